This is an optimization exercise on Yosys and OpenROAD, whose aim is small area, not a production implementation. In this exercise RTL edits were held to simulation tests only and were not proved equivalent to the original. The runs stand in the order in which they began. Some may have run side by side, so a run need not build on the results above it, and the first need not be the original design. Some runs may be left out. An edit can pass the tests and still lose a function that they never use. In runs 11 to 16 the design's own scripts or RTL, not TritonCTS, make the clock network. The flow treats the clock pin as an ideal source. Dropping or thinning the clock tree relies on that and would not hold on a real chip. Power and IR drop assume default switching activity.

$ cat flow/run.sh
#!/bin/bash
# synth_recipe.tcl (not shown) runs the flow's synth.tcl, then flattens the netlist and writes it again
# the make line also repeats each setting of config.mk as NAME=value (left out here)
make -C /OpenROAD-flow-scripts/flow DESIGN_CONFIG=/design/flow/config.mk WORK_HOME=/design/flow/orfs CLKGATE_MAP_FILE= SYNTH_SCRIPT=/design/flow/synth_recipe.tcl finish
$ cat flow/constraint.sdc
create_clock -name core_clock -period 10.0 [get_ports {clk}]
set_input_delay 2.0000 -clock core_clock [delete_from_list [all_inputs] [get_ports {clk}]]
set_output_delay 2.0000 -clock core_clock [all_outputs]
set_load 0.01 [all_outputs]
$ cat flow/design.v
`timescale 1ns / 1ps
module clk_1khz(
    input clk,
    input rst,
    output reg clock_1khz_output,
    output tick
    );
    parameter HALF_PERIOD = 4; 
    reg [19:0] clock_counter;
    always @(posedge clk)
    begin
        if (rst) begin
            clock_counter <= 0;
            clock_1khz_output <= 0;
        end
        else begin
            clock_counter <= clock_counter +1;
            if (clock_counter == HALF_PERIOD) begin 
                clock_counter <= 0;
                clock_1khz_output <= ~clock_1khz_output;
            end
        end
    end
    assign tick = !rst && (clock_counter == HALF_PERIOD) && !clock_1khz_output;
endmodule
`timescale 1ns / 1ps
module clock_display_refresh(
    input clk,
    input rst,
    output clk_div,
    output tick
    );
    parameter DIV_BIT = 4; 
    reg [25:0] count;
    always @(posedge clk)
    begin
        if (rst) begin
            count <= 0;
        end
        else begin
            count <= count +1;
        end
    end
    assign clk_div = count[DIV_BIT];
    assign tick = !rst && !count[DIV_BIT] && (&count[DIV_BIT-1:0]);
endmodule
`timescale 1ns / 1ps
module pulse_interpreter(
    input morse_in,
    input spaceKey,
    input clk,
    input tick, 
    input includeSpaces,
    input rst,
    output reg [2:0] pulse_event
    );
    parameter dash_time                 = 200; 
    parameter inter_letter_space_time   = 500; 
    parameter inter_word_space_time     = 1600; 
    parameter debounce_width = 30;
    parameter timer_width = 12;
    parameter MAX_TIMER_COUNT = (1 << timer_width) - 1; 
    parameter nothing                   = 0;
    parameter dit                       = 1;
    parameter dash                      = 2;
    parameter inter_letter_space        = 3;
    parameter inter_word_space          = 4;
    reg includeSpaces_registered;
    reg [debounce_width-1:0] morse_shift;
    wire debounced_morse;
    reg debounced_morse_d1;  
    reg [debounce_width-1:0] spaceKey_shift;
    wire debounced_spaceKey;
    reg debounced_spaceKey_d1;
    reg [2:0] next_pulse_event;
    reg [timer_width-1:0] high_pulse_counter;  
    reg [timer_width-1:0] low_pulse_counter;  
    reg high_pulse_counter_enable;
    reg low_pulse_counter_enable;
    always @(posedge clk) begin
        if (rst) begin
            morse_shift <= 0;
            spaceKey_shift <= 0;
        end else if (tick) begin
            morse_shift <= {morse_shift[debounce_width-2:0], morse_in};
            spaceKey_shift <= {spaceKey_shift[debounce_width-2:0], spaceKey};
        end
    end
    assign debounced_morse = &morse_shift;
    assign debounced_spaceKey = &spaceKey_shift;
    always @(posedge clk) begin
        if (rst) begin
            high_pulse_counter_enable <= 0;
            low_pulse_counter_enable <= 0;
            high_pulse_counter <= 0;
            low_pulse_counter <= 0;
            debounced_morse_d1 <= 0;
            debounced_spaceKey_d1 <= 0;
            next_pulse_event <= nothing;
            pulse_event <= nothing;
        end else if (tick) begin
            includeSpaces_registered <= includeSpaces;
            debounced_morse_d1 <= debounced_morse;  
            debounced_spaceKey_d1 <= debounced_spaceKey;
            next_pulse_event <= nothing;  
            if (debounced_spaceKey && !debounced_spaceKey_d1) begin 
                next_pulse_event <= inter_word_space;
            end
            else begin
                if (high_pulse_counter_enable) begin
                    high_pulse_counter <= high_pulse_counter + 1;
                    if (high_pulse_counter == MAX_TIMER_COUNT) begin
                        high_pulse_counter_enable <= 0;
                    end
                end else begin
                    high_pulse_counter <= 0;
                end
                if (low_pulse_counter_enable) begin
                    low_pulse_counter <= low_pulse_counter + 1;
                    if (low_pulse_counter == MAX_TIMER_COUNT) begin
                        low_pulse_counter_enable <= 0;
                    end
                end else begin
                    low_pulse_counter <= 0;
                end
                if (debounced_morse && !debounced_morse_d1) begin
                    high_pulse_counter_enable <= 1;
                    low_pulse_counter_enable <= 0;
                end
                else if (!debounced_morse && debounced_morse_d1) begin
                    high_pulse_counter_enable <= 0;
                    low_pulse_counter_enable <= 1;
                    if (high_pulse_counter < dash_time) begin
                        next_pulse_event <= dit;  
                    end else begin
                        next_pulse_event <= dash;  
                    end
                end
                else if (low_pulse_counter_enable) begin
                    if (low_pulse_counter == inter_word_space_time && includeSpaces_registered) begin
                        next_pulse_event <= inter_word_space;
                    end else if (low_pulse_counter == inter_letter_space_time) begin
                        next_pulse_event <= inter_letter_space;
                    end
                end
                if (next_pulse_event != nothing) begin
                    pulse_event <= next_pulse_event;  
                end else begin
                    pulse_event <= nothing;  
                end
            end
        end
    end
endmodule
`timescale 1ns / 1ps
module translate_morse(
    input clk,
    input tick, 
    input rst,
    input [2:0] pulse_event,
    output reg [4:0] letter,
    output reg shift,
    output shift_done 
    );
    parameter Init = 31;
    parameter ShiftOut = 30;
    parameter Space = 0;
    parameter A = 1;
    parameter B = 2;
    parameter C = 3;
    parameter D = 4;
    parameter E = 5;
    parameter F = 6;
    parameter G = 7;
    parameter H = 8;
    parameter I = 9;
    parameter J = 10;
    parameter K = 11;
    parameter L = 12;
    parameter M = 13;
    parameter N = 14;
    parameter O = 15;
    parameter P = 16;
    parameter Q = 17;
    parameter R = 18;
    parameter S = 19;
    parameter T = 20;
    parameter U = 21;
    parameter V = 22;
    parameter W = 23;
    parameter X = 24;
    parameter Y = 25;
    parameter Z = 26;
    parameter nothing                   = 0;
    parameter dit                       = 1;
    parameter dash                      = 2;
    parameter inter_letter_space        = 3;
    parameter inter_word_space          = 4;
    reg [4:0] current_state;
    reg [4:0] next_state;
    reg [4:0] next_letter;
    reg next_shift;
    always @(posedge clk) begin
        if (rst) begin
            current_state <= Init;
            letter <= 0;
        end
        else if (tick) begin
            current_state   <= next_state; 
            letter          <= next_letter; 
            shift <= next_shift;
        end
    end
    assign shift_done = tick && !rst && shift && !next_shift;
    always @(*) begin
        next_state = current_state;  
        next_letter = letter;        
        next_shift = 0;           
        case (current_state)
            Init: begin
                case (pulse_event)
                    nothing:                next_state = Init;
                    dit:                    next_state = E;
                    dash:                   next_state = T;
                    inter_letter_space: begin
                                            next_state = Init;
                                        end
                    inter_word_space:   begin
                                            next_state = Init;
                                            next_letter = Space;
                                            next_shift = 1;
                                        end
                endcase
                end
            A: begin
                case (pulse_event)
                    nothing:                next_state = current_state;
                    dit:                    next_state = R;
                    dash:                   next_state = W;
                    inter_letter_space: begin
                                            next_state = Init;
                                            next_letter = current_state;
                                            next_shift = 1;
                                        end
                    inter_word_space:   begin
                                            next_state = Init;
                                            next_letter = Space;
                                            next_shift = 1;
                                        end
                endcase
                end
            B: begin
                case (pulse_event)
                    nothing:                next_state = current_state;
                    dit:                    next_state = Init; 
                    dash:                   next_state = Init; 
                    inter_letter_space: begin
                                            next_state = Init;
                                            next_letter = current_state;
                                            next_shift = 1;
                                        end
                    inter_word_space:   begin
                                            next_state = Init;
                                            next_letter = Space;
                                            next_shift = 1;
                                        end
                endcase
                end
            C: begin
                case (pulse_event)
                    nothing:                next_state = current_state;
                    dit:                    next_state = Init; 
                    dash:                   next_state = Init; 
                    inter_letter_space: begin
                                            next_state = Init;
                                            next_letter = current_state;
                                            next_shift = 1;
                                        end
                    inter_word_space:   begin
                                            next_state = Init;
                                            next_letter = Space;
                                            next_shift = 1;
                                        end
                endcase
                end
            D: begin
                case (pulse_event)
                    nothing:                next_state = current_state;
                    dit:                    next_state = B;
                    dash:                   next_state = X;
                    inter_letter_space: begin
                                            next_state = Init;
                                            next_letter = current_state;
                                            next_shift = 1;
                                        end
                    inter_word_space:   begin
                                            next_state = Init;
                                            next_letter = Space;
                                            next_shift = 1;
                                        end
                endcase
                end
            E: begin
                case (pulse_event)
                    nothing:                next_state = current_state;
                    dit:                    next_state = I;
                    dash:                   next_state = A;
                    inter_letter_space: begin
                                            next_state = Init;
                                            next_letter = current_state;
                                            next_shift = 1;
                                        end
                    inter_word_space:   begin
                                            next_state = Init;
                                            next_letter = Space;
                                            next_shift = 1;
                                        end
                endcase
                end
            F: begin
                case (pulse_event)
                    nothing:                next_state = current_state;
                    dit:                    next_state = Init; 
                    dash:                   next_state = Init; 
                    inter_letter_space: begin
                                            next_state = Init;
                                            next_letter = current_state;
                                            next_shift = 1;
                                        end
                    inter_word_space:   begin
                                            next_state = Init;
                                            next_letter = Space;
                                            next_shift = 1;
                                        end
                endcase
                end
            G: begin
                case (pulse_event)
                    nothing:                next_state = current_state;
                    dit:                    next_state = Z;
                    dash:                   next_state = Q;
                    inter_letter_space: begin
                                            next_state = Init;
                                            next_letter = current_state;
                                            next_shift = 1;
                                        end
                    inter_word_space:   begin
                                            next_state = Init;
                                            next_letter = Space;
                                            next_shift = 1;
                                        end
                endcase
                end
            H: begin
                case (pulse_event)
                    nothing:                next_state = current_state;
                    dit:                    next_state = Init; 
                    dash:                   next_state = Init; 
                    inter_letter_space: begin
                                            next_state = Init;
                                            next_letter = current_state;
                                            next_shift = 1;
                                        end
                    inter_word_space:   begin
                                            next_state = Init;
                                            next_letter = Space;
                                            next_shift = 1;
                                        end
                endcase
                end
            I: begin
                case (pulse_event)
                    nothing:                next_state = current_state;
                    dit:                    next_state = S;
                    dash:                   next_state = U;
                    inter_letter_space: begin
                                            next_state = Init;
                                            next_letter = current_state;
                                            next_shift = 1;
                                        end
                    inter_word_space:   begin
                                            next_state = Init;
                                            next_letter = Space;
                                            next_shift = 1;
                                        end
                endcase
                end
            J: begin
                case (pulse_event)
                    nothing:                next_state = current_state;
                    dit:                    next_state = Init; 
                    dash:                   next_state = Init; 
                    inter_letter_space: begin
                                            next_state = Init;
                                            next_letter = current_state;
                                            next_shift = 1;
                                        end
                    inter_word_space:   begin
                                            next_state = Init;
                                            next_letter = Space;
                                            next_shift = 1;
                                        end
                endcase
                end
            K: begin
                case (pulse_event)
                    nothing:                next_state = current_state;
                    dit:                    next_state = C;
                    dash:                   next_state = Y;
                    inter_letter_space: begin
                                            next_state = Init;
                                            next_letter = current_state;
                                            next_shift = 1;
                                        end
                    inter_word_space:   begin
                                            next_state = Init;
                                            next_letter = Space;
                                            next_shift = 1;
                                        end
                endcase
                end
            L: begin
                case (pulse_event)
                    nothing:                next_state = current_state;
                    dit:                    next_state = Init; 
                    dash:                   next_state = Init; 
                    inter_letter_space: begin
                                            next_state = Init;
                                            next_letter = current_state;
                                            next_shift = 1;
                                        end
                    inter_word_space:   begin
                                            next_state = Init;
                                            next_letter = Space;
                                            next_shift = 1;
                                        end
                endcase
                end
            M: begin
                case (pulse_event)
                    nothing:                next_state = current_state;
                    dit:                    next_state = G;
                    dash:                   next_state = O;
                    inter_letter_space: begin
                                            next_state = Init;
                                            next_letter = current_state;
                                            next_shift = 1;
                                        end
                    inter_word_space:   begin
                                            next_state = Init;
                                            next_letter = Space;
                                            next_shift = 1;
                                        end
                endcase
                end
            N: begin
                case (pulse_event)
                    nothing:                next_state = current_state;
                    dit:                    next_state = D;
                    dash:                   next_state = K;
                    inter_letter_space: begin
                                            next_state = Init;
                                            next_letter = current_state;
                                            next_shift = 1;
                                        end
                    inter_word_space:   begin
                                            next_state = Init;
                                            next_letter = Space;
                                            next_shift = 1;
                                        end
                endcase
                end
            O: begin
                case (pulse_event)
                    nothing:                next_state = current_state;
                    dit:                    next_state = Init; 
                    dash:                   next_state = Init; 
                    inter_letter_space: begin
                                            next_state = Init;
                                            next_letter = current_state;
                                            next_shift = 1;
                                        end
                    inter_word_space:   begin
                                            next_state = Init;
                                            next_letter = Space;
                                            next_shift = 1;
                                        end
                endcase
                end
            P: begin
                case (pulse_event)
                    nothing:                next_state = current_state;
                    dit:                    next_state = Init; 
                    dash:                   next_state = Init; 
                    inter_letter_space: begin
                                            next_state = Init;
                                            next_letter = current_state;
                                            next_shift = 1;
                                        end
                    inter_word_space:   begin
                                            next_state = Init;
                                            next_letter = Space;
                                            next_shift = 1;
                                        end
                endcase
                end
            Q: begin
                case (pulse_event)
                    nothing:                next_state = current_state;
                    dit:                    next_state = Init; 
                    dash:                   next_state = Init; 
                    inter_letter_space: begin
                                            next_state = Init;
                                            next_letter = current_state;
                                            next_shift = 1;
                                        end
                    inter_word_space:   begin
                                            next_state = Init;
                                            next_letter = Space;
                                            next_shift = 1;
                                        end
                endcase
                end
            R: begin
                case (pulse_event)
                    nothing:                next_state = current_state;
                    dit:                    next_state = L;
                    dash:                   next_state = Init; 
                    inter_letter_space: begin
                                            next_state = Init;
                                            next_letter = current_state;
                                            next_shift = 1;
                                        end
                    inter_word_space:   begin
                                            next_state = Init;
                                            next_letter = Space;
                                            next_shift = 1;
                                        end
                endcase
                end
            S: begin
                case (pulse_event)
                    nothing:                next_state = current_state;
                    dit:                    next_state = H;
                    dash:                   next_state = V;
                    inter_letter_space: begin
                                            next_state = Init;
                                            next_letter = current_state;
                                            next_shift = 1;
                                        end
                    inter_word_space:   begin
                                            next_state = Init;
                                            next_letter = Space;
                                            next_shift = 1;
                                        end
                endcase
                end
            T: begin
                case (pulse_event)
                    nothing:                next_state = current_state;
                    dit:                    next_state = N;
                    dash:                   next_state = M;
                    inter_letter_space: begin
                                            next_state = Init;
                                            next_letter = current_state;
                                            next_shift = 1;
                                        end
                    inter_word_space:   begin
                                            next_state = Init;
                                            next_letter = Space;
                                            next_shift = 1;
                                        end
                endcase
                end
            U: begin
                case (pulse_event)
                    nothing:                next_state = current_state;
                    dit:                    next_state = F;
                    dash:                   next_state = Init; 
                    inter_letter_space: begin
                                            next_state = Init;
                                            next_letter = current_state;
                                            next_shift = 1;
                                        end
                    inter_word_space:   begin
                                            next_state = Init;
                                            next_letter = Space;
                                            next_shift = 1;
                                        end
                endcase
                end
            V: begin
                case (pulse_event)
                    nothing:                next_state = current_state;
                    dit:                    next_state = Init; 
                    dash:                   next_state = Init; 
                    inter_letter_space: begin
                                            next_state = Init;
                                            next_letter = current_state;
                                            next_shift = 1;
                                        end
                    inter_word_space:   begin
                                            next_state = Init;
                                            next_letter = Space;
                                            next_shift = 1;
                                        end
                endcase
                end
            W: begin
                case (pulse_event)
                    nothing:                next_state = current_state;
                    dit:                    next_state = P;
                    dash:                   next_state = J;
                    inter_letter_space: begin
                                            next_state = Init;
                                            next_letter = current_state;
                                            next_shift = 1;
                                        end
                    inter_word_space:   begin
                                            next_state = Init;
                                            next_letter = Space;
                                            next_shift = 1;
                                        end
                endcase
                end
            X: begin
                case (pulse_event)
                    nothing:                next_state = current_state;
                    dit:                    next_state = Init; 
                    dash:                   next_state = Init; 
                    inter_letter_space: begin
                                            next_state = Init;
                                            next_letter = current_state;
                                            next_shift = 1;
                                        end
                    inter_word_space:   begin
                                            next_state = Init;
                                            next_letter = Space;
                                            next_shift = 1;
                                        end
                endcase
                end
            Y: begin
                case (pulse_event)
                    nothing:                next_state = current_state;
                    dit:                    next_state = Init; 
                    dash:                   next_state = Init; 
                    inter_letter_space: begin
                                            next_state = Init;
                                            next_letter = current_state;
                                            next_shift = 1;
                                        end
                    inter_word_space:   begin
                                            next_state = Init;
                                            next_letter = Space;
                                            next_shift = 1;
                                        end
                endcase
                end
            Z: begin
                case (pulse_event)
                    nothing:                next_state = current_state;
                    dit:                    next_state = Init; 
                    dash:                   next_state = Init; 
                    inter_letter_space: begin
                                            next_state = Init;
                                            next_letter = current_state;
                                            next_shift = 1;
                                        end
                    inter_word_space:   begin
                                            next_state = Init;
                                            next_letter = Space;
                                            next_shift = 1;
                                        end
                endcase
                end
        endcase
    end
endmodule
`timescale 1ns / 1ps
module digit_selector(
    input clk,
    input tick, 
    input rst,
    output reg [3:0] digit_sel
    );
    always @(posedge clk)
    begin
        if (rst) begin
            digit_sel <= 4'b1110;
        end
        else if (tick) begin
            case (digit_sel)
            4'b1110: digit_sel <= 4'b1101;
            4'b1101: digit_sel <= 4'b1011;
            4'b1011: digit_sel <= 4'b0111;
            4'b0111: digit_sel <= 4'b1110;
            default: digit_sel <= 4'b1110;
            endcase
        end
    end
endmodule
`timescale 1ns / 1ps
module character_selector(
    input clk,
    input [3:0] digit_sel, 
    input [4:0] char_num, 
    input shift, 
    input rst, 
    output reg [4:0] char_num_output 
    );
    reg [19:0] digits;
    always @(posedge clk) begin
        if (rst) begin
            digits <= 0;
        end else if (shift) begin
            digits <= {digits[14:0], char_num};
        end
    end
    always @(*)
    begin
    case (digit_sel)
        4'b1110: char_num_output = digits[4:0];
        4'b1101: char_num_output = digits[9:5];
        4'b1011: char_num_output = digits[14:10];
        4'b0111: char_num_output = digits[19:15];
        default: char_num_output = digits[4:0];
        endcase
    end
endmodule
`timescale 1ns / 1ps
module sseg_display(
    output reg [6:0] seg,
    output dp,
    input [4:0] char_num
    );
    assign dp = 1'b1; 
    always @(*) begin
        case (char_num)
            5'd0: seg = 7'b1111111;  
            5'd1:  seg = 7'b0001000;  
            5'd2:  seg = 7'b0000011;  
            5'd3:  seg = 7'b1000110;  
            5'd4:  seg = 7'b0100001;  
            5'd5:  seg = 7'b0000110;  
            5'd6:  seg = 7'b0001110;  
            5'd7:  seg = 7'b0010000;  
            5'd8:  seg = 7'b0001011;  
            5'd9:  seg = 7'b1001111;  
            5'd10:  seg = 7'b1100001;  
            5'd11: seg = 7'b0001010;  
            5'd12: seg = 7'b1000111;  
            5'd13: seg = 7'b0101010;  
            5'd14: seg = 7'b0101011;  
            5'd15: seg = 7'b0100011;  
            5'd16: seg = 7'b0001100;  
            5'd17: seg = 7'b0011000;  
            5'd18: seg = 7'b0101111;  
            5'd19: seg = 7'b0010010;  
            5'd20: seg = 7'b0000111;  
            5'd21: seg = 7'b1100011;  
            5'd22: seg = 7'b1010101;  
            5'd23: seg = 7'b0010101;  
            5'd24: seg = 7'b1101011;  
            5'd25: seg = 7'b0010001;  
            5'd26: seg = 7'b0100100;  
            default: seg = 7'b1111111;
        endcase
    end
endmodule
`timescale 1ns / 1ps
module morse_code_interpreter_top (
    input clk,
    input btnL,
    input btnC,
    input btnR,
    input btnD,
    input [15:0] sw,
    input [4:0] JB,  
    output [6:0] seg,
    output [3:0] an,
    output dp,
    output [4:0] JA,
    output led
    );
    wire d_out;
    wire d_out_raw;
    wire rst;
    wire clock_1khz;
    wire tick_1khz;
    reg source_talking;
    reg source_talking_d1;
    assign rst = btnC || (source_talking ^ source_talking_d1);
    assign JA[0] = btnR;
    assign JA[4:1] = 4'b0000; 
    assign d_out_raw = btnR || JB[0];
    assign led = ~source_talking;
    reg [4:0] d_out_shift;
    always @(posedge clk) begin
        if (btnC) begin
            source_talking <= 0;
            source_talking_d1 <= 0; 
            d_out_shift <= 0; 
        end
        else if (tick_1khz) begin
            if (JB[0]) begin
                source_talking <= 0;
            end
            else if (btnR) begin
                source_talking <= 1;
            end
            d_out_shift <= {d_out_shift[3:0], d_out_raw};
            source_talking_d1 <= source_talking;
        end
    end
    assign d_out = d_out_shift[4];
    clk_1khz U1 (
        .clk(clk),
        .rst(btnC),
        .clock_1khz_output(clock_1khz),
        .tick(tick_1khz)
    );
    wire clk_display_refresh;
    wire tick_refresh;
    clock_display_refresh U2 (
        .clk(clk),
        .rst(rst),
        .clk_div(clk_display_refresh),
        .tick(tick_refresh)
    );
    wire [2:0] output_pulse_event;
    pulse_interpreter U3 (
        .morse_in(d_out),
        .spaceKey(btnD),
        .includeSpaces(sw[15]),
        .clk(clk),
        .tick(tick_1khz),
        .rst(rst),
        .pulse_event(output_pulse_event)
    );
    wire [4:0] letter;
    wire shift_letters;
    wire shift_done;
    translate_morse U4 (
        .clk(clk),
        .tick(tick_1khz),
        .rst(rst),
        .pulse_event(output_pulse_event),
        .letter(letter),
        .shift(shift_letters),
        .shift_done(shift_done)
    );
    digit_selector U5 ( 
    .clk(clk),
    .tick(tick_refresh),
    .rst(rst),
    .digit_sel(an)
    );
    wire [4:0] selected_letter;
    character_selector U6 ( 
    .clk(clk),
    .digit_sel(an),
    .char_num(letter),
    .shift(shift_done),
    .rst(rst),
    .char_num_output(selected_letter)
    );
    sseg_display U7 (
    .seg(seg),
    .dp(dp),
    .char_num(selected_letter)
    );
endmodule
$ cat flow/config.mk
export PLATFORM = sky130hd
export DESIGN_NAME = morse_code_interpreter_top
export DESIGN_NICKNAME = morse_code_interpreter_top
export VERILOG_FILES = /design/flow/design.v
export SDC_FILE = /design/flow/constraint.sdc
export NUM_CORES = 4
export LEC_CHECK = 0
export CAP_MARGIN = 20
export CORE_MARGIN = 2
export CORE_UTILIZATION = 40
export SLEW_MARGIN = 20
==> results.yml, run 1 <==
status:
  outcome: "complete, no violations"
global_route:
  grt_pass1_vias: 6107
  number_of_antenna_violations_at_the_first_check_in_global_routing: 0
  global_routing_usage_summed_across_all_routing_layers: 0.1583
  globalRouteOverflowTotal: 0
  grt_max_degree: 86
  grt_pass1_wl_um: 28660
placed_design:
  global_placement_routability_congestion: 0.8768
  port_buffers: 18
  hpwl_um: 10980
  place.detailed.instances: 1279
synth:
  synth.top_cell.area_share: 0.3978
  post_synth.cell_area_avg_um2: 7.708
  cell_taking_the_most_area_after_synthesis: "sky130_fd_sc_hd__dfxtp_1"
  yosys_most_used_dff: "sky130_fd_sc_hd__dfxtp_1"
  yosysUniqueCellTypes: 66
  synth_seq_cells: 163
  synth_cells: 1051
  yosysWarnings: 8
  ys_async_sr_fraction: 0
  post_synth_edffs: 2
  post_synth_main_area_contributors: "sky130_fd_sc_hd__dfxtp_1, sky130_fd_sc_hd__nand2_1, sky130_fd_sc_hd__a21oi_1, sky130_fd_sc_hd__nor2_1, sky130_fd_sc_hd__mux2i_1"
  synth.most_common_cell: "sky130_fd_sc_hd__nand2_1"
  synth_top_cells_by_count: "sky130_fd_sc_hd__nand2_1, sky130_fd_sc_hd__dfxtp_1, sky130_fd_sc_hd__a21oi_1"
  synth_area_um2: 8102
  ys_seq_area_frac: 0.4053
die:
  placement_rows: 52
  die-area_um2: 21410
  coreArea_um2: 20040
  die_width_um: 146.3
  initial_utilization: 0.4043
  die-height_um: 146.3
  ioPinCount: 44
cells_and_area:
  finish.cell_count_without_fillers: 1311
  layout.nets: 1068
  layout.filler_cells: 2059
  n_antenna_cell: 0
  synthToLayoutAreaGrowth_pct: 11.01
  final_layout_size_suffix_gt1_frac: 0.04803
timing:
  finClkSkew_ns: 0.01083
  period_share: 0.5741
  setup-violations-final: 0
  achievable-frequency_ghz: 0.1742
  worst-slew-pin-transition_ns: 1.100
  setup_total_negative_slack_ns: 0
  final-hold-violation-count: 0
  fin_crit_ns: 5.741
  grt_setup_unrepaired: "no"
  timing.final.max_slew_violations: 0
  slew-limit-headroom: 0.2669
clock_tree:
  cts-buffers-inserted: 17
  holdBufCountCts: 0
  cts_root_buf: "sky130_fd_sc_hd__clkbuf_16"
  cts_tree: "yes"
  cts-root-to-sink-buffers: 2
  h-tree-depth: 4
  post_cts_resize_count: 0
  cts_setup_buffers: 0
  clkTransAtPathRegs_ns: 0.07
  clkSinkCount: 163
  clk-insertion-delay-late_ns: 0.43
worst_setup_path:
  maximum_single_stage_delay_on_the_critical_path_ns: 0.67
  critical-path-slowest-cell: "sky130_fd_sc_hd__dfxtp_1"
  cp-end-kind: "output pin"
  ff2ff_setup_slack_ns: 6.74
  critical_path.startpoint_type: "register"
  critPathArrivalTime_ns: 3.74
  timing.setup.critical_path_class: "register to output pin"
  ordered_list_of_cells_on_the_worst_path: "and4b_1 > a31oi_1 > a221o_1 > inv_1 > ha_1 > o22a_1 > a2bb2oi_1 > clkdlybuf4s50_1"
  critical_path_peak_fanout: 19
  worstPathRequired_ns: 8.00
routing:
  drt_pre_antenna_iters: 5
  drc: 0
  wl_met3_um: 631
  post_drt_wl_per_cell_um: 13.11
  final_antenna_net_count: 0
  top_layer_used: "met4"
  wl_met2_um: 7779
  wl_met1_um: 8522
  drt-total-wl_um: 17190
  detailedRoute.firstIterationViolations: 518
  routed-via-count: 7005
  routed_via_count_divided_by_cell_count: 5.343
min_path:
  worstHoldPathType: "register to register"
power_and_ir_drop:
  power.ir.vdd_worst_mv: 0.09886
  power_per_cell_area_nw_per_um2: 148.5
  power.static_leakage_nw: 3.139
flow_run:
  cap_viol_max_count: 0
per-layer routing:
layer	vias up	track usage
li1	3646	-
met1	3216	0.2081
met2	125	0.2545
met3	18	0.03813
met4	0	0.05680
met5	-	0
power breakdown:
| part | total, mW | leakage, nW | switching (mW) | internal (mW) |
|---|---|---|---|---|
| Sequential | 0.658 | 1.32 | 0.00364 | 0.654 |
| Clock | 0.636 | 0.281 | 0.262 | 0.374 |
| Combinational | 0.0424 | 1.54 | 0.0310 | 0.0114 |
| Total | 1.34 | 3.14 | 0.296 | 1.04 |
cell families after synthesis:
kind of cell / after synthesis / share of synthesized area
and+or+nand+nor: 489 / 0.2882
AOI/OAI and AO/OA: 234 / 0.1711
DFF: 163 / 0.4053
buffers and inverters: 93 / 0.04679
muxes: 33 / 0.04108
xor gates and xnor gates: 22 / 0.02378
adders and majority gates: 15 / 0.02286
other: 2 / 0.0009270
worst paths after layout:
check	from	cells past startpoint	to
min reg2reg	d_out_shift[1]$_SDFFE_PP0P_	2	d_out_shift[1]$_SDFFE_PP0P_
max reg2reg	U1.clock_counter[5]$_SDFF_PP0_	7	U3.low_pulse_counter[8]$_SDFFE_PP0P_
max	U5.digit_sel[3]$_SDFFE_PP1P_	8	seg[1]
min	d_out_shift[1]$_SDFFE_PP0P_	2	d_out_shift[1]$_SDFFE_PP0P_
layout by cell type, fill, tap and decap left out, types with 10 or more instances in the layout:
cell type and instances:
sky130_fd_sc_hd__nand2_1 206, sky130_fd_sc_hd__dfxtp_1 161, sky130_fd_sc_hd__a21oi_1 129, sky130_fd_sc_hd__nor2_1 91, sky130_fd_sc_hd__o21ai_0 40, sky130_fd_sc_hd__nand3_1 34, sky130_fd_sc_hd__nand4_1 32, sky130_fd_sc_hd__mux2i_1 31
sky130_fd_sc_hd__inv_1 19, sky130_fd_sc_hd__clkdlybuf4s50_1 18, sky130_fd_sc_hd__clkbuf_16 17, sky130_fd_sc_hd__nand3b_1 16, sky130_fd_sc_hd__nor3_1 16, sky130_fd_sc_hd__ha_1 14, sky130_fd_sc_hd__xor2_1 13, sky130_fd_sc_hd__and3_1 13
sky130_fd_sc_hd__and2_1 12, sky130_fd_sc_hd__nor4_1 12, sky130_fd_sc_hd__buf_4 10
state kept, by name (all words and copies together) (netlist names), 3 cells and up:
name,cells
U4.current_state,5
d_out_shift,5
U4.letter,5
U3.low_pulse_counter,12
U3.morse_shift,30
U3.pulse_event,3
U6.digits,20
U3.spaceKey_shift,30
U1.clock_counter,20
U3.high_pulse_counter,12
U3.next_pulse_event,3
U5.digit_sel,4
U2.count,5
through the flow:
step	utilization	power (mW)	area [um2]	hold slack (ns)	setup WS, ns
2_1_floorplan	-	0.7032	8113	0.4176	5.457
3_3_place_gp	0.4200	0.7152	8417	0.4337	4.755
3_5_place_dp	0.4200	0.7151	8417	0.4463	4.707
4_1_cts	0.4488	1.354	8994	0.4535	4.251
5_1_grt	0.4488	1.387	8994	0.4773	3.938
6_report	0.4488	1.336	8994	0.4517	4.259
cell type report:
class / count / area [um2] / area share
Multi-Input combinational cell: 798 / 4466 / 0.4965
Sequential cell: 163 / 3283 / 0.3651
Clock buffer: 20 / 446.7 / 0.04967
Tap cell: 270 / 337.8 / 0.03756
Timing Repair Buffer: 28 / 255.2 / 0.02838
Clock inverter: 12 / 130.1 / 0.01447
Inverter: 20 / 75.07 / 0.008347
critical path, delay by kind of cell (launching register included):
family          cells  cell delay (ns)
simple gates        1             0.27
fa+ha+maj           1             0.35
buf+inv             2             0.84
compound gates      4             1.18
flops               1             0.67
==> run 2: changes to the inputs <==
==> flow/design.v (replaced) <==
`timescale 1ns / 1ps
module morse_code_interpreter_top (
    input clk,
    input btnL,
    input btnC,
    input btnR,
    input btnD,
    input [15:0] sw,
    input [4:0] JB,
    output reg [6:0] seg,
    output [3:0] an,
    output dp,
    output [4:0] JA,
    output led
    );
    localparam EV_NONE = 3'b000, EV_LETTER = 3'b010, EV_WORD = 3'b011,
               EV_DIT = 3'b100, EV_DASH = 3'b101;
    reg [3:0] ph;
    always @(posedge clk) begin
        if (btnC || ph == 4'd9) ph <= 4'd0;
        else ph <= ph + 4'd1;
    end
    wire tick = !btnC && ph == 4'd4;
    reg source_talking, source_talking_d1;
    reg [4:0] d_out_shift;
    always @(posedge clk) begin
        if (btnC) begin
            source_talking <= 1'b0;
            source_talking_d1 <= 1'b0;
            d_out_shift <= 5'd0;
        end else if (tick) begin
            if (JB[0]) source_talking <= 1'b0;
            else if (btnR) source_talking <= 1'b1;
            source_talking_d1 <= source_talking;
            d_out_shift <= {d_out_shift[3:0], btnR | JB[0]};
        end
    end
    wire rst = btnC | (source_talking ^ source_talking_d1);
    assign JA = {4'b0000, btnR};
    assign dp = 1'b1;
    assign led = ~source_talking;
    reg [6:0] refresh;
    always @(posedge clk) begin
        if (rst) refresh <= 7'd16;
        else refresh <= refresh + 7'd1;
    end
    wire [1:0] digit = refresh[6:5];
    assign an = ~(4'b0001 << digit);
    reg [4:0] mcnt, scnt;
    reg md1, incl;
    reg mode_h, mode_l;
    reg [11:0] timer;
    reg [2:0] next_ev, ev;
    wire deb   = &mcnt[4:1];
    wire rise  = deb & ~mcnt[0];
    wire fall  = md1 & ~deb;
    wire sedge = scnt == 5'd30;
    wire tmax  = &timer;
    always @(posedge clk) begin
        if (rst) begin
            mcnt <= 5'd0;
            scnt <= 5'd0;
            md1 <= 1'b0;
            mode_h <= 1'b0;
            mode_l <= 1'b0;
            next_ev <= EV_NONE;
            ev <= EV_NONE;
        end else if (tick) begin
            mcnt <= d_out_shift[4] ? (mcnt | {4'd0, &mcnt} ) + {4'd0, ~&mcnt} : 5'd0;
            scnt <= btnD ? (scnt | {4'd0, &scnt}) + {4'd0, ~&scnt} : 5'd0;
            md1 <= deb;
            incl <= sw[15];
            if (sedge) begin
                next_ev <= EV_WORD;
            end else begin
                next_ev <= EV_NONE;
                if (tmax) begin
                    mode_h <= 1'b0;
                    mode_l <= 1'b0;
                end
                if (rise) begin
                    mode_h <= 1'b1;
                    mode_l <= 1'b0;
                end else if (fall) begin
                    mode_h <= 1'b0;
                    mode_l <= 1'b1;
                    next_ev <= (mode_h && timer >= 12'd200) ? EV_DASH : EV_DIT;
                end else if (mode_l) begin
                    if (timer == 12'd1600 && incl) next_ev <= EV_WORD;
                    else if (timer == 12'd500) next_ev <= EV_LETTER;
                end
                ev <= next_ev;
            end
        end
    end
    always @(posedge clk) begin
        if (tick && !sedge) begin
            if ((rise && !mode_h) || (fall && !mode_l)) timer <= 12'd0;
            else timer <= timer + 12'd1;
        end
    end
    reg [4:0] state;
    reg sh;
    wire [4:0] node = sh ? 5'd1 : state;
    wire is_elem = ev[2];
    wire [4:0] child = {node[3:0], ev[0]};
    wire child_bad = node[4] || (node == 5'd9 && ev[0]) || (node == 5'd10 && ev[0]) || node == 5'd15;
    wire emit_letter = ev == EV_LETTER && node != 5'd1;
    wire emit_word = ev == EV_WORD;
    wire next_sh = emit_letter | emit_word;
    always @(posedge clk) begin
        if (rst) begin
            state <= 5'd1;
            sh <= 1'b0;
        end else if (tick) begin
            sh <= next_sh;
            if (emit_word) state <= 5'd0;
            else if (is_elem) state <= child_bad ? 5'd1 : child;
            else state <= node;
        end
    end
    wire shift_done = tick && sh && !next_sh;
    reg [19:0] digits;
    always @(posedge clk) begin
        if (rst) digits <= 20'd0;
        else if (shift_done) digits <= {digits[14:0], state};
    end
    reg [4:0] ch;
    always @(*) begin
        case (digit)
            2'd0: ch = digits[4:0];
            2'd1: ch = digits[9:5];
            2'd2: ch = digits[14:10];
            default: ch = digits[19:15];
        endcase
    end
    always @(*) begin
        case (ch)
            5'd2:  seg = 7'b0000110;  
            5'd3:  seg = 7'b0000111;  
            5'd4:  seg = 7'b1001111;  
            5'd5:  seg = 7'b0001000;  
            5'd6:  seg = 7'b0101011;  
            5'd7:  seg = 7'b0101010;  
            5'd8:  seg = 7'b0010010;  
            5'd9:  seg = 7'b1100011;  
            5'd10: seg = 7'b0101111;  
            5'd11: seg = 7'b0010101;  
            5'd12: seg = 7'b0100001;  
            5'd13: seg = 7'b0001010;  
            5'd14: seg = 7'b0010000;  
            5'd15: seg = 7'b0100011;  
            5'd16: seg = 7'b0001011;  
            5'd17: seg = 7'b1010101;  
            5'd18: seg = 7'b0001110;  
            5'd20: seg = 7'b1000111;  
            5'd22: seg = 7'b0001100;  
            5'd23: seg = 7'b1100001;  
            5'd24: seg = 7'b0000011;  
            5'd25: seg = 7'b1101011;  
            5'd26: seg = 7'b1000110;  
            5'd27: seg = 7'b0010001;  
            5'd28: seg = 7'b0100100;  
            5'd29: seg = 7'b0011000;  
            default: seg = 7'b1111111;  
        endcase
    end
endmodule
==> run 2 against run 1 <==
Against the previous run: power fell by 55%; clock power fell by 59%; die area fell by 48%; final area fell by 49%; clock skew rose by 0.00058 ns; synthesized cell count fell by 56%; hold slack got worse by 0.014 ns; largest power group unchanged.
==> results.yml, run 2 <==
worst_setup_path:
  ordered_list_of_cells_on_the_worst_path: "mux4_1 > inv_1 > ha_1 > o211ai_1 > o21ai_0 > o21ai_0 > clkdlybuf4s50_1"
  ff2ff_setup_slack_ns: 7.45
  maximum_single_stage_delay_on_the_critical_path_ns: 0.81
  cp-end-kind: "output pin"
  rr_worst_depth: 8
  critical_path.startpoint_type: "register"
  worstPathRequired_ns: 8.00
  worstReg2RegEnd: "mode_h$_SDFFE_PP0P_"
  critical-path-slowest-cell: "sky130_fd_sc_hd__mux4_1"
  critical_path_peak_fanout: 11
  cp_common_cell: "sky130_fd_sc_hd__o21ai_0"
  timing.setup.critical_path_class: "register to output pin"
  critPathArrivalTime_ns: 3.42
  crit-reg2reg-launch: "ph[0]$_SDFF_PP0_"
clock_tree:
  cts_setup_buffers: 0
  post_cts_resize_count: 0
  h-tree-depth: 3
  clk-insertion-delay-late_ns: 0.35
  holdBufCountCts: 0
  cts_root_buf: "sky130_fd_sc_hd__clkbuf_8"
  cts-root-to-sink-buffers: 2
  cts-buffers-inserted: 9
  clkSinkCount: 76
  clkTransAtPathRegs_ns: 0.08
  cts_tree: "yes"
cells_and_area:
  final_cell_area_um2: 4592
  layout.nets: 512
  final_cell_mix: "sky130_fd_sc_hd__nor2_1, sky130_fd_sc_hd__dfxtp_1, sky130_fd_sc_hd__nand2_1, sky130_fd_sc_hd__a21oi_1, sky130_fd_sc_hd__mux2i_1"
  synthToLayoutAreaGrowth_pct: 10.74
  most_common_cell_after_layout_fill_and_taps_aside: "sky130_fd_sc_hd__nor2_1"
  layout.filler_cells: 995
  largestRegisters: "digits (20), timer (12), refresh (7)"
  n_antenna_cell: 0
  finish.cell_count_without_fillers: 608
  regMostFlops: "digits"
  largest_register_ff_count: 20
  final_layout_size_suffix_gt1_frac: 0.06780
timing:
  timing.final.max_slew_violations: 0
  setup-violations-final: 0
  final_critical_path_setup_slack_ns: 4.577
  finClkSkew_ns: 0.01141
  worst-slew-pin-transition_ns: 0.9467
  achievable-frequency_ghz: 0.1844
  setup_total_negative_slack_ns: 0
  fin_crit_ns: 5.423
  slew-limit-headroom: 0.3689
  final-hold-violation-count: 0
  grt_setup_unrepaired: "no"
  period_share: 0.5423
global_route:
  number_of_antenna_violations_at_the_first_check_in_global_routing: 0
  grt_max_degree: 45
  globalRouteOverflowTotal: 0
  global_routing_usage_summed_across_all_routing_layers: 0.1469
  grt_pass1_wl_um: 13530
  grt_pass1_vias: 2993
flow_run:
  cap_viol_max_count: 0
power_and_ir_drop:
  power.ir.vdd_worst_mv: 0.07261
  design_power_total_mw: 0.5946
  power_per_cell_area_nw_per_um2: 129.5
  power.static_leakage_nw: 1.754
placed_design:
  port_buffers: 18
  place.detailed.instances: 592
  post_dp_cell_area_um2: 4363
  detailedPlace.worstSlack_ns: 4.952
  hpwl_um: 5233
  global_placement_routability_congestion: 0.8220
synth:
  synth_top_cells_by_count: "sky130_fd_sc_hd__nor2_1, sky130_fd_sc_hd__dfxtp_1, sky130_fd_sc_hd__nand2_1"
  post_synth_main_area_contributors: "sky130_fd_sc_hd__dfxtp_1, sky130_fd_sc_hd__edfxtp_1, sky130_fd_sc_hd__nor2_1, sky130_fd_sc_hd__mux2i_1, sky130_fd_sc_hd__ha_1"
  synth.most_common_cell: "sky130_fd_sc_hd__nor2_1"
  synth_cells: 463
  ys_async_sr_fraction: 0
  ys_seq_area_frac: 0.3983
  synth.top_cell.area_share: 0.3042
  synth_area_um2: 4146
  synth_seq_cells: 76
  post_synth.cell_area_avg_um2: 8.956
  post_synth_edffs: 13
  yosysWarnings: 1
  cell_taking_the_most_area_after_synthesis: "sky130_fd_sc_hd__dfxtp_1"
  yosys_most_used_dff: "sky130_fd_sc_hd__dfxtp_1"
  yosysUniqueCellTypes: 63
routing:
  final_antenna_net_count: 0
  drc: 0
  routed_via_count_divided_by_cell_count: 5.281
  detailedRoute.firstIterationViolations: 110
  post_drt_wl_per_cell_um: 12.78
  drt_pre_antenna_iters: 6
  drt-total-wl_um: 7773
  routed-via-count: 3211
die:
  die_width_um: 105.8
  die-area_um2: 11200
  ioPinCount: 44
  die-height_um: 105.8
  coreArea_um2: 10180
  placement_rows: 37
  initial_utilization: 0.4071
min_path:
  min_delay_worst_endpoint: "d_out_shift[2]$_SDFFE_PP0P_"
  worstHoldPathType: "register to register"
  holdPathStages: 2
  hp-start: "d_out_shift[1]$_SDFFE_PP0P_"
status:
  outcome: "complete, no violations"
run 2: power by group:
part	total (mW)	internal, mW	leakage, nW	switching [mW]
Clock	0.258	0.145	0.114	0.114
Sequential	0.317	0.313	0.626	0.00325
Combinational	0.0196	0.00813	1.01	0.0115
run 2: metrics by stage:
step,util,hold WS (ns)
2_1_floorplan,-,0.4160
3_3_place_gp,0.4284,0.4295
3_5_place_dp,0.4284,0.4310
4_1_cts,0.4509,0.4424
5_1_grt,0.4509,0.4595
6_report,0.4509,0.4380
run 2: metal layers:
metal | vias to the layer above | GRT usage | routed length (um)
li1 | 1627 | - | -
met1 | 1523 | 0.1864 | 3847
met2 | 50 | 0.2415 | 3552
met3 | 11 | 0.02597 | 212
met4 | 0 | 0.07049 | 161
met5 | - | 0 | 0
run 2: how the worst max path moves through the flow:
stage                                     start      to  slack, ns
after global routing      refresh[6]$_SDFF_PP0_  seg[4]       4.37
final                     refresh[6]$_SDFF_PP0_  seg[4]       4.58
after floorplan           refresh[6]$_SDFF_PP0_  seg[4]       5.86
after detailed placement                   btnR   JA[0]       4.95
after CTS                 refresh[6]$_SDFF_PP0_  seg[5]       4.57
after global placement                     btnR   JA[0]       4.96
run 2: logic make-up (layout without fill, tap and decap cells):
group,after synthesis,count (layout),synth area share
muxes,34,34,0.1011
DFF,76,76,0.3983
AOI/OAI and AO/OA,83,83,0.1258
and+or+nand+nor,183,183,0.2124
xor gates and xnor gates,22,22,0.04647
other,2,5,0.001811
adders and majority gates,19,19,0.05733
buffers and inverters,44,50,0.05673
run 2: cell type report:
| type | count | area, um2 | share of cell area |
|---|---|---|---|
| well taps | 136 | 170.2 | 0.03706 |
| flip-flops and latches | 76 | 1652 | 0.3597 |
| multi-input cells | 346 | 2286 | 0.4978 |
| inverters | 12 | 45.04 | 0.009809 |
| repair buffers | 22 | 210.2 | 0.04578 |
| clock inverters | 4 | 52.55 | 0.01144 |
| clock buffers | 12 | 176.4 | 0.03842 |
run 2: critical path: cells and delay by family (launching register included):
kind	cells	cell delay [ns]
adder cells (fa/ha/maj)	1	0.33
buffers and inverters	2	0.81
multiplexers	1	0.81
AO/OA/AOI/OAI	3	0.48
flip-flops	1	0.65
==> run 3: changes to the inputs <==
--- a/flow/design.v
+++ b/flow/design.v
@@ -15,12 +15,12 @@
     );
     localparam EV_NONE = 3'b000, EV_LETTER = 3'b010, EV_WORD = 3'b011,
                EV_DIT = 3'b100, EV_DASH = 3'b101;
-    reg [3:0] ph;
+    reg [4:0] ph;  
     always @(posedge clk) begin
-        if (btnC || ph == 4'd9) ph <= 4'd0;
-        else ph <= ph + 4'd1;
+        if (btnC) ph <= 5'd0;
+        else ph <= {ph[3:0], ~ph[4]};
     end
-    wire tick = !btnC && ph == 4'd4;
+    wire tick = !btnC && ph[3] && !ph[4];
     reg source_talking, source_talking_d1;
     reg [4:0] d_out_shift;
     always @(posedge clk) begin
@@ -50,12 +50,18 @@
     reg md1, incl;
     reg mode_h, mode_l;
     reg [11:0] timer;
+    reg tflag;
     reg [2:0] next_ev, ev;
-    wire deb   = &mcnt[4:1];
-    wire rise  = deb & ~mcnt[0];
+    wire m30   = mcnt == 5'b10000;
+    wire deb   = m30 | (&mcnt);
+    wire rise  = m30;
     wire fall  = md1 & ~deb;
-    wire sedge = scnt == 5'd30;
-    wire tmax  = &timer;
+    wire sedge = scnt == 5'b10000;
+    wire [4:0] mnext = m30 ? 5'b11111 : {mcnt[3:0], ~(mcnt[4] ^ mcnt[2])};
+    wire [4:0] snext = sedge ? 5'b11111 : {scnt[3:0], ~(scnt[4] ^ scnt[2])};
+    localparam [11:0] T199 = 12'b100000000100, T500 = 12'b001100001000,
+                      T1600 = 12'b110010110011;
+    wire tmax = tflag && timer == 12'd0;
     always @(posedge clk) begin
         if (rst) begin
             mcnt <= 5'd0;
@@ -66,8 +72,8 @@
             next_ev <= EV_NONE;
             ev <= EV_NONE;
         end else if (tick) begin
-            mcnt <= d_out_shift[4] ? (mcnt | {4'd0, &mcnt} ) + {4'd0, ~&mcnt} : 5'd0;
-            scnt <= btnD ? (scnt | {4'd0, &scnt}) + {4'd0, ~&scnt} : 5'd0;
+            mcnt <= d_out_shift[4] ? mnext : 5'd0;
+            scnt <= btnD ? snext : 5'd0;
             md1 <= deb;
             incl <= sw[15];
             if (sedge) begin
@@ -84,10 +90,10 @@
                 end else if (fall) begin
                     mode_h <= 1'b0;
                     mode_l <= 1'b1;
-                    next_ev <= (mode_h && timer >= 12'd200) ? EV_DASH : EV_DIT;
+                    next_ev <= (mode_h && tflag) ? EV_DASH : EV_DIT;
                 end else if (mode_l) begin
-                    if (timer == 12'd1600 && incl) next_ev <= EV_WORD;
-                    else if (timer == 12'd500) next_ev <= EV_LETTER;
+                    if (timer == T1600 && incl) next_ev <= EV_WORD;
+                    else if (timer == T500) next_ev <= EV_LETTER;
                 end
                 ev <= next_ev;
             end
@@ -95,8 +101,13 @@
     end
     always @(posedge clk) begin
         if (tick && !sedge) begin
-            if ((rise && !mode_h) || (fall && !mode_l)) timer <= 12'd0;
-            else timer <= timer + 12'd1;
+            if ((rise && !mode_h) || (fall && !mode_l)) begin
+                timer <= 12'd0;
+                tflag <= 1'b0;
+            end else begin
+                timer <= {timer[10:0], ~(timer[11] ^ timer[7] ^ timer[1] ^ timer[0])};
+                if (timer == T199) tflag <= 1'b1;
+            end
         end
     end
     reg [4:0] state;
==> run 3 against run 2 <==
Against the previous run: hold slack lost 0.00055 ns; largest power group unchanged; combinational power shrank 29%; critical path type unchanged; via count shrank 10%; power grew 0.77%; clock power grew 2%; die area shrank 5.6%; area after synthesis shrank 5.8%.
==> results.yml, run 3 <==
synth:
  synth_seq_cells: 78
  complex_gate_fraction_of_the_synthesized_area: 0.1371
  ys_seq_area_frac: 0.4358
  yosys_most_used_dff: "sky130_fd_sc_hd__dfxtp_1"
  yosysWarnings: 1
  main_combinational_cell_family_by_area_after_synthesis: "simple AND/OR/NAND/NOR gates"
  synth.top_cell.area_share: 0.3281
  synth_area_um2: 3905
  synth_cells: 412
  synth_simple_gate_area_frac: 0.2099
  post_synth.cell_area_avg_um2: 9.478
  synth.most_common_cell: "sky130_fd_sc_hd__dfxtp_1"
  synth_top_cells_by_count: "sky130_fd_sc_hd__dfxtp_1, sky130_fd_sc_hd__nor2_1, sky130_fd_sc_hd__nand2_1"
  synthesized_area_fraction_occupied_by_adder_cells: 0.03845
  ys_async_sr_fraction: 0
  post_synth_edffs: 14
  yosysUniqueCellTypes: 65
  cell_taking_the_most_area_after_synthesis: "sky130_fd_sc_hd__dfxtp_1"
  synth_xor_area_frac: 0.02691
  synth.mux.area_fraction: 0.1009
  post_synth_main_area_contributors: "sky130_fd_sc_hd__dfxtp_1, sky130_fd_sc_hd__edfxtp_1, sky130_fd_sc_hd__mux2i_1, sky130_fd_sc_hd__nor2_1, sky130_fd_sc_hd__ha_1"
placed_design:
  port_buffers: 18
  global_placement_routability_congestion: 0.8222
  hpwl_um: 4873
worst_setup_path:
  critPathArrivalTime_ns: 3.44
  worstReg2RegEnd: "tflag$_SDFFCE_PP0P_"
  worstPathRequired_ns: 8.00
  worst_path_dominant_cell_family: "buffers and inverters"
  critical_path.startpoint_type: "register"
  ordered_list_of_cells_on_the_worst_path: "mux4_2 > inv_1 > ha_1 > or2_0 > a311oi_1 > a31o_1 > clkdlybuf4s50_1"
  critical_path_peak_fanout: 12
  timing.setup.critical_path_class: "register to output pin"
  rr_worst_depth: 4
  crit-reg2reg-launch: "mcnt[1]$_SDFFE_PP0P_"
  maximum_single_stage_delay_on_the_critical_path_ns: 0.72
  path_buf_inv: 2
  cp-end-kind: "output pin"
  ff2ff_setup_slack_ns: 7.81
  critical-path-slowest-cell: "sky130_fd_sc_hd__mux4_2"
cells_and_area:
  regMostFlops: "digits"
  layout.filler_cells: 961
  largestRegisters: "digits (20), timer (12), refresh (7)"
  n_antenna_cell: 0
  layout.nets: 457
  largest_register_ff_count: 20
  finalCoreUtilization: 0.4529
  final_cell_mix: "sky130_fd_sc_hd__dfxtp_1, sky130_fd_sc_hd__nor2_1, sky130_fd_sc_hd__nand2_1, sky130_fd_sc_hd__mux2i_1, sky130_fd_sc_hd__a21oi_1"
  final_layout_size_suffix_gt1_frac: 0.08274
  synthToLayoutAreaGrowth_pct: 11.79
  most_common_cell_after_layout_fill_and_taps_aside: "sky130_fd_sc_hd__dfxtp_1"
routing:
  post_drt_wl_per_cell_um: 12.89
  routed_via_count_divided_by_cell_count: 5.182
  final_antenna_net_count: 0
  drc: 0
  drt-total-wl_um: 7168
  routed-via-count: 2881
  detailedRoute.firstIterationViolations: 167
  drt_pre_antenna_iters: 5
timing:
  final-hold-violation-count: 0
  setup_total_negative_slack_ns: 0
  grt_setup_unrepaired: "no"
  worst-slew-pin-transition_ns: 0.8477
  period_share: 0.5439
  timing.final.max_slew_violations: 0
  slew-limit-headroom: 0.4327
  setup-violations-final: 0
  finClkSkew_ns: 0.01091
  achievable-frequency_ghz: 0.1838
  fin_crit_ns: 5.439
die:
  die-area_um2: 10570
  placement_rows: 36
  die-height_um: 102.8
  initial_utilization: 0.4051
  coreArea_um2: 9639
  die_width_um: 102.8
  ioPinCount: 44
clock_tree:
  clkSinkCount: 78
  clk-insertion-delay-late_ns: 0.34
  clkTransAtPathRegs_ns: 0.08
  cts_root_buf: "sky130_fd_sc_hd__clkbuf_8"
  post_cts_resize_count: 0
  cts-root-to-sink-buffers: 2
  cts_tree: "yes"
  cts_setup_buffers: 0
  cts-buffers-inserted: 9
  holdBufCountCts: 0
  h-tree-depth: 3
flow_run:
  cap_viol_max_count: 0
global_route:
  grt_max_degree: 45
  global_routing_usage_summed_across_all_routing_layers: 0.1455
  grt_pass1_vias: 2662
  grt_pass1_wl_um: 12310
  number_of_antenna_violations_at_the_first_check_in_global_routing: 0
  globalRouteOverflowTotal: 0
power_and_ir_drop:
  power.static_leakage_nw: 1.600
  power.ir.vdd_worst_mv: 0.06061
  power_per_cell_area_nw_per_um2: 137.3
min_path:
  holdPathStages: 2
  worstHoldPathType: "register to register"
  hp-start: "d_out_shift[0]$_SDFFE_PP0P_"
  min_delay_worst_endpoint: "d_out_shift[1]$_SDFFE_PP0P_"
status:
  outcome: "complete, no violations"
==> run 3: cell count changes in the layout (fill, tap and decap cells not counted), moves of 4 or more <==
| cell | change |
|---|---|
| sky130_fd_sc_hd__and2_1 | +10 |
| sky130_fd_sc_hd__nand2_1 | -6 |
| sky130_fd_sc_hd__ha_1 | -7 |
| sky130_fd_sc_hd__o21ai_0 | -10 |
| sky130_fd_sc_hd__nand3_1 | -11 |
| sky130_fd_sc_hd__nor3_1 | -5 |
| sky130_fd_sc_hd__nor2_1 | -26 |
| sky130_fd_sc_hd__xor2_1 | -9 |
| sky130_fd_sc_hd__o211ai_1 | +4 |
| sky130_fd_sc_hd__nor2b_1 | +9 |
| sky130_fd_sc_hd__nor3b_1 | -5 |
==> run 3: worst max path at each step <==
stage | start | end | slack (ns) | cells past startpoint
after global routing | refresh[5]$_SDFF_PP0_ | seg[4] | 4.35 | 7
after CTS | refresh[5]$_SDFF_PP0_ | seg[4] | 4.49 | 7
after detailed placement | refresh[5]$_SDFF_PP0_ | seg[4] | 4.86 | 7
final | refresh[5]$_SDFF_PP0_ | seg[4] | 4.56 | 7
after global placement | refresh[5]$_SDFF_PP0_ | seg[4] | 4.89 | 7
after floorplan | refresh[5]$_SDFF_PP0_ | seg[4] | 5.79 | 7
==> run 3: tightest hold or removal path, stage by stage, from the launching register on <==
cell and delay, ns:
sky130_fd_sc_hd__dfxtp_1 0.32, sky130_fd_sc_hd__nand2_1 0.05, sky130_fd_sc_hd__nand2_1 0.04
==> run 3: layout make-up <==
type                            instances  area (um2)  area share
Multi-Input combinational cell        298        2023      0.4635
Sequential cell                        78        1702      0.3898
Timing Repair Buffer                   21       202.7     0.04643
Tap cell                              133       166.4     0.03812
Clock buffer                           10       148.9     0.03411
Clock inverter                          5       81.33     0.01863
Inverter                               11       41.29    0.009458
==> run 3: cells by family after synthesis <==
group	Yosys count
xor gates and xnor gates	12
buffers and inverters	39
and+or+nand+nor	156
muxes	33
adders and majority gates	12
other	2
DFF	78
AOI/OAI and AO/OA	80
==> run 3: per-layer routing <==
metal  vias up  routed length [um]  track usage
met4         0                 104      0.05466
li1       1467                   -            -
met1      1365                3519       0.1918
met3        10                 195      0.02847
met5         -                   0            0
met2        39                3349       0.2378
==> run 3: report_power, final <==
| part | switching (mW) | internal, mW | leakage (nW) |
|---|---|---|---|
| Clock | 0.109 | 0.154 | 0.113 |
| Sequential | 0.00116 | 0.321 | 0.599 |
| Combinational | 0.00888 | 0.00500 | 0.888 |
==> run 3: per-stage QoR <==
stage               cells  total power [mW]  worst slack, ns  hold slack [ns]  area [um2]
floorplan             415            0.3396            5.794           0.4132        3916
global placement      541            0.3430            4.889           0.4168        4135
detailed placement    541            0.3431            4.864           0.4256        4135
CTS                   556            0.6087            4.487           0.4404        4365
global route          556            0.6232            4.353           0.4621        4365
finish                556            0.5992            4.561           0.4375        4365
==> run 4: changes to the inputs <==
--- a/flow/config.mk
+++ b/flow/config.mk
@@ -5,7 +5,8 @@
 export SDC_FILE = /design/flow/constraint.sdc
 export NUM_CORES = 4
 export LEC_CHECK = 0
-export CAP_MARGIN = 20
+export CAP_MARGIN = 0
 export CORE_MARGIN = 2
-export CORE_UTILIZATION = 40
-export SLEW_MARGIN = 20
+export CORE_UTILIZATION = 60
+export CTS_BUF_LIST = sky130_fd_sc_hd__clkbuf_4 sky130_fd_sc_hd__clkbuf_8
+export SLEW_MARGIN = 0
==> run 4 against run 3 <==
Against the previous run: setup slack got worse by 0.021 ns; non-clock buffer count decreased by 1; fmax decreased by 0.39%; area after synthesis unchanged; synthesized cell count unchanged; core utilization increased by 22 points; register-to-register slack got worse by 0.07 ns.
==> results.yml, run 4 <==
status:
  outcome: "complete, no violations"
synth:
  ys_seq_area_frac: 0.4358
  synth_top_cells_by_count: "sky130_fd_sc_hd__dfxtp_1, sky130_fd_sc_hd__nor2_1, sky130_fd_sc_hd__nand2_1"
  cell_taking_the_most_area_after_synthesis: "sky130_fd_sc_hd__dfxtp_1"
  post_synth_main_area_contributors: "sky130_fd_sc_hd__dfxtp_1, sky130_fd_sc_hd__edfxtp_1, sky130_fd_sc_hd__mux2i_1, sky130_fd_sc_hd__nor2_1, sky130_fd_sc_hd__ha_1"
  post_synth.cell_area_avg_um2: 9.478
  synth.most_common_cell: "sky130_fd_sc_hd__dfxtp_1"
  synth_area_um2: 3905
  yosysUniqueCellTypes: 65
  synth.top_cell.area_share: 0.3281
  post_synth_edffs: 14
  yosys_most_used_dff: "sky130_fd_sc_hd__dfxtp_1"
  synth_seq_cells: 78
  ys_async_sr_fraction: 0
  synth_cells: 412
  yosysWarnings: 1
timing:
  setup_total_negative_slack_ns: 0
  fin_crit_ns: 5.460
  period_share: 0.5460
  grt_setup_unrepaired: "no"
  slew-limit-headroom: 0.3960
  finClkSkew_ns: 0.01436
  final-hold-violation-count: 0
  setup-violations-final: 0
  worst-slew-pin-transition_ns: 0.9050
  achievable-frequency_ghz: 0.1831
  timing.final.max_slew_violations: 0
global_route:
  grt_pass1_vias: 2672
  grt_pass1_wl_um: 11910
  number_of_antenna_violations_at_the_first_check_in_global_routing: 0
  grt_max_degree: 31
  globalRouteOverflowTotal: 0
  global_routing_usage_summed_across_all_routing_layers: 0.2040
power_and_ir_drop:
  clock_power_share: 0.418
  power.static_leakage_nw: 1.586
  p_int_mw: 0.4544
  p_switching_mw: 0.1232
  comb_power_share: 0.025
  power_per_cell_area_nw_per_um2: 135.5
  power.ir.vdd_worst_mv: 0.1240
  power.share.switching: 0.2133
  power_frac_seq: 0.557
placed_design:
  post_dp_cell_area_um2: 4058
  port_buffers: 18
  hpwl_um: 4596
  global_placement_routability_congestion: 0.8080
  place.detailed.instances: 484
worst_setup_path:
  critPathLaunch: "refresh[5]$_SDFF_PP0_"
  worst_path_dominant_cell_family: "buffers and inverters"
  critical_path_peak_fanout: 12
  worstPathRequired_ns: 8.00
  cp-end-kind: "output pin"
  ordered_list_of_cells_on_the_worst_path: "mux4_2 > inv_1 > ha_1 > or2_0 > a311oi_1 > a31o_1 > clkdlybuf4s50_1"
  rr_worst_depth: 4
  path_depth: 7
  critical_path.endpoint: "seg[4]"
  timing.setup.critical_path_class: "register to output pin"
  path_buf_inv: 2
  critPathArrivalTime_ns: 3.46
  crit-reg2reg-launch: "mcnt[1]$_SDFFE_PP0P_"
  maximum_single_stage_delay_on_the_critical_path_ns: 0.73
  critical-path-slowest-cell: "sky130_fd_sc_hd__mux4_2"
  worstReg2RegEnd: "tflag$_SDFFCE_PP0P_"
  ff2ff_setup_slack_ns: 7.74
  critical_path.startpoint_type: "register"
clock_tree:
  cts-root-to-sink-buffers: 2
  clkTransAtPathRegs_ns: 0.08
  cts-buffers-inserted: 9
  clkSinkCount: 78
  h-tree-depth: 3
  cts_root_buf: "sky130_fd_sc_hd__clkbuf_8"
  cts_setup_buffers: 0
  post_cts_resize_count: 0
  cts_tree: "yes"
  holdBufCountCts: 0
  clk-insertion-delay-late_ns: 0.35
die:
  placement_rows: 29
  initial_utilization: 0.6185
  ioPinCount: 44
  die-area_um2: 7170
  coreArea_um2: 6314
  die-height_um: 84.68
  die_width_um: 84.68
cells_and_area:
  most_common_cell_after_layout_fill_and_taps_aside: "sky130_fd_sc_hd__dfxtp_1"
  synthToLayoutAreaGrowth_pct: 9.164
  layout.nets: 456
  final_layout_size_suffix_gt1_frac: 0.08274
  largestRegisters: "digits (20), timer (12), refresh (7)"
  layout.filler_cells: 519
  n_antenna_cell: 0
  final_cell_area_um2: 4263
  largest_register_ff_count: 20
  finish.cell_count_without_fillers: 500
  final_cell_mix: "sky130_fd_sc_hd__dfxtp_1, sky130_fd_sc_hd__nor2_1, sky130_fd_sc_hd__nand2_1, sky130_fd_sc_hd__mux2i_1, sky130_fd_sc_hd__a21oi_1"
  regMostFlops: "digits"
routing:
  post_drt_wl_per_cell_um: 13.88
  routed-via-count: 2888
  detailedRoute.firstIterationViolations: 69
  final_antenna_net_count: 0
  routed_via_count_divided_by_cell_count: 5.776
  drc: 0
  drt_pre_antenna_iters: 4
  drt-total-wl_um: 6938
min_path:
  worstHoldPathType: "register to register"
  hp-start: "ph[2]$_SDFF_PP0_"
flow_run:
  cap_viol_max_count: 0
## run 4: final cells by class
class | count | area (um2) | share of cell area
clock inverters | 4 | 52.55 | 0.01233
well taps | 77 | 96.34 | 0.02260
multi-input cells | 298 | 2023 | 0.4746
repair buffers | 20 | 195.2 | 0.04579
inverters | 11 | 41.29 | 0.009686
flip-flops and latches | 78 | 1702 | 0.3992
clock buffers | 12 | 152.6 | 0.03581
## run 4: logic make-up after synthesis
group,share of synthesized area
AND/OR/NAND/NOR,0.2099
AO/OA/AOI/OAI,0.1371
flip-flops,0.4358
buffers and inverters,0.04902
multiplexers,0.1009
adder cells (fa/ha/maj),0.03845
XOR/XNOR,0.02691
other,0.001923
## run 4: routing by layer
metal,vias up,track usage,share of wire
li1,1469,-,-
met1,1368,0.2647,0.48
met2,38,0.3278,0.47
met3,13,0.05211,0.031
met4,0,0.07937,0.017
met5,-,0,0
## run 4: worst min-delay path by stage
stage,slack (ns),to,depth (start not counted)
floorplan,0.41,refresh[0]$_SDFF_PP0_,1
global placement,0.42,ph[3]$_SDFF_PP0_,1
detailed placement,0.42,ph[3]$_SDFF_PP0_,1
CTS,0.44,ph[3]$_SDFF_PP0_,1
global route,0.46,ph[3]$_SDFF_PP0_,1
finish,0.44,ph[3]$_SDFF_PP0_,1
## run 4: power by group through the flow
stage	registers, mW	clock network, mW	logic, mW
final	0.322	0.242	0.0142
after detailed placement	0.329	0	0.0142
after CTS	0.322	0.249	0.0143
after global placement	0.329	0	0.0140
after floorplan	0.329	0	0.0108
after global routing	0.322	0.263	0.0156
## run 4: metrics by stage
| stage | power [mW] | hold WS (ns) | utilization | worst slack [ns] |
|---|---|---|---|---|
| CTS | 0.5852 | 0.4397 | 0.6752 | 4.498 |
| detailed placement | 0.3433 | 0.4204 | 0.6427 | 4.909 |
| global route | 0.6007 | 0.4623 | 0.6752 | 4.220 |
| floorplan | 0.3396 | 0.4132 | - | 5.794 |
| finish | 0.5776 | 0.4360 | 0.6752 | 4.540 |
| global placement | 0.3431 | 0.4161 | 0.6427 | 4.905 |
==> run 5: changes to the inputs <==
==> flow/flow/run.sh (new file) <==
#!/bin/bash
# Standard ORFS layout with three changes to how the layout is made:
#  - port buffers use the smallest buffer cell (buf_1)
#  - CTS uses clkbuf_4 and inserts no dummy clock loads
set -euo pipefail
export BUFFER_PORTS_ARGS="-buffer_cell sky130_fd_sc_hd__buf_1"
export CTS_ARGS="-sink_clustering_enable -repair_clock_nets -buf_list sky130_fd_sc_hd__clkbuf_4 -dont_use_dummy_load ${CTS_EXTRA:-}"
bash standard.sh > standard.log 2>&1
==> flow/standard.sh (new file) <==
#!/bin/bash
# synth_recipe.tcl (not shown) runs the flow's synth.tcl, then flattens the netlist and writes it again
# the make line also repeats each setting of config.mk as NAME=value (left out here)
make -C /OpenROAD-flow-scripts/flow DESIGN_CONFIG=/design/flow/config.mk WORK_HOME=/design/flow/orfs CLKGATE_MAP_FILE= SYNTH_SCRIPT=/design/flow/synth_recipe.tcl "${@:-finish}"
--- a/flow/config.mk
+++ b/flow/config.mk
@@ -8,5 +8,4 @@
 export CAP_MARGIN = 0
 export CORE_MARGIN = 2
 export CORE_UTILIZATION = 60
-export CTS_BUF_LIST = sky130_fd_sc_hd__clkbuf_4 sky130_fd_sc_hd__clkbuf_8
 export SLEW_MARGIN = 0
removed: flow/run.sh
==> run 5 against run 4 <==
Against the previous run: die area unchanged; hold slack improved by 0.013 ns; non-clock buffer count unchanged; clock skew increased by 0.028 ns; critical endpoint unchanged; via count decreased by 0.38%; routed wire length increased by 0.94%; register-to-register slack improved by 0.08 ns; area after synthesis unchanged; still clean; critical path depth unchanged; combinational power decreased by 11%; sequential cell count unchanged.
==> results.yml, run 5 <==
min_path:
  hp-start: "d_out_shift[3]$_SDFFE_PP0P_"
  min_delay_worst_endpoint: "d_out_shift[4]$_SDFFE_PP0P_"
  worstHoldPathType: "register to register"
  holdPathStages: 2
cells_and_area:
  final_cell_mix: "sky130_fd_sc_hd__dfxtp_1, sky130_fd_sc_hd__nor2_1, sky130_fd_sc_hd__nand2_1, sky130_fd_sc_hd__mux2i_1, sky130_fd_sc_hd__a21oi_1"
  finalCoreUtilization: 0.6356
  regMostFlops: "digits"
  synthToLayoutAreaGrowth_pct: 2.756
  layout.nets: 456
  n_antenna_cell: 0
  largest_register_ff_count: 20
  finish.cell_count_without_fillers: 493
  final_layout_size_suffix_gt1_frac: 0.06731
  layout.filler_cells: 575
  largestRegisters: "digits (20), timer (12), refresh (7)"
  final_cell_area_um2: 4013
  most_common_cell_after_layout_fill_and_taps_aside: "sky130_fd_sc_hd__dfxtp_1"
global_route:
  number_of_antenna_violations_at_the_first_check_in_global_routing: 0
  grt_max_degree: 45
  grt_pass1_wl_um: 12080
  global_routing_usage_summed_across_all_routing_layers: 0.2051
  grt_pass1_vias: 2669
  globalRouteOverflowTotal: 0
synth:
  ys_seq_area_frac: 0.4358
  synth.top_cell.area_share: 0.3281
  synth_seq_cells: 78
  synth_cells: 412
  post_synth_main_area_contributors: "sky130_fd_sc_hd__dfxtp_1, sky130_fd_sc_hd__edfxtp_1, sky130_fd_sc_hd__mux2i_1, sky130_fd_sc_hd__nor2_1, sky130_fd_sc_hd__ha_1"
  ys_async_sr_fraction: 0
  yosys_most_used_dff: "sky130_fd_sc_hd__dfxtp_1"
  post_synth_edffs: 14
  synth_top_cells_by_count: "sky130_fd_sc_hd__dfxtp_1, sky130_fd_sc_hd__nor2_1, sky130_fd_sc_hd__nand2_1"
  post_synth.cell_area_avg_um2: 9.478
  yosysWarnings: 1
  yosysUniqueCellTypes: 65
  synth_area_um2: 3905
  synth.most_common_cell: "sky130_fd_sc_hd__dfxtp_1"
  cell_taking_the_most_area_after_synthesis: "sky130_fd_sc_hd__dfxtp_1"
status:
  outcome: "complete, no violations"
timing:
  timing.final.max_slew_violations: 0
  grt_setup_unrepaired: "no"
  setup_total_negative_slack_ns: 0
  worst-slew-pin-transition_ns: 0.9294
  final-hold-violation-count: 0
  fin_crit_ns: 5.160
  achievable-frequency_ghz: 0.1938
  period_share: 0.5160
  finClkSkew_ns: 0.04243
  setup-violations-final: 0
  slew-limit-headroom: 0.3797
  hold_slack_ns: 0.4488
worst_setup_path:
  timing.setup.critical_path_class: "register to output pin"
  critical-path-slowest-cell: "sky130_fd_sc_hd__mux4_2"
  critPathArrivalTime_ns: 3.16
  worstReg2RegEnd: "tflag$_SDFFCE_PP0P_"
  worst_path_dominant_cell_family: "multiplexers"
  ordered_list_of_cells_on_the_worst_path: "mux4_2 > inv_1 > ha_1 > or2_0 > a311oi_1 > a31o_1 > buf_1"
  critical_path.startpoint_type: "register"
  critical_path_peak_fanout: 12
  critPathLaunch: "refresh[5]$_SDFF_PP0_"
  rr_worst_depth: 4
  path_buf_inv: 2
  crit-reg2reg-launch: "mcnt[2]$_SDFFE_PP0P_"
  worstPathRequired_ns: 8.00
  maximum_single_stage_delay_on_the_critical_path_ns: 0.73
  cp-end-kind: "output pin"
  ff2ff_setup_slack_ns: 7.82
placed_design:
  global_placement_routability_congestion: 0.7954
  hpwl_um: 4698
  place.detailed.instances: 484
  post_dp_cell_area_um2: 3945
  port_buffers: 18
clock_tree:
  clkSinkCount: 78
  post_cts_resize_count: 0
  clkTransAtPathRegs_ns: 0.12
  cts-buffers-inserted: 9
  clk-insertion-delay-late_ns: 0.40
  holdBufCountCts: 0
  cts-root-to-sink-buffers: 2
  cts_setup_buffers: 0
  cts_tree: "yes"
  h-tree-depth: 3
  cts_root_buf: "sky130_fd_sc_hd__clkbuf_4"
routing:
  post_drt_wl_per_cell_um: 14.20
  routed-via-count: 2877
  detailedRoute.firstIterationViolations: 67
  drt-total-wl_um: 7003
  final_antenna_net_count: 0
  routed_via_count_divided_by_cell_count: 5.836
  drc: 0
  drt_pre_antenna_iters: 4
power_and_ir_drop:
  power.ir.vdd_worst_mv: 0.08550
  power.static_leakage_nw: 1.468
  power_per_cell_area_nw_per_um2: 116.2
die:
  die_width_um: 84.68
  die-height_um: 84.68
  die-area_um2: 7170
  placement_rows: 29
  coreArea_um2: 6314
  ioPinCount: 44
  initial_utilization: 0.6185
flow_run:
  cap_viol_max_count: 0
[run 5: layer usage]
layer	GRT usage	routed length, um
met5	0	0
met2	0.3350	3361
met1	0.2701	3323
met4	0.08225	149
met3	0.03736	169
[run 5: cell families (layout without fill, tap and decap cells)]
group | count (synthesis) | count (layout) | share of synthesized area
mux | 33 | 33 | 0.1009
other cells | 2 | 5 | 0.001923
compound gates | 80 | 80 | 0.1371
xor+xnor | 12 | 12 | 0.02691
fa+ha+maj | 12 | 12 | 0.03845
simple gates | 156 | 156 | 0.2099
buf+inv | 39 | 40 | 0.04902
flops | 78 | 78 | 0.4358
[run 5: how the worst max path moves through the flow]
stage / depth (start not counted) / endpoint / slack (ns)
floorplan: 7 / seg[4] / 5.79
global placement: 7 / seg[4] / 5.29
detailed placement: 7 / seg[4] / 5.26
CTS: 7 / seg[4] / 4.78
global route: 7 / seg[4] / 4.61
finish: 7 / seg[4] / 4.84
[run 5: cell type report]
cell class / count / area (um2) / share of cell area
Multi-Input combinational cell: 298 / 2023 / 0.5042
Sequential cell: 78 / 1702 / 0.4241
Tap cell: 77 / 96.34 / 0.02401
Timing Repair Buffer: 20 / 82.58 / 0.02058
Clock buffer: 9 / 67.56 / 0.01684
Inverter: 11 / 41.29 / 0.01029
[run 5: through the flow]
stage,power (mW),worst slack [ns]
after CTS,0.4730,4.777
final,0.4661,4.840
after detailed placement,0.3420,5.255
after floorplan,0.3396,5.794
after global placement,0.3413,5.285
after global routing,0.4850,4.610
[run 5: power breakdown]
part	internal, mW	total [mW]	switching (mW)	leakage [nW]
registers	0.321	0.322	0.00123	0.599
logic	0.00341	0.0127	0.00925	0.828
clock network	0.0420	0.131	0.0895	0.0414
[run 5: tightest hold or removal path, cell delays in order (launching register included)]
cell and delay (ns):
sky130_fd_sc_hd__dfxtp_1 0.33, sky130_fd_sc_hd__nand2_1 0.05, sky130_fd_sc_hd__nand2_1 0.04
==> run 6: changes to the inputs <==
==> flow/flow/run.sh (replaced) <==
#!/bin/bash
# Own layout flow: the standard ORFS flow (standard.sh) with these changes
# to how the layout is made:
#  1. after the standard synthesis, the combinational logic is mapped again for
#     area (Yosys + ABC); every flip-flop of the standard synthesis is kept as
#     it is (same instance, name and cell type). Each candidate netlist must be
#     proven equivalent to the standard netlist (Yosys equiv_*); the smallest
#     proven one is used, else the standard netlist is kept.
#  2. port buffers use the smallest buffer cell (buf_1)
#  3. CTS uses clkbuf_4 and inserts no dummy clock loads; afterwards a clock
#     buffer that drives more than 10 pins is made a clkbuf_8 (flow/post_cts.tcl)
# Each tool's output goes to a log file in this folder.
set -euo pipefail
cd "$(dirname "$0")/.."
export BUFFER_PORTS_ARGS="-buffer_cell sky130_fd_sc_hd__buf_1"
export CTS_ARGS="-sink_clustering_enable -repair_clock_nets -buf_list sky130_fd_sc_hd__clkbuf_4 -dont_use_dummy_load"
export POST_CTS_TCL="$PWD/flow/post_cts.tcl"
YOSYS="$FLOW_HOME/../tools/install/yosys/bin/yosys"
[[ -x "$YOSYS" ]] || YOSYS=yosys
PLATFORM="${FLOW_PLATFORM:-sky130hd}"
RES="orfs/results/$PLATFORM/morse_code_interpreter_top/base"
export REOPT_LIB="$FLOW_HOME/platforms/$PLATFORM/lib/sky130_fd_sc_hd__tt_025C_1v80.lib"
export REOPT_TOP="${FLOW_TOP:-morse_code_interpreter_top}"

bash standard.sh synth > flow_synth.log 2>&1
mkdir -p reopt
cp "$RES/1_2_yosys.v" reopt/std.v

best=""
best_area=""
i=0
while read -r script; do
  [[ -z "$script" || "$script" == \#* ]] && continue
  i=$((i + 1))
  export REOPT_IN=reopt/std.v REOPT_OUT=reopt/cand$i.v REOPT_STAT=reopt/cand$i.stat REOPT_SCRIPT="$script"
  if "$YOSYS" -c flow/reopt.tcl > reopt_map_$i.log 2>&1 \
     && REOPT_GATE=reopt/cand$i.v "$YOSYS" -c flow/equiv.tcl > reopt_equiv_$i.log 2>&1; then
    area=$(awk '/Chip area/ {print $NF}' reopt/cand$i.stat)
    echo "candidate $i: area $area, proven equivalent" >> reopt.log
    if [[ -z "$best" ]] || awk -v a="$area" -v b="$best_area" 'BEGIN {exit !(a < b)}'; then
      best=reopt/cand$i.v
      best_area=$area
    fi
  else
    echo "candidate $i: failed or not proven" >> reopt.log
  fi
done < flow/abc_scripts.txt

if [[ -n "$best" ]]; then
  echo "using $best (area $best_area)" >> reopt.log
  cp "$best" "$RES/1_2_yosys.v"
else
  echo "keeping the standard netlist" >> reopt.log
fi

bash standard.sh > flow_layout.log 2>&1
==> flow/flow/abc_scripts.txt (new file) <==
# ABC scripts tried for the area re-mapping, one per line
+strash;&get,-n;&st;&syn2;&dch,-f;&nf,-R,1000,-p;&st;&syn2;&dch,-f;&nf,-R,1000,-p;&put;topo;
+strash;&get,-n;&st;&dc2;&syn2;&dch,-f;&nf,-R,1000,-p;&st;&dc2;&syn2;&dch,-f;&nf,-R,1000,-p;&put;topo;
+strash;compress2rs;compress2rs;&get,-n;&dch,-f;&nf,-R,1000,-p;&put;topo;
+strash;&get,-n;&dch,-f;&nf,-R,1000,-p;&put;topo;
+strash;dch,-f;map,-a;topo;
==> flow/flow/equiv.tcl (new file) <==
# Prove the re-mapped netlist equivalent to the standard one: flip-flops are
# paired by instance name, every other net name is hidden.
set lib $::env(REOPT_LIB)
yosys read_liberty -ignore_miss_func $lib
yosys read_verilog $::env(REOPT_IN)
yosys rename $::env(REOPT_TOP) gold
yosys read_verilog $::env(REOPT_GATE)
yosys rename $::env(REOPT_TOP) gate
yosys hierarchy -check
yosys rename -hide gold/w:_* gold/c:_* gate/w:_* gate/c:_*
yosys flatten gold gate
yosys opt_clean
yosys equiv_make gold gate equiv
yosys hierarchy -top equiv
yosys equiv_simple -seq 2
yosys equiv_induct
yosys equiv_status -assert
==> flow/flow/post_cts.tcl (new file) <==
# After CTS: a clkbuf_4 that drives more than 10 clock pins becomes a clkbuf_8,
# to keep the flip-flop clock-pin slew low; then the placement is legalized again.
set block [ord::get_db_block]
set master8 [[ord::get_db] findMaster sky130_fd_sc_hd__clkbuf_8]
set changed 0
foreach inst [$block getInsts] {
  if { [[$inst getMaster] getName] ne "sky130_fd_sc_hd__clkbuf_4" } { continue }
  set net [[$inst findITerm X] getNet]
  if { $net eq "NULL" } { continue }
  set fanout [expr { [llength [$net getITerms]] - 1 }]
  if { $fanout > 10 } {
    puts "post_cts: [$inst getName] drives $fanout pins: clkbuf_8"
    $inst swapMaster $master8
    incr changed
  }
}
if { $changed } {
  detailed_placement
  check_placement -verbose
  estimate_parasitics -placement
}
==> flow/flow/reopt.tcl (new file) <==
# Map the combinational logic of the standard netlist again; flip-flop cells are
# black boxes, so they stay exactly as the standard synthesis made them.
set lib $::env(REOPT_LIB)
yosys read_liberty -ignore_miss_func $lib
yosys blackbox =sky130_fd_sc_hd__*df* =sky130_fd_sc_hd__*dl*
yosys read_verilog $::env(REOPT_IN)
yosys hierarchy -check -top $::env(REOPT_TOP)
yosys flatten
yosys opt -purge
set dont_use {}
foreach c {probe_p_8 probec_p_8 lpflow_bleeder_1 lpflow_clkbufkapwr_1 lpflow_clkbufkapwr_16
  lpflow_clkbufkapwr_2 lpflow_clkbufkapwr_4 lpflow_clkbufkapwr_8 lpflow_clkinvkapwr_1
  lpflow_clkinvkapwr_16 lpflow_clkinvkapwr_2 lpflow_clkinvkapwr_4 lpflow_clkinvkapwr_8
  lpflow_decapkapwr_12 lpflow_decapkapwr_3 lpflow_decapkapwr_4 lpflow_decapkapwr_6
  lpflow_decapkapwr_8 lpflow_inputiso0n_1 lpflow_inputiso0p_1 lpflow_inputiso1n_1
  lpflow_inputiso1p_1 lpflow_inputisolatch_1 lpflow_isobufsrc_1 lpflow_isobufsrc_16
  lpflow_isobufsrc_2 lpflow_isobufsrc_4 lpflow_isobufsrc_8 lpflow_isobufsrckapwr_16
  lpflow_lsbuf_lh_hl_isowell_tap_1 lpflow_lsbuf_lh_hl_isowell_tap_2
  lpflow_lsbuf_lh_hl_isowell_tap_4 lpflow_lsbuf_lh_isowell_4 lpflow_lsbuf_lh_isowell_tap_1
  lpflow_lsbuf_lh_isowell_tap_2 lpflow_lsbuf_lh_isowell_tap_4} {
  lappend dont_use -dont_use sky130_fd_sc_hd__$c
}
yosys abc -liberty $lib {*}$dont_use -script $::env(REOPT_SCRIPT)
yosys splitnets
yosys opt_clean -purge
yosys hilomap -singleton -hicell sky130_fd_sc_hd__conb_1 HI -locell sky130_fd_sc_hd__conb_1 LO
yosys tee -o $::env(REOPT_STAT) stat -liberty $lib
yosys write_verilog -noattr -nohex -nodec $::env(REOPT_OUT)
==> run 6 against run 5 <==
Against the previous run: combinational power rose by 34%; setup slack better by 0.12 ns; critical path depth rose by 2; hold slack lost 0.019 ns; global-route usage up 1.9 points; register-to-register slack improved by 0.04 ns; via count down 1.2%; area after synthesis shrank 15%; clock skew down 0.019 ns.
==> results.yml, run 6 <==
status:
  outcome: "complete, no violations"
global_route:
  globalRouteOverflowTotal: 0
  grt_pass1_wl_um: 11040
  number_of_antenna_violations_at_the_first_check_in_global_routing: 0
  grt_pass1_vias: 2441
  global_routing_usage_summed_across_all_routing_layers: 0.2239
  grt_max_degree: 24
power_and_ir_drop:
  power.ir.vdd_worst_mv: 0.1098
  power.static_leakage_nw: 1.249
  design_power_total_mw: 0.4828
  power_per_cell_area_nw_per_um2: 134.0
worst_setup_path:
  critical_path.startpoint_type: "register"
  worst_path_dominant_cell_family: "simple AND/OR/NAND/NOR gates"
  cp_common_cell: "sky130_fd_sc_hd__nor2_1"
  worstReg2RegEnd: "mode_h$_SDFFE_PP0P_"
  ff2ff_setup_slack_ns: 7.86
  critical_path_peak_fanout: 14
  crit-reg2reg-launch: "timer[6]$_SDFFCE_PP0P_"
  timing.setup.critical_path_class: "register to output pin"
  critical-path-slowest-cell: "sky130_fd_sc_hd__nor2_1"
  worstPathRequired_ns: 8.00
  critPathArrivalTime_ns: 3.04
  rr_worst_depth: 8
  ordered_list_of_cells_on_the_worst_path: "or2_0 > o22ai_1 > nor2_1 > clkinv_1 > nor2_1 > o21ai_0 > nor2_1 > a31oi_1 > buf_1"
  critPathLaunch: "refresh[5]$_SDFF_PP0_"
  path_buf_inv: 2
  maximum_single_stage_delay_on_the_critical_path_ns: 0.70
  cp-end-kind: "output pin"
cells_and_area:
  finish.cell_count_without_fillers: 501
  n_antenna_cell: 0
  most_common_cell_after_layout_fill_and_taps_aside: "sky130_fd_sc_hd__nor2_1"
  final_layout_size_suffix_gt1_frac: 0.03030
  largestRegisters: "digits (20), timer (12), refresh (7)"
  final_cell_mix: "sky130_fd_sc_hd__nor2_1, sky130_fd_sc_hd__dfxtp_1, sky130_fd_sc_hd__o21ai_0, sky130_fd_sc_hd__nand2_1, sky130_fd_sc_hd__a21oi_1"
  largest_register_ff_count: 20
  finalCoreUtilization: 0.6623
  regMostFlops: "digits"
  layout.nets: 457
  synthToLayoutAreaGrowth_pct: 8.396
min_path:
  hp-start: "ph[4]$_SDFF_PP0_"
  holdPathStages: 1
  min_delay_worst_endpoint: "ph[0]$_SDFF_PP0_"
  worstHoldPathType: "register to register"
routing:
  detailedRoute.firstIterationViolations: 119
  routed_via_count_divided_by_cell_count: 5.673
  drc: 0
  drt_pre_antenna_iters: 5
  final_antenna_net_count: 0
  routed-via-count: 2842
  post_drt_wl_per_cell_um: 12.75
  drt-total-wl_um: 6387
synth:
  synth_area_um2: 3323
  yosysWarnings: 1
  synth_cells: 395
  post_synth.cell_area_avg_um2: 8.413
timing:
  setup_total_negative_slack_ns: 0
  timing.final.max_slew_violations: 0
  grt_setup_unrepaired: "no"
  slew-limit-headroom: 0.4146
  final-hold-violation-count: 0
  setup-violations-final: 0
  achievable-frequency_ghz: 0.1985
  fin_crit_ns: 5.039
  period_share: 0.5039
  final_critical_path_setup_slack_ns: 4.961
  finClkSkew_ns: 0.02328
  worst-slew-pin-transition_ns: 0.8749
die:
  initial_utilization: 0.6110
  die_width_um: 78.42
  coreArea_um2: 5439
  die-height_um: 78.42
  placement_rows: 27
  ioPinCount: 44
  die-area_um2: 6150
clock_tree:
  clkTransAtPathRegs_ns: 0.10
  clkSinkCount: 78
  cts_tree: "yes"
  clk-insertion-delay-late_ns: 0.41
placed_design:
  hpwl_um: 4364
  detailedPlace.worstSlack_ns: 5.460
  port_buffers: 18
  place.detailed.instances: 492
  global_placement_routability_congestion: 0.8443
flow_run:
  cap_viol_max_count: 0
[run 6: worst reg2reg max path: stages (launching register included)]
cell                       delay, ns
sky130_fd_sc_hd__edfxtp_1       0.42
sky130_fd_sc_hd__or4_1          0.54
sky130_fd_sc_hd__nor4_1         0.27
sky130_fd_sc_hd__nor3b_1        0.31
sky130_fd_sc_hd__nand3_1        0.12
sky130_fd_sc_hd__nand2_1        0.08
sky130_fd_sc_hd__nand2_1        0.06
sky130_fd_sc_hd__a22oi_1        0.17
sky130_fd_sc_hd__nor2_1         0.05
[run 6: per-layer routing]
| metal | GRT usage | share of wire | vias up |
|---|---|---|---|
| li1 | - | - | 1474 |
| met1 | 0.3219 | 0.50 | 1296 |
| met2 | 0.3319 | 0.44 | 67 |
| met3 | 0.06322 | 0.047 | 5 |
| met4 | 0.06316 | 0.0080 | 0 |
| met5 | 0 | 0 | - |
[run 6: worst max path at each step]
stage / cells past startpoint / slack [ns] / endpoint
2_1_floorplan: 7 / 5.81 / seg[0]
3_3_place_gp: 8 / 5.49 / seg[0]
3_5_place_dp: 9 / 5.46 / seg[1]
5_1_grt: 9 / 4.65 / seg[1]
6_report: 9 / 4.96 / seg[1]
[run 6: area by class of cell]
cell class	instances	area [um2]
inverter	5	18.77
sequential	78	1702
timing repair buffer	22	97.59
fill	490	1837
tap	72	90.09
multi-input combinational	315	1614
clock buffer	9	80.08
[run 6: power breakdown]
group / switching [mW] / internal [mW] / leakage [nW]
Clock: 0.0904 / 0.0503 / 0.0466
Combinational: 0.0116 / 0.00546 / 0.560
Sequential: 0.00235 / 0.323 / 0.642
Total: 0.104 / 0.378 / 1.25
[run 6: per-stage QoR]
| step | instance area [um2] | hold slack, ns |
|---|---|---|
| 6_report | 3602 | 0.4293 |
| 5_1_grt | 3602 | 0.4627 |
| 3_5_place_dp | 3522 | 0.4175 |
| 3_3_place_gp | 3522 | 0.4137 |
| 2_1_floorplan | 3334 | 0.3990 |
==> run 7: changes to the inputs <==
--- a/flow/design.v
+++ b/flow/design.v
@@ -39,12 +39,17 @@
     assign JA = {4'b0000, btnR};
     assign dp = 1'b1;
     assign led = ~source_talking;
-    reg [6:0] refresh;
+    reg [4:0] refresh;
+    reg [1:0] digit;
     always @(posedge clk) begin
-        if (rst) refresh <= 7'd16;
-        else refresh <= refresh + 7'd1;
+        if (rst) begin
+            refresh <= 5'd0;
+            digit <= 2'd0;
+        end else begin
+            refresh <= refresh + 5'd1;
+            if (refresh == 5'd15) digit <= digit + 2'd1;
+        end
     end
-    wire [1:0] digit = refresh[6:5];
     assign an = ~(4'b0001 << digit);
     reg [4:0] mcnt, scnt;
     reg md1, incl;
@@ -173,6 +178,10 @@
             5'd27: seg = 7'b0010001;  
             5'd28: seg = 7'b0100100;  
             5'd29: seg = 7'b0011000;  
+            5'd19: seg = 7'b0001110;
+            5'd21: seg = 7'b1000111;
+            5'd30: seg = 7'b0100100;
+            5'd31: seg = 7'b0011000;
             default: seg = 7'b1111111;  
         endcase
     end
--- a/flow/flow/run.sh
+++ b/flow/flow/run.sh
@@ -26,25 +26,38 @@
 mkdir -p reopt
 cp "$RES/1_2_yosys.v" reopt/std.v
 
-best=""
-best_area=""
+# map every candidate (up to NUM_CORES at a time), prove each one, keep the smallest
+run_candidate() {
+  local i=$1 script=$2
+  export REOPT_IN=reopt/std.v REOPT_OUT=reopt/cand$i.v REOPT_STAT=reopt/cand$i.stat REOPT_SCRIPT="$script"
+  if "$YOSYS" -c flow/reopt.tcl > reopt_map_$i.log 2>&1 \
+     && REOPT_GATE=reopt/cand$i.v "$YOSYS" -c flow/equiv.tcl > reopt_equiv_$i.log 2>&1; then
+    touch reopt/cand$i.ok
+  fi
+}
 i=0
 while read -r script; do
   [[ -z "$script" || "$script" == \#* ]] && continue
   i=$((i + 1))
-  export REOPT_IN=reopt/std.v REOPT_OUT=reopt/cand$i.v REOPT_STAT=reopt/cand$i.stat REOPT_SCRIPT="$script"
-  if "$YOSYS" -c flow/reopt.tcl > reopt_map_$i.log 2>&1 \
-     && REOPT_GATE=reopt/cand$i.v "$YOSYS" -c flow/equiv.tcl > reopt_equiv_$i.log 2>&1; then
-    area=$(awk '/Chip area/ {print $NF}' reopt/cand$i.stat)
-    echo "candidate $i: area $area, proven equivalent" >> reopt.log
+  run_candidate $i "$script" &
+  while (( $(jobs -rp | wc -l) >= ${NUM_CORES:-4} )); do sleep 1; done
+done < flow/abc_scripts.txt
+wait
+
+best=""
+best_area=""
+for ((j = 1; j <= i; j++)); do
+  if [[ -f reopt/cand$j.ok ]]; then
+    area=$(awk '/Chip area/ {print $NF}' reopt/cand$j.stat)
+    echo "candidate $j: area $area, proven equivalent" >> reopt.log
     if [[ -z "$best" ]] || awk -v a="$area" -v b="$best_area" 'BEGIN {exit !(a < b)}'; then
-      best=reopt/cand$i.v
+      best=reopt/cand$j.v
       best_area=$area
     fi
   else
-    echo "candidate $i: failed or not proven" >> reopt.log
+    echo "candidate $j: failed or not proven" >> reopt.log
   fi
-done < flow/abc_scripts.txt
+done
 
 if [[ -n "$best" ]]; then
   echo "using $best (area $best_area)" >> reopt.log
==> flow/flow/abc_scripts.txt (replaced) <==
# ABC scripts tried for the area re-mapping, one per line
+strash;&get,-n;&deepsyn,-T,30,-S,0;&dch,-f;&nf,-R,1000,-p;&put;topo;
+strash;&get,-n;&deepsyn,-T,30,-S,2;&dch,-f;&nf,-R,1000,-p;&put;topo;
+strash;&get,-n;&deepsyn,-T,30,-S,1;&dch,-f;&nf,-R,1000,-p;&put;topo;
+strash;&get,-n;&deepsyn,-T,30,-S,3;&dch,-f;&nf,-R,1000,-p;&put;topo;
+strash;&get,-n;&st;&syn2;&dch,-f;&nf,-R,1000,-p;&st;&syn2;&dch,-f;&nf,-R,1000,-p;&put;topo;
+strash;&get,-n;&st;&dc2;&syn2;&dch,-f;&nf,-R,1000,-p;&st;&dc2;&syn2;&dch,-f;&nf,-R,1000,-p;&put;topo;
+strash;&get,-n;&dch,-f;&nf,-R,1000,-p;&put;topo;
+strash;dch,-f;map,-a;topo;
==> run 7 against run 6 <==
Against the previous run: fmax is 6.0% lower; routed wire length is 5.6% lower; hold slack worse by 0.015 ns; highest routed layer unchanged; register-to-register slack worse by 0.74 ns; still clean on timing, DRC and antenna.
==> results.yml, run 7 <==
cells_and_area:
  final_cell_mix: "sky130_fd_sc_hd__dfxtp_1, sky130_fd_sc_hd__nor2_1, sky130_fd_sc_hd__nand2_1, sky130_fd_sc_hd__a22o_1, sky130_fd_sc_hd__o21ai_0"
  layout.nets: 389
  final_cell_area_um2: 3385
  most_common_cell_after_layout_fill_and_taps_aside: "sky130_fd_sc_hd__dfxtp_1"
  largestRegisters: "digits (20), timer (12)"
  largest_register_ff_count: 20
  regMostFlops: "digits"
  synthToLayoutAreaGrowth_pct: 8.114
  final_layout_size_suffix_gt1_frac: 0.02770
  finish.cell_count_without_fillers: 431
  n_antenna_cell: 0
placed_design:
  port_buffers: 18
  place.detailed.instances: 422
  hpwl_um: 4289
  post_dp_cell_area_um2: 3304
  global_placement_routability_congestion: 1.003
synth:
  post_synth.cell_area_avg_um2: 9.486
  yosysWarnings: 1
  synth_area_um2: 3131
  synth_cells: 330
worst_setup_path:
  cp-end-kind: "output pin"
  worstPathRequired_ns: 8.00
  maximum_single_stage_delay_on_the_critical_path_ns: 0.45
  ordered_list_of_cells_on_the_worst_path: "or2_0 > o22a_1 > o221a_1 > o21ai_0 > o21ai_0 > nor2_1 > a21oi_1 > clkinv_1 > a221oi_1 > buf_1"
  crit-reg2reg-launch: "mcnt[2]$_SDFFE_PP0P_"
  critPathArrivalTime_ns: 3.36
  critPathLaunch: "digit[0]$_SDFFE_PP0N_"
  timing.setup.critical_path_class: "register to output pin"
  cp_common_cell: "sky130_fd_sc_hd__o21ai_0"
  critical_path_peak_fanout: 9
  critical-path-slowest-cell: "sky130_fd_sc_hd__dfxtp_1"
  critical_path.startpoint_type: "register"
timing:
  slew-limit-headroom: 0.2798
  hold_slack_ns: 0.4146
  worst-slew-pin-transition_ns: 1.080
  finClkSkew_ns: 0.02525
  setup_total_negative_slack_ns: 0
  setup-violations-final: 0
  timing.final.max_slew_violations: 0
  fin_crit_ns: 5.359
  period_share: 0.5359
  final-hold-violation-count: 0
  achievable-frequency_ghz: 0.1866
  grt_setup_unrepaired: "no"
die:
  initial_utilization: 0.6169
  die-height_um: 76.23
  die_width_um: 76.23
  die-area_um2: 5811
  coreArea_um2: 5075
  ioPinCount: 44
  placement_rows: 26
routing:
  routed_via_count_divided_by_cell_count: 5.893
  routed-via-count: 2540
  drt-total-wl_um: 6030
  final_antenna_net_count: 0
  drt_pre_antenna_iters: 4
  detailedRoute.firstIterationViolations: 215
  drc: 0
  post_drt_wl_per_cell_um: 13.99
min_path:
  worstHoldPathType: "register to register"
  hp-start: "ph[4]$_SDFF_PP0_"
power_and_ir_drop:
  power_frac_seq: 0.683
  power.static_leakage_nw: 1.141
  power_per_cell_area_nw_per_um2: 139.2
  p_switching_mw: 0.09751
  p_int_mw: 0.3738
  power.ir.vdd_worst_mv: 0.1237
  power.share.switching: 0.2069
  comb_power_share: 0.024
  clock_power_share: 0.293
  design_power_total_mw: 0.4713
global_route:
  global_routing_usage_summed_across_all_routing_layers: 0.2269
  grt_max_degree: 22
  grt_pass1_wl_um: 10720
  grt_pass1_vias: 2366
  globalRouteOverflowTotal: 0
  number_of_antenna_violations_at_the_first_check_in_global_routing: 0
clock_tree:
  clk-insertion-delay-late_ns: 0.40
  clkSinkCount: 78
  cts_tree: "yes"
  clkTransAtPathRegs_ns: 0.08
status:
  outcome: "complete, no violations"
flow_run:
  cap_viol_max_count: 0
run 7: power groups by stage:
stage	combinational [mW]	clock [mW]	sequential, mW
floorplan	0.00729	0	0.329
global placement	0.0113	0	0.329
detailed placement	0.0114	0	0.329
global route	0.0131	0.155	0.322
finish	0.0115	0.138	0.322
run 7: layer usage:
layer / part of all wire / vias up / GRT usage
li1: - / 1276 / -
met1: 0.50 / 1195 / 0.3039
met2: 0.44 / 56 / 0.3496
met3: 0.043 / 13 / 0.07583
met4: 0.016 / 0 / 0.07091
met5: 0 / - / 0
run 7: worst paths after layout:
check,slack (ns),to,cells past startpoint
worst max-delay path,4.64,seg[0],10
worst min register to register,0.41,ph[0]$_SDFF_PP0_,1
worst max register to register,7.12,tflag$_SDFFCE_PP0P_,7
worst min-delay path,0.41,ph[0]$_SDFF_PP0_,1
run 7: critical path, delay by kind of cell, from the launching register on:
kind	cells	cell delay [ns]
AO/OA/AOI/OAI	6	1.70
buffers and inverters	2	0.28
flip-flops	1	0.45
AND/OR/NAND/NOR	2	0.52
run 7: per-stage QoR:
step	setup slack (ns)	utilization
3_3_place_gp	5.220	0.6511
2_1_floorplan	5.502	-
5_1_grt	4.310	0.6669
6_report	4.641	0.6669
3_5_place_dp	5.200	0.6511
run 7: cell type report:
| type | instances | area [um2] |
|---|---|---|
| fill | 442 | 1690 |
| inverter | 7 | 26.28 |
| sequential | 78 | 1702 |
| tap | 70 | 87.58 |
| clock buffer | 9 | 80.08 |
| multi-input combinational | 248 | 1414 |
| timing repair buffer | 19 | 75.07 |
==> run 8: changes to the inputs <==
--- a/flow/flow/run.sh
+++ b/flow/flow/run.sh
@@ -7,13 +7,15 @@
 #     proven equivalent to the standard netlist (Yosys equiv_*); the smallest
 #     proven one is used, else the standard netlist is kept.
 #  2. port buffers use the smallest buffer cell (buf_1)
-#  3. CTS uses clkbuf_4 and inserts no dummy clock loads; afterwards a clock
+#  3. constant outputs share one tie cell per value (no tie fan-out repair)
+#  4. CTS uses clkbuf_4 and inserts no dummy clock loads; afterwards a clock
 #     buffer that drives more than 10 pins is made a clkbuf_8 (flow/post_cts.tcl)
 # Each tool's output goes to a log file in this folder.
 set -euo pipefail
 cd "$(dirname "$0")/.."
 export BUFFER_PORTS_ARGS="-buffer_cell sky130_fd_sc_hd__buf_1"
 export CTS_ARGS="-sink_clustering_enable -repair_clock_nets -buf_list sky130_fd_sc_hd__clkbuf_4 -dont_use_dummy_load"
+export SKIP_REPAIR_TIE_FANOUT=1
 export POST_CTS_TCL="$PWD/flow/post_cts.tcl"
 YOSYS="$FLOW_HOME/../tools/install/yosys/bin/yosys"
 [[ -x "$YOSYS" ]] || YOSYS=yosys
==> run 8 against run 7 <==
Against the previous run: die area did not move; final area fell by 0.33%; setup slack improved by 0.015 ns; first-iteration DRC count rose by 37%; clock skew rose by 0.0056 ns; sequential cell count did not move; synthesized cell count did not move.
==> results.yml, run 8 <==
status:
  outcome: "complete, no violations"
global_route:
  grt_max_degree: 22
  global_routing_usage_summed_across_all_routing_layers: 0.2257
  number_of_antenna_violations_at_the_first_check_in_global_routing: 0
  grt_pass1_wl_um: 10590
  globalRouteOverflowTotal: 0
  grt_pass1_vias: 2337
die:
  ioPinCount: 44
  initial_utilization: 0.6169
  die-height_um: 76.23
  coreArea_um2: 5075
  die_width_um: 76.23
  die-area_um2: 5811
  placement_rows: 26
timing:
  setup_total_negative_slack_ns: 0
  worst-slew-pin-transition_ns: 1.013
  setup-violations-final: 0
  period_share: 0.5344
  grt_setup_unrepaired: "no"
  finClkSkew_ns: 0.03081
  timing.final.max_slew_violations: 0
  achievable-frequency_ghz: 0.1871
  slew-limit-headroom: 0.3248
  final-hold-violation-count: 0
  fin_crit_ns: 5.344
routing:
  drt-total-wl_um: 6009
  routed-via-count: 2500
  detailedRoute.firstIterationViolations: 295
  top_layer_used: "met4"
  drt_pre_antenna_iters: 4
  wl_met2_um: 2597
  wl_met1_um: 3003
  drc: 0
  post_drt_wl_per_cell_um: 14.04
  wl_met3_um: 314
  final_antenna_net_count: 0
  routed_via_count_divided_by_cell_count: 5.841
cells_and_area:
  final_layout_size_suffix_gt1_frac: 0.02793
  largestRegisters: "digits (20), timer (12)"
  final_cell_mix: "sky130_fd_sc_hd__dfxtp_1, sky130_fd_sc_hd__nor2_1, sky130_fd_sc_hd__nand2_1, sky130_fd_sc_hd__a22o_1, sky130_fd_sc_hd__o21ai_0"
  most_common_cell_after_layout_fill_and_taps_aside: "sky130_fd_sc_hd__dfxtp_1"
  finalCoreUtilization: 0.6647
  n_antenna_cell: 0
  layout.nets: 386
  largest_register_ff_count: 20
  synthToLayoutAreaGrowth_pct: 7.754
  regMostFlops: "digits"
  layout.filler_cells: 440
power_and_ir_drop:
  power.static_leakage_nw: 1.131
  power_per_cell_area_nw_per_um2: 140.1
  power.ir.vdd_worst_mv: 0.1313
min_path:
  hp-start: "ph[2]$_SDFF_PP0_"
  worstHoldPathType: "register to register"
  holdPathStages: 1
  min_delay_worst_endpoint: "ph[3]$_SDFF_PP0_"
worst_setup_path:
  worst_path_dominant_cell_family: "compound AO/OA/AOI/OAI gates"
  critical_path.startpoint_type: "register"
  critical_path_peak_fanout: 9
  path_buf_inv: 2
  rr_worst_depth: 7
  critical-path-slowest-cell: "sky130_fd_sc_hd__dfxtp_1"
  worstPathRequired_ns: 8.00
  cp-end-kind: "output pin"
  cp_common_cell: "sky130_fd_sc_hd__o21ai_0"
  maximum_single_stage_delay_on_the_critical_path_ns: 0.46
  worstReg2RegEnd: "tflag$_SDFFCE_PP0P_"
  ordered_list_of_cells_on_the_worst_path: "or2_0 > o22a_1 > o221a_1 > o21ai_0 > o21ai_0 > nor2_1 > a21oi_1 > clkinv_1 > a221oi_1 > buf_1"
  crit-reg2reg-launch: "mcnt[2]$_SDFFE_PP0P_"
  ff2ff_setup_slack_ns: 7.09
  timing.setup.critical_path_class: "register to output pin"
  critPathArrivalTime_ns: 3.34
synth:
  synth_area_um2: 3131
  post_synth.cell_area_avg_um2: 9.486
  yosysWarnings: 1
  synth_cells: 330
placed_design:
  hpwl_um: 4235
  port_buffers: 18
  global_placement_routability_congestion: 0.9171
clock_tree:
  clkSinkCount: 78
  cts_tree: "yes"
  clk-insertion-delay-late_ns: 0.41
  clkTransAtPathRegs_ns: 0.10
flow_run:
  cap_viol_max_count: 0
[run 8: cell count changes in the layout (fill, tap and decap cells not counted)]
cell | previous run | this run
sky130_fd_sc_hd__conb_1 | 5 | 2
[run 8: metrics by stage]
stage	hold WS, ns	std cells	total power, mW	setup slack, ns	instance area (um2)
6_report	0.4152	428	0.4726	4.656	3373
5_1_grt	0.4432	428	0.4932	4.290	3373
3_5_place_dp	0.4057	419	0.3404	5.173	3293
2_1_floorplan	0.3821	330	0.3361	5.502	3131
3_3_place_gp	0.4070	419	0.3403	5.225	3293
[run 8: worst max-delay path by stage]
stage / slack (ns) / end / cells past startpoint / from
floorplan: 5.50 / state[2]$_SDFFE_PP0P_ / 11 / btnC
detailed placement: 5.17 / seg[0] / 10 / digit[0]$_SDFFE_PP0N_
global placement: 5.23 / seg[0] / 10 / digit[0]$_SDFFE_PP0N_
finish: 4.66 / seg[0] / 10 / digit[0]$_SDFFE_PP0N_
global route: 4.29 / seg[0] / 10 / digit[0]$_SDFFE_PP0N_
[run 8: worst reg2reg max path, stage by stage, from the launching register on]
cell	delay (ns)
sky130_fd_sc_hd__dfxtp_1	0.40
sky130_fd_sc_hd__nor4_1	0.11
sky130_fd_sc_hd__and2_0	0.25
sky130_fd_sc_hd__a41oi_1	0.39
sky130_fd_sc_hd__nand2_1	0.18
sky130_fd_sc_hd__o22ai_1	0.81
sky130_fd_sc_hd__clkinv_1	0.27
sky130_fd_sc_hd__a21oi_1	0.24
[run 8: final cells by class]
| type | instances | area, um2 | area share |
|---|---|---|---|
| repair buffers | 19 | 75.07 | 0.02226 |
| flip-flops and latches | 78 | 1702 | 0.5044 |
| inverters | 7 | 26.28 | 0.007789 |
| clock buffers | 9 | 80.08 | 0.02374 |
| well taps | 70 | 87.58 | 0.02596 |
| multi-input cells | 245 | 1403 | 0.4158 |
[run 8: layer usage]
metal / vias to the layer above / track usage
li1: 1266 / -
met1: 1162 / 0.3080
met2: 62 / 0.3389
met3: 10 / 0.07701
met4: 0 / 0.07273
met5: - / 0
[run 8: report_power, final]
part / switching (mW) / internal [mW] / total, mW
clock: 0.0891 / 0.0503 / 0.139
combinational: 0.00857 / 0.00283 / 0.0114
sequential: 0.00113 / 0.321 / 0.322
==> run 9: changes to the inputs <==
--- a/flow/flow/run.sh
+++ b/flow/flow/run.sh
@@ -14,7 +14,7 @@
 set -euo pipefail
 cd "$(dirname "$0")/.."
 export BUFFER_PORTS_ARGS="-buffer_cell sky130_fd_sc_hd__buf_1"
-export CTS_ARGS="-sink_clustering_enable -repair_clock_nets -buf_list sky130_fd_sc_hd__clkbuf_4 -dont_use_dummy_load"
+export CTS_ARGS="-sink_clustering_enable -repair_clock_nets -buf_list sky130_fd_sc_hd__clkbuf_8 -dont_use_dummy_load -sink_clustering_size 25 -sink_clustering_max_diameter 100"
 export SKIP_REPAIR_TIE_FANOUT=1
 export POST_CTS_TCL="$PWD/flow/post_cts.tcl"
 YOSYS="$FLOW_HOME/../tools/install/yosys/bin/yosys"
==> run 9 against run 8 <==
Against the previous run: still clean; power rose by 7.5%; final area rose by 1.3%; first-iteration DRC count rose by 17%; combinational power barely moved; clock skew fell by 0.012 ns; sequential share of layout area fell by 0.65 points; routed wire length rose by 2.6%; synthesized cell count did not move; critical path depth did not move; global-route usage rose by 0.41 points; die area did not move; critical path type unchanged; critical endpoint unchanged; highest routed layer unchanged.
==> results.yml, run 9 <==
status:
  outcome: "complete, no violations"
timing:
  achievable-frequency_ghz: 0.1886
  worst-slew-pin-transition_ns: 1.013
  final_critical_path_setup_slack_ns: 4.697
  period_share: 0.5303
  setup_total_negative_slack_ns: 0
  setup-violations-final: 0
  finClkSkew_ns: 0.01928
  timing.final.max_slew_violations: 0
  slew-limit-headroom: 0.3244
  fin_crit_ns: 5.303
  grt_setup_unrepaired: "no"
  final-hold-violation-count: 0
die:
  die-area_um2: 5811
  die-height_um: 76.23
  ioPinCount: 44
  placement_rows: 26
  die_width_um: 76.23
  initial_utilization: 0.6169
  coreArea_um2: 5075
worst_setup_path:
  ff2ff_setup_slack_ns: 6.98
  worstPathRequired_ns: 8.00
  critical_path.startpoint_type: "register"
  critPathArrivalTime_ns: 3.30
  timing.setup.critical_path_class: "register to output pin"
  cp-end-kind: "output pin"
  critical_path_peak_fanout: 9
flow_run:
  cap_viol_max_count: 0
power_and_ir_drop:
  p_int_mw: 0.4040
  power.static_leakage_nw: 1.149
  clock_power_share: 0.344
  p_switching_mw: 0.1042
  power.ir.vdd_worst_mv: 0.1348
  power_frac_seq: 0.634
  comb_power_share: 0.023
  power.share.switching: 0.2050
  power_per_cell_area_nw_per_um2: 148.7
cells_and_area:
  final_layout_size_suffix_gt1_frac: 0.02793
  final_cell_mix: "sky130_fd_sc_hd__dfxtp_1, sky130_fd_sc_hd__nor2_1, sky130_fd_sc_hd__nand2_1, sky130_fd_sc_hd__a22o_1, sky130_fd_sc_hd__o21ai_0"
  layout.filler_cells: 438
  final-seq-area_um2: 1702
  n_antenna_cell: 0
  largest_register_ff_count: 20
  synthToLayoutAreaGrowth_pct: 9.153
  most_common_cell_after_layout_fill_and_taps_aside: "sky130_fd_sc_hd__dfxtp_1"
  multi_input_comb_area_um2: 1403
  regMostFlops: "digits"
  largestRegisters: "digits (20), timer (12)"
  layout.nets: 386
global_route:
  global_routing_usage_summed_across_all_routing_layers: 0.2298
  number_of_antenna_violations_at_the_first_check_in_global_routing: 0
  grt_pass1_vias: 2347
  grt_max_degree: 22
  grt_pass1_wl_um: 10790
  globalRouteOverflowTotal: 0
routing:
  final_antenna_net_count: 0
  detailedRoute.firstIterationViolations: 344
  drt-total-wl_um: 6168
  drt_pre_antenna_iters: 4
  routed_via_count_divided_by_cell_count: 5.879
  post_drt_wl_per_cell_um: 14.41
  drc: 0
  routed-via-count: 2516
synth:
  yosysWarnings: 1
  synth_cells: 330
  synth_area_um2: 3131
  post_synth.cell_area_avg_um2: 9.486
clock_tree:
  cts_tree: "yes"
  clkSinkCount: 78
  clkTransAtPathRegs_ns: 0.08
  clk-insertion-delay-late_ns: 0.34
placed_design:
  hpwl_um: 4235
  global_placement_routability_congestion: 0.9171
  detailedPlace.worstSlack_ns: 5.173
  port_buffers: 18
min_path:
  worstHoldPathType: "register to register"
-- run 9: path summary, 6_finish.rpt --
check / start / end / cells after the start
setup / recovery: digit[0]$_SDFFE_PP0N_ / seg[0] / 10
hold reg to reg: ph[4]$_SDFF_PP0_ / ph[0]$_SDFF_PP0_ / 1
hold / removal: ph[4]$_SDFF_PP0_ / ph[0]$_SDFF_PP0_ / 1
setup reg to reg: mcnt[2]$_SDFFE_PP0P_ / tflag$_SDFFCE_PP0P_ / 7
-- run 9: through the flow --
| step | area, um2 | instances | hold WS (ns) | power [mW] | utilization |
|---|---|---|---|---|---|
| 6_report | 3417 | 428 | 0.4192 | 0.5082 | 0.6733 |
| 3_3_place_gp | 3293 | 419 | 0.4070 | 0.3403 | 0.6489 |
| 2_1_floorplan | 3131 | 330 | 0.3821 | 0.3361 | - |
| 3_5_place_dp | 3293 | 419 | 0.4057 | 0.3404 | 0.6489 |
| 5_1_grt | 3417 | 428 | 0.4436 | 0.5277 | 0.6733 |
-- run 9: area by class of cell --
cell class | instances | share of cell area
Multi-Input combinational cell | 245 | 0.4105
Timing Repair Buffer | 19 | 0.02197
Clock buffer | 9 | 0.03625
Sequential cell | 78 | 0.4980
Tap cell | 70 | 0.02563
Inverter | 7 | 0.007689
-- run 9: routing by layer --
metal / vias to the layer above / global-route usage / routed length [um]
li1: 1270 / - / -
met1: 1183 / 0.3181 / 3078
met2: 52 / 0.3442 / 2720
met3: 11 / 0.06872 / 289
met4: 0 / 0.08000 / 80
met5: - / 0 / 0
-- run 9: power groups by stage --
stage	logic, mW	registers [mW]	clock network [mW]
finish	0.0116	0.322	0.175
global route	0.0130	0.322	0.193
detailed placement	0.0114	0.329	0
global placement	0.0113	0.329	0
floorplan	0.00729	0.329	0
-- run 9: worst max-delay path: stages (launching register included) --
cell and delay [ns]:
sky130_fd_sc_hd__dfxtp_1 0.45, sky130_fd_sc_hd__or2_0 0.39, sky130_fd_sc_hd__o22a_1 0.21, sky130_fd_sc_hd__o221a_1 0.28
sky130_fd_sc_hd__o21ai_0 0.27, sky130_fd_sc_hd__o21ai_0 0.40, sky130_fd_sc_hd__nor2_1 0.10, sky130_fd_sc_hd__a21oi_1 0.28
sky130_fd_sc_hd__clkinv_1 0.13, sky130_fd_sc_hd__a221oi_1 0.27, sky130_fd_sc_hd__buf_1 0.18
==> run 10: changes to the inputs <==
--- a/flow/flow/run.sh
+++ b/flow/flow/run.sh
@@ -14,7 +14,7 @@
 set -euo pipefail
 cd "$(dirname "$0")/.."
 export BUFFER_PORTS_ARGS="-buffer_cell sky130_fd_sc_hd__buf_1"
-export CTS_ARGS="-sink_clustering_enable -repair_clock_nets -buf_list sky130_fd_sc_hd__clkbuf_8 -dont_use_dummy_load -sink_clustering_size 25 -sink_clustering_max_diameter 100"
+export CTS_ARGS="-sink_clustering_enable -repair_clock_nets -buf_list sky130_fd_sc_hd__clkbuf_4 -dont_use_dummy_load -sink_clustering_size 30 -sink_clustering_max_diameter 200 -sink_clustering_levels 1"
 export SKIP_REPAIR_TIE_FANOUT=1
 export POST_CTS_TCL="$PWD/flow/post_cts.tcl"
 YOSYS="$FLOW_HOME/../tools/install/yosys/bin/yosys"
==> run 10 against run 9 <==
Against the previous run: still clean; first-iteration DRC count shrank 14%; clock skew is 0.012 ns higher; clock-buffer cell count did not move; hold slack worse by 0.0039 ns; critical path type unchanged; core utilization shrank 0.86 points; final area down 1.3%; sequential share of layout area grew 0.65 points; combinational power about the same; critical path depth stayed put; power is 7.0% lower; via count fell by 0.64%.
==> results.yml, run 10 <==
status:
  outcome: "complete, no violations"
global_route:
  grt_max_degree: 22
  number_of_antenna_violations_at_the_first_check_in_global_routing: 0
  global_routing_usage_summed_across_all_routing_layers: 0.2257
  grt_pass1_wl_um: 10590
  globalRouteOverflowTotal: 0
  grt_pass1_vias: 2337
worst_setup_path:
  ordered_list_of_cells_on_the_worst_path: "or2_0 > o22a_1 > o221a_1 > o21ai_0 > o21ai_0 > nor2_1 > a21oi_1 > clkinv_1 > a221oi_1 > buf_1"
  critical-path-slowest-cell: "sky130_fd_sc_hd__dfxtp_1"
  critical_path.startpoint_type: "register"
  critical_path_peak_fanout: 9
  cp-end-kind: "output pin"
  path_buf_inv: 2
  timing.setup.critical_path_class: "register to output pin"
  worstPathRequired_ns: 8.00
  cp_common_cell: "sky130_fd_sc_hd__o21ai_0"
  critPathArrivalTime_ns: 3.34
  worst_path_dominant_cell_family: "compound AO/OA/AOI/OAI gates"
  maximum_single_stage_delay_on_the_critical_path_ns: 0.46
placed_design:
  port_buffers: 18
  global_placement_routability_congestion: 0.9171
  post_dp_cell_area_um2: 3293
  place.detailed.instances: 419
  hpwl_um: 4235
die:
  placement_rows: 26
  die-height_um: 76.23
  coreArea_um2: 5075
  die_width_um: 76.23
  ioPinCount: 44
  die-area_um2: 5811
  initial_utilization: 0.6169
synth:
  yosysWarnings: 1
  synth_cells: 330
  synth_area_um2: 3131
  post_synth.cell_area_avg_um2: 9.486
cells_and_area:
  n_antenna_cell: 0
  finalCoreUtilization: 0.6647
  most_common_cell_after_layout_fill_and_taps_aside: "sky130_fd_sc_hd__dfxtp_1"
  final_cell_mix: "sky130_fd_sc_hd__dfxtp_1, sky130_fd_sc_hd__nor2_1, sky130_fd_sc_hd__nand2_1, sky130_fd_sc_hd__a22o_1, sky130_fd_sc_hd__o21ai_0"
  final_layout_size_suffix_gt1_frac: 0.02793
  layout.nets: 386
  synthToLayoutAreaGrowth_pct: 7.754
  finish.cell_count_without_fillers: 428
  final_cell_area_um2: 3373
  regMostFlops: "digits"
  largest_register_ff_count: 20
  layout.filler_cells: 440
  largestRegisters: "digits (20), timer (12)"
power_and_ir_drop:
  p_int_mw: 0.3737
  power_per_cell_area_nw_per_um2: 140.1
  comb_power_share: 0.024
  power.share.switching: 0.2092
  p_switching_mw: 0.09885
  power.static_leakage_nw: 1.131
  power.ir.vdd_worst_mv: 0.1313
  clock_power_share: 0.295
  power_frac_seq: 0.681
timing:
  fin_crit_ns: 5.344
  worst-slew-pin-transition_ns: 1.013
  timing.final.max_slew_violations: 0
  period_share: 0.5344
  setup-violations-final: 0
  grt_setup_unrepaired: "no"
  finClkSkew_ns: 0.03081
  final-hold-violation-count: 0
  setup_total_negative_slack_ns: 0
  slew-limit-headroom: 0.3248
  achievable-frequency_ghz: 0.1871
clock_tree:
  clkTransAtPathRegs_ns: 0.10
  cts_tree: "yes"
  clkSinkCount: 78
  clk-insertion-delay-late_ns: 0.41
routing:
  wl_met3_um: 314
  wl_met2_um: 2597
  drc: 0
  wl_met1_um: 3003
  routed_via_count_divided_by_cell_count: 5.841
  top_layer_used: "met4"
  drt_pre_antenna_iters: 4
  final_antenna_net_count: 0
  routed-via-count: 2500
  detailedRoute.firstIterationViolations: 295
  drt-total-wl_um: 6009
  post_drt_wl_per_cell_um: 14.04
flow_run:
  cap_viol_max_count: 0
min_path:
  worstHoldPathType: "register to register"
[run 10: layout make-up]
cell class / instances / area (um2) / area share
flip-flops and latches: 78 / 1702 / 0.5044
clock buffers: 9 / 80.08 / 0.02374
well taps: 70 / 87.58 / 0.02596
repair buffers: 19 / 75.07 / 0.02226
multi-input cells: 245 / 1403 / 0.4158
inverters: 7 / 26.28 / 0.007789
[run 10: final timing paths]
check,from,end,slack (ns),depth (start not counted)
worst max-delay path,digit[0]$_SDFFE_PP0N_,seg[0],4.66,10
worst min-delay path,ph[2]$_SDFF_PP0_,ph[3]$_SDFF_PP0_,0.42,1
worst max register to register,mcnt[2]$_SDFFE_PP0P_,tflag$_SDFFCE_PP0P_,7.09,7
worst min register to register,ph[2]$_SDFF_PP0_,ph[3]$_SDFF_PP0_,0.42,1
[run 10: through the flow]
step / hold slack, ns / worst slack, ns / power (mW)
finish: 0.4152 / 4.656 / 0.4726
global route: 0.4432 / 4.290 / 0.4932
detailed placement: 0.4057 / 5.173 / 0.3404
global placement: 0.4070 / 5.225 / 0.3403
floorplan: 0.3821 / 5.502 / 0.3361
[run 10: power groups by stage]
stage / registers [mW] / logic (mW) / clock network, mW
after floorplan: 0.329 / 0.00729 / 0
after detailed placement: 0.329 / 0.0114 / 0
final: 0.322 / 0.0114 / 0.139
after global routing: 0.322 / 0.0129 / 0.158
after global placement: 0.329 / 0.0113 / 0
[run 10: per-layer routing]
metal | vias to the layer above | track usage
li1 | 1266 | -
met1 | 1162 | 0.3080
met2 | 62 | 0.3389
met3 | 10 | 0.07701
met4 | 0 | 0.07273
met5 | - | 0
==> run 11: changes to the inputs <==
--- a/flow/flow/run.sh
+++ b/flow/flow/run.sh
@@ -14,9 +14,9 @@
 set -euo pipefail
 cd "$(dirname "$0")/.."
 export BUFFER_PORTS_ARGS="-buffer_cell sky130_fd_sc_hd__buf_1"
-export CTS_ARGS="-sink_clustering_enable -repair_clock_nets -buf_list sky130_fd_sc_hd__clkbuf_4 -dont_use_dummy_load -sink_clustering_size 30 -sink_clustering_max_diameter 200 -sink_clustering_levels 1"
+export CTS_ARGS="-sink_clustering_enable -repair_clock_nets -buf_list sky130_fd_sc_hd__clkbuf_4 -dont_use_dummy_load"
 export SKIP_REPAIR_TIE_FANOUT=1
-export POST_CTS_TCL="$PWD/flow/post_cts.tcl"
+export POST_CTS_TCL="$PWD/flow/post_cts_manual.tcl" CLKTREE_K=4 CLKTREE_BUF=sky130_fd_sc_hd__clkbuf_8
 YOSYS="$FLOW_HOME/../tools/install/yosys/bin/yosys"
 [[ -x "$YOSYS" ]] || YOSYS=yosys
 PLATFORM="${FLOW_PLATFORM:-sky130hd}"
==> flow/flow/post_cts_manual.tcl (new file) <==
# After CTS: replace the CTS clock tree by CLKTREE_K buffers of type CLKTREE_BUF,
# each fed by the clock port and driving the flip-flops of one region of the die
# (the flip-flops are split in two halves by x, and each half again by y when
# CLKTREE_K is 4). Then the placement is legalized again.
set k $::env(CLKTREE_K)
set bufcell $::env(CLKTREE_BUF)
set block [ord::get_db_block]
set db [ord::get_db]
set clk_net [$block findNet clk]
set master [$db findMaster $bufcell]

# clock pins of the flip-flops
set sinks {}
foreach inst [$block getInsts] {
  if { ![string match "sky130_fd_sc_hd__*df*" [[$inst getMaster] getName]] } { continue }
  set it [$inst findITerm CLK]
  if { $it eq "NULL" } { continue }
  lappend sinks $it
}
# the CTS buffers: every clock buffer reachable from the clock port
set todo [list $clk_net]
set bufs {}
set nets {}
while { [llength $todo] } {
  set net [lindex $todo 0]
  set todo [lrange $todo 1 end]
  foreach it [$net getITerms] {
    set inst [$it getInst]
    if { [string match "sky130_fd_sc_hd__clkbuf_*" [[$inst getMaster] getName]]
         && [[$it getMTerm] getName] eq "A" } {
      lappend bufs $inst
      set onet [[$inst findITerm X] getNet]
      if { $onet ne "NULL" } {
        lappend nets $onet
        lappend todo $onet
      }
    }
  }
}
puts "manual clock tree: [llength $sinks] flip-flops, removing [llength $bufs] CTS buffers"
foreach it $sinks { $it disconnect }
foreach b $bufs { odb::dbInst_destroy $b }
foreach n $nets { odb::dbNet_destroy $n }

proc center { it } {
  set bb [[$it getInst] getBBox]
  return [list [expr { ([$bb xMin] + [$bb xMax]) / 2 }] [expr { ([$bb yMin] + [$bb yMax]) / 2 }]]
}
proc split_by { items axis } {
  set keyed {}
  foreach it $items { lappend keyed [list [lindex [center $it] $axis] $it] }
  set sorted [lsort -integer -index 0 $keyed]
  set half [expr { [llength $sorted] / 2 }]
  set a {}
  set b {}
  set i 0
  foreach p $sorted {
    if { $i < $half } { lappend a [lindex $p 1] } else { lappend b [lindex $p 1] }
    incr i
  }
  return [list $a $b]
}
set groups [list $sinks]
if { $k >= 2 } { set groups [split_by $sinks 0] }
if { $k >= 4 } {
  set g {}
  foreach grp $groups {
    foreach h [split_by $grp 1] { lappend g $h }
  }
  set groups $g
}
set n 0
foreach grp $groups {
  set sx 0
  set sy 0
  foreach it $grp {
    lassign [center $it] x y
    incr sx $x
    incr sy $y
  }
  set cx [expr { $sx / [llength $grp] }]
  set cy [expr { $sy / [llength $grp] }]
  set inst [odb::dbInst_create $block $master "clkbuf_manual_$n"]
  $inst setLocation $cx $cy
  $inst setPlacementStatus PLACED
  set net [odb::dbNet_create $block "clknet_manual_$n"]
  $net setSigType CLOCK
  [$inst findITerm A] connect $clk_net
  [$inst findITerm X] connect $net
  foreach it $grp { $it connect $net }
  puts "manual clock tree: clkbuf_manual_$n ($bufcell) drives [llength $grp] flip-flops"
  incr n
}
detailed_placement
check_placement -verbose
estimate_parasitics -placement
global_connect
removed: flow/flow/post_cts.tcl
==> run 11 against run 10 <==
Against the previous run: still clean; setup slack better by 0.19 ns; synthesized cell count stayed put; global-route usage is 0.89 points lower; register-to-register slack worse by 0.09 ns; first-iteration DRC count is 14% lower; sequential power hardly changed; critical path type unchanged; critical endpoint unchanged; highest routed layer unchanged.
==> results.yml, run 11 <==
global_route:
  grt_pass1_wl_um: 10440
  global_routing_usage_summed_across_all_routing_layers: 0.2168
  grt_pass1_vias: 2275
  globalRouteOverflowTotal: 0
  number_of_antenna_violations_at_the_first_check_in_global_routing: 0
  grt_max_degree: 22
routing:
  drt-total-wl_um: 5926
  routed-via-count: 2466
  final_antenna_net_count: 0
  drt_pre_antenna_iters: 4
  detailedRoute.firstIterationViolations: 255
  drc: 0
  routed_via_count_divided_by_cell_count: 5.830
  post_drt_wl_per_cell_um: 14.01
worst_setup_path:
  worstPathRequired_ns: 8.00
  cp-end-kind: "output pin"
  critical_path_peak_fanout: 9
  timing.setup.critical_path_class: "register to output pin"
  path_buf_inv: 2
  critical_path.startpoint_type: "register"
  maximum_single_stage_delay_on_the_critical_path_ns: 0.46
  worst_path_dominant_cell_family: "compound AO/OA/AOI/OAI gates"
  critPathArrivalTime_ns: 3.15
  crit-reg2reg-launch: "mcnt[2]$_SDFFE_PP0P_"
  critPathLaunch: "digit[0]$_SDFFE_PP0N_"
  ordered_list_of_cells_on_the_worst_path: "or2_0 > o22a_1 > o221a_1 > o21ai_0 > o21ai_0 > nor2_1 > a21oi_1 > clkinv_1 > a221oi_1 > buf_1"
  critical-path-slowest-cell: "sky130_fd_sc_hd__dfxtp_1"
  cp_common_cell: "sky130_fd_sc_hd__o21ai_0"
cells_and_area:
  final_layout_size_suffix_gt1_frac: 0.01416
  largestRegisters: "digits (20), timer (12)"
  n_antenna_cell: 0
  layout.filler_cells: 441
  regMostFlops: "digits"
  most_common_cell_after_layout_fill_and_taps_aside: "sky130_fd_sc_hd__dfxtp_1"
  final_cell_mix: "sky130_fd_sc_hd__dfxtp_1, sky130_fd_sc_hd__nor2_1, sky130_fd_sc_hd__nand2_1, sky130_fd_sc_hd__a22o_1, sky130_fd_sc_hd__o21ai_0"
  layout.nets: 381
  synthToLayoutAreaGrowth_pct: 6.954
  largest_register_ff_count: 20
clock_tree:
  clk-insertion-delay-late_ns: 0.17
  clkTransAtPathRegs_ns: 0.10
  clkSinkCount: 78
min_path:
  hp-start: "ph[4]$_SDFF_PP0_"
  worstHoldPathType: "register to register"
timing:
  finClkSkew_ns: 0.01238
  grt_setup_unrepaired: "no"
  hold_slack_ns: 0.4181
  slew-limit-headroom: 0.3173
  final-hold-violation-count: 0
  period_share: 0.5154
  setup-violations-final: 0
  worst-slew-pin-transition_ns: 1.024
  achievable-frequency_ghz: 0.1940
  setup_total_negative_slack_ns: 0
  timing.final.max_slew_violations: 0
  fin_crit_ns: 5.154
die:
  die-area_um2: 5811
  die-height_um: 76.23
  ioPinCount: 44
  initial_utilization: 0.6169
  coreArea_um2: 5075
  die_width_um: 76.23
  placement_rows: 26
power_and_ir_drop:
  power.ir.vdd_worst_mv: 0.1298
  power_per_cell_area_nw_per_um2: 132.5
  power.static_leakage_nw: 1.113
placed_design:
  global_placement_routability_congestion: 0.9171
  hpwl_um: 4235
  port_buffers: 18
synth:
  yosysWarnings: 1
  synth_cells: 330
  post_synth.cell_area_avg_um2: 9.486
  synth_area_um2: 3131
status:
  outcome: "complete, no violations"
flow_run:
  cap_viol_max_count: 0
[run 11: stage by stage]
step | setup WS, ns | power, mW | instances | instance area (um2) | util
after floorplan | 5.502 | 0.3361 | 330 | 3131 | -
after global placement | 5.225 | 0.3403 | 419 | 3293 | 0.6489
after detailed placement | 5.173 | 0.3404 | 419 | 3293 | 0.6489
after global routing | 4.533 | 0.4615 | 423 | 3348 | 0.6598
final | 4.846 | 0.4437 | 423 | 3348 | 0.6598
[run 11: layout make-up]
cell class	count	area, um2	share of cell area
inverter	7	26.28	0.007848
tap	70	87.58	0.02616
timing repair buffer	19	75.07	0.02242
multi-input combinational	245	1403	0.4189
buffer	4	55.05	0.01644
sequential	78	1702	0.5082
[run 11: worst paths after layout]
kind,endpoint,slack (ns),depth (start not counted)
min reg2reg,ph[0]$_SDFF_PP0_,0.42,1
max,seg[0],4.85,10
min,ph[0]$_SDFF_PP0_,0.42,1
max reg2reg,tflag$_SDFFCE_PP0P_,7.00,7
[run 11: worst register-to-register path, cell delays in order, from the launching register on]
cell	delay, ns
sky130_fd_sc_hd__dfxtp_1	0.41
sky130_fd_sc_hd__nor4_1	0.11
sky130_fd_sc_hd__and2_0	0.26
sky130_fd_sc_hd__a41oi_1	0.41
sky130_fd_sc_hd__nand2_1	0.18
sky130_fd_sc_hd__o22ai_1	0.82
sky130_fd_sc_hd__clkinv_1	0.29
sky130_fd_sc_hd__a21oi_1	0.25
[run 11: power breakdown]
group / switching, mW / total, mW / internal [mW]
registers: 0.00113 / 0.322 / 0.321
logic: 0.00861 / 0.0114 / 0.00283
clock network: 0.0730 / 0.110 / 0.0374
total: 0.0827 / 0.444 / 0.361
[run 11: metal layers]
layer,track usage,vias up,part of all wire
met5,0,-,0
met4,0.07455,0,0.012
met3,0.02962,6,0.044
met2,0.3301,55,0.44
met1,0.3189,1143,0.50
li1,-,1262,-
==> run 12: changes to the inputs <==
--- a/flow/flow/run.sh
+++ b/flow/flow/run.sh
@@ -8,8 +8,9 @@
 #     proven one is used, else the standard netlist is kept.
 #  2. port buffers use the smallest buffer cell (buf_1)
 #  3. constant outputs share one tie cell per value (no tie fan-out repair)
-#  4. CTS uses clkbuf_4 and inserts no dummy clock loads; afterwards a clock
-#     buffer that drives more than 10 pins is made a clkbuf_8 (flow/post_cts.tcl)
+#  4. CTS runs without dummy clock loads; afterwards its tree is replaced by
+#     four clkbuf_8, fed by the clock port, each driving the flip-flops of one
+#     quarter of the die (flow/post_cts_manual.tcl)
 # Each tool's output goes to a log file in this folder.
 set -euo pipefail
 cd "$(dirname "$0")/.."
==> run 12 against run 11 <==
Against the previous run: core utilization unchanged; hold slack unchanged; sequential cell count did not move; setup slack unchanged; routed wire length stayed put; largest power group unchanged; via count stayed put; synthesized cell count unchanged; clock skew stayed put; power did not move; clock power about the same; fmax unchanged; critical path type unchanged; combinational power about the same.
==> results.yml, run 12 <==
synth:
  yosysWarnings: 1
  synth_cells: 330
  post_synth.cell_area_avg_um2: 9.486
  synth_area_um2: 3131
status:
  outcome: "complete, no violations"
die:
  placement_rows: 26
  ioPinCount: 44
  initial_utilization: 0.6169
  die_width_um: 76.23
  die-area_um2: 5811
  coreArea_um2: 5075
  die-height_um: 76.23
routing:
  drt_pre_antenna_iters: 4
  routed_via_count_divided_by_cell_count: 5.830
  final_antenna_net_count: 0
  drt-total-wl_um: 5926
  post_drt_wl_per_cell_um: 14.01
  detailedRoute.firstIterationViolations: 255
  drc: 0
  routed-via-count: 2466
global_route:
  grt_pass1_wl_um: 10440
  grt_pass1_vias: 2275
  globalRouteOverflowTotal: 0
  number_of_antenna_violations_at_the_first_check_in_global_routing: 0
  global_routing_usage_summed_across_all_routing_layers: 0.2168
  grt_max_degree: 22
cells_and_area:
  largestRegisters: "digits (20), timer (12)"
  n_antenna_cell: 0
  most_common_cell_after_layout_fill_and_taps_aside: "sky130_fd_sc_hd__dfxtp_1"
  regMostFlops: "digits"
  largest_register_ff_count: 20
  final_cell_mix: "sky130_fd_sc_hd__dfxtp_1, sky130_fd_sc_hd__nor2_1, sky130_fd_sc_hd__nand2_1, sky130_fd_sc_hd__a22o_1, sky130_fd_sc_hd__o21ai_0"
  layout.nets: 381
  final_layout_size_suffix_gt1_frac: 0.01416
  synthToLayoutAreaGrowth_pct: 6.954
  finish.cell_count_without_fillers: 423
  layout.filler_cells: 441
clock_tree:
  clkTransAtPathRegs_ns: 0.10
  clkSinkCount: 78
  clk-insertion-delay-late_ns: 0.17
timing:
  timing.final.max_slew_violations: 0
  grt_setup_unrepaired: "no"
  setup-violations-final: 0
  achievable-frequency_ghz: 0.1940
  fin_crit_ns: 5.154
  final-hold-violation-count: 0
  slew-limit-headroom: 0.3173
  period_share: 0.5154
  setup_total_negative_slack_ns: 0
  worst-slew-pin-transition_ns: 1.024
  finClkSkew_ns: 0.01238
placed_design:
  port_buffers: 18
  global_placement_routability_congestion: 0.9171
  hpwl_um: 4235
  place.detailed.instances: 419
power_and_ir_drop:
  power.static_leakage_nw: 1.113
  power_per_cell_area_nw_per_um2: 132.5
  p_int_mw: 0.3609
  power.ir.vdd_worst_mv: 0.1298
  comb_power_share: 0.026
  p_switching_mw: 0.08272
  clock_power_share: 0.249
  power.share.switching: 0.1864
  power_frac_seq: 0.726
flow_run:
  cap_viol_max_count: 0
worst_setup_path:
  critical_path_peak_fanout: 9
  critical_path.startpoint_type: "register"
  timing.setup.critical_path_class: "register to output pin"
  cp-end-kind: "output pin"
  critPathArrivalTime_ns: 3.15
  worstPathRequired_ns: 8.00
min_path:
  worstHoldPathType: "register to register"
## run 12: worst max-delay path: stages (launching register included)
cell and delay (ns):
sky130_fd_sc_hd__dfxtp_1 0.46, sky130_fd_sc_hd__or2_0 0.40, sky130_fd_sc_hd__o22a_1 0.21, sky130_fd_sc_hd__o221a_1 0.28
sky130_fd_sc_hd__o21ai_0 0.28, sky130_fd_sc_hd__o21ai_0 0.40, sky130_fd_sc_hd__nor2_1 0.10, sky130_fd_sc_hd__a21oi_1 0.27
sky130_fd_sc_hd__clkinv_1 0.13, sky130_fd_sc_hd__a221oi_1 0.27, sky130_fd_sc_hd__buf_1 0.18
## run 12: worst paths after layout
| check | slack [ns] | endpoint | depth (start not counted) | startpoint |
|---|---|---|---|---|
| hold / removal | 0.42 | ph[0]$_SDFF_PP0_ | 1 | ph[4]$_SDFF_PP0_ |
| hold reg to reg | 0.42 | ph[0]$_SDFF_PP0_ | 1 | ph[4]$_SDFF_PP0_ |
| setup / recovery | 4.85 | seg[0] | 10 | digit[0]$_SDFFE_PP0N_ |
| setup reg to reg | 7.00 | tflag$_SDFFCE_PP0P_ | 7 | mcnt[2]$_SDFFE_PP0P_ |
## run 12: cell type report
type	count	area [um2]	area share
timing repair buffer	19	75.07	0.02242
sequential	78	1702	0.5082
inverter	7	26.28	0.007848
tap	70	87.58	0.02616
multi-input combinational	245	1403	0.4189
buffer	4	55.05	0.01644
## run 12: power groups by stage
stage	clock (mW)	combinational (mW)	sequential, mW
6_report	0.110	0.0114	0.322
5_1_grt	0.126	0.0129	0.322
3_5_place_dp	0	0.0114	0.329
3_3_place_gp	0	0.0113	0.329
2_1_floorplan	0	0.00729	0.329
## run 12: metal layers
metal  part of all wire  track usage
met2               0.44       0.3301
met1               0.50       0.3189
met3              0.044      0.02962
met4              0.012      0.07455
met5                  0            0
## run 12: per-stage QoR
step	cell area (um2)	util	hold WS, ns	worst slack [ns]	total power [mW]
final	3348	0.6598	0.4181	4.846	0.4437
after global routing	3348	0.6598	0.4481	4.533	0.4615
after detailed placement	3293	0.6489	0.4057	5.173	0.3404
after global placement	3293	0.6489	0.4070	5.225	0.3403
after floorplan	3131	-	0.3821	5.502	0.3361
==> run 13: changes to the inputs <==
--- a/flow/config.mk
+++ b/flow/config.mk
@@ -7,5 +7,6 @@
 export LEC_CHECK = 0
 export CAP_MARGIN = 0
 export CORE_MARGIN = 2
-export CORE_UTILIZATION = 60
+export CORE_UTILIZATION = 75
+export PLACE_DENSITY = 0.85
 export SLEW_MARGIN = 0
==> run 13 against run 12 <==
Against the previous run: synthesized cell count unchanged; hold slack got worse by 0.0087 ns; clock skew decreased by 0.0041 ns; final area decreased by 0.75%; routed wire length increased by 13%; combinational power about the same; setup slack improved by 0.013 ns; core utilization increased by 17 points; critical path depth unchanged; clock power increased by 5%; via count increased by 7.5%; critical endpoint unchanged; largest cell class unchanged; largest power group unchanged.
==> results.yml, run 13 <==
routing:
  detailedRoute.firstIterationViolations: 296
  drc: 0
  routed-via-count: 2650
  drt-total-wl_um: 6687
  final_antenna_net_count: 0
  post_drt_wl_per_cell_um: 16.59
  drt_pre_antenna_iters: 5
  routed_via_count_divided_by_cell_count: 6.576
power_and_ir_drop:
  power.share.switching: 0.1954
  p_switching_mw: 0.08768
  comb_power_share: 0.026
  p_int_mw: 0.3611
  design_power_total_mw: 0.4488
  clock_power_share: 0.256
  power.static_leakage_nw: 1.113
  power.ir.vdd_worst_mv: 0.1306
  power_per_cell_area_nw_per_um2: 135.1
  power_frac_seq: 0.718
placed_design:
  hpwl_um: 4558
  port_buffers: 18
  global_placement_routability_congestion: 0.9015
  place.detailed.instances: 399
global_route:
  number_of_antenna_violations_at_the_first_check_in_global_routing: 0
  globalRouteOverflowTotal: 0
  globalRouteMet1Util: 0.3721
  grt_max_degree: 22
  grt_pass1_vias: 2341
  grt.busiest_layer: "met2"
  grt_pass1_wl_um: 10620
  gr-usage-met2: 0.5096
  met3_usage_in_global_routing: 0.07468
  global_routing_usage_summed_across_all_routing_layers: 0.3033
cells_and_area:
  most_common_cell_after_layout_fill_and_taps_aside: "sky130_fd_sc_hd__dfxtp_1"
  finish.cell_count_without_fillers: 403
  regMostFlops: "digits"
  final_cell_mix: "sky130_fd_sc_hd__dfxtp_1, sky130_fd_sc_hd__nor2_1, sky130_fd_sc_hd__nand2_1, sky130_fd_sc_hd__a22o_1, sky130_fd_sc_hd__o21ai_0"
  final_layout_size_suffix_gt1_frac: 0.01416
  layout.filler_cells: 241
  synthToLayoutAreaGrowth_pct: 6.155
  largest_register_ff_count: 20
  largestRegisters: "digits (20), timer (12)"
  layout.nets: 381
  n_antenna_cell: 0
worst_setup_path:
  critical_path_peak_fanout: 9
  critPathArrivalTime_ns: 3.14
  critical_path.endpoint: "seg[0]"
  worstReg2RegEnd: "tflag$_SDFFCE_PP0P_"
  rr_worst_depth: 7
  critPathLaunch: "digit[0]$_SDFFE_PP0N_"
  cp-end-kind: "output pin"
  crit-reg2reg-launch: "mcnt[2]$_SDFFE_PP0P_"
  timing.setup.critical_path_class: "register to output pin"
  worstPathRequired_ns: 8.00
  critical_path.startpoint_type: "register"
  ff2ff_setup_slack_ns: 7.17
clock_tree:
  clk-insertion-delay-late_ns: 0.17
  clkTransAtPathRegs_ns: 0.11
  clkSinkCount: 78
die:
  initial_utilization: 0.7826
  die-height_um: 68.61
  ioPinCount: 44
  coreArea_um2: 4000
  die-area_um2: 4707
  die_width_um: 68.61
  placement_rows: 23
timing:
  fin_crit_ns: 5.141
  finClkSkew_ns: 0.008332
  achievable-frequency_ghz: 0.1945
  grt_setup_unrepaired: "no"
  worst-slew-pin-transition_ns: 1.030
  hold_slack_ns: 0.4095
  slew-limit-headroom: 0.3134
  setup-violations-final: 0
  period_share: 0.5141
  final-hold-violation-count: 0
  setup_total_negative_slack_ns: 0
  timing.final.max_slew_violations: 0
min_path:
  worstHoldPathType: "register to register"
flow_run:
  cap_viol_max_count: 0
status:
  outcome: "complete, no violations"
synth:
  post_synth.cell_area_avg_um2: 9.486
  synth_area_um2: 3131
  synth_cells: 330
  yosysWarnings: 1
[run 13: critical path, cell delays in order (launching register included)]
cell and delay (ns):
sky130_fd_sc_hd__dfxtp_1 0.46, sky130_fd_sc_hd__or2_0 0.42, sky130_fd_sc_hd__o22a_1 0.22, sky130_fd_sc_hd__o221a_1 0.28, sky130_fd_sc_hd__o21ai_0 0.27, sky130_fd_sc_hd__o21ai_0 0.40, sky130_fd_sc_hd__nor2_1 0.10, sky130_fd_sc_hd__a21oi_1 0.28
sky130_fd_sc_hd__clkinv_1 0.11, sky130_fd_sc_hd__a221oi_1 0.27, sky130_fd_sc_hd__buf_1 0.18
[run 13: final cells by class]
cell class	instances	area (um2)	area share
Sequential cell	78	1702	0.5120
Multi-Input combinational cell	245	1403	0.4221
Timing Repair Buffer	19	75.07	0.02259
Tap cell	50	62.56	0.01883
Buffer	4	55.05	0.01657
Inverter	7	26.28	0.007907
[run 13: power by group through the flow]
stage	registers, mW	logic [mW]	clock network (mW)
after floorplan	0.329	0.00729	0
after global placement	0.329	0.0109	0
after detailed placement	0.329	0.0113	0
after global routing	0.323	0.0131	0.122
final	0.322	0.0115	0.115
[run 13: how the worst min path moves through the flow]
stage                                  end             start  cells after the start  slack [ns]
final                     ph[0]$_SDFF_PP0_  ph[4]$_SDFF_PP0_                      1        0.41
after global routing      ph[0]$_SDFF_PP0_  ph[4]$_SDFF_PP0_                      1        0.43
after detailed placement  ph[0]$_SDFF_PP0_  ph[4]$_SDFF_PP0_                      1        0.39
after global placement    ph[0]$_SDFF_PP0_  ph[4]$_SDFF_PP0_                      1        0.39
after floorplan           ph[0]$_SDFF_PP0_  ph[4]$_SDFF_PP0_                      1        0.38
[run 13: layer usage]
metal,vias to the layer above,routed length (um)
met5,-,0
met1,1255,2899
met2,111,3283
met3,14,397
met4,0,106
li1,1270,-
[run 13: stage by stage]
stage | instance area, um2 | setup slack, ns | utilization
final | 3323 | 4.859 | 0.8308
after global routing | 3323 | 4.383 | 0.8308
after detailed placement | 3268 | 5.200 | 0.8170
after global placement | 3268 | 5.257 | 0.8170
after floorplan | 3131 | 5.502 | -
==> run 14: changes to the inputs <==
--- a/flow/flow/abc_scripts.txt
+++ b/flow/flow/abc_scripts.txt
@@ -1,4 +1,8 @@
 # ABC scripts tried for the area re-mapping, one per line
++strash;&get,-n;&deepsyn,-T,60,-S,0;&deepsyn,-T,60,-S,1;&dch,-f;&nf,-R,1000,-p;&put;topo;
++strash;&get,-n;&deepsyn,-T,60,-S,0;&deepsyn,-T,60,-S,1;&dch,-f;&nf,-R,1000,-p,-C,32,-F,10,-A,6;&put;topo;&get,-n;&st;&dch,-f;&nf,-R,1000,-p,-C,32,-F,10,-A,6;&put;topo;
++strash;&get,-n;&deepsyn,-T,30,-S,0;&dch,-f;&nf,-R,1000,-p,-C,32,-F,10,-A,6;&put;topo;
++strash;&get,-n;&deepsyn,-T,30,-S,0;&dch,-f;&nf,-R,1000,-p;&put;topo;&get,-n;&st;&dch,-f;&nf,-R,1000,-p;&put;topo;
 +strash;&get,-n;&deepsyn,-T,30,-S,0;&dch,-f;&nf,-R,1000,-p;&put;topo;
 +strash;&get,-n;&deepsyn,-T,30,-S,2;&dch,-f;&nf,-R,1000,-p;&put;topo;
 +strash;&get,-n;&deepsyn,-T,30,-S,1;&dch,-f;&nf,-R,1000,-p;&put;topo;
--- a/flow/config.mk
+++ b/flow/config.mk
@@ -7,6 +7,5 @@
 export LEC_CHECK = 0
 export CAP_MARGIN = 0
 export CORE_MARGIN = 2
-export CORE_UTILIZATION = 75
-export PLACE_DENSITY = 0.85
+export CORE_UTILIZATION = 60
 export SLEW_MARGIN = 0
==> run 14 against run 13 <==
Against the previous run: critical path type unchanged; final area is 0.34% higher; power is 0.83% lower; via count is 7.1% lower; combinational power hardly changed; area after synthesis is 0.68% lower; sequential share of layout area is 0.17 points lower; still clean on timing, DRC and antenna; largest cell class unchanged; die area is 23% higher.
==> results.yml, run 14 <==
timing:
  grt_setup_unrepaired: "no"
  final-hold-violation-count: 0
  setup-violations-final: 0
  setup_total_negative_slack_ns: 0
  hold_slack_ns: 0.4313
  fin_crit_ns: 4.821
  final_critical_path_setup_slack_ns: 5.179
  period_share: 0.4821
  achievable-frequency_ghz: 0.2074
  finClkSkew_ns: 0.01005
  slew-limit-headroom: 0.3388
  timing.final.max_slew_violations: 0
  worst-slew-pin-transition_ns: 0.9918
min_path:
  holdPathStages: 1
  worstHoldPathType: "register to register"
routing:
  post_drt_wl_per_cell_um: 13.61
  routed-via-count: 2462
  detailedRoute.firstIterationViolations: 137
  drt-total-wl_um: 5759
  drc: 0
  routed_via_count_divided_by_cell_count: 5.820
  drt_pre_antenna_iters: 5
  final_antenna_net_count: 0
cells_and_area:
  final_cell_mix: "sky130_fd_sc_hd__dfxtp_1, sky130_fd_sc_hd__nor2_1, sky130_fd_sc_hd__nand2_1, sky130_fd_sc_hd__a22o_1, sky130_fd_sc_hd__o21ai_0"
  finish.cell_count_without_fillers: 423
  largestRegisters: "digits (20), timer (12)"
  synthToLayoutAreaGrowth_pct: 7.244
  n_antenna_cell: 0
  final_layout_size_suffix_gt1_frac: 0.01700
  layout.filler_cells: 454
  largest_register_ff_count: 20
  multi_input_comb_area_um2: 1381
  finalCoreUtilization: 0.6613
  final-seq-area_um2: 1702
  regMostFlops: "digits"
  most_common_cell_after_layout_fill_and_taps_aside: "sky130_fd_sc_hd__dfxtp_1"
  layout.nets: 381
power_and_ir_drop:
  comb_power_share: 0.026
  p_int_mw: 0.3611
  power_per_cell_area_nw_per_um2: 133.5
  power.share.switching: 0.1886
  clock_power_share: 0.251
  p_switching_mw: 0.08396
  power.static_leakage_nw: 1.114
  power_frac_seq: 0.723
  power.ir.vdd_worst_mv: 0.1120
synth:
  synth_cells: 329
  post_synth.cell_area_avg_um2: 9.451
  yosysWarnings: 1
  synth_area_um2: 3109
worst_setup_path:
  timing.setup.critical_path_class: "register to output pin"
  cp-end-kind: "output pin"
  critical_path.startpoint_type: "register"
  worstPathRequired_ns: 8.00
  rr_worst_depth: 7
  critical_path_peak_fanout: 9
  critPathArrivalTime_ns: 2.82
placed_design:
  hpwl_um: 4081
  detailedPlace.worstSlack_ns: 5.446
  global_placement_routability_congestion: 0.8029
  port_buffers: 18
  place.detailed.instances: 419
die:
  die_width_um: 75.99
  coreArea_um2: 5042
  die-area_um2: 5774
  die-height_um: 75.99
  initial_utilization: 0.6166
  placement_rows: 26
  ioPinCount: 44
clock_tree:
  clk-insertion-delay-late_ns: 0.17
  clkSinkCount: 78
  clkTransAtPathRegs_ns: 0.11
global_route:
  grt_pass1_vias: 2246
  globalRouteOverflowTotal: 0
  number_of_antenna_violations_at_the_first_check_in_global_routing: 0
  global_routing_usage_summed_across_all_routing_layers: 0.2100
  grt_pass1_wl_um: 10110
  grt_max_degree: 22
flow_run:
  cap_viol_max_count: 0
status:
  outcome: "complete, no violations"
-- run 14: cell types whose count changed in the layout (fill, tap and decap cells not counted), moves of 2 or more --
cell,previous run,this run
sky130_fd_sc_hd__or3_1,2,0
sky130_fd_sc_hd__nor2b_1,16,18
sky130_fd_sc_hd__o22ai_1,7,9
sky130_fd_sc_hd__nand2_1,35,37
sky130_fd_sc_hd__a311oi_1,2,4
sky130_fd_sc_hd__nor3_1,10,12
-- run 14: worst paths after layout --
kind	from	to	slack [ns]
setup / recovery	digit[0]$_SDFFE_PP0N_	seg[3]	5.18
hold / removal	ph[4]$_SDFF_PP0_	ph[0]$_SDFF_PP0_	0.43
setup reg to reg	mcnt[2]$_SDFFE_PP0P_	tflag$_SDFFCE_PP0P_	7.21
hold reg to reg	ph[4]$_SDFF_PP0_	ph[0]$_SDFF_PP0_	0.43
-- run 14: through the flow --
stage                     total power, mW  area, um2
final                              0.4451       3334
after detailed placement           0.3406       3279
after floorplan                    0.3361       3109
after global placement             0.3403       3279
after global routing               0.4599       3334
-- run 14: worst max-delay path, stage by stage (launching register included) --
cell,delay (ns)
sky130_fd_sc_hd__dfxtp_1,0.48
sky130_fd_sc_hd__nand2b_1,0.30
sky130_fd_sc_hd__o22ai_1,0.15
sky130_fd_sc_hd__nor2_1,0.38
sky130_fd_sc_hd__o21ai_0,0.33
sky130_fd_sc_hd__nand2_1,0.16
sky130_fd_sc_hd__nor2_1,0.06
sky130_fd_sc_hd__a21oi_1,0.28
sky130_fd_sc_hd__nor3_1,0.08
sky130_fd_sc_hd__a311oi_1,0.26
sky130_fd_sc_hd__buf_1,0.18
-- run 14: power groups by stage --
stage	Clock, mW	Combinational [mW]	Sequential [mW]
final	0.112	0.0114	0.322
after global placement	0	0.0113	0.329
after floorplan	0	0.00730	0.329
after detailed placement	0	0.0115	0.329
after global routing	0.124	0.0130	0.322
-- run 14: area by class of cell --
type,instances,share of cell area
Buffer,4,0.01651
Inverter,7,0.007880
Multi-Input combinational cell,244,0.4143
Sequential cell,78,0.5103
Tap cell,70,0.02627
Timing Repair Buffer,20,0.02477
-- run 14: per-layer routing --
layer,up-vias,part of all wire,wire [um],track usage
met5,-,0,0,0
met4,0,0.011,65,0.04909
met3,7,0.046,265,0.04502
met2,58,0.44,2541,0.3304
met1,1134,0.50,2887,0.3004
li1,1263,-,-,-
==> run 15: changes to the inputs <==
--- a/flow/config.mk
+++ b/flow/config.mk
@@ -8,4 +8,5 @@
 export CAP_MARGIN = 0
 export CORE_MARGIN = 2
 export CORE_UTILIZATION = 60
+export GPL_TIMING_DRIVEN = 0
 export SLEW_MARGIN = 0
==> run 15 against run 14 <==
Against the previous run: still clean on timing, DRC and antenna; first-iteration DRC count up 20%; fmax decreased by 2.5%; sequential power hardly changed; routed wire length up 1.1%; area after synthesis is the same; combinational power down 4%; power decreased by 0.16%.
==> results.yml, run 15 <==
cells_and_area:
  finish.cell_count_without_fillers: 421
  n_antenna_cell: 0
  synthToLayoutAreaGrowth_pct: 6.841
  largest_register_ff_count: 20
  layout.nets: 379
  regMostFlops: "digits"
  largestRegisters: "digits (20), timer (12)"
  final_cell_mix: "sky130_fd_sc_hd__dfxtp_1, sky130_fd_sc_hd__nor2_1, sky130_fd_sc_hd__nand2_1, sky130_fd_sc_hd__a22o_1, sky130_fd_sc_hd__o21ai_0"
  final_layout_size_suffix_gt1_frac: 0.01425
  most_common_cell_after_layout_fill_and_taps_aside: "sky130_fd_sc_hd__dfxtp_1"
routing:
  drc: 0
  drt-total-wl_um: 5820
  drt_pre_antenna_iters: 4
  final_antenna_net_count: 0
  routed_via_count_divided_by_cell_count: 5.893
  detailedRoute.firstIterationViolations: 165
  routed-via-count: 2481
  post_drt_wl_per_cell_um: 13.82
die:
  initial_utilization: 0.6166
  placement_rows: 26
  die_width_um: 75.99
  die-area_um2: 5774
  die-height_um: 75.99
  ioPinCount: 44
  coreArea_um2: 5042
worst_setup_path:
  ff2ff_setup_slack_ns: 6.80
  timing.setup.critical_path_class: "input pin to register"
  critical_path.startpoint_type: "input pin"
  critical_path_peak_fanout: 21
  cp-end-kind: "register"
  worstPathRequired_ns: 10.11
  critPathArrivalTime_ns: 5.06
timing:
  finClkSkew_ns: 0.006973
  setup-violations-final: 0
  fin_crit_ns: 4.945
  worst-slew-pin-transition_ns: 1.000
  hold_slack_ns: 0.4427
  achievable-frequency_ghz: 0.2022
  grt_setup_unrepaired: "no"
  final-hold-violation-count: 0
  timing.final.max_slew_violations: 0
  setup_total_negative_slack_ns: 0
  period_share: 0.4945
  slew-limit-headroom: 0.3330
synth:
  post_synth.cell_area_avg_um2: 9.451
  synth_cells: 329
  synth_area_um2: 3109
  yosysWarnings: 1
power_and_ir_drop:
  power.share.switching: 0.1881
  power_frac_seq: 0.725
  comb_power_share: 0.025
  p_switching_mw: 0.08359
  clock_power_share: 0.251
  power.static_leakage_nw: 1.104
  p_int_mw: 0.3608
  power.ir.vdd_worst_mv: 0.1142
  power_per_cell_area_nw_per_um2: 133.8
placed_design:
  port_buffers: 18
  hpwl_um: 4156
  place.detailed.instances: 417
  global_placement_routability_congestion: 0.8122
global_route:
  grt_pass1_wl_um: 10380
  gr-usage-met2: 0.3384
  grt.busiest_layer: "met2"
  globalRouteOverflowTotal: 0
  number_of_antenna_violations_at_the_first_check_in_global_routing: 0
  global_routing_usage_summed_across_all_routing_layers: 0.2157
  grt_pass1_vias: 2299
  grt_max_degree: 22
  met3_usage_in_global_routing: 0.04384
  globalRouteMet1Util: 0.3115
clock_tree:
  clkSinkCount: 78
  clkTransAtPathRegs_ns: 0.11
  clk-insertion-delay-late_ns: 0.17
flow_run:
  cap_viol_max_count: 0
min_path:
  worstHoldPathType: "register to register"
status:
  outcome: "complete, no violations"
==> run 15: cell count changes in the layout (fill, tap and decap cells not counted) <==
| cell | change |
|---|---|
| sky130_fd_sc_hd__buf_4 | -2 |
| sky130_fd_sc_hd__nor2_2 | +1 |
| sky130_fd_sc_hd__nor2_1 | -1 |
==> run 15: power by group through the flow <==
| stage | logic [mW] | clock network (mW) | registers (mW) |
|---|---|---|---|
| 2_1_floorplan | 0.00730 | 0 | 0.329 |
| 3_5_place_dp | 0.0110 | 0 | 0.329 |
| 6_report | 0.0110 | 0.111 | 0.322 |
| 5_1_grt | 0.0126 | 0.126 | 0.322 |
| 3_3_place_gp | 0.0109 | 0 | 0.329 |
==> run 15: worst max-delay path, stage by stage <==
cell and delay, ns:
sky130_fd_sc_hd__buf_1 0.18, sky130_fd_sc_hd__nor2_1 0.17, sky130_fd_sc_hd__nand2_1 0.11, sky130_fd_sc_hd__nor2_1 0.44
sky130_fd_sc_hd__nand2_1 0.10, sky130_fd_sc_hd__nor2_1 0.18, sky130_fd_sc_hd__nand2_1 0.09, sky130_fd_sc_hd__and3_1 0.43
sky130_fd_sc_hd__nor2_2 0.71, sky130_fd_sc_hd__nand2_1 0.16, sky130_fd_sc_hd__a21oi_1 0.29, sky130_fd_sc_hd__a22o_1 0.18
==> run 15: worst paths after layout <==
| path | startpoint | end | cells past startpoint |
|---|---|---|---|
| setup reg to reg | ph[4]$_SDFF_PP0_ | state[4]$_SDFFE_PP0P_ | 11 |
| hold / removal | ph[4]$_SDFF_PP0_ | ph[0]$_SDFF_PP0_ | 1 |
| setup / recovery | btnC | state[4]$_SDFFE_PP0P_ | 12 |
| hold reg to reg | ph[4]$_SDFF_PP0_ | ph[0]$_SDFF_PP0_ | 1 |
==> run 15: metal layers <==
metal  vias up  wire [um]
met5         -          0
met4         0         77
met3         5        176
met2        42       2653
met1      1169       2912
li1       1265          -
==> run 15: layout make-up <==
| class | count | area, um2 |
|---|---|---|
| buffer | 4 | 55.05 |
| fill | 430 | 1720 |
| inverter | 7 | 26.28 |
| multi-input combinational | 244 | 1384 |
| sequential | 78 | 1702 |
| tap | 70 | 87.58 |
| timing repair buffer | 18 | 67.56 |
==> run 15: per-stage QoR <==
stage	setup slack [ns]	power [mW]	instance area (um2)	util
6_report	5.055	0.4444	3322	0.6588
5_1_grt	4.580	0.4605	3322	0.6588
3_5_place_dp	4.468	0.3402	3264	0.6474
3_3_place_gp	4.510	0.3399	3264	0.6474
2_1_floorplan	5.548	0.3361	3109	-
==> run 16: changes to the inputs <==
--- a/flow/flow/run.sh
+++ b/flow/flow/run.sh
@@ -7,7 +7,8 @@
 #     proven equivalent to the standard netlist (Yosys equiv_*); the smallest
 #     proven one is used, else the standard netlist is kept.
 #  2. port buffers use the smallest buffer cell (buf_1)
-#  3. constant outputs share one tie cell per value (no tie fan-out repair)
+#  3. the constant outputs share one tie cell (its HI and LO outputs;
+#     flow/merge_ties.py) and no tie fan-out repair
 #  4. CTS runs without dummy clock loads; afterwards its tree is replaced by
 #     four clkbuf_8, fed by the clock port, each driving the flip-flops of one
 #     quarter of the die (flow/post_cts_manual.tcl)
@@ -34,6 +35,7 @@
   local i=$1 script=$2
   export REOPT_IN=reopt/std.v REOPT_OUT=reopt/cand$i.v REOPT_STAT=reopt/cand$i.stat REOPT_SCRIPT="$script"
   if "$YOSYS" -c flow/reopt.tcl > reopt_map_$i.log 2>&1 \
+     && python3 flow/merge_ties.py reopt/cand$i.v reopt/cand$i.v > reopt_ties_$i.log 2>&1 \
      && REOPT_GATE=reopt/cand$i.v "$YOSYS" -c flow/equiv.tcl > reopt_equiv_$i.log 2>&1; then
     touch reopt/cand$i.ok
   fi
==> flow/flow/merge_ties.py (new file) <==
"""Merge the tie-high and the tie-low cell of a netlist into one conb_1 cell
(a conb_1 has both a HI and a LO output). Usage: merge_ties.py IN OUT"""
import re
import sys

text = open(sys.argv[1]).read()
inst = re.compile(r"  sky130_fd_sc_hd__conb_1 (\S+) \(\n    \.(HI|LO)\(([^)]*)\)\n  \);\n")
found = inst.findall(text)
hi = [f for f in found if f[1] == "HI"]
lo = [f for f in found if f[1] == "LO"]
if len(hi) == 1 and len(lo) == 1 and len(found) == 2:
    text = inst.sub(lambda m: "" if m.group(2) == "LO" else m.group(0), text)
    old = "  sky130_fd_sc_hd__conb_1 %s (\n    .HI(%s)\n  );\n" % (hi[0][0], hi[0][2])
    new = "  sky130_fd_sc_hd__conb_1 %s (\n    .HI(%s),\n    .LO(%s)\n  );\n" % (hi[0][0], hi[0][2], lo[0][2])
    assert old in text
    text = text.replace(old, new)
open(sys.argv[2], "w").write(text)
==> run 16 against run 15 <==
Against the previous run: still clean on timing, DRC and antenna; cell count decreased by 0.24%; clock power about the same; core utilization decreased by 0.12 points; synthesized cell count decreased by 0.30%; hold slack improved by 0.0055 ns; fmax decreased by 7.9%; sequential share of layout area increased by 0.097 points; global-route usage decreased by 1.1 points; critical path type unchanged; critical endpoint is now state[2]$_SDFFE_PP0P_.
==> results.yml, run 16 <==
clock_tree:
  clkSinkCount: 78
  clkTransAtPathRegs_ns: 0.11
  clk-insertion-delay-late_ns: 0.17
synth:
  post_synth.cell_area_avg_um2: 9.468
  yosysWarnings: 1
  synth_area_um2: 3105
  synth_cells: 328
cells_and_area:
  final_layout_size_suffix_gt1_frac: 0.01143
  final_cell_mix: "sky130_fd_sc_hd__dfxtp_1, sky130_fd_sc_hd__nor2_1, sky130_fd_sc_hd__nand2_1, sky130_fd_sc_hd__a22o_1, sky130_fd_sc_hd__o21ai_0"
  regMostFlops: "digits"
  n_antenna_cell: 0
  most_common_cell_after_layout_fill_and_taps_aside: "sky130_fd_sc_hd__dfxtp_1"
  largestRegisters: "digits (20), timer (12)"
  synthToLayoutAreaGrowth_pct: 6.769
  layout.nets: 379
  largest_register_ff_count: 20
  finish.cell_count_without_fillers: 420
routing:
  drt-total-wl_um: 5724
  drt_pre_antenna_iters: 4
  drc: 0
  post_drt_wl_per_cell_um: 13.63
  detailedRoute.firstIterationViolations: 165
  routed-via-count: 2467
  final_antenna_net_count: 0
  routed_via_count_divided_by_cell_count: 5.874
worst_setup_path:
  timing.setup.critical_path_class: "input pin to register"
  ff2ff_setup_slack_ns: 6.37
  critPathArrivalTime_ns: 5.49
  maximum_single_stage_delay_on_the_critical_path_ns: 1.08
  rr_worst_depth: 11
  crit-reg2reg-launch: "ph[4]$_SDFF_PP0_"
  critical_path.startpoint_type: "input pin"
  critical_path_peak_fanout: 21
  worstPathRequired_ns: 10.12
  ordered_list_of_cells_on_the_worst_path: "buf_1 > nor2_1 > nand2_1 > nor2_1 > nand2_1 > nor2_1 > nand2_1 > and3_1 > nor2_1 > nand2_1 > a21oi_1 > a22o_1"
  cp-end-kind: "register"
  critical-path-slowest-cell: "sky130_fd_sc_hd__nor2_1"
  worstReg2RegEnd: "state[2]$_SDFFE_PP0P_"
timing:
  period_share: 0.5371
  slew-limit-headroom: 0.1340
  setup-violations-final: 0
  grt_setup_unrepaired: "no"
  worst-slew-pin-transition_ns: 1.294
  final-hold-violation-count: 0
  fin_crit_ns: 5.371
  setup_total_negative_slack_ns: 0
  finClkSkew_ns: 0.008534
  timing.final.max_slew_violations: 0
  achievable-frequency_ghz: 0.1862
global_route:
  globalRouteOverflowTotal: 0
  grt_pass1_wl_um: 9894
  grt_pass1_vias: 2193
  number_of_antenna_violations_at_the_first_check_in_global_routing: 0
  grt_max_degree: 22
  global_routing_usage_summed_across_all_routing_layers: 0.2051
placed_design:
  hpwl_um: 4113
  place.detailed.instances: 416
  global_placement_routability_congestion: 0.8939
  port_buffers: 18
die:
  die-area_um2: 5768
  ioPinCount: 44
  placement_rows: 26
  coreArea_um2: 5042
  die-height_um: 75.95
  die_width_um: 75.95
  initial_utilization: 0.6159
min_path:
  hp-start: "d_out_shift[0]$_SDFFE_PP0P_"
  worstHoldPathType: "register to register"
  holdPathStages: 2
  min_delay_worst_endpoint: "d_out_shift[0]$_SDFFE_PP0P_"
power_and_ir_drop:
  design_power_total_mw: 0.4430
  power.static_leakage_nw: 1.101
  power_per_cell_area_nw_per_um2: 133.6
  power.ir.vdd_worst_mv: 0.1104
status:
  outcome: "complete, no violations"
flow_run:
  cap_viol_max_count: 0
run 16: changes by cell type in the layout (fill, tap and decap cells not counted), sizes merged:
cell	before	now
conb	2	1
run 16: area by class of cell:
| type | count | area, um2 |
|---|---|---|
| fill | 420 | 1727 |
| multi-input combinational | 243 | 1378 |
| inverter | 7 | 26.28 |
| sequential | 78 | 1702 |
| tap | 70 | 87.58 |
| timing repair buffer | 18 | 67.56 |
| buffer | 4 | 55.05 |
run 16: power breakdown:
group	switching, mW	internal [mW]	total (mW)
clock network	0.0725	0.0374	0.110
registers	0.00131	0.321	0.322
logic	0.00844	0.00259	0.0110
total	0.0823	0.361	0.443
run 16: metrics by stage:
stage	hold slack, ns	setup WS, ns	utilization	instance area (um2)
global route	0.4637	4.227	0.6576	3316
finish	0.4482	4.629	0.6576	3316
floorplan	0.3990	5.548	-	3105
detailed placement	0.4268	4.439	0.6467	3261
global placement	0.4183	4.489	0.6467	3261
run 16: worst max-delay path, delay by kind of cell:
family	cells	cell delay, ns
AOI/OAI and AO/OA	2	0.52
and+or+nand+nor	9	2.79
buffers and inverters	1	0.18
run 16: metal layers:
metal  part of all wire  GRT usage  wire length (um)
met2               0.45     0.3196              2563
met5                  0          0                 0
met4              0.013    0.06727                73
met3              0.039    0.02619               222
met1               0.50     0.2984              2865
run 16: worst max path at each step:
stage | end | start | slack, ns
2_1_floorplan | state[2]$_SDFFE_PP0P_ | btnC | 5.55
3_3_place_gp | state[2]$_SDFFE_PP0P_ | btnC | 4.49
3_5_place_dp | state[1]$_SDFFE_PP0P_ | btnC | 4.44
5_1_grt | state[1]$_SDFFE_PP0P_ | btnC | 4.23
6_report | state[2]$_SDFFE_PP0P_ | btnC | 4.63

## what the ideal ports hide
The flow's constraints put no driver on any port. The routed layouts listed below were extracted and timed again, unchanged, in two steps.
Step 1 sets driving cells, clkbuf_16 on the clock port and buf_2 on the other inputs (assumed; they add their load-dependent delay and slew).
Step 2 also shifts input and output timing later by t, the mid clock arrival at the registers, as if the neighbouring blocks saw the same clock.
Slacks: ideal / step 1 / step 2; pairs: ideal / step 1.
run | t, ns | setup slack, ns | hold slack, ns | worst slew at a driven data input, ns | pins driven straight from the clock port
run 1 | 0.466 | 4.259 / 4.215 / 4.680 | 0.452 / 0.452 / 0.452 | 0.03 | 1
run 2 | 0.379 | 4.577 / 4.546 / 4.925 | 0.438 / 0.438 / 0.438 | 0.03 | 1
run 3 | 0.364 | 4.561 / 4.530 / 4.894 | 0.437 / 0.437 / 0.437 | 0.03 | 1
run 4 | 0.370 | 4.540 / 4.512 / 4.882 | 0.436 / 0.436 / 0.436 | 0.03 | 1
run 5 | 0.409 | 4.840 / 4.812 / 5.221 | 0.449 / 0.449 / 0.449 | 0.03 | 1
run 6 | 0.428 | 4.961 / 4.935 / 5.363 | 0.429 / 0.429 / 0.429 | 0.03 | 1
run 7 | 0.415 | 4.641 / 4.613 / 5.029 | 0.415 / 0.415 / 0.415 | 0.03 | 1
run 8 | 0.419 | 4.656 / 4.629 / 5.048 | 0.415 / 0.415 / 0.415 | 0.03 | 1
run 9 | 0.364 | 4.697 / 4.668 / 5.032 | 0.419 / 0.419 / 0.419 | 0.03 | 1
run 10 | 0.419 | 4.656 / 4.629 / 5.048 | 0.415 / 0.415 / 0.415 | 0.03 | 1
run 11 | 0.222 | 4.846 / 4.787 / 5.009 | 0.418 / 0.418 / 0.418 | 0.03 | 4
run 12 | 0.222 | 4.846 / 4.787 / 5.009 | 0.418 / 0.418 / 0.418 | 0.03 | 4
run 13 | 0.230 | 4.859 / 4.797 / 5.026 | 0.409 / 0.409 / 0.409 | 0.03 | 4
run 14 | 0.221 | 5.179 / 5.122 / 5.343 | 0.431 / 0.431 / 0.431 | 0.03 | 4
run 15 | 0.221 | 5.055 / 5.094 / 4.873 | 0.443 / 0.443 / 0.443 | 0.03 | 4
run 16 | 0.215 | 4.629 / 4.663 / 4.448 | 0.448 / 0.448 / 0.448 | 0.04 | 4
After both steps setup and hold are still met in every run listed. For run 15, which loses most, drivers alone change the setup slack by +0.039 ns; drivers and shift together by -0.182 ns.
